Context: an optimization exercise on an open-source flow, tuned for small area. The choices shown serve that exercise and are no tape-out recipe.
Where RTL was checked, it was by simulation tests only, not by an equivalence proof against the original.
The runs stand in the order in which they began. Some may have run side by side, so a run need not build on the results above it, and the first need not be the original design.
Some runs may be left out. An edit can pass the tests and still lose a function that they never use.
The RTL of runs 6 to 17, 31 and 32 was laid out without a check of its function.
In runs 7 to 33 the design's own scripts or RTL, not TritonCTS, make the clock network.
No driver is modelled on the clock port, so clock power and skew are understated where the tree is cut down; a real chip needs a root buffer or a tree.

$ cat flow/design.v
module Segment_Selector (
    input wire [3:0] input_bits,     
    input wire dash,                 
    output wire [6:0] segments       
    );
    reg [6:0] raw_logic;
    assign segments = ~raw_logic;    
    always @(*) begin
        if (~dash) begin             
            case (input_bits)
                4'h0: raw_logic = 7'b0111111;
                4'h1: raw_logic = 7'b0000110;
                4'h2: raw_logic = 7'b1011011;
                4'h3: raw_logic = 7'b1001111;
                4'h4: raw_logic = 7'b1100110;
                4'h5: raw_logic = 7'b1101101;
                4'h6: raw_logic = 7'b1111101;
                4'h7: raw_logic = 7'b0000111;
                4'h8: raw_logic = 7'b1111111;
                4'h9: raw_logic = 7'b1100111;
                4'hA: raw_logic = 7'b1110111;
                4'hB: raw_logic = 7'b1111100;
                4'hC: raw_logic = 7'b0111001;
                4'hD: raw_logic = 7'b1011110;
                4'hE: raw_logic = 7'b1111001;
                4'hF: raw_logic = 7'b1110001;
                default: raw_logic = 7'b0000000;
            endcase
        end else begin               
            raw_logic = 7'b1000000;
        end
    end
endmodule
module uart_rx(
input  wire       clk          ,  
input  wire       resetn       ,  
input  wire       uart_rxd     ,  
input  wire       uart_rx_en   ,  
output wire       uart_rx_break,  
output wire       uart_rx_valid,  
output reg  [PAYLOAD_BITS-1:0] uart_rx_data    
);
parameter   BIT_RATE        = 9600;  
localparam  BIT_P           = 1_000_000_000 * 1/BIT_RATE;  
parameter   CLK_HZ          =    50_000_000;
localparam  CLK_P           = 1_000_000_000 * 1/CLK_HZ;  
parameter   PAYLOAD_BITS    = 8;
parameter   STOP_BITS       = 1;
localparam       CYCLES_PER_BIT     = BIT_P / CLK_P;
localparam       COUNT_REG_LEN      = 1+$clog2(CYCLES_PER_BIT);
reg rxd_reg;
reg rxd_reg_0;
reg [PAYLOAD_BITS-1:0] recieved_data;
reg [COUNT_REG_LEN-1:0] cycle_counter;
reg [3:0] bit_counter;
reg bit_sample;
reg [2:0] fsm_state;
reg [2:0] n_fsm_state;
localparam FSM_IDLE = 0;
localparam FSM_START= 1;
localparam FSM_RECV = 2;
localparam FSM_STOP = 3;
assign uart_rx_break = uart_rx_valid && ~|recieved_data;
assign uart_rx_valid = fsm_state == FSM_STOP && n_fsm_state == FSM_IDLE;
always @(posedge clk) begin
    if(!resetn) begin
        uart_rx_data  <= {PAYLOAD_BITS{1'b0}};
    end else if (fsm_state == FSM_STOP) begin
        uart_rx_data  <= recieved_data;
    end
end
wire next_bit     = cycle_counter == CYCLES_PER_BIT ||
                        fsm_state       == FSM_STOP && 
                        cycle_counter   == CYCLES_PER_BIT/2;
wire payload_done = bit_counter   == PAYLOAD_BITS  ;
always @(*) begin : p_n_fsm_state
    case(fsm_state)
        FSM_IDLE : n_fsm_state = rxd_reg      ? FSM_IDLE : FSM_START;
        FSM_START: n_fsm_state = next_bit     ? FSM_RECV : FSM_START;
        FSM_RECV : n_fsm_state = payload_done ? FSM_STOP : FSM_RECV ;
        FSM_STOP : n_fsm_state = next_bit     ? FSM_IDLE : FSM_STOP ;
        default  : n_fsm_state = FSM_IDLE;
    endcase
end
integer i;
always @(posedge clk) begin : p_recieved_data
    if(!resetn) begin
        recieved_data <= {PAYLOAD_BITS{1'b0}};
    end else if(fsm_state == FSM_IDLE             ) begin
        recieved_data <= {PAYLOAD_BITS{1'b0}};
    end else if(fsm_state == FSM_RECV && next_bit ) begin
        recieved_data[PAYLOAD_BITS-1] <= bit_sample;
        for ( i = PAYLOAD_BITS-2; i >= 0; i = i - 1) begin
            recieved_data[i] <= recieved_data[i+1];
        end
    end
end
always @(posedge clk) begin : p_bit_counter
    if(!resetn) begin
        bit_counter <= 4'b0;
    end else if(fsm_state != FSM_RECV) begin
        bit_counter <= {COUNT_REG_LEN{1'b0}};
    end else if(fsm_state == FSM_RECV && next_bit) begin
        bit_counter <= bit_counter + 1'b1;
    end
end
always @(posedge clk) begin : p_bit_sample
    if(!resetn) begin
        bit_sample <= 1'b0;
    end else if (cycle_counter == CYCLES_PER_BIT/2) begin
        bit_sample <= rxd_reg;
    end
end
always @(posedge clk) begin : p_cycle_counter
    if(!resetn) begin
        cycle_counter <= {COUNT_REG_LEN{1'b0}};
    end else if(next_bit) begin
        cycle_counter <= {COUNT_REG_LEN{1'b0}};
    end else if(fsm_state == FSM_START || 
                fsm_state == FSM_RECV  || 
                fsm_state == FSM_STOP   ) begin
        cycle_counter <= cycle_counter + 1'b1;
    end
end
always @(posedge clk) begin : p_fsm_state
    if(!resetn) begin
        fsm_state <= FSM_IDLE;
    end else begin
        fsm_state <= n_fsm_state;
    end
end
always @(posedge clk) begin : p_rxd_reg
    if(!resetn) begin
        rxd_reg     <= 1'b1;
        rxd_reg_0   <= 1'b1;
    end else if(uart_rx_en) begin
        rxd_reg     <= rxd_reg_0;
        rxd_reg_0   <= uart_rxd;
    end
end
endmodule
module uart_tx(
input  wire         clk         ,  
input  wire         resetn      ,  
output wire         uart_txd    ,  
output wire         uart_tx_busy,  
input  wire         uart_tx_en  ,  
input  wire [PAYLOAD_BITS-1:0]   uart_tx_data   
);
parameter   BIT_RATE        = 9600;  
localparam  BIT_P           = 1_000_000_000 * 1/BIT_RATE;  
parameter   CLK_HZ          =    50_000_000;
localparam  CLK_P           = 1_000_000_000 * 1/CLK_HZ;  
parameter   PAYLOAD_BITS    = 8;
parameter   STOP_BITS       = 1;
localparam       CYCLES_PER_BIT     = BIT_P / CLK_P;
localparam       COUNT_REG_LEN      = 1+$clog2(CYCLES_PER_BIT);
reg txd_reg;
reg [PAYLOAD_BITS-1:0] data_to_send;
reg [COUNT_REG_LEN-1:0] cycle_counter;
reg [3:0] bit_counter;
reg [2:0] fsm_state;
reg [2:0] n_fsm_state;
localparam FSM_IDLE = 0;
localparam FSM_START= 1;
localparam FSM_SEND = 2;
localparam FSM_STOP = 3;
assign uart_tx_busy = fsm_state != FSM_IDLE;
assign uart_txd     = txd_reg;
wire next_bit     = cycle_counter == CYCLES_PER_BIT;
wire payload_done = bit_counter   == PAYLOAD_BITS  ;
wire stop_done    = bit_counter   == STOP_BITS && fsm_state == FSM_STOP;
always @(*) begin : p_n_fsm_state
    case(fsm_state)
        FSM_IDLE : n_fsm_state = uart_tx_en   ? FSM_START: FSM_IDLE ;
        FSM_START: n_fsm_state = next_bit     ? FSM_SEND : FSM_START;
        FSM_SEND : n_fsm_state = payload_done ? FSM_STOP : FSM_SEND ;
        FSM_STOP : n_fsm_state = stop_done    ? FSM_IDLE : FSM_STOP ;
        default  : n_fsm_state = FSM_IDLE;
    endcase
end
integer i;
always @(posedge clk) begin : p_data_to_send
    if(!resetn) begin
        data_to_send <= {PAYLOAD_BITS{1'b0}};
    end else if(fsm_state == FSM_IDLE && uart_tx_en) begin
        data_to_send <= uart_tx_data;
    end else if(fsm_state       == FSM_SEND       && next_bit ) begin
        for ( i = PAYLOAD_BITS-2; i >= 0; i = i - 1) begin
            data_to_send[i] <= data_to_send[i+1];
        end
    end
end
always @(posedge clk) begin : p_bit_counter
    if(!resetn) begin
        bit_counter <= 4'b0;
    end else if(fsm_state != FSM_SEND && fsm_state != FSM_STOP) begin
        bit_counter <= {COUNT_REG_LEN{1'b0}};
    end else if(fsm_state == FSM_SEND && n_fsm_state == FSM_STOP) begin
        bit_counter <= {COUNT_REG_LEN{1'b0}};
    end else if(fsm_state == FSM_STOP&& next_bit) begin
        bit_counter <= bit_counter + 1'b1;
    end else if(fsm_state == FSM_SEND && next_bit) begin
        bit_counter <= bit_counter + 1'b1;
    end
end
always @(posedge clk) begin : p_cycle_counter
    if(!resetn) begin
        cycle_counter <= {COUNT_REG_LEN{1'b0}};
    end else if(next_bit) begin
        cycle_counter <= {COUNT_REG_LEN{1'b0}};
    end else if(fsm_state == FSM_START || 
                fsm_state == FSM_SEND  || 
                fsm_state == FSM_STOP   ) begin
        cycle_counter <= cycle_counter + 1'b1;
    end
end
always @(posedge clk) begin : p_fsm_state
    if(!resetn) begin
        fsm_state <= FSM_IDLE;
    end else begin
        fsm_state <= n_fsm_state;
    end
end
always @(posedge clk) begin : p_txd_reg
    if(!resetn) begin
        txd_reg <= 1'b1;
    end else if(fsm_state == FSM_IDLE) begin
        txd_reg <= 1'b1;
    end else if(fsm_state == FSM_START) begin
        txd_reg <= 1'b0;
    end else if(fsm_state == FSM_SEND) begin
        txd_reg <= data_to_send[0];
    end else if(fsm_state == FSM_STOP) begin
        txd_reg <= 1'b1;
    end
end
endmodule
module uart_communication #(
    parameter CLK_HZ = 50000000,
    parameter BIT_RATE = 9600,
    parameter PAYLOAD_BITS = 8
) (
    input        clk,            
    input        rst,           
    input  wire  uart_rxd,       
    output wire  uart_txd,       
    output wire [PAYLOAD_BITS-1:0] uart_rx_data,     
    output wire       uart_rx_valid,                 
    output wire  uart_rx_break,                      
    input  wire [PAYLOAD_BITS-1:0] uart_tx_data,     
    input  wire       uart_tx_en,                
    output wire       uart_tx_busy               
);
    uart_rx #(
        .BIT_RATE(BIT_RATE),
        .PAYLOAD_BITS(PAYLOAD_BITS),
        .CLK_HZ  (CLK_HZ  )
    ) i_uart_rx(
        .clk          (clk          ), 
        .resetn       (rst          ),  
        .uart_rxd     (uart_rxd     ), 
        .uart_rx_en   (1'b1         ), 
        .uart_rx_break(uart_rx_break), 
        .uart_rx_valid(uart_rx_valid), 
        .uart_rx_data (uart_rx_data )  
    );
    uart_tx #(
        .BIT_RATE(BIT_RATE),
        .PAYLOAD_BITS(PAYLOAD_BITS),
        .CLK_HZ  (CLK_HZ  )
    ) i_uart_tx(
        .clk          (clk          ),
        .resetn       (rst          ),  
        .uart_txd     (uart_txd     ),
        .uart_tx_en   (uart_tx_en   ),
        .uart_tx_busy (uart_tx_busy ),
        .uart_tx_data (uart_tx_data ) 
    );
endmodule
module uart_full_ssd_display (
    input clk,                   
    input rst,                   
    input wire uart_rxd,         
    output wire uart_txd,        
    output wire [6:0] segments,  
    output reg [3:0] dig_sel     
    );
    parameter PAYLOAD_BITS = 8;
    parameter BIT_RATE = 115200;             
    parameter max_sel_count = 41_667;        
    parameter STARTUP_WAIT = 1_000_000;      
    wire [PAYLOAD_BITS-1:0] uart_rx_data;    
    wire                    uart_rx_valid;   
    reg [3:0] bottom_rx_data;                
    reg [3:0] top_rx_data;                   
    reg [3:0] dig_update;                    
    reg [3:0] input_bits;
    reg       dash;                          
    reg [15:0] sel_counter;                  
    reg [19:0] startup_counter;
    always @ (posedge clk) begin
        if (~rst) begin                              
            startup_counter <= 0;
            dash <= 1'b1;
            bottom_rx_data <= 4'b0000;
            top_rx_data <= 4'b0000;
        end else if (startup_counter < STARTUP_WAIT) begin
            startup_counter <= startup_counter + 1;
            dash <= 1'b1;
        end else if (rst) begin                      
            if (uart_rx_valid) begin
                bottom_rx_data <= uart_rx_data[3:0];
                top_rx_data <= uart_rx_data[7:4];
                dash <= 1'b0;
            end
        end else if (~rst) begin                     
            dash <= 1'b1;
        end
    end
    always @ (posedge clk) begin
        if (~rst) begin                              
            sel_counter <= 0;
            dig_update <= 4'b1110;
            dig_sel <= 4'b0000;
            input_bits <= 4'b0000;
        end else if (sel_counter >= max_sel_count) begin
            sel_counter <= 0;
            if (dig_update == 4'b1110) begin             
                input_bits <= bottom_rx_data;            
                dig_sel <= dig_update;
                dig_update <= 4'b1101;                   
            end else if (dig_update == 4'b1101) begin    
                input_bits <= top_rx_data;               
                dig_sel <= dig_update;
                dig_update <= 4'b1110;                   
            end else begin                               
                dig_update <= 4'b1110;                   
                dig_sel <= dig_update;
            end
        end else
            sel_counter <= sel_counter + 1;
    end
    uart_communication #(
        .BIT_RATE(BIT_RATE)
    ) uart_logic (
        .clk(clk),
        .rst(rst),
        .uart_rxd(uart_rxd),
        .uart_txd(uart_txd),
        .uart_tx_data(uart_rx_data),
        .uart_tx_en(uart_rx_valid),
        .uart_rx_data(uart_rx_data),
        .uart_rx_valid(uart_rx_valid)
    );
    Segment_Selector ssd_display (
        .input_bits(input_bits),
        .dash(dash),
        .segments(segments)
    );
endmodule
$ cat flow/run.sh
#!/bin/bash
# synth_recipe.tcl (not shown) runs the flow's synth.tcl, then flattens the netlist and writes it again
# the make line also repeats each setting of config.mk as NAME=value (left out here)
make -C /OpenROAD-flow-scripts/flow DESIGN_CONFIG=/design/flow/config.mk WORK_HOME=/design/flow/orfs CLKGATE_MAP_FILE= SYNTH_SCRIPT=/design/flow/synth_recipe.tcl finish
$ cat flow/config.mk
export PLATFORM = sky130hd
export DESIGN_NAME = uart_full_ssd_display
export DESIGN_NICKNAME = uart_full_ssd_display
export VERILOG_FILES = /design/flow/design.v
export SDC_FILE = /design/flow/constraint.sdc
export NUM_CORES = 4
export LEC_CHECK = 0
export CAP_MARGIN = 20
export CORE_MARGIN = 2
export CORE_UTILIZATION = 40
export SLEW_MARGIN = 20
$ cat flow/constraint.sdc
create_clock -name core_clock -period 20.0 [get_ports {clk}]
set_input_delay 4.0000 -clock core_clock [delete_from_list [all_inputs] [get_ports {clk}]]
set_output_delay 4.0000 -clock core_clock [all_outputs]
set_load 0.01 [all_outputs]
==> results.toml, run 1 <==
[run_status]
status = "no timing/DRC/antenna violations"

[synthesis]
synth_edf_count = 0
synth_common_cells = "dfxtp_1, nor2_1, nand2_1, a21oi_1, xnor2_1"
yosysUniqueCellTypes = 55
synth_area_per_cell_um2 = 8.85
yosysMostFrequentCell = "dfxtp_1"
yosysTopAreaCellShare_pct = 44.9
netlist_instances = 609
synth-seq-area-share_pct = 44.9
synthTopCellsByArea = "dfxtp_1, nor2_1, xnor2_1, ha_1, nand2_1"
syn_area_um2 = 5390
synth_seq_cells = 121
synth-main-ff-cell = "dfxtp_1"
syn_nets = 632
ys_warn_count = 4
async_reset_ff_share_pct = 0
synth_top_cell_by_area = "dfxtp_1"

[drt]
drc_errors = 0
num_vias = 4077
wl_per_cell_um = 12.2
drtIter0Drc = 241
dr.max_layer_used = "met4"
drt-pass1-iter-count = 4
routed_wirelength_um = 9790
met3_length_um = 245
final_antenna_net_count = 0
drt-vias-per-instance = 5.06
routed-wl-met2_um = 4710
met1_length_um = 4740

[final_layout]
seqCellArea_um2 = 2420
nets = 639
antennaDiodeCount = 0
drive_above_1_share_pct = 7.63
area_growth_pct = 16.7
top_regs = "startup_counter: 20 flops, sel_counter: 16 flops"
n_fill_cell = 1219
top_register = "startup_counter"
largest_reg_flops = 20
multi_input_area_um2 = 2760

[clocking]
ctsHoldBuffers = 0
cts.clk_slew.worst_paths_ps = 50
clock_path_buffers = 2
clk_latency_ps = 410
cts_setup_buffers = 0
numCtsBuffers = 17
ctsResizeCount = 0
cts-root-buf = "clkbuf_16"
cts.sinks = 121
htree_levels = 4
cts_tree = "built"

[sta]
slew_headroom_pct = 44.2
worst_pin_slew_ps = 836
hold_viol = 0
min_period_over_period_pct = 31.7
clock_skew_ps = 6.40
setup_viol = 0
setup_tns_ps = 0
rsz0062_at_grt = "false"
fmax_mhz = 158
layout_min_cycle_time_ps = 6350
finalMaxSlewViolations = 0

[global_routing]
antenna_found_initial = 0
grt_max_degree = 65
grt_first_pass_wirelength_um = 16900
track_usage_pct = 14.6
grt_overflow = 0
grt_pass1_vias = 3833

[setup_path]
crit_fanout = 14
critPathKind = "in2reg"
slowest_delay_ps = 840
reg2reg_slack_ps = 16720
path_cells = "clkdlybuf4s50_1 > clkinv_1 > a211oi_1 > inv_1 > ha_1 > mux2_2 > o211ai_1"
critPathLaunchType = "primary input"
crit_arrival_ps = 6680
reg2regPathDepth = 8
path_depth = 7
worst_setup_path_end_kind = "flop"
cp_slowest_cell = "clkdlybuf4s50_1"
cp.required_ps = 20330
r2r-start = "sel_counter[9]$_SDFF_PP0_"
crit_family = "buffers and inverters"
crit_buf_inv = 3

[floorplanning]
num_io_pins = 15
die_w_um = 120
row_count = 42
fp.dieArea_um2 = 14400
die_h_um = 120
start_util_pct = 40.9
coreArea_um2 = 13200

[place]
io_buffers = 14
dpl.hpwl_um = 6540
place_congestion = 0.749

[worst_hold_path]
hold_end = "uart_logic.i_uart_rx.rxd_reg$_SDFF_PN1_"
hold_depth = 1
hold_path.class = "reg2reg"
hp-start = "uart_logic.i_uart_rx.rxd_reg_0$_SDFF_PN1_"

[job]
drv_cap = 0
area by class of cell:
class,instances,share of cell area [%]
timing repair buffer,16,2.47
multi-input combinational,437,43.8
clock inverter,8,2.62
clock buffer,24,7.66
tap,176,3.50
sequential,121,38.5
inverter,23,1.45
per-layer routing:
metal	global-route usage, %	up-vias
met4	6.91	0
met5	0	-
met1	17.7	1928
met3	5.04	7
li1	-	2099
met2	23.1	43
cell usage in the layout, fill, tap and decap left out, drive strengths merged, types with 2 or more instances in the layout:
cell and instances:
dfxtp 121, nor2 95, nand2 58, a21oi 31
xnor2 29, clkbuf 24, xor2 23, inv 21
mux2i 21, ha 20, o21ai 16, nand3 14
clkdlybuf4s50 14, a211oi 14, nand4 13, nor3 12
a22oi 11, and3 10, nand2b 9, or2 6
nor4 6, nor3b 6, o211ai 5, bufinv 5
clkinv 5, mux2 5, nor4b 4, nand3b 3
nand4b 3, or3 3, and4 3, o211a 2
a21o 2, a21boi 2, buf 2, and2 2
how the worst max path moves through the flow:
| stage | startpoint | to |
|---|---|---|
| 5_1_grt | rst | flop |
| 3_5_place_dp | rst | flop |
| 3_3_place_gp | rst | flop |
| 4_1_cts | rst | flop |
| 6_report | rst | flop |
| 2_1_floorplan | rst | flop |
worst register-to-register path: cells and delay by family (launching register included):
kind	cells	cell delay (ps)
AOI/OAI and AO/OA	4	1520
adders and majority gates	1	410
buffers and inverters	1	230
DFF	1	340
muxes	1	360
and+or+nand+nor	1	340
cells by family (layout without fill, tap and decap cells):
kind of cell,Yosys count,after routing,share of synthesized area [%]
flops,121,121,44.9
compound gates,88,88,10.4
xor+xnor,52,52,8.45
fa+ha+maj,20,20,4.64
simple gates,251,251,22.5
buf+inv,51,71,3.92
mux,26,26,5.08
through the flow:
stage | utilization [%] | worst slack (ps) | hold WS (ps) | cell area, um^2 | instances
3_3_place_gp | 42.8 | 13360 | 397 | 5650 | 773
6_report | 47.7 | 13650 | 413 | 6290 | 805
2_1_floorplan | - | 14300 | 386 | 5390 | 609
4_1_cts | 47.7 | 13670 | 418 | 6290 | 805
5_1_grt | 47.7 | 13360 | 441 | 6290 | 805
3_5_place_dp | 42.8 | 13240 | 405 | 5650 | 773
Power of run 1 is not shown: the default activity estimate is doubtful for this run.
==> run 2, diff against run 1 <==
==> flow/design.v (replaced) <==
module Segment_Selector (
    input wire [3:0] input_bits,     
    input wire dash,                 
    output wire [6:0] segments       
    );
    localparam [111:0] HEX = 112'he3e6f39f9df3ff0ff76e69f6c33f;
    wire [6:0] raw_logic = dash ? 7'b1000000 : HEX[input_bits*7 +: 7];
    assign segments = ~raw_logic;    
endmodule
module uart_full_ssd_display (
    input clk,                   
    input rst,                   
    input wire uart_rxd,         
    output wire uart_txd,        
    output wire [6:0] segments,  
    output wire [3:0] dig_sel    
    );
    localparam BIT_END  = 9'd434;            
    localparam BIT_HALF = 9'd217;            
    localparam SEL_END  = 16'd41667;         
    localparam DONE_SEL = 16'd41635;         
    localparam DONE_W   = 5'd23;
    localparam P_STOP  = 4'd8;
    localparam P_IDLE  = 4'd9;
    localparam P_START = 4'd15;
    reg        rxd_0, rxd_1;
    reg [3:0]  rp;
    reg [8:0]  rc;
    reg [7:0]  rd;
    wire r_half  = rc == BIT_HALF;
    wire r_end   = rc == BIT_END;
    wire r_data  = ~rp[3];
    wire r_stop  = rp == P_STOP;
    wire r_idle  = rp == P_IDLE;
    wire r_valid = r_stop & r_half;
    wire r_just  = r_idle & rc[0];           
    always @(posedge clk) begin
        if (~rst) begin
            rxd_0 <= 1'b1;
            rxd_1 <= 1'b1;
        end else begin
            rxd_0 <= uart_rxd;
            rxd_1 <= rxd_0;
        end
    end
    always @(posedge clk) begin
        if (~rst) begin
            rp <= P_IDLE;
            rc <= 9'd0;
        end else if (r_idle) begin
            rc <= 9'd0;
            if (~rxd_1) rp <= P_START;
        end else if (r_valid) begin
            rp <= P_IDLE;
            rc <= 9'd1;
        end else if (r_end) begin
            rp <= rp + 4'd1;
            rc <= 9'd0;
        end else begin
            rc <= rc + 9'd1;
        end
    end
    always @(posedge clk) begin
        if (r_data & r_half) rd <= {rxd_1, rd[7:1]};
    end
    reg [7:0] last_byte;
    always @(posedge clk) begin
        if (r_valid) last_byte <= rd;
    end
    reg [3:0] tp;
    reg [8:0] tc;
    wire t_data = ~tp[3];
    wire t_idle = tp == P_IDLE;
    wire t_stop = tp == P_STOP;
    wire t_end  = tc == {8'd217, tp == 4'd7};    
    always @(posedge clk) begin
        if (~rst) begin
            tp <= P_IDLE;
            tc <= 9'd0;
        end else if (t_idle) begin
            if (r_just) tp <= P_START;
        end else if (t_end) begin
            tp <= tp + 4'd1;
            tc <= t_stop ? 9'd1 : 9'd0;
        end else begin
            tc <= tc + 9'd1;
        end
    end
    assign uart_txd = t_data ? last_byte[tp[2:0]] : ~tp[2];
    reg [15:0] sel;
    reg [4:0]  w;          
    reg        done;       
    reg        dash;
    reg [3:0]  input_bits;
    wire wrap = sel == SEL_END;
    always @(posedge clk) begin
        if (~rst) begin
            sel  <= 16'd0;
            w    <= 5'd0;
            done <= 1'b0;
            dash <= 1'b1;
        end else begin
            sel <= wrap ? 16'd0 : sel + 16'd1;
            if (wrap) w <= w + 5'd1;
            if (w == DONE_W && sel == DONE_SEL) done <= 1'b1;
            if (done & r_valid) dash <= 1'b0;
        end
    end
    always @(posedge clk) begin
        if (wrap)
            input_bits <= dash ? 4'd0 : (w[0] ? last_byte[7:4] : last_byte[3:0]);
    end
    wire started = done | (|w);
    assign dig_sel = {started, started, w[0], started & ~w[0]};
    Segment_Selector ssd_display (
        .input_bits(input_bits),
        .dash(dash),
        .segments(segments)
    );
endmodule
==> results.toml, run 2 <==
[final_layout]
layout_commonest_cell = "dfxtp_1"
n_fill_cell = 830
top_regs = "sel: 16 flops, rc: 9 flops, tc: 9 flops"
largest_reg_flops = 16
nets = 405
multi_input_area_um2 = 1820
top_register = "sel"
area_growth_pct = 10.0
drive_above_1_share_pct = 5.66
antennaDiodeCount = 0
final_cell_mix = "dfxtp_1, nor2_1, nand2_1, inv_1, edfxtp_1"
seqCellArea_um2 = 1620

[drt]
wl_per_cell_um = 13.2
drt-vias-per-instance = 5.39
final_antenna_net_count = 0
num_vias = 2679
drtIter0Drc = 132
drc_errors = 0
drt-pass1-iter-count = 4
routed_wirelength_um = 6540

[place]
dpl.hpwl_um = 4660
place_congestion = 0.835
io_buffers = 14

[global_routing]
grt_first_pass_wirelength_um = 11400
antenna_found_initial = 0
grt_overflow = 0
track_usage_pct = 14.1
grt_pass1_vias = 2510
grt_max_degree = 27

[sta]
holdWs_ps = 408
worst_pin_slew_ps = 666
fmax_mhz = 163
hold_viol = 0
finalMaxSlewViolations = 0
setup_tns_ps = 0
rsz0062_at_grt = "false"
layout_min_cycle_time_ps = 6130
clock_skew_ps = 9.97
min_period_over_period_pct = 30.6
setup_viol = 0
slew_headroom_pct = 55.4

[floorplanning]
row_count = 34
die_h_um = 98.9
coreArea_um2 = 8720
start_util_pct = 41.3
fp.dieArea_um2 = 9780
num_io_pins = 15
die_w_um = 98.9

[synthesis]
synth_seq_cells = 71
synth_top_cell_by_area = "dfxtp_1"
yosysMostFrequentCell = "dfxtp_1"
synth-seq-area-share_pct = 45.0
syn_nets = 396
synthTopCellsByArea = "dfxtp_1, edfxtp_1, ha_1, nor2_1, xnor2_1"
netlist_instances = 375
async_reset_ff_share_pct = 0
synth_common_cells = "dfxtp_1, nor2_1, nand2_1, inv_1, edfxtp_1"
ys_warn_count = 1
synth_area_per_cell_um2 = 9.61
yosysUniqueCellTypes = 55
synth_edf_count = 20
syn_area_um2 = 3600
yosysTopAreaCellShare_pct = 28.3
synth-main-ff-cell = "dfxtp_1"

[worst_hold_path]
hold_depth = 1
hold_end = "rxd_1$_SDFF_PN1_"
hp-start = "rxd_0$_SDFF_PN1_"
hold_path.class = "reg2reg"

[setup_path]
cp.required_ps = 16000
reg2regPathDepth = 5
r2r_end = "sel[10]$_SDFF_PP0_"
crit_fanout = 4
critPathKind = "reg2out"
worst_setup_path_end_kind = "output pin"
crit_arrival_ps = 2130
r2r-start = "sel[0]$_SDFF_PP0_"
reg2reg_slack_ps = 17600
critPathLaunchType = "flop"

[clocking]
ctsResizeCount = 0
cts-root-buf = "clkbuf_8"
cts_setup_buffers = 0
clock_path_buffers = 2
htree_levels = 3
numCtsBuffers = 9
cts.sinks = 71
cts.clk_slew.worst_paths_ps = 80
clk_latency_ps = 340
ctsHoldBuffers = 0
cts_tree = "built"

[job]
drv_cap = 0

[run_status]
status = "no timing/DRC/antenna violations"
==> run 2: changes by cell type in the layout (fill, tap and decap cells not counted), moves of 6 or more <==
cell,previous run,this run
dfxtp_1,121,51
nor2_1,95,46
nand2_1,58,22
a21oi_1,31,9
edfxtp_1,0,20
clkbuf_16,17,0
xnor2_1,29,16
a211oi_1,13,1
mux2i_1,21,9
a22oi_1,10,0
xor2_1,23,14
clkbuf_8,3,9
==> run 2: final cells by class <==
| class | count | area share [%] |
|---|---|---|
| Clock buffer | 11 | 3.31 |
| Clock inverter | 5 | 0.852 |
| Inverter | 21 | 1.99 |
| Multi-Input combinational cell | 266 | 45.8 |
| Sequential cell | 71 | 40.9 |
| Tap cell | 108 | 3.41 |
| Timing Repair Buffer | 15 | 3.72 |
==> run 2: metal layers <==
layer  wire, um  share of wire (%)  GRT usage [%]  up-vias
li1           -                  -              -     1349
met1       3230                 49           19.1     1277
met2       2940                 45           21.7       42
met3        241                3.7           2.70       11
met4        131                2.0           6.53        0
met5          0                  0              0        -
==> run 2: cells by family (layout without fill, tap and decap cells) <==
group	count (synthesis)	after routing	synth area share (%)
xor gates and xnor gates	30	30	7.29
muxes	11	11	3.75
buffers and inverters	38	52	4.58
AOI/OAI and AO/OA	42	42	7.53
and+or+nand+nor	165	165	25.6
adders and majority gates	18	18	6.25
DFF	71	71	45.0
==> run 2: per-stage QoR <==
| stage | cells | util (%) | instance area (um^2) | worst slack [ps] |
|---|---|---|---|---|
| 6_report | 497 | 45.5 | 3970 | 13870 |
| 5_1_grt | 497 | 45.5 | 3970 | 13760 |
| 4_1_cts | 497 | 45.5 | 3970 | 13870 |
| 3_5_place_dp | 481 | 43.6 | 3800 | 14250 |
| 3_3_place_gp | 481 | 43.6 | 3800 | 14290 |
| 2_1_floorplan | 375 | - | 3600 | 14750 |
==> run 2: worst max-delay path: stages (launching register included) <==
cell,delay [ps]
edfxtp_1,400
inv_1,100
ha_1,240
nor2_1,160
nor3_1,60
or3_1,340
clkdlybuf4s50_1,480
==> run 2: worst max-delay path by stage <==
stage                                            from     endpoint  slack [ps]  cells after the start
after floorplan           input_bits[0]$_SDFFCE_PP0N_  segments[0]       14750                      4
after global placement    input_bits[0]$_SDFFCE_PP0N_  segments[0]       14290                      5
after detailed placement  input_bits[1]$_SDFFCE_PP0N_  segments[0]       14250                      6
after CTS                 input_bits[1]$_SDFFCE_PP0N_  segments[0]       13870                      6
after global routing      input_bits[1]$_SDFFCE_PP0N_  segments[0]       13760                      6
final                     input_bits[1]$_SDFFCE_PP0N_  segments[0]       13870                      6
Power of run 2 is not shown: the default activity estimate is doubtful for this run.
==> run 3, diff against run 2 <==
--- a/flow/design.v
+++ b/flow/design.v
@@ -17,7 +17,16 @@
     );
-    localparam BIT_END  = 9'd434;            
-    localparam BIT_HALF = 9'd217;            
-    localparam SEL_END  = 16'd41667;         
-    localparam DONE_SEL = 16'd41635;         
-    localparam DONE_W   = 5'd23;
+    function [8:0] step9(input [8:0] s);
+        step9 = {s[7:0], ~(s[8] ^ s[4])};
+    endfunction
+    function [15:0] step16(input [15:0] s);
+        step16 = {s[14:0], ~(s[15] ^ s[14] ^ s[12] ^ s[3])};
+    endfunction
+    localparam [8:0]  BIT_END  = 9'b101101100;
+    localparam [8:0]  BIT_HALF = 9'b001001101;
+    localparam [15:0] SEL_END  = 16'b0100111011000001;
+    localparam [4:0]  DONE_W   = 5'd23;
+    localparam [15:0] DONE_SEL = 16'b0111000011001010;
+    localparam [8:0]  CNT_ONE  = 9'b000000001;       
+    localparam [8:0]  CNT_PRE  = 9'b100000000;       
+    localparam P_D6    = 4'd6;
     localparam P_STOP  = 4'd8;
@@ -54,3 +63,3 @@
             rp <= P_IDLE;
-            rc <= 9'd1;
+            rc <= CNT_ONE;
         end else if (r_end) begin
@@ -59,3 +68,3 @@
         end else begin
-            rc <= rc + 9'd1;
+            rc <= step9(rc);
         end
@@ -74,3 +83,3 @@
     wire t_stop = tp == P_STOP;
-    wire t_end  = tc == {8'd217, tp == 4'd7};    
+    wire t_end  = tc == BIT_END;
     always @(posedge clk) begin
@@ -83,5 +92,5 @@
             tp <= tp + 4'd1;
-            tc <= t_stop ? 9'd1 : 9'd0;
+            tc <= t_stop ? CNT_ONE : (tp == P_D6) ? CNT_PRE : 9'd0;
         end else begin
-            tc <= tc + 9'd1;
+            tc <= step9(tc);
         end
@@ -102,3 +111,3 @@
         end else begin
-            sel <= wrap ? 16'd0 : sel + 16'd1;
+            sel <= wrap ? 16'd0 : step16(sel);
             if (wrap) w <= w + 5'd1;
==> results.toml, run 3 <==
[sta]
min_period_over_period_pct = 31.2
layout_min_cycle_time_ps = 6240
hold_viol = 0
setup_viol = 0
setup_tns_ps = 0
worst_pin_slew_ps = 640
finalMaxSlewViolations = 0
clock_skew_ps = 13.1
slew_headroom_pct = 57.1
fmax_mhz = 160
rsz0062_at_grt = "false"
worst_slack_ps = 13760
holdWs_ps = 410

[floorplanning]
num_io_pins = 15
fp.dieArea_um2 = 8530
start_util_pct = 40.8
row_count = 32
die_w_um = 92.3
coreArea_um2 = 7650
die_h_um = 92.3

[final_layout]
largest_reg_flops = 16
top_regs = "sel: 16 flops, rc: 9 flops, tc: 9 flops"
final_cell_mix = "dfxtp_1, nand2_1, edfxtp_1, a21oi_1"
area_growth_pct = 13.3
antennaDiodeCount = 0
nets = 328
post-route-util_pct = 46.3
drive_above_1_share_pct = 8.89
top_register = "sel"
n_fill_cell = 722
layout_commonest_cell = "dfxtp_1"

[global_routing]
antenna_found_initial = 0
grt_max_degree = 30
track_usage_pct = 13.5
grt_overflow = 0
grt_pass1_vias = 1951
grt_first_pass_wirelength_um = 9140

[setup_path]
reg2regPathDepth = 6
worst_setup_path_end_kind = "output pin"
cp.required_ps = 16000
crit_fanout = 5
critPathLaunchType = "flop"
critPathKind = "reg2out"
crit_arrival_ps = 2240

[clocking]
cts-root-buf = "clkbuf_8"
clock_path_buffers = 2
numCtsBuffers = 9
cts_tree = "built"
htree_levels = 3
cts_setup_buffers = 0
cts.clk_slew.worst_paths_ps = 80
clk_latency_ps = 340
ctsResizeCount = 0
cts.sinks = 71
ctsHoldBuffers = 0

[synthesis]
synth_top_cell_by_area = "dfxtp_1"
netlist_instances = 299
synth-seq-area-share_pct = 51.9
synth_area_per_cell_um2 = 10.4
synth_common_cells = "dfxtp_1, nand2_1, edfxtp_1, a21oi_1"
yosysUniqueCellTypes = 47
synth_edf_count = 20
synth-main-ff-cell = "dfxtp_1"
ys_warn_count = 1
syn_nets = 317
synthTopCellsByArea = "dfxtp_1, edfxtp_1, ha_1, nand2_1, and2_1"
yosysTopAreaCellShare_pct = 32.7
yosysMostFrequentCell = "dfxtp_1"
async_reset_ff_share_pct = 0
syn_area_um2 = 3120
synth_seq_cells = 71

[place]
place_congestion = 0.808
io_buffers = 14
place_ws_ps = 14120
dpl.hpwl_um = 3550

[drt]
drtIter0Drc = 96
drt-pass1-iter-count = 4
final_antenna_net_count = 0
drc_errors = 0
routed_wirelength_um = 5150
drt-vias-per-instance = 5.00
wl_per_cell_um = 12.4
num_vias = 2083

[run_status]
status = "no timing/DRC/antenna violations"

[worst_hold_path]
hold_path.class = "reg2reg"
hold_depth = 1

[job]
drv_cap = 0
run 3: cell types whose count changed after synthesis, moves of 5 or more:
cell	previous run	this run
and3_1	4	11
nand2_1	22	27
and2_1	3	15
nand4_1	16	0
xor2_1	14	4
inv_1	21	12
a21oi_1	9	18
nor2_1	46	15
xnor2_1	16	2
nor3_1	12	7
nand3_1	18	3
and4_1	5	0
run 3: final timing paths:
path | from | to | slack [ps]
worst max-delay path | input_bits[0]$_SDFFCE_PP0N_ | segments[0] | 13760
worst min-delay path | rxd_0$_SDFF_PN1_ | rxd_1$_SDFF_PN1_ | 410
worst max register to register | tp[1]$_SDFFE_PN0P_ | tp[2]$_SDFFE_PN0P_ | 17850
worst min register to register | rxd_0$_SDFF_PN1_ | rxd_1$_SDFF_PN1_ | 410
run 3: layout make-up:
type                       count  area (um^2)  area share, %
clock buffer                  13          191           5.41
clock inverter                 3         21.3          0.601
inverter                      13         48.8           1.38
multi-input combinational    199         1370           38.8
sequential                    71         1620           45.8
tap                          102          128           3.61
timing repair buffer          16          155           4.38
run 3: critical path, cell delays in order, from the launching register on:
cell             delay [ps]
edfxtp_1                460
ha_1                    280
nor2b_1                 140
a211oi_1                210
a21oi_1                  50
or2_2                   280
clkdlybuf4s50_1         470
run 3: cells by family after synthesis:
family / share of synthesized area [%]
fa+ha+maj: 6.01
mux: 4.73
simple gates: 22.6
buf+inv: 4.25
compound gates: 8.78
flops: 51.9
xor+xnor: 1.68
run 3: metal layers:
metal | up-vias | track usage, % | share of wire, %
li1 | 1082 | - | -
met1 | 960 | 19.0 | 51
met2 | 30 | 19.8 | 44
met3 | 11 | 2.20 | 2.5
met4 | 0 | 7.59 | 2.2
met5 | - | 0 | 0
run 3: through the flow:
step                std cells  cell area (um^2)
floorplan                 299              3120
global placement          401              3320
detailed placement        401              3320
CTS                       417              3530
global route              417              3540
finish                    417              3540
Power of run 3 is not shown: the default activity estimate is doubtful for this run.
==> run 4, diff against run 3 <==
--- a/flow/config.mk
+++ b/flow/config.mk
@@ -10,2 +10,5 @@
 export CORE_UTILIZATION = 40
+export CTS_BUF_LIST = sky130_fd_sc_hd__clkbuf_2 sky130_fd_sc_hd__clkbuf_4
+export CTS_CLUSTER_DIAMETER = 200
+export CTS_CLUSTER_SIZE = 50
 export SLEW_MARGIN = 20
==> results.toml, run 4 <==
[setup_path]
r2r_end = "tp[2]$_SDFFE_PN0P_"
crit_arrival_ps = 2320
worst_setup_path_end_kind = "output pin"
crit_fanout = 5
reg2regPathDepth = 6
crit_buf_inv = 1
crit_family = "flip-flops"
critPathKind = "reg2out"
cp_slowest_cell = "edfxtp_1"
r2r-start = "tp[1]$_SDFFE_PN0P_"
reg2reg_slack_ps = 17830
cp.required_ps = 16000
critPathLaunchType = "flop"
slowest_delay_ps = 470
path_cells = "ha_1 > nor2b_1 > a211oi_1 > a21oi_1 > or2_2 > clkdlybuf4s50_1"

[synthesis]
synth_edf_count = 20
yosysMostFrequentCell = "dfxtp_1"
synth_seq_cells = 71
synth-seq-area-share_pct = 51.9
async_reset_ff_share_pct = 0
synth_common_cells = "dfxtp_1, nand2_1, edfxtp_1, a21oi_1"
yosysTopAreaCellShare_pct = 32.7
yosysUniqueCellTypes = 47
syn_nets = 317
netlist_instances = 299
synth_area_per_cell_um2 = 10.4
ys_warn_count = 1
synth_top_cell_by_area = "dfxtp_1"
synth-main-ff-cell = "dfxtp_1"
syn_area_um2 = 3120
synthTopCellsByArea = "dfxtp_1, edfxtp_1, ha_1, nand2_1, and2_1"

[drt]
num_vias = 2088
wl_per_cell_um = 12.4
drt-pass1-iter-count = 4
drc_errors = 0
final_antenna_net_count = 0
drtIter0Drc = 104
routed_wirelength_um = 5160
drt-vias-per-instance = 5.01

[clocking]
clock_path_buffers = 2
numCtsBuffers = 9
htree_levels = 3
cts_tree = "built"
clk_latency_ps = 410
cts_setup_buffers = 0
cts.clk_slew.worst_paths_ps = 120
cts.sinks = 71
ctsResizeCount = 0
cts-root-buf = "clkbuf_4"
ctsHoldBuffers = 0

[sta]
min_period_over_period_pct = 31.6
rsz0062_at_grt = "false"
finalMaxSlewViolations = 0
fmax_mhz = 158
setup_tns_ps = 0
hold_viol = 0
setup_viol = 0
layout_min_cycle_time_ps = 6320
worst_pin_slew_ps = 645
holdWs_ps = 418
slew_headroom_pct = 56.7
clock_skew_ps = 17.0

[place]
place_congestion = 0.808
dpl_cell_area_um2 = 3320
dp_cells = 401
io_buffers = 14
dpl.hpwl_um = 3550

[floorplanning]
coreArea_um2 = 7650
row_count = 32
fp.dieArea_um2 = 8530
die_h_um = 92.3
num_io_pins = 15
die_w_um = 92.3
start_util_pct = 40.8

[global_routing]
grt_pass1_vias = 1955
grt_overflow = 0
grt_first_pass_wirelength_um = 9170
antenna_found_initial = 0
track_usage_pct = 13.6
grt_max_degree = 30

[job]
drv_cap = 0

[worst_hold_path]
hp-start = "rxd_0$_SDFF_PN1_"
hold_end = "rxd_1$_SDFF_PN1_"
hold_depth = 1
hold_path.class = "reg2reg"

[final_layout]
area_growth_pct = 11.7
top_register = "sel"
final_cell_mix = "dfxtp_1, nand2_1, edfxtp_1, a21oi_1"
n_fill_cell = 726
nets = 328
top_regs = "sel: 16 flops, rc: 9 flops, tc: 9 flops"
design_area_um2 = 3490
antennaDiodeCount = 0
largest_reg_flops = 16
instances_no_fill = 417
drive_above_1_share_pct = 9.21
layout_commonest_cell = "dfxtp_1"

[run_status]
status = "no timing/DRC/antenna violations"
[run 4: cell families (layout without fill, tap and decap cells)]
logic type                 after synthesis  in the layout  synth area share [%]
buffers and inverters                   29             45                  4.25
DFF                                     71             71                  51.9
AOI/OAI and AO/OA                       45             45                  8.78
muxes                                   12             12                  4.73
adders and majority gates               15             15                  6.01
and+or+nand+nor                        121            121                  22.6
xor gates and xnor gates                 6              6                  1.68
[run 4: area by class of cell]
| class | instances | area [um^2] | area share, % |
|---|---|---|---|
| inverter | 13 | 48.8 | 1.40 |
| clock inverter | 6 | 85.1 | 2.44 |
| clock buffer | 10 | 75.1 | 2.15 |
| multi-input combinational | 199 | 1370 | 39.4 |
| sequential | 71 | 1620 | 46.5 |
| tap | 102 | 128 | 3.66 |
| timing repair buffer | 16 | 155 | 4.45 |
[run 4: how the worst max path moves through the flow]
stage,from,end,slack (ps),depth (start not counted)
3_3_place_gp,input_bits[0]$_SDFFCE_PP0N_,segments[0],14120,6
5_1_grt,input_bits[0]$_SDFFCE_PP0N_,segments[0],13480,6
6_report,input_bits[0]$_SDFFCE_PP0N_,segments[0],13680,6
2_1_floorplan,input_bits[0]$_SDFFCE_PP0N_,segments[0],14640,5
4_1_cts,input_bits[0]$_SDFFCE_PP0N_,segments[0],13650,6
3_5_place_dp,input_bits[1]$_SDFFCE_PP0N_,segments[0],14120,7
[run 4: metrics by stage]
stage | setup WS (ps) | util (%)
global placement | 14120 | 43.4
CTS | 13650 | 45.5
detailed placement | 14120 | 43.4
floorplan | 14640 | -
finish | 13680 | 45.6
global route | 13480 | 45.6
[run 4: worst reg2reg max path: cells and delay by family (launching register included)]
| family | cells | cell delay [ps] |
|---|---|---|
| buffers and inverters | 1 | 120 |
| flip-flops | 1 | 490 |
| adder cells (fa/ha/maj) | 1 | 200 |
| AO/OA/AOI/OAI | 2 | 420 |
| AND/OR/NAND/NOR | 2 | 850 |
[run 4: per-layer routing]
| metal | GRT usage [%] | up-vias | wire length [um] |
|---|---|---|---|
| li1 | - | 1080 | - |
| met4 | 7.59 | 0 | 114 |
| met2 | 19.5 | 29 | 2280 |
| met3 | 2.20 | 9 | 136 |
| met1 | 19.4 | 970 | 2620 |
| met5 | 0 | - | 0 |
Power of run 4 is not shown: the default activity estimate is doubtful for this run.
==> run 5, diff against run 4 <==
--- a/flow/config.mk
+++ b/flow/config.mk
@@ -10,5 +10,5 @@
 export CORE_UTILIZATION = 40
-export CTS_BUF_LIST = sky130_fd_sc_hd__clkbuf_2 sky130_fd_sc_hd__clkbuf_4
-export CTS_CLUSTER_DIAMETER = 200
-export CTS_CLUSTER_SIZE = 50
+export CTS_BUF_LIST = sky130_fd_sc_hd__clkbuf_4
+export CTS_CLUSTER_DIAMETER = 100
+export CTS_CLUSTER_SIZE = 30
 export SLEW_MARGIN = 20
==> results.toml, run 5 <==
[run_status]
status = "no timing/DRC/antenna violations"

[drt]
drt-pass1-iter-count = 4
routed_wirelength_um = 5160
drt-vias-per-instance = 5.01
drc_errors = 0
final_antenna_net_count = 0
num_vias = 2088
wl_per_cell_um = 12.4
drtIter0Drc = 104

[clocking]
ctsResizeCount = 0
cts_tree = "built"
ctsHoldBuffers = 0
cts.sinks = 71
clock_path_buffers = 2
clk_latency_ps = 410
cts-root-buf = "clkbuf_4"
numCtsBuffers = 9
htree_levels = 3
cts.clk_slew.worst_paths_ps = 120
cts_setup_buffers = 0

[sta]
setup_viol = 0
setup_tns_ps = 0
worst_pin_slew_ps = 645
layout_min_cycle_time_ps = 6320
min_period_over_period_pct = 31.6
hold_viol = 0
fmax_mhz = 158
finalMaxSlewViolations = 0
clock_skew_ps = 17.0
slew_headroom_pct = 56.7
rsz0062_at_grt = "false"

[synthesis]
synth_common_cells = "dfxtp_1, nand2_1, edfxtp_1, a21oi_1"
synthSimpleGateAreaFrac_pct = 22.6
synth_area_per_cell_um2 = 10.4
synth_seq_cells = 71
ys_warn_count = 1
synth_top_cell_by_area = "dfxtp_1"
netlist_instances = 299
synth-seq-area-share_pct = 51.9
synth_edf_count = 20
synth_top_family_by_area = "simple AND/OR/NAND/NOR gates"
yosysMostFrequentCell = "dfxtp_1"
yosysUniqueCellTypes = 47
yosysTopAreaCellShare_pct = 32.7
async_reset_ff_share_pct = 0
synthAdderAreaFrac_pct = 6.01
synth_compound_area_share_pct = 8.78
synth-main-ff-cell = "dfxtp_1"
synthTopCellsByArea = "dfxtp_1, edfxtp_1, ha_1, nand2_1, and2_1"
synth_xor_xnor_area_share_pct = 1.68
syn_area_um2 = 3120
synth_mux_area_share_pct = 4.73
syn_nets = 317

[place]
place_congestion = 0.808
dpl.hpwl_um = 3550
io_buffers = 14

[global_routing]
grt_first_pass_wirelength_um = 9170
grt_max_degree = 30
antenna_found_initial = 0
grt_overflow = 0
grt_pass1_vias = 1955
track_usage_pct = 13.6

[final_layout]
drive_above_1_share_pct = 9.21
seqCellArea_um2 = 1620
layout_commonest_cell = "dfxtp_1"
nets = 328
area_growth_pct = 11.7
multi_input_area_um2 = 1370
largest_reg_flops = 16
n_fill_cell = 726
final_cell_mix = "dfxtp_1, nand2_1, edfxtp_1, a21oi_1"
antennaDiodeCount = 0
top_regs = "sel: 16 flops, rc: 9 flops, tc: 9 flops"
top_register = "sel"

[floorplanning]
num_io_pins = 15
start_util_pct = 40.8
row_count = 32
die_w_um = 92.3
coreArea_um2 = 7650
fp.dieArea_um2 = 8530
die_h_um = 92.3

[worst_hold_path]
hold_path.class = "reg2reg"

[setup_path]
critPathKind = "reg2out"
critPathLaunchType = "flop"
cp.required_ps = 16000
crit_arrival_ps = 2320
crit_fanout = 5
worst_setup_path_end_kind = "output pin"

[job]
drv_cap = 0
-- run 5: per-layer routing --
layer  track usage [%]  wire, um  vias up
met2              19.5      2280       29
met1              19.4      2620      970
met4              7.59       114        0
li1                  -         -     1080
met5                 0         0        -
met3              2.20       136        9
-- run 5: kinds of logic (layout without fill, tap and decap cells) --
family,after synthesis,count (layout)
AOI/OAI and AO/OA,45,45
xor gates and xnor gates,6,6
adders and majority gates,15,15
buffers and inverters,29,45
DFF,71,71
muxes,12,12
and+or+nand+nor,121,121
-- run 5: worst max-delay path: stages, from the launching register on --
cell             delay [ps]
edfxtp_1                470
ha_1                    280
nor2b_1                 140
a211oi_1                210
a21oi_1                  50
or2_2                   280
clkdlybuf4s50_1         470
-- run 5: layout make-up --
type                       count  share of cell area (%)
clock buffer                  10                    2.15
tap                          102                    3.66
timing repair buffer          16                    4.45
clock inverter                 6                    2.44
sequential                    71                    46.5
inverter                      13                    1.40
multi-input combinational    199                    39.4
-- run 5: worst paths after layout --
path	start	end	cells after the start	slack [ps]
worst min register to register	rxd_0$_SDFF_PN1_	rxd_1$_SDFF_PN1_	1	420
worst max-delay path	input_bits[0]$_SDFFCE_PP0N_	segments[0]	6	13680
worst min-delay path	rxd_0$_SDFF_PN1_	rxd_1$_SDFF_PN1_	1	420
worst max register to register	tp[1]$_SDFFE_PN0P_	tp[2]$_SDFFE_PN0P_	6	17830
-- run 5: metrics by stage --
stage          hold slack, ps  utilization, %  std cells  cell area (um^2)  worst slack (ps)
3_5_place_dp              394            43.4        401              3320             14120
5_1_grt                   458            45.6        417              3490             13480
4_1_cts                   422            45.5        417              3480             13650
6_report                  418            45.6        417              3490             13680
2_1_floorplan             386               -        299              3120             14640
3_3_place_gp              389            43.4        401              3320             14120
Power of run 5 is not shown: the default activity estimate is doubtful for this run.
==> run 6, diff against run 5 <==
--- a/flow/design.v
+++ b/flow/design.v
@@ -30,2 +30,4 @@
     localparam [8:0]  CNT_PRE  = 9'b100000000;       
+    localparam [8:0]  M9  = 9'b010101010;
+    localparam [15:0] M16 = 16'b0101010101010101;
     localparam P_D6    = 4'd6;
@@ -36,3 +38,4 @@
     reg [3:0]  rp;
-    reg [8:0]  rc;
+    reg [8:0]  rcx;
+    wire [8:0] rc = rcx ^ M9;
     reg [7:0]  rd;
@@ -57,5 +60,5 @@
             rp <= P_IDLE;
-            rc <= 9'd0;
+            rcx <= M9;
         end else if (r_idle) begin
-            rc <= 9'd0;
+            rcx <= M9;
             if (~rxd_1) rp <= P_START;
@@ -63,8 +66,8 @@
             rp <= P_IDLE;
-            rc <= CNT_ONE;
+            rcx <= CNT_ONE ^ M9;
         end else if (r_end) begin
             rp <= rp + 4'd1;
-            rc <= 9'd0;
+            rcx <= M9;
         end else begin
-            rc <= step9(rc);
+            rcx <= step9(rc) ^ M9;
         end
@@ -79,3 +82,4 @@
     reg [3:0] tp;
-    reg [8:0] tc;
+    reg [8:0] tcx;
+    wire [8:0] tc = tcx ^ M9;
     wire t_data = ~tp[3];
@@ -87,3 +91,3 @@
             tp <= P_IDLE;
-            tc <= 9'd0;
+            tcx <= M9;
         end else if (t_idle) begin
@@ -92,5 +96,5 @@
             tp <= tp + 4'd1;
-            tc <= t_stop ? CNT_ONE : (tp == P_D6) ? CNT_PRE : 9'd0;
+            tcx <= (t_stop ? CNT_ONE : (tp == P_D6) ? CNT_PRE : 9'd0) ^ M9;
         end else begin
-            tc <= step9(tc);
+            tcx <= step9(tc) ^ M9;
         end
@@ -98,3 +102,4 @@
     assign uart_txd = t_data ? last_byte[tp[2:0]] : ~tp[2];
-    reg [15:0] sel;
+    reg [15:0] selx;
+    wire [15:0] sel = selx ^ M16;
     reg [4:0]  w;          
@@ -106,3 +111,3 @@
         if (~rst) begin
-            sel  <= 16'd0;
+            selx <= M16;
             w    <= 5'd0;
@@ -111,3 +116,3 @@
         end else begin
-            sel <= wrap ? 16'd0 : step16(sel);
+            selx <= (wrap ? 16'd0 : step16(sel)) ^ M16;
             if (wrap) w <= w + 5'd1;
==> flow/flow/run.sh (new file) <==
#!/bin/bash
set -e
cp standard.sh standard_sh.log
export BUFFER_PORTS_ARGS="-buffer_cell sky130_fd_sc_hd__buf_1"
export CTS_ARGS="-sink_clustering_enable -repair_clock_nets -dont_use_dummy_load -sink_clustering_size 80 -sink_clustering_max_diameter 500 -buf_list sky130_fd_sc_hd__clkbuf_16"
bash standard.sh > standard_flow.log 2>&1
==> flow/standard.sh (new file) <==
#!/bin/bash
# synth_recipe.tcl (not shown) runs the flow's synth.tcl, then flattens the netlist and writes it again
# the make line also repeats each setting of config.mk as NAME=value (left out here)
make -C /OpenROAD-flow-scripts/flow DESIGN_CONFIG=/design/flow/config.mk WORK_HOME=/design/flow/orfs CLKGATE_MAP_FILE= SYNTH_SCRIPT=/design/flow/synth_recipe.tcl "${@:-finish}"
--- a/flow/config.mk
+++ b/flow/config.mk
@@ -10,5 +10,2 @@
 export CORE_UTILIZATION = 40
-export CTS_BUF_LIST = sky130_fd_sc_hd__clkbuf_4
-export CTS_CLUSTER_DIAMETER = 100
-export CTS_CLUSTER_SIZE = 30
 export SLEW_MARGIN = 20
removed: flow/run.sh
==> results.toml, run 6 <==
[clocking]
clock_path_buffers = 2
cts-root-buf = "clkbuf_16"
cts.clk_slew.worst_paths_ps = 60
clk_latency_ps = 330
numCtsBuffers = 9
htree_levels = 3
ctsResizeCount = 0
cts_tree = "built"
cts_setup_buffers = 0
ctsHoldBuffers = 0
cts.sinks = 71

[synthesis]
async_reset_ff_share_pct = 0
synth-main-ff-cell = "dfxtp_1"
synth_top_cell_by_area = "dfxtp_1"
synth_seq_cells = 71
syn_nets = 323
synth_area_per_cell_um2 = 10.2
ys_warn_count = 1
yosysUniqueCellTypes = 49
yosysTopAreaCellShare_pct = 33.0
synthTopCellsByArea = "dfxtp_1, edfxtp_1, ha_1, nand2_1, nor2_1"
netlist_instances = 305
yosysMostFrequentCell = "dfxtp_1"
synth_edf_count = 20
synth_common_cells = "dfxtp_1, nand2_1, nor2_1, edfxtp_1, inv_1"
syn_area_um2 = 3100
synth-seq-area-share_pct = 52.4

[global_routing]
grt_pass1_vias = 2073
antenna_found_initial = 0
track_usage_pct = 14.2
grt_first_pass_wirelength_um = 9460
grt_max_degree = 28
grt_overflow = 0

[sta]
finalMaxSlewViolations = 0
clock_skew_ps = 17.0
layout_min_cycle_time_ps = 5760
worst_pin_slew_ps = 631
slew_headroom_pct = 57.8
setup_viol = 0
fmax_mhz = 174
hold_viol = 0
setup_tns_ps = 0
rsz0062_at_grt = "false"
min_period_over_period_pct = 28.8

[floorplanning]
die_h_um = 92.0
coreArea_um2 = 7610
num_io_pins = 15
die_w_um = 92.0
start_util_pct = 40.7
row_count = 32
fp.dieArea_um2 = 8460

[final_layout]
design_area_um2 = 3440
drive_above_1_share_pct = 6.03
post-route-util_pct = 45.2
nets = 335
area_growth_pct = 11.0
final_cell_mix = "dfxtp_1, nand2_1, nor2_1, edfxtp_1, inv_1"
layout_commonest_cell = "dfxtp_1"
top_register = "selx"
largest_reg_flops = 16
top_regs = "selx: 16 flops, rcx: 9 flops, tcx: 9 flops"
antennaDiodeCount = 0
n_fill_cell = 741

[drt]
drt-pass1-iter-count = 4
wl_per_cell_um = 13.1
routed_wirelength_um = 5460
num_vias = 2120
final_antenna_net_count = 0
drtIter0Drc = 89
drc_errors = 0
drt-vias-per-instance = 5.08

[run_status]
status = "no timing/DRC/antenna violations"

[place]
dpl.hpwl_um = 3720
dpl_cell_area_um2 = 3210
io_buffers = 14
place_congestion = 0.826

[setup_path]
critPathKind = "reg2out"
critPathLaunchType = "flop"
cp.required_ps = 16000
crit_fanout = 5
crit_arrival_ps = 1760
reg2regPathDepth = 6
worst_setup_path_end_kind = "output pin"

[worst_hold_path]
hold_path.class = "reg2reg"
hold_depth = 1

[job]
drv_cap = 0
run 6: cell count changes in the layout (fill, tap and decap cells not counted), sizes merged, moves of 5 or more:
cell / previous run / this run
nor2: 15 / 32
and2: 15 / 1
clkdlybuf4s50: 14 / 0
buf: 2 / 15
nand2: 27 / 37
and3: 11 / 5
inv: 13 / 19
nand4: 0 / 6
a21oi: 18 / 13
nand3: 3 / 8
nor2b: 5 / 0
run 6: logic make-up after synthesis:
kind of cell | synth area share, %
adders and majority gates | 6.06
muxes | 3.72
DFF | 52.4
and+or+nand+nor | 21.1
buffers and inverters | 4.65
AOI/OAI and AO/OA | 10.2
xor gates and xnor gates | 1.98
run 6: through the flow:
step / hold WS [ps] / instances / setup WS [ps]
global placement: 358 / 408 / 14630
detailed placement: 361 / 408 / 14580
global route: 392 / 417 / 14150
CTS: 374 / 417 / 14230
floorplan: 353 / 305 / 14760
finish: 372 / 417 / 14240
run 6: per-layer routing:
layer  global-route usage, %  share of wire, %  routed length (um)
met2                    22.5                45                2440
met3                    3.45               3.6                 194
met4                    7.96               2.4                 129
met1                    17.8                49                2700
met5                       0                 0                   0
run 6: worst max-delay path: stages (launching register included):
cell	delay, ps
edfxtp_1	410
inv_1	100
ha_1	360
nand3b_1	180
a31o_2	270
buf_1	120
run 6: final cells by class:
type / instances / area, um^2 / share of cell area, %
Tap cell: 102 / 128 / 3.71
Timing Repair Buffer: 15 / 60.1 / 1.75
Clock buffer: 9 / 225 / 6.55
Inverter: 19 / 71.3 / 2.07
Multi-Input combinational cell: 201 / 1330 / 38.7
Sequential cell: 71 / 1620 / 47.2
run 6: path summary, 6_finish.rpt:
kind,from,to,slack (ps)
max,input_bits[0]$_SDFFCE_PP0P_,segments[3],14240
max reg2reg,tp[1]$_SDFFE_PN0P_,tp[3]$_SDFFE_PN1P_,17960
min,rcx[2]$_SDFF_PP0_,rcx[3]$_SDFF_PP1_,370
min reg2reg,rcx[2]$_SDFF_PP0_,rcx[3]$_SDFF_PP1_,370
Power of run 6 is not shown: the default activity estimate is doubtful for this run.
==> run 7, diff against run 6 <==
--- a/flow/design.v
+++ b/flow/design.v
@@ -5,4 +5,12 @@
     );
-    localparam [111:0] HEX = 112'he3e6f39f9df3ff0ff76e69f6c33f;
-    wire [6:0] raw_logic = dash ? 7'b1000000 : HEX[input_bits*7 +: 7];
+    localparam [15:0] SEG_A = 16'hd7ed;
+    localparam [15:0] SEG_B = 16'h279f;
+    localparam [15:0] SEG_C = 16'h2ffb;
+    localparam [15:0] SEG_D = 16'h796d;
+    localparam [15:0] SEG_E = 16'hfd45;
+    localparam [15:0] SEG_F = 16'hdf71;
+    localparam [15:0] SEG_G = 16'hef7c;
+    wire [6:0] hex = {SEG_G[input_bits], SEG_F[input_bits], SEG_E[input_bits], SEG_D[input_bits],
+                      SEG_C[input_bits], SEG_B[input_bits], SEG_A[input_bits]};
+    wire [6:0] raw_logic = dash ? 7'b1000000 : hex;
     assign segments = ~raw_logic;    
==> flow/flow/run.sh (replaced) <==
#!/bin/bash
# The standard layout (standard.sh) with two changes:
# - ports are buffered with the smallest buffer, buf_1;
# - clock tree synthesis is replaced by flow/pre_cts.tcl: the clock port
#   drives CLOCK_BUF_GROUPS buffers, one per group of nearby flip-flops.
# standard.sh's full output goes to standard_flow.log; ORFS keeps each
# step's log under orfs/logs/.
set -euo pipefail
export BUFFER_PORTS_ARGS="-buffer_cell sky130_fd_sc_hd__buf_1"
export PRE_CTS_TCL="$PWD/flow/pre_cts.tcl"
export CLOCK_BUF_CELL=sky130_fd_sc_hd__clkbuf_16
export CLOCK_BUF_GROUPS=2
bash standard.sh > standard_flow.log 2>&1
==> flow/flow/pre_cts.tcl (new file) <==
# Replace TritonCTS with a flat clock tree: the flip-flops are split into
# CLOCK_BUF_GROUPS groups by position (1, 2 = halves, 4 = quadrants) and the
# clock port drives one CLOCK_BUF_CELL per group, placed at the group's centre,
# which drives the clock pins of that group.
rename clock_tree_synthesis __tritoncts
proc median {l} {
  set s [lsort -real $l]
  return [lindex $s [expr {[llength $s] / 2}]]
}
proc clock_tree_synthesis {args} {
  set bufcell $::env(CLOCK_BUF_CELL)
  set groups $::env(CLOCK_BUF_GROUPS)
  set block [ord::get_db_block]
  set dbu [$block getDbUnitsPerMicron]
  set pins {}
  set xs {}
  set ys {}
  foreach pin [get_pins -hierarchical */CLK] {
    set inst [[sta::sta_to_db_pin $pin] getInst]
    set bb [$inst getBBox]
    set x [expr {([$bb xMin] + [$bb xMax]) / 2.0 / $dbu}]
    set y [expr {([$bb yMin] + [$bb yMax]) / 2.0 / $dbu}]
    lappend pins [list $pin $x $y]
    lappend xs $x
    lappend ys $y
  }
  set mx [median $xs]
  set my [median $ys]
  array set grp {}
  foreach p $pins {
    lassign $p pin x y
    if {$groups == 1} {
      set g 0
    } elseif {$groups == 2} {
      set g [expr {$x >= $mx}]
    } else {
      set g [expr {($x >= $mx) + 2 * ($y >= $my)}]
    }
    lappend grp($g) $p
  }
  set k 0
  foreach g [lsort [array names grp]] {
    set sx 0; set sy 0; set plist {}
    foreach p $grp($g) {
      lassign $p pin x y
      set sx [expr {$sx + $x}]
      set sy [expr {$sy + $y}]
      lappend plist $pin
    }
    set n [llength $plist]
    set cx [expr {$sx / $n}]
    set cy [expr {$sy / $n}]
    puts "Clock buffer $k: $bufcell at $cx $cy driving $n clock pins"
    insert_buffer -buffer_cell $bufcell -net clk -load_pins $plist -location [list $cx $cy] -buffer_name clkbuf_$k -net_name clk_$k
    incr k
  }
}
==> results.toml, run 7 <==
[setup_path]
cp_slowest_cell = "edfxtp_1"
critPathKind = "reg2out"
crit_fanout = 5
slowest_delay_ps = 440
crit_family = "flip-flops"
worst_setup_path_end_kind = "output pin"
reg2reg_slack_ps = 17860
crit_arrival_ps = 1650
cp.required_ps = 16000
crit_buf_inv = 2
path_cells = "inv_1 > ha_1 > nand3b_1 > a31o_2 > buf_1"
critPathLaunchType = "flop"

[global_routing]
antenna_found_initial = 0
grt_overflow = 0
grt_first_pass_wirelength_um = 8550
grt_pass1_vias = 1899
track_usage_pct = 11.7
grt_max_degree = 37

[run_status]
status = "no timing/DRC/antenna violations"

[sta]
worst_pin_slew_ps = 824
layout_min_cycle_time_ps = 5650
min_period_over_period_pct = 28.2
setup_viol = 0
finalMaxSlewViolations = 0
hold_viol = 0
clock_skew_ps = 15.3
setup_tns_ps = 0
rsz0062_at_grt = "false"
fmax_mhz = 177
slew_headroom_pct = 45.0

[final_layout]
top_register = "selx"
antennaDiodeCount = 0
drive_above_1_share_pct = 4.62
final_cell_mix = "dfxtp_1, nand2_1, nor2_1, edfxtp_1, inv_1"
top_regs = "selx: 16 flops, rcx: 9 flops, tcx: 9 flops"
seqCellArea_um2 = 1620
n_fill_cell = 692
nets = 323
largest_reg_flops = 16
layout_commonest_cell = "dfxtp_1"
design_area_um2 = 3230
multi_input_area_um2 = 1310
area_growth_pct = 5.21

[clocking]
clk_latency_ps = 180
cts_setup_buffers = 0
ctsHoldBuffers = 0
ctsResizeCount = 0
cts.clk_slew.worst_paths_ps = 120

[synthesis]
yosysMostFrequentCell = "dfxtp_1"
synth-seq-area-share_pct = 52.7
syn_nets = 318
async_reset_ff_share_pct = 0
synth_seq_cells = 71
synth_area_per_cell_um2 = 10.2
synth-main-ff-cell = "dfxtp_1"
yosysUniqueCellTypes = 49
yosysTopAreaCellShare_pct = 33.2
synthTopCellsByArea = "dfxtp_1, edfxtp_1, ha_1, nand2_1, nor2_1"
syn_area_um2 = 3070
synth_top_cell_by_area = "dfxtp_1"
ys_warn_count = 1
synth_edf_count = 20
netlist_instances = 300
synth_common_cells = "dfxtp_1, nand2_1, nor2_1, edfxtp_1, inv_1"

[place]
place_congestion = 0.784
dpl.hpwl_um = 3670
dpl_cell_area_um2 = 3180
io_buffers = 14

[drt]
drt-pass1-iter-count = 4
drtIter0Drc = 66
routed_wirelength_um = 5010
drt-vias-per-instance = 5.11
drc_errors = 0
final_antenna_net_count = 0
wl_per_cell_um = 12.5
num_vias = 2054

[floorplanning]
num_io_pins = 15
coreArea_um2 = 7330
row_count = 31
die_h_um = 91.7
start_util_pct = 41.9
die_w_um = 91.7
fp.dieArea_um2 = 8400

[worst_hold_path]
hold_path.class = "reg2reg"

[job]
drv_cap = 0
==> run 7: worst paths after layout <==
kind / start / end / cells past startpoint
max: input_bits[0]$_SDFFCE_PP0P_ / segments[3] / 5
min: selx[5]$_SDFF_PP0_ / selx[6]$_SDFF_PN1_ / 1
max reg2reg: tp[1]$_SDFFE_PN0P_ / tp[0]$_SDFFE_PN1P_ / 6
min reg2reg: selx[5]$_SDFF_PP0_ / selx[6]$_SDFF_PN1_ / 1
==> run 7: cell type report, clock buffers not listed <==
cell class / instances / share of cell area (%)
flip-flops and latches: 71 / 50.1
multi-input cells: 196 / 40.5
well taps: 99 / 3.83
inverters: 19 / 2.21
repair buffers: 15 / 1.78
==> run 7: stage by stage <==
stage / setup slack, ps / utilization, % / hold slack [ps] / cells
floorplan: 14760 / - / 353 / 300
CTS: 14290 / 44.1 / 365 / 402
detailed placement: 14300 / 43.4 / 366 / 400
global route: 14200 / 44.1 / 411 / 402
global placement: 14340 / 43.4 / 366 / 399
finish: 14350 / 44.1 / 387 / 402
==> run 7: cells by family after synthesis <==
kind of cell	share of synthesized area [%]
DFF	52.7
buffers and inverters	4.64
muxes	4.11
xor gates and xnor gates	1.71
adders and majority gates	6.11
AOI/OAI and AO/OA	10.1
and+or+nand+nor	20.6
==> run 7: layer usage <==
| layer | part of all wire [%] | vias up | global-route usage, % | routed length [um] |
|---|---|---|---|---|
| li1 | - | 1052 | - | - |
| met1 | 48 | 967 | 16.1 | 2410 |
| met2 | 48 | 31 | 21.2 | 2400 |
| met3 | 3.3 | 4 | 0.822 | 166 |
| met4 | 0.84 | 0 | 0.884 | 42 |
| met5 | 0 | - | 0 | 0 |
Power of run 7 is not shown: the default activity estimate is doubtful for this run.
==> run 8, diff against run 7 <==
--- a/flow/flow/run.sh
+++ b/flow/flow/run.sh
@@ -10,4 +10,4 @@
 export PRE_CTS_TCL="$PWD/flow/pre_cts.tcl"
-export CLOCK_BUF_CELL=sky130_fd_sc_hd__clkbuf_16
-export CLOCK_BUF_GROUPS=2
+export CLOCK_BUF_CELL=sky130_fd_sc_hd__clkbuf_8
+export CLOCK_BUF_GROUPS=4
 bash standard.sh > standard_flow.log 2>&1
==> results.toml, run 8 <==
[run_status]
status = "no timing/DRC/antenna violations"

[synthesis]
yosysMostFrequentCell = "dfxtp_1"
yosysTopAreaCellShare_pct = 33.2
syn_nets = 318
synth_seq_cells = 71
synth_edf_count = 20
yosysUniqueCellTypes = 49
syn_area_um2 = 3070
netlist_instances = 300
synthTopCellsByArea = "dfxtp_1, edfxtp_1, ha_1, nand2_1, nor2_1"
ys_warn_count = 1
synth-seq-area-share_pct = 52.7
synth_top_cell_by_area = "dfxtp_1"
synth-main-ff-cell = "dfxtp_1"
async_reset_ff_share_pct = 0
synth_area_per_cell_um2 = 10.2
synth_common_cells = "dfxtp_1, nand2_1, nor2_1, edfxtp_1, inv_1"

[final_layout]
drive_above_1_share_pct = 5.25
nets = 325
largest_reg_flops = 16
antennaDiodeCount = 0
n_fill_cell = 696
top_register = "selx"
final_cell_mix = "dfxtp_1, nand2_1, nor2_1, edfxtp_1, inv_1"
layout_commonest_cell = "dfxtp_1"
area_growth_pct = 5.37
top_regs = "selx: 16 flops, rcx: 9 flops, tcx: 9 flops"

[clocking]
cts.clk_slew.worst_paths_ps = 110
cts_setup_buffers = 0
clk_latency_ps = 170
ctsResizeCount = 0
ctsHoldBuffers = 0

[floorplanning]
row_count = 31
fp.dieArea_um2 = 8400
num_io_pins = 15
start_util_pct = 41.9
die_w_um = 91.7
die_h_um = 91.7
coreArea_um2 = 7330

[global_routing]
grt_max_degree = 23
grt_pass1_vias = 1904
grt_overflow = 0
antenna_found_initial = 0
track_usage_pct = 11.8
grt_first_pass_wirelength_um = 8550

[sta]
holdWs_ps = 387
setup_viol = 0
worst_pin_slew_ps = 816
slew_headroom_pct = 45.6
min_period_over_period_pct = 28.1
rsz0062_at_grt = "false"
clock_skew_ps = 33.8
finalMaxSlewViolations = 0
hold_viol = 0
setup_tns_ps = 0
layout_min_cycle_time_ps = 5620
fmax_mhz = 178

[setup_path]
path_cells = "inv_1 > ha_1 > nand3b_1 > a31o_2 > buf_1"
crit_buf_inv = 2
critPathKind = "reg2out"
cp.required_ps = 16000
crit_arrival_ps = 1620
critPathLaunchType = "flop"
crit_family = "flip-flops"
crit_fanout = 5
cp_slowest_cell = "edfxtp_1"
slowest_delay_ps = 440
worst_setup_path_end_kind = "output pin"

[drt]
drtIter0Drc = 77
num_vias = 2052
drc_errors = 0
final_antenna_net_count = 0
wl_per_cell_um = 12.4
drt-pass1-iter-count = 4
drt-vias-per-instance = 5.08
routed_wirelength_um = 5020

[job]
drv_cap = 0

[place]
place_congestion = 0.784
io_buffers = 14
dpl.hpwl_um = 3670

[worst_hold_path]
hold_path.class = "reg2reg"
## run 8: cell counts after synthesis
Identical to the previous run, type by type.
## run 8: logic make-up after synthesis
logic type	synth area share (%)
AND/OR/NAND/NOR	20.6
flip-flops	52.7
AO/OA/AOI/OAI	10.1
buffers and inverters	4.64
adder cells (fa/ha/maj)	6.11
multiplexers	4.11
XOR/XNOR	1.71
## run 8: per-stage QoR
step / instance area [um^2] / std cells / utilization, % / setup slack, ps
after floorplan: 3070 / 300 / - / 14760
after global placement: 3180 / 399 / 43.4 / 14340
after detailed placement: 3180 / 400 / 43.4 / 14300
after CTS: 3240 / 404 / 44.2 / 14290
after global routing: 3240 / 404 / 44.2 / 14220
final: 3240 / 404 / 44.2 / 14380
## run 8: path summary, 6_finish.rpt
check | start | end | slack (ps) | depth (start not counted)
min | selx[7]$_SDFF_PP0_ | selx[8]$_SDFF_PN1_ | 390 | 1
max reg2reg | selx[3]$_SDFF_PP0_ | w[3]$_SDFFE_PN0P_ | 17860 | 4
min reg2reg | selx[7]$_SDFF_PP0_ | selx[8]$_SDFF_PN1_ | 390 | 1
max | input_bits[0]$_SDFFCE_PP0P_ | segments[3] | 14380 | 5
## run 8: layout make-up, clock buffers not listed
type                       instances  area [um^2]  area share, %
sequential                        71         1620           50.1
timing repair buffer              15         57.6           1.78
multi-input combinational        196         1310           40.4
inverter                          19         71.3           2.20
tap                               99          124           3.82
## run 8: worst register-to-register path: stages (launching register included)
cell and delay, ps:
dfxtp_1 370, or4b_1 470, or4_4 580, or3_2 470, a21oi_1 150
## run 8: layer usage
layer | GRT usage (%) | vias to the layer above | part of all wire (%)
li1 | - | 1059 | -
met1 | 16.5 | 972 | 50
met2 | 20.6 | 17 | 47
met3 | 1.07 | 4 | 2.1
met4 | 1.14 | 0 | 0.82
met5 | 0 | - | 0
Power of run 8 is not shown: the default activity estimate is doubtful for this run.
==> run 9, diff against run 8 <==
--- a/flow/flow/run.sh
+++ b/flow/flow/run.sh
@@ -10,3 +10,3 @@
 export PRE_CTS_TCL="$PWD/flow/pre_cts.tcl"
-export CLOCK_BUF_CELL=sky130_fd_sc_hd__clkbuf_8
+export CLOCK_BUF_CELL=sky130_fd_sc_hd__clkbuf_16
 export CLOCK_BUF_GROUPS=4
==> results.toml, run 9 <==
[drt]
drtIter0Drc = 85
drt-pass1-iter-count = 4
wl_per_cell_um = 12.5
drt-vias-per-instance = 5.08
drc_errors = 0
routed_wirelength_um = 5060
final_antenna_net_count = 0
num_vias = 2053

[place]
place_congestion = 0.784
dpl.hpwl_um = 3670
dp_cells = 400
io_buffers = 14

[setup_path]
reg2reg_slack_ps = 17870
critPathLaunchType = "flop"
worst_setup_path_end_kind = "output pin"
crit_fanout = 5
cp.required_ps = 16000
r2r-start = "tp[1]$_SDFFE_PN0P_"
crit_arrival_ps = 1590
cp_slowest_cell = "edfxtp_1"
critPathKind = "reg2out"
r2r_end = "tp[0]$_SDFFE_PN1P_"
path_cells = "inv_1 > ha_1 > nand3b_1 > a31o_2 > buf_1"
reg2regPathDepth = 6
slowest_delay_ps = 420

[synthesis]
yosysTopAreaCellShare_pct = 33.2
synth_top_cell_by_area = "dfxtp_1"
synth-seq-area-share_pct = 52.7
yosysMostFrequentCell = "dfxtp_1"
ys_warn_count = 1
syn_area_um2 = 3070
synthTopCellsByArea = "dfxtp_1, edfxtp_1, ha_1, nand2_1, nor2_1"
synth_common_cells = "dfxtp_1, nand2_1, nor2_1, edfxtp_1, inv_1"
syn_nets = 318
synth_seq_cells = 71
async_reset_ff_share_pct = 0
synth-main-ff-cell = "dfxtp_1"
synth_edf_count = 20
netlist_instances = 300
synth_area_per_cell_um2 = 10.2
yosysUniqueCellTypes = 49

[final_layout]
final_cell_mix = "dfxtp_1, nand2_1, nor2_1, edfxtp_1, inv_1"
nets = 325
largest_reg_flops = 16
area_growth_pct = 6.84
drive_above_1_share_pct = 5.25
instances_no_fill = 404
post-route-util_pct = 44.8
top_regs = "selx: 16 flops, rcx: 9 flops, tcx: 9 flops"
multi_input_area_um2 = 1310
n_fill_cell = 690
seqCellArea_um2 = 1620
top_register = "selx"
layout_commonest_cell = "dfxtp_1"
antennaDiodeCount = 0

[sta]
fmax_mhz = 179
rsz0062_at_grt = "false"
min_period_over_period_pct = 28.0
slew_headroom_pct = 44.2
clock_skew_ps = 18.2
layout_min_cycle_time_ps = 5590
setup_viol = 0
worst_pin_slew_ps = 837
finalMaxSlewViolations = 0
hold_viol = 0
setup_tns_ps = 0

[clocking]
cts.clk_slew.worst_paths_ps = 80
ctsHoldBuffers = 0
ctsResizeCount = 0
cts_setup_buffers = 0
clk_latency_ps = 150

[run_status]
status = "no timing/DRC/antenna violations"

[global_routing]
grt_pass1_vias = 1909
grt_max_degree = 23
track_usage_pct = 11.8
antenna_found_initial = 0
grt_overflow = 0
busiest_layer = "met2"
grt_first_pass_wirelength_um = 8600
grt_use_met3_pct = 0.986
grtUsageMet2_pct = 20.7
gr-usage-met1_pct = 16.5

[worst_hold_path]
hold_end = "selx[8]$_SDFF_PN1_"
hp-start = "selx[7]$_SDFF_PP0_"
hold_path.class = "reg2reg"
hold_depth = 1

[floorplanning]
num_io_pins = 15
fp.dieArea_um2 = 8400
row_count = 31
start_util_pct = 41.9
coreArea_um2 = 7330
die_h_um = 91.7
die_w_um = 91.7

[job]
drv_cap = 0
run 9: kinds of logic after synthesis:
group,synth area share (%)
AOI/OAI and AO/OA,10.1
and+or+nand+nor,20.6
muxes,4.11
adders and majority gates,6.11
DFF,52.7
buffers and inverters,4.64
xor gates and xnor gates,1.71
run 9: metal layers:
metal  up-vias  routed length (um)  share of wire [%]
li1       1063                   -                  -
met1       969                2520                 50
met2        15                2390                 47
met3         6                  98                1.9
met4         0                  48               0.95
met5         -                   0                  0
run 9: stage by stage:
step	hold WS (ps)	setup WS (ps)	instance area, um^2
floorplan	353	14760	3070
global placement	366	14340	3180
finish	383	14410	3280
detailed placement	366	14300	3180
global route	401	14260	3280
CTS	365	14290	3280
run 9: worst max-delay path by stage:
stage | endpoint | startpoint | depth (start not counted)
floorplan | segments[3] | input_bits[0]$_SDFFCE_PP0P_ | 4
global placement | tp[0]$_SDFFE_PN1P_ | rst | 3
detailed placement | tp[0]$_SDFFE_PN1P_ | rst | 3
CTS | tp[0]$_SDFFE_PN1P_ | rst | 3
global route | segments[0] | input_bits[1]$_SDFFCE_PP0P_ | 7
finish | segments[3] | input_bits[0]$_SDFFCE_PP0P_ | 5
run 9: area by class of cell, clock buffers not listed:
| cell class | count | area share, % |
|---|---|---|
| Timing Repair Buffer | 15 | 1.75 |
| Tap cell | 99 | 3.77 |
| Inverter | 19 | 2.17 |
| Multi-Input combinational cell | 196 | 39.9 |
| Sequential cell | 71 | 49.4 |
run 9: worst max-delay path, delay by kind of cell, from the launching register on:
family / cells / cell delay (ps)
AO/OA/AOI/OAI: 1 / 250
adder cells (fa/ha/maj): 1 / 370
buffers and inverters: 2 / 230
flip-flops: 1 / 420
AND/OR/NAND/NOR: 1 / 180
Power of run 9 is not shown: the default activity estimate is doubtful for this run.
==> run 10, diff against run 9 <==
--- a/flow/flow/run.sh
+++ b/flow/flow/run.sh
@@ -10,3 +10,3 @@
 export PRE_CTS_TCL="$PWD/flow/pre_cts.tcl"
-export CLOCK_BUF_CELL=sky130_fd_sc_hd__clkbuf_16
+export CLOCK_BUF_CELL=sky130_fd_sc_hd__buf_8
 export CLOCK_BUF_GROUPS=4
==> results.toml, run 10 <==
[run_status]
status = "no timing/DRC/antenna violations"

[synthesis]
netlist_instances = 300
synth_edf_count = 20
synth-seq-area-share_pct = 52.7
async_reset_ff_share_pct = 0
yosysUniqueCellTypes = 49
syn_area_um2 = 3070
synthTopCellsByArea = "dfxtp_1, edfxtp_1, ha_1, nand2_1, nor2_1"
synth_common_cells = "dfxtp_1, nand2_1, nor2_1, edfxtp_1, inv_1"
synth-main-ff-cell = "dfxtp_1"
synth_seq_cells = 71
ys_warn_count = 1
yosysMostFrequentCell = "dfxtp_1"
syn_nets = 318
synth_top_cell_by_area = "dfxtp_1"
synth_area_per_cell_um2 = 10.2
yosysTopAreaCellShare_pct = 33.2

[setup_path]
crit_buf_inv = 2
crit_fanout = 5
critPathLaunchType = "flop"
worst_setup_path_end_kind = "output pin"
path_cells = "inv_1 > ha_1 > nand3b_1 > a31o_2 > buf_1"
cp.required_ps = 16000
crit_arrival_ps = 1580
slowest_delay_ps = 430
cp_slowest_cell = "edfxtp_1"
crit_family = "flip-flops"
critPathKind = "reg2out"

[sta]
layout_min_cycle_time_ps = 5580
fmax_mhz = 179
slew_headroom_pct = 45.4
clock_skew_ps = 31.5
worst_pin_slew_ps = 819
setup_viol = 0
worst_slack_ps = 14420
hold_viol = 0
finalMaxSlewViolations = 0
min_period_over_period_pct = 27.9
setup_tns_ps = 0
rsz0062_at_grt = "false"

[global_routing]
track_usage_pct = 11.8
grt_pass1_vias = 1903
antenna_found_initial = 0
grt_overflow = 0
grt_first_pass_wirelength_um = 8550
grt_max_degree = 23

[floorplanning]
row_count = 31
start_util_pct = 41.9
num_io_pins = 15
die_h_um = 91.7
die_w_um = 91.7
fp.dieArea_um2 = 8400
coreArea_um2 = 7330

[final_layout]
layout_commonest_cell = "dfxtp_1"
instances_no_fill = 404
final_cell_mix = "dfxtp_1, nand2_1, nor2_1, edfxtp_1, inv_1"
top_register = "selx"
drive_above_1_share_pct = 5.25
n_fill_cell = 692
multi_input_area_um2 = 1310
top_regs = "selx: 16 flops, rcx: 9 flops, tcx: 9 flops"
seqCellArea_um2 = 1620
nets = 325
antennaDiodeCount = 0
largest_reg_flops = 16
design_area_um2 = 3240
area_growth_pct = 5.54

[place]
dp_cells = 400
place_congestion = 0.784
dpl_cell_area_um2 = 3180
dpl.hpwl_um = 3670
place_ws_ps = 14300
io_buffers = 14

[clocking]
cts_setup_buffers = 0
ctsHoldBuffers = 0
clk_latency_ps = 140
cts.clk_slew.worst_paths_ps = 100
ctsResizeCount = 0

[drt]
drt-vias-per-instance = 5.09
drtIter0Drc = 71
final_antenna_net_count = 0
wl_per_cell_um = 12.4
routed_wirelength_um = 5010
drt-pass1-iter-count = 4
drc_errors = 0
num_vias = 2056

[job]
drv_cap = 0

[worst_hold_path]
hold_path.class = "reg2reg"
-- run 10: path summary, 6_finish.rpt --
kind | start | to | slack, ps | depth (start not counted)
setup / recovery | input_bits[0]$_SDFFCE_PP0P_ | segments[3] | 14420 | 5
hold / removal | selx[7]$_SDFF_PP0_ | selx[8]$_SDFF_PN1_ | 390 | 1
setup reg to reg | selx[3]$_SDFF_PP0_ | w[3]$_SDFFE_PN0P_ | 17860 | 4
hold reg to reg | selx[7]$_SDFF_PP0_ | selx[8]$_SDFF_PN1_ | 390 | 1
-- run 10: kinds of logic after synthesis --
family	synth area share, %
compound gates	10.1
flops	52.7
simple gates	20.6
fa+ha+maj	6.11
xor+xnor	1.71
buf+inv	4.64
mux	4.11
-- run 10: per-layer routing --
metal | global-route usage, % | part of all wire [%] | wire (um) | vias up
li1 | - | - | - | 1058
met1 | 16.4 | 49 | 2470 | 972
met2 | 20.6 | 47 | 2370 | 23
met3 | 1.07 | 2.4 | 122 | 3
met4 | 1.14 | 0.96 | 48 | 0
met5 | 0 | 0 | 0 | -
-- run 10: worst reg2reg max path, cell delays in order (launching register included) --
cell	delay, ps
dfxtp_1	370
or4b_1	470
or4_4	580
or3_2	470
a21oi_1	150
-- run 10: final cells by class, clock buffers not listed --
type	count	share of cell area [%]
inverter	19	2.20
multi-input combinational	196	40.4
sequential	71	50.0
tap	99	3.82
timing repair buffer	15	1.77
-- run 10: through the flow --
step,util [%],hold slack [ps]
2_1_floorplan,-,353
6_report,44.3,386
3_5_place_dp,43.4,366
5_1_grt,44.3,405
3_3_place_gp,43.4,366
4_1_cts,44.3,365
Power of run 10 is not shown: the default activity estimate is doubtful for this run.
==> run 11, diff against run 10 <==
--- a/flow/flow/run.sh
+++ b/flow/flow/run.sh
@@ -10,3 +10,3 @@
 export PRE_CTS_TCL="$PWD/flow/pre_cts.tcl"
-export CLOCK_BUF_CELL=sky130_fd_sc_hd__buf_8
+export CLOCK_BUF_CELL=sky130_fd_sc_hd__clkbuf_8
 export CLOCK_BUF_GROUPS=4
--- a/flow/config.mk
+++ b/flow/config.mk
@@ -9,3 +9,4 @@
 export CORE_MARGIN = 2
-export CORE_UTILIZATION = 40
+export CORE_UTILIZATION = 70
+export PLACE_DENSITY = 0.85
 export SLEW_MARGIN = 20
==> results.toml, run 11 <==
[run_status]
status = "no timing/DRC/antenna violations"

[clocking]
clk_latency_ps = 170
cts.clk_slew.worst_paths_ps = 100
ctsHoldBuffers = 0
ctsResizeCount = 0
cts_setup_buffers = 0

[synthesis]
synth_common_cells = "dfxtp_1, nand2_1, nor2_1, edfxtp_1, inv_1"
syn_area_um2 = 3070
synth_area_per_cell_um2 = 10.2
async_reset_ff_share_pct = 0
netlist_instances = 300
yosysTopAreaCellShare_pct = 33.2
yosysUniqueCellTypes = 49
synth_edf_count = 20
synth_seq_cells = 71
yosysMostFrequentCell = "dfxtp_1"
ys_warn_count = 1
synth-seq-area-share_pct = 52.7
synth_top_cell_by_area = "dfxtp_1"
syn_nets = 318
synth-main-ff-cell = "dfxtp_1"
synthTopCellsByArea = "dfxtp_1, edfxtp_1, ha_1, nand2_1, nor2_1"

[floorplanning]
start_util_pct = 71.6
die_h_um = 70.3
fp.dieArea_um2 = 4940
num_io_pins = 15
coreArea_um2 = 4290
die_w_um = 70.3
row_count = 24

[drt]
wl_per_cell_um = 14.6
num_vias = 2106
drc_errors = 0
drtIter0Drc = 129
routed_wirelength_um = 5200
drt-vias-per-instance = 5.92
final_antenna_net_count = 0
drt-pass1-iter-count = 4

[sta]
rsz0062_at_grt = "false"
finalMaxSlewViolations = 0
fmax_mhz = 178
hold_viol = 0
worst_pin_slew_ps = 835
min_period_over_period_pct = 28.1
clock_skew_ps = 25.3
layout_min_cycle_time_ps = 5620
setup_tns_ps = 0
setup_viol = 0
slew_headroom_pct = 44.3

[setup_path]
cp.required_ps = 16000
cp_slowest_cell = "edfxtp_1"
r2r-start = "selx[0]$_SDFF_PN1_"
path_cells = "inv_1 > ha_1 > nand3b_1 > a31o_2 > buf_1"
crit_fanout = 5
reg2reg_slack_ps = 17860
worst_setup_path_end_kind = "output pin"
critPathKind = "reg2out"
reg2regPathDepth = 4
critPathLaunchType = "flop"
r2r_end = "w[3]$_SDFFE_PN0P_"
slowest_delay_ps = 430
crit_arrival_ps = 1620

[global_routing]
grt_first_pass_wirelength_um = 9310
grt_pass1_vias = 2067
track_usage_pct = 22.4
antenna_found_initial = 0
grt_max_degree = 21
grt_overflow = 0

[final_layout]
seqCellArea_um2 = 1620
final_cell_mix = "dfxtp_1, nand2_1, nor2_1, edfxtp_1, inv_1"
layout_commonest_cell = "dfxtp_1"
largest_reg_flops = 16
top_regs = "selx: 16 flops, rcx: 9 flops, tcx: 9 flops"
multi_input_area_um2 = 1320
nets = 324
antennaDiodeCount = 0
top_register = "selx"
n_fill_cell = 318
area_growth_pct = 3.46
drive_above_1_share_pct = 5.26

[worst_hold_path]
hold_end = "selx[8]$_SDFF_PN1_"
hold_path.class = "reg2reg"
hp-start = "selx[7]$_SDFF_PP0_"
hold_depth = 1

[place]
place_congestion = 0.806
io_buffers = 14
dpl.hpwl_um = 3810

[job]
drv_cap = 0
==> run 11: stage by stage <==
stage | hold WS [ps] | utilization [%] | cells | setup slack [ps] | instance area, um^2
6_report | 391 | 74.1 | 356 | 14380 | 3180
5_1_grt | 402 | 74.1 | 356 | 14250 | 3180
4_1_cts | 368 | 74.0 | 356 | 14340 | 3180
3_5_place_dp | 368 | 72.7 | 352 | 14330 | 3120
3_3_place_gp | 364 | 72.7 | 352 | 14390 | 3120
2_1_floorplan | 353 | - | 300 | 14760 | 3070
==> run 11: final cells by class, clock buffers not listed <==
class,count,area share [%]
inverters,19,2.24
flip-flops and latches,71,51.0
well taps,52,2.05
multi-input cells,196,41.3
repair buffers,14,1.65
==> run 11: logic make-up after synthesis <==
logic type	after synthesis	share of synthesized area, %
flip-flops	71	52.7
buffers and inverters	33	4.64
AO/OA/AOI/OAI	47	10.1
AND/OR/NAND/NOR	118	20.6
multiplexers	10	4.11
adder cells (fa/ha/maj)	15	6.11
XOR/XNOR	6	1.71
==> run 11: layer usage <==
layer	wire length, um	global-route usage, %	vias to the layer above
met4	121	4.91	0
met2	2610	39.6	34
met3	110	1.15	12
met1	2360	30.6	996
li1	-	-	1064
met5	0	0	-
==> run 11: worst max-delay path by stage <==
stage | depth (start not counted) | end | startpoint | slack [ps]
after CTS | 3 | tp[0]$_SDFFE_PN1P_ | rst | 14340
after global placement | 3 | tp[0]$_SDFFE_PN1P_ | rst | 14390
after detailed placement | 3 | tp[0]$_SDFFE_PN1P_ | rst | 14330
after floorplan | 4 | segments[3] | input_bits[0]$_SDFFCE_PP0P_ | 14760
final | 5 | segments[3] | input_bits[0]$_SDFFCE_PP0P_ | 14380
after global routing | 7 | segments[0] | input_bits[1]$_SDFFCE_PP0P_ | 14250
==> run 11: worst max-delay path, delay by kind of cell (launching register included) <==
family,cells,cell delay (ps)
adders and majority gates,1,370
AOI/OAI and AO/OA,1,260
and+or+nand+nor,1,190
buffers and inverters,2,230
DFF,1,430
Power of run 11 is not shown: the default activity estimate is doubtful for this run.
==> run 12, diff against run 11 <==
--- a/flow/flow/run.sh
+++ b/flow/flow/run.sh
@@ -10,4 +10,4 @@
 export PRE_CTS_TCL="$PWD/flow/pre_cts.tcl"
-export CLOCK_BUF_CELL=sky130_fd_sc_hd__clkbuf_8
-export CLOCK_BUF_GROUPS=4
+export CLOCK_BUF_CELL=sky130_fd_sc_hd__clkbuf_16
+export CLOCK_BUF_GROUPS=2
 bash standard.sh > standard_flow.log 2>&1
==> results.toml, run 12 <==
[synthesis]
synth_seq_cells = 71
synth_top_cell_by_area = "dfxtp_1"
synth_area_per_cell_um2 = 10.2
syn_area_um2 = 3070
yosysMostFrequentCell = "dfxtp_1"
yosysUniqueCellTypes = 49
synth-main-ff-cell = "dfxtp_1"
synth-seq-area-share_pct = 52.7
syn_nets = 318
async_reset_ff_share_pct = 0
synth_edf_count = 20
synthTopCellsByArea = "dfxtp_1, edfxtp_1, ha_1, nand2_1, nor2_1"
synth_common_cells = "dfxtp_1, nand2_1, nor2_1, edfxtp_1, inv_1"
netlist_instances = 300
yosysTopAreaCellShare_pct = 33.2
ys_warn_count = 1

[final_layout]
drive_above_1_share_pct = 4.64
nets = 322
antennaDiodeCount = 0
area_growth_pct = 3.30
layout_commonest_cell = "dfxtp_1"
post-route-util_pct = 74.0
top_register = "selx"
top_regs = "selx: 16 flops, rcx: 9 flops, tcx: 9 flops"
final_cell_mix = "dfxtp_1, nand2_1, nor2_1, edfxtp_1, inv_1"
largest_reg_flops = 16

[global_routing]
antenna_found_initial = 0
grt_overflow = 0
grt_max_degree = 37
grt_first_pass_wirelength_um = 9350
track_usage_pct = 22.6
grt_pass1_vias = 2056

[run_status]
status = "no timing/DRC/antenna violations"

[sta]
slew_headroom_pct = 45.3
finalMaxSlewViolations = 0
clock_skew_ps = 9.70
worst_slack_ps = 14330
worst_pin_slew_ps = 820
min_period_over_period_pct = 28.3
rsz0062_at_grt = "false"
fmax_mhz = 177
holdWs_ps = 395
hold_viol = 0
setup_viol = 0
layout_min_cycle_time_ps = 5670
setup_tns_ps = 0

[setup_path]
cp_slowest_cell = "edfxtp_1"
crit_arrival_ps = 1670
r2r-start = "selx[0]$_SDFF_PN1_"
cp.required_ps = 16000
startpoint = "input_bits[0]$_SDFFCE_PP0P_"
critPathLaunchType = "flop"
critPathKind = "reg2out"
crit_fanout = 5
slowest_delay_ps = 440
worst_setup_path_end_kind = "output pin"
path_cells = "inv_1 > ha_1 > nand3b_1 > a31o_2 > buf_1"
reg2regPathDepth = 4

[drt]
drt-vias-per-instance = 5.96
drc_errors = 0
final_antenna_net_count = 0
drt-pass1-iter-count = 4
routed_wirelength_um = 5170
drtIter0Drc = 168
num_vias = 2110
wl_per_cell_um = 14.6

[floorplanning]
die_w_um = 70.3
coreArea_um2 = 4290
die_h_um = 70.3
num_io_pins = 15
start_util_pct = 71.6
row_count = 24
fp.dieArea_um2 = 4940

[clocking]
cts.clk_slew.worst_paths_ps = 120
ctsResizeCount = 0
clk_latency_ps = 180
ctsHoldBuffers = 0
cts_setup_buffers = 0

[worst_hold_path]
hold_depth = 1
hp-start = "selx[7]$_SDFF_PP0_"
hold_path.class = "reg2reg"

[place]
place_ws_ps = 14330
dpl.hpwl_um = 3810
place_congestion = 0.806
io_buffers = 14

[job]
drv_cap = 0
==> run 12: cell counts after synthesis <==
No cell type changed its count.
==> run 12: per-layer routing <==
metal / wire [um] / global-route usage (%) / vias up
met5: 0 / 0 / -
met4: 75 / 3.85 / 0
met3: 135 / 1.73 / 7
met2: 2700 / 40.6 / 34
met1: 2270 / 30.3 / 1010
li1: - / - / 1059
==> run 12: cell type report, clock buffers not listed <==
cell class                 count  area [um^2]
sequential                    71         1620
fill                         317         1120
timing repair buffer          14         52.6
multi-input combinational    196         1320
inverter                      19         71.3
tap                           52         65.1
==> run 12: path summary, 6_finish.rpt <==
| check | slack [ps] | endpoint |
|---|---|---|
| worst max-delay path | 14330 | segments[3] |
| worst min-delay path | 400 | selx[8]$_SDFF_PN1_ |
| worst max register to register | 17880 | w[3]$_SDFFE_PN0P_ |
| worst min register to register | 400 | selx[8]$_SDFF_PN1_ |
==> run 12: kinds of logic (layout without fill, tap and decap cells) <==
| kind of cell | Yosys count | count (layout) | share of synthesized area (%) |
|---|---|---|---|
| and+or+nand+nor | 118 | 118 | 20.6 |
| DFF | 71 | 71 | 52.7 |
| AOI/OAI and AO/OA | 47 | 47 | 10.1 |
| buffers and inverters | 33 | 35 | 4.64 |
| adders and majority gates | 15 | 15 | 6.11 |
| muxes | 10 | 10 | 4.11 |
| xor gates and xnor gates | 6 | 6 | 1.71 |
==> run 12: worst max-delay path: cells and delay by family, from the launching register on <==
kind / cells / cell delay (ps)
AOI/OAI and AO/OA: 1 / 260
and+or+nand+nor: 1 / 190
buffers and inverters: 2 / 230
DFF: 1 / 440
adders and majority gates: 1 / 370
==> run 12: metrics by stage <==
step	cells	instance area (um^2)
finish	354	3180
global route	354	3180
CTS	354	3170
detailed placement	352	3120
global placement	352	3120
floorplan	300	3070
Power of run 12 is not shown: the default activity estimate is doubtful for this run.
==> run 13, diff against run 12 <==
--- a/flow/flow/run.sh
+++ b/flow/flow/run.sh
@@ -10,4 +10,4 @@
 export PRE_CTS_TCL="$PWD/flow/pre_cts.tcl"
-export CLOCK_BUF_CELL=sky130_fd_sc_hd__clkbuf_16
-export CLOCK_BUF_GROUPS=2
+export CLOCK_BUF_CELL=sky130_fd_sc_hd__clkbuf_8
+export CLOCK_BUF_GROUPS=4
 bash standard.sh > standard_flow.log 2>&1
==> flow/flow/pre_cts.tcl (replaced) <==
# Replaces TritonCTS with a flat clock tree: the flip-flops are split into
# CLOCK_BUF_GROUPS groups of equal size by position (1; 2 = halves by x;
# 4 = halves by x, each split by y), and the clock port drives one
# CLOCK_BUF_CELL per group, placed at the group's centre, which drives the
# clock pins of that group.
rename clock_tree_synthesis __tritoncts
proc clock_tree_synthesis {args} {
  set bufcell $::env(CLOCK_BUF_CELL)
  set groups $::env(CLOCK_BUF_GROUPS)
  set dbu [[ord::get_db_block] getDbUnitsPerMicron]
  set pins {}
  foreach pin [get_pins -hierarchical */CLK] {
    set bb [[[sta::sta_to_db_pin $pin] getInst] getBBox]
    set x [expr {([$bb xMin] + [$bb xMax]) / 2.0 / $dbu}]
    set y [expr {([$bb yMin] + [$bb yMax]) / 2.0 / $dbu}]
    lappend pins [list $pin $x $y]
  }
  set byx [lsort -real -index 1 $pins]
  set half [expr {[llength $byx] / 2}]
  if {$groups == 1} {
    set parts [list $byx]
  } elseif {$groups == 2} {
    set parts [list [lrange $byx 0 [expr {$half - 1}]] [lrange $byx $half end]]
  } else {
    set parts {}
    foreach h [list [lrange $byx 0 [expr {$half - 1}]] [lrange $byx $half end]] {
      set byy [lsort -real -index 2 $h]
      set q [expr {[llength $byy] / 2}]
      lappend parts [lrange $byy 0 [expr {$q - 1}]] [lrange $byy $q end]
    }
  }
  set k 0
  foreach part $parts {
    set sx 0
    set sy 0
    set plist {}
    foreach p $part {
      lassign $p pin x y
      set sx [expr {$sx + $x}]
      set sy [expr {$sy + $y}]
      lappend plist $pin
    }
    set n [llength $plist]
    set cx [expr {$sx / $n}]
    set cy [expr {$sy / $n}]
    puts "Clock buffer $k: $bufcell at $cx $cy driving $n clock pins"
    insert_buffer -buffer_cell $bufcell -net clk -load_pins $plist -location [list $cx $cy] -buffer_name clkbuf_$k -net_name clk_$k
    incr k
  }
}
--- a/flow/config.mk
+++ b/flow/config.mk
@@ -9,4 +9,3 @@
 export CORE_MARGIN = 2
-export CORE_UTILIZATION = 70
-export PLACE_DENSITY = 0.85
+export CORE_UTILIZATION = 40
 export SLEW_MARGIN = 20
==> results.toml, run 13 <==
[synthesis]
yosysUniqueCellTypes = 49
synth_mux_area_share_pct = 4.11
synthTopCellsByArea = "dfxtp_1, edfxtp_1, ha_1, nand2_1, nor2_1"
synth-main-ff-cell = "dfxtp_1"
synth_edf_count = 20
yosysMostFrequentCell = "dfxtp_1"
syn_area_um2 = 3070
synth_common_cells = "dfxtp_1, nand2_1, nor2_1, edfxtp_1, inv_1"
yosysTopAreaCellShare_pct = 33.2
ys_warn_count = 1
synth_seq_cells = 71
syn_nets = 318
synth_top_cell_by_area = "dfxtp_1"
synthAdderAreaFrac_pct = 6.11
synthSimpleGateAreaFrac_pct = 20.6
synth_top_family_by_area = "simple AND/OR/NAND/NOR gates"
synth_xor_xnor_area_share_pct = 1.71
netlist_instances = 300
synth_compound_area_share_pct = 10.1
synth-seq-area-share_pct = 52.7
synth_area_per_cell_um2 = 10.2
async_reset_ff_share_pct = 0

[global_routing]
grt_first_pass_wirelength_um = 8580
antenna_found_initial = 0
grt_pass1_vias = 1922
grt_overflow = 0
track_usage_pct = 11.8
grt_max_degree = 21

[final_layout]
drive_above_1_share_pct = 5.25
top_regs = "selx: 16 flops, rcx: 9 flops, tcx: 9 flops"
largest_reg_flops = 16
top_register = "selx"
antennaDiodeCount = 0
area_growth_pct = 5.37
layout_commonest_cell = "dfxtp_1"
final_cell_mix = "dfxtp_1, nand2_1, nor2_1, edfxtp_1, inv_1"
n_fill_cell = 697
nets = 325

[floorplanning]
die_h_um = 91.7
row_count = 31
start_util_pct = 41.9
num_io_pins = 15
coreArea_um2 = 7330
fp.dieArea_um2 = 8400
die_w_um = 91.7

[drt]
drc_errors = 0
drtIter0Drc = 96
num_vias = 2045
final_antenna_net_count = 0
wl_per_cell_um = 12.5
drt-vias-per-instance = 5.06
drt-pass1-iter-count = 4
routed_wirelength_um = 5050

[sta]
finalMaxSlewViolations = 0
clock_skew_ps = 9.31
setup_viol = 0
fmax_mhz = 178
layout_min_cycle_time_ps = 5620
slew_headroom_pct = 45.8
hold_viol = 0
min_period_over_period_pct = 28.1
setup_tns_ps = 0
worst_pin_slew_ps = 813
rsz0062_at_grt = "false"

[worst_hold_path]
hp-start = "selx[5]$_SDFF_PP0_"
hold_path.class = "reg2reg"

[run_status]
status = "no timing/DRC/antenna violations"

[setup_path]
critPathLaunchType = "flop"
crit_fanout = 5
r2r-start = "tp[1]$_SDFFE_PN0P_"
reg2reg_slack_ps = 17870
startpoint = "input_bits[0]$_SDFFCE_PP0P_"
cp.required_ps = 16000
crit_arrival_ps = 1620
worst_setup_path_end_kind = "output pin"
critPathKind = "reg2out"

[clocking]
cts_setup_buffers = 0
ctsResizeCount = 0
cts.clk_slew.worst_paths_ps = 100
clk_latency_ps = 160
ctsHoldBuffers = 0

[job]
drv_cap = 0

[place]
dpl.hpwl_um = 3670
place_congestion = 0.784
io_buffers = 14
## run 13: worst max-delay path, cell delays in order (launching register included)
cell and delay (ps):
edfxtp_1 430, inv_1 110, ha_1 370, nand3b_1 180
a31o_2 250, buf_1 120
## run 13: cells by family (layout without fill, tap and decap cells)
kind of cell	count (synthesis)	in the layout
simple gates	118	118
compound gates	47	47
fa+ha+maj	15	15
buf+inv	33	38
mux	10	10
xor+xnor	6	6
flops	71	71
## run 13: routing by layer
metal  part of all wire (%)  wire (um)  track usage (%)  up-vias
met5                      0          0                0        -
met4                   0.93         47             1.52        0
met3                    3.1        154            0.657        4
met2                     47       2380             21.0       20
met1                     49       2470             16.3      963
li1                       -          -                -     1058
## run 13: final timing paths
| path | to | cells past startpoint |
|---|---|---|
| min reg2reg | selx[6]$_SDFF_PN1_ | 1 |
| min | selx[6]$_SDFF_PN1_ | 1 |
| max | segments[3] | 5 |
| max reg2reg | tp[0]$_SDFFE_PN1P_ | 6 |
## run 13: metrics by stage
step                std cells  area (um^2)  util, %  setup slack (ps)  hold WS (ps)
finish                    404         3240     44.2             14380           383
detailed placement        400         3180     43.4             14300           366
global placement          399         3180     43.4             14340           366
floorplan                 300         3070        -             14760           353
global route              404         3240     44.2             14230           407
CTS                       404         3240     44.2             14300           365
## run 13: cell type report, clock buffers not listed
| type | instances | area (um^2) | share of cell area, % |
|---|---|---|---|
| inverters | 19 | 71.3 | 2.20 |
| repair buffers | 15 | 57.6 | 1.78 |
| flip-flops and latches | 71 | 1620 | 50.1 |
| well taps | 99 | 124 | 3.82 |
| multi-input cells | 196 | 1310 | 40.4 |
Power of run 13 is not shown: the default activity estimate is doubtful for this run.
==> run 14, diff against run 13 <==
--- a/flow/flow/run.sh
+++ b/flow/flow/run.sh
@@ -10,4 +10,4 @@
 export PRE_CTS_TCL="$PWD/flow/pre_cts.tcl"
-export CLOCK_BUF_CELL=sky130_fd_sc_hd__clkbuf_8
-export CLOCK_BUF_GROUPS=4
+export CLOCK_BUF_CELL=sky130_fd_sc_hd__clkbuf_16
+export CLOCK_BUF_GROUPS=2
 bash standard.sh > standard_flow.log 2>&1
==> results.toml, run 14 <==
[run_status]
status = "no timing/DRC/antenna violations"

[sta]
setup_viol = 0
worst_slack_ps = 14350
clock_skew_ps = 15.3
setup_tns_ps = 0
min_period_over_period_pct = 28.2
holdWs_ps = 387
worst_pin_slew_ps = 824
rsz0062_at_grt = "false"
hold_viol = 0
finalMaxSlewViolations = 0
fmax_mhz = 177
layout_min_cycle_time_ps = 5650
slew_headroom_pct = 45.0

[synthesis]
async_reset_ff_share_pct = 0
synthTopCellsByArea = "dfxtp_1, edfxtp_1, ha_1, nand2_1, nor2_1"
yosysMostFrequentCell = "dfxtp_1"
synth_common_cells = "dfxtp_1, nand2_1, nor2_1, edfxtp_1, inv_1"
yosysTopAreaCellShare_pct = 33.2
synth_top_cell_by_area = "dfxtp_1"
synth_seq_cells = 71
synth-seq-area-share_pct = 52.7
syn_area_um2 = 3070
synth_area_per_cell_um2 = 10.2
netlist_instances = 300
synth-main-ff-cell = "dfxtp_1"
ys_warn_count = 1
synth_edf_count = 20
yosysUniqueCellTypes = 49
syn_nets = 318

[clocking]
ctsResizeCount = 0
cts_setup_buffers = 0
ctsHoldBuffers = 0
clk_latency_ps = 180
cts.clk_slew.worst_paths_ps = 120

[final_layout]
top_register = "selx"
area_growth_pct = 5.21
final_cell_mix = "dfxtp_1, nand2_1, nor2_1, edfxtp_1, inv_1"
nets = 323
top_regs = "selx: 16 flops, rcx: 9 flops, tcx: 9 flops"
design_area_um2 = 3230
layout_commonest_cell = "dfxtp_1"
antennaDiodeCount = 0
n_fill_cell = 692
drive_above_1_share_pct = 4.62
largest_reg_flops = 16

[global_routing]
grt_max_degree = 37
grt_pass1_vias = 1899
grt_first_pass_wirelength_um = 8550
antenna_found_initial = 0
track_usage_pct = 11.7
grt_overflow = 0

[floorplanning]
die_h_um = 91.7
num_io_pins = 15
fp.dieArea_um2 = 8400
coreArea_um2 = 7330
row_count = 31
start_util_pct = 41.9
die_w_um = 91.7

[setup_path]
path_cells = "inv_1 > ha_1 > nand3b_1 > a31o_2 > buf_1"
worst_setup_path_end_kind = "output pin"
slowest_delay_ps = 440
r2r-start = "tp[1]$_SDFFE_PN0P_"
r2r_end = "tp[0]$_SDFFE_PN1P_"
cp.required_ps = 16000
cp_slowest_cell = "edfxtp_1"
startpoint = "input_bits[0]$_SDFFCE_PP0P_"
critPathKind = "reg2out"
reg2reg_slack_ps = 17860
crit_family = "flip-flops"
crit_arrival_ps = 1650
crit_buf_inv = 2
path_depth = 5
critPathLaunchType = "flop"
crit_fanout = 5
reg2regPathDepth = 6

[place]
dpl_cell_area_um2 = 3180
dpl.hpwl_um = 3670
place_ws_ps = 14300
io_buffers = 14
place_congestion = 0.784

[drt]
wl_per_cell_um = 12.5
num_vias = 2054
routed-wl-met2_um = 2400
drtIter0Drc = 66
met3_length_um = 166
drt-vias-per-instance = 5.11
met1_length_um = 2410
final_antenna_net_count = 0
drt-pass1-iter-count = 4
routed_wirelength_um = 5010
drc_errors = 0
dr.max_layer_used = "met4"

[worst_hold_path]
hold_path.class = "reg2reg"
hp-start = "selx[5]$_SDFF_PP0_"
hold_depth = 1
hold_end = "selx[6]$_SDFF_PN1_"

[job]
drv_cap = 0
run 14: cell count changes in the layout (fill, tap and decap cells not counted), sizes merged:
cell / change
clkbuf: -2
run 14: worst max path at each step:
stage | end | slack [ps]
after detailed placement | tp[0]$_SDFFE_PN1P_ | 14300
after CTS | tp[0]$_SDFFE_PN1P_ | 14290
after global routing | segments[0] | 14200
after floorplan | segments[3] | 14760
after global placement | tp[0]$_SDFFE_PN1P_ | 14340
final | segments[3] | 14350
run 14: routing by layer:
metal | up-vias | global-route usage (%)
li1 | 1052 | -
met1 | 967 | 16.1
met2 | 31 | 21.2
met3 | 4 | 0.822
met4 | 0 | 0.884
met5 | - | 0
run 14: per-stage QoR:
step,utilization (%),instances
global placement,43.4,399
detailed placement,43.4,400
global route,44.1,402
CTS,44.1,402
finish,44.1,402
floorplan,-,300
run 14: kinds of logic (layout without fill, tap and decap cells):
| kind of cell | Yosys count | count (layout) | synth area share (%) |
|---|---|---|---|
| AND/OR/NAND/NOR | 118 | 118 | 20.6 |
| adder cells (fa/ha/maj) | 15 | 15 | 6.11 |
| multiplexers | 10 | 10 | 4.11 |
| XOR/XNOR | 6 | 6 | 1.71 |
| AO/OA/AOI/OAI | 47 | 47 | 10.1 |
| buffers and inverters | 33 | 36 | 4.64 |
| flip-flops | 71 | 71 | 52.7 |
run 14: area by class of cell, clock buffers not listed:
class | count | area (um^2) | share of cell area [%]
Multi-Input combinational cell | 196 | 1310 | 40.5
Sequential cell | 71 | 1620 | 50.1
Inverter | 19 | 71.3 | 2.21
Timing Repair Buffer | 15 | 57.6 | 1.78
Tap cell | 99 | 124 | 3.83
Power of run 14 is not shown: the default activity estimate is doubtful for this run.
==> run 15, diff against run 14 <==
==> flow/flow/run.sh (replaced) <==
#!/bin/bash
# The standard layout (standard.sh, standard synthesis included) with
# three changes, made through ORFS's own hooks and variables:
# - ports are buffered with the smallest buffer, buf_1 (BUFFER_PORTS_ARGS);
# - clock tree synthesis is replaced by flow/pre_cts.tcl: the clock port
#   drives four clkbuf_8, each driving a quarter of the flip-flops;
# - after clock tree synthesis, flow/post_cts.tcl swaps logic cells for the
#   smallest drive strength of the same function and repairs slew and load.
# standard.sh's full output goes to standard_flow.log; ORFS writes each
# step's log under orfs/logs/.
set -euo pipefail
export BUFFER_PORTS_ARGS="-buffer_cell sky130_fd_sc_hd__buf_1"
export PRE_CTS_TCL="$PWD/flow/pre_cts.tcl"
export POST_CTS_TCL="$PWD/flow/post_cts.tcl"
export CLOCK_BUF_CELL=sky130_fd_sc_hd__clkbuf_8
export CLOCK_BUF_GROUPS=4
bash standard.sh > standard_flow.log 2>&1
==> flow/flow/post_cts.tcl (new file) <==
# After clock tree synthesis: swap every logic cell for the smallest cell of
# the same function (same name but the drive-strength suffix), then repair any
# max-slew or max-capacitance violation this causes.  Clock buffers and
# flip-flops are left alone.
proc downsize_logic {} {
  set db [ord::get_db]
  set dont_use $::env(DONT_USE_CELLS)
  set n 0
  set saved 0.0
  foreach inst [[ord::get_db_block] getInsts] {
    set master [$inst getMaster]
    set name [$master getName]
    if {![regexp {^(sky130_fd_sc_hd__[a-z0-9]+)_([0-9]+)$} $name -> base size]} { continue }
    if {[regexp {clkbuf|clkinv|clkdly|df|tap|fill|decap|conb|probe} $base]} { continue }
    if {[$inst isFixed]} { continue }
    set area [expr {[$master getWidth] * [$master getHeight]}]
    set best $name
    set best_area $area
    foreach s {0 1 2 3 4 6 8 12 16} {
      set cand ${base}_$s
      if {[lsearch -exact $dont_use $cand] >= 0} { continue }
      set cm [$db findMaster $cand]
      if {$cm eq "NULL" || $cm eq ""} { continue }
      set ca [expr {[$cm getWidth] * [$cm getHeight]}]
      if {$ca < $best_area} {
        set best $cand
        set best_area $ca
      }
    }
    if {$best ne $name} {
      replace_cell [$inst getName] $best
      incr n
      set saved [expr {$saved + ($area - $best_area) / 1e6}]
    }
  }
  puts "Downsized $n cells, saving $saved um2"
}
downsize_logic
estimate_parasitics -placement
repair_design
==> results.toml, run 15 <==
[drt]
drt-vias-per-instance = 5.09
drtIter0Drc = 90
drt-pass1-iter-count = 4
final_antenna_net_count = 0
drc_errors = 0
wl_per_cell_um = 12.5
num_vias = 2058
routed_wirelength_um = 5040

[synthesis]
netlist_instances = 300
syn_nets = 318
yosysUniqueCellTypes = 49
syn_area_um2 = 3070
async_reset_ff_share_pct = 0
synth_common_cells = "dfxtp_1, nand2_1, nor2_1, edfxtp_1, inv_1"
synth-seq-area-share_pct = 52.7
synthTopCellsByArea = "dfxtp_1, edfxtp_1, ha_1, nand2_1, nor2_1"
yosysTopAreaCellShare_pct = 33.2
ys_warn_count = 1
synth_edf_count = 20
synth_seq_cells = 71
yosysMostFrequentCell = "dfxtp_1"
synth_area_per_cell_um2 = 10.2
synth-main-ff-cell = "dfxtp_1"
synth_top_cell_by_area = "dfxtp_1"

[floorplanning]
num_io_pins = 15
die_w_um = 91.7
start_util_pct = 41.9
die_h_um = 91.7
row_count = 31
fp.dieArea_um2 = 8400
coreArea_um2 = 7330

[worst_hold_path]
hold_path.class = "reg2reg"

[sta]
finalMaxSlewViolations = 0
slew_headroom_pct = 38.8
hold_viol = 0
setup_tns_ps = 0
fmax_mhz = 178
setup_viol = 0
worst_pin_slew_ps = 910
min_period_over_period_pct = 28.1
clock_skew_ps = 9.35
layout_min_cycle_time_ps = 5620
rsz0062_at_grt = "false"

[clocking]
clk_latency_ps = 160
cts.clk_slew.worst_paths_ps = 100

[setup_path]
critPathLaunchType = "flop"
critPathKind = "reg2out"
cp.required_ps = 16000
worst_setup_path_end_kind = "output pin"
crit_arrival_ps = 1620
crit_fanout = 5

[job]
drv_cap = 0

[global_routing]
grt_pass1_vias = 1922
grt_overflow = 0
track_usage_pct = 11.8
antenna_found_initial = 0
grt_first_pass_wirelength_um = 8580
grt_max_degree = 21

[place]
io_buffers = 14
place_congestion = 0.784
dpl.hpwl_um = 3670

[final_layout]
drive_above_1_share_pct = 3.93
top_regs = "selx: 16 flops, rcx: 9 flops, tcx: 9 flops"
antennaDiodeCount = 0
layout_commonest_cell = "dfxtp_1"
n_fill_cell = 701
final_cell_mix = "dfxtp_1, nand2_1, nor2_1, edfxtp_1, inv_1"
nets = 325
top_register = "selx"
post-route-util_pct = 43.9
area_growth_pct = 4.68
largest_reg_flops = 16

[run_status]
status = "no timing/DRC/antenna violations"
run 15: logic make-up after synthesis:
family,count (synthesis),synth area share [%]
and+or+nand+nor,118,20.6
DFF,71,52.7
AOI/OAI and AO/OA,47,10.1
buffers and inverters,33,4.64
adders and majority gates,15,6.11
muxes,10,4.11
xor gates and xnor gates,6,1.71
run 15: worst paths after layout:
check,start,to,slack (ps),cells past startpoint
max,input_bits[0]$_SDFFCE_PP0P_,segments[3],14380,5
min,selx[5]$_SDFF_PP0_,selx[6]$_SDFF_PN1_,380,1
max reg2reg,tp[1]$_SDFFE_PN0P_,tp[0]$_SDFFE_PN1P_,17510,6
min reg2reg,selx[5]$_SDFF_PP0_,selx[6]$_SDFF_PN1_,380,1
run 15: layer usage:
layer  vias up  wire, um  global-route usage, %
met2        22      2360                   21.0
met5         -         0                      0
met1       974      2490                   16.3
li1       1058         -                      -
met4         0        47                   1.52
met3         4       152                  0.657
run 15: per-stage QoR:
step,worst slack (ps),hold slack [ps],cells,instance area [um^2]
after global routing,14230,407,404,3220
after floorplan,14760,353,300,3070
after detailed placement,14300,366,400,3180
final,14380,383,404,3220
after global placement,14340,366,399,3180
run 15: layout make-up, clock buffers not listed:
type | instances | area, um^2 | area share [%]
repair buffers | 15 | 56.3 | 1.75
well taps | 99 | 124 | 3.85
inverters | 19 | 71.3 | 2.22
flip-flops and latches | 71 | 1620 | 50.4
multi-input cells | 196 | 1290 | 40.1
run 15: worst max-delay path, stage by stage, from the launching register on:
cell and delay (ps):
edfxtp_1 430, inv_1 110, ha_1 370, nand3b_1 180, a31o_2 250, buf_1 120
Power of run 15 is not shown: the default activity estimate is doubtful for this run.
==> run 16, diff against run 15 <==
--- a/flow/design.v
+++ b/flow/design.v
@@ -25,15 +25,22 @@
     );
-    function [8:0] step9(input [8:0] s);
-        step9 = {s[7:0], ~(s[8] ^ s[4])};
+    function [8:0] rx_step(input [8:0] s);
+        rx_step = {s[7:0], ~(s[8] ^ s[4])};
     endfunction
-    function [15:0] step16(input [15:0] s);
-        step16 = {s[14:0], ~(s[15] ^ s[14] ^ s[12] ^ s[3])};
+    function [8:0] tx_step(input [8:0] s);
+        tx_step = {s[7:0], ~(s[8] ^ s[4])};
     endfunction
-    localparam [8:0]  BIT_END  = 9'b101101100;
-    localparam [8:0]  BIT_HALF = 9'b001001101;
-    localparam [15:0] SEL_END  = 16'b0100111011000001;
+    function [15:0] sel_step(input [15:0] s);
+        sel_step = {s[14:0], ~(s[15] ^ s[11] ^ s[2] ^ s[0])};
+    endfunction
+    localparam [8:0]  RX_SEED  = 9'b000000000;
+    localparam [8:0]  RX_HALF  = 9'b001001101;
+    localparam [8:0]  RX_END   = 9'b101101100;
+    localparam [8:0]  TX_SEED  = 9'b000000000;
+    localparam [8:0]  TX_ONE   = 9'b000000001;
+    localparam [8:0]  TX_END   = 9'b101101100;
+    localparam [15:0] SEL_SEED = 16'b1001111100110101;
+    localparam [15:0] SEL_END  = 16'b1111100111111111;
     localparam [4:0]  DONE_W   = 5'd23;
-    localparam [15:0] DONE_SEL = 16'b0111000011001010;
-    localparam [8:0]  CNT_ONE  = 9'b000000001;       
-    localparam [8:0]  CNT_PRE  = 9'b100000000;       
+    localparam [15:0] DONE_SEL = 16'b1111100111111110;
+    localparam [8:0]  TX_PRE   = 9'b100000000;       
     localparam [8:0]  M9  = 9'b010101010;
@@ -43,2 +50,3 @@
     localparam P_IDLE  = 4'd9;
+    localparam P_JUST  = 4'd11;
     localparam P_START = 4'd15;
@@ -49,9 +57,10 @@
     reg [7:0]  rd;
-    wire r_half  = rc == BIT_HALF;
-    wire r_end   = rc == BIT_END;
+    wire r_hi    = rc[8:1] == RX_HALF[8:1];
+    wire r_half  = (RX_HALF[8:1] == RX_END[8:1]) ? r_hi & (rc[0] == RX_HALF[0]) : rc == RX_HALF;
+    wire r_end   = (RX_HALF[8:1] == RX_END[8:1]) ? r_hi & (rc[0] == RX_END[0])  : rc == RX_END;
     wire r_data  = ~rp[3];
     wire r_stop  = rp == P_STOP;
-    wire r_idle  = rp == P_IDLE;
+    wire r_idle  = rp[3] & ~rp[2] & rp[0];   
+    wire r_just  = r_idle & rp[1];           
     wire r_valid = r_stop & r_half;
-    wire r_just  = r_idle & rc[0];           
     always @(posedge clk) begin
@@ -67,15 +76,15 @@
         if (~rst) begin
-            rp <= P_IDLE;
-            rcx <= M9;
+            rp  <= P_IDLE;
+            rcx <= RX_SEED ^ M9;
         end else if (r_idle) begin
-            rcx <= M9;
-            if (~rxd_1) rp <= P_START;
+            rcx <= RX_SEED ^ M9;
+            rp  <= rxd_1 ? P_IDLE : P_START;
         end else if (r_valid) begin
-            rp <= P_IDLE;
-            rcx <= CNT_ONE ^ M9;
+            rp  <= P_JUST;
+            rcx <= RX_SEED ^ M9;
         end else if (r_end) begin
-            rp <= rp + 4'd1;
-            rcx <= M9;
+            rp  <= rp + 4'd1;
+            rcx <= RX_SEED ^ M9;
         end else begin
-            rcx <= step9(rc) ^ M9;
+            rcx <= rx_step(rc) ^ M9;
         end
@@ -95,7 +104,7 @@
     wire t_stop = tp == P_STOP;
-    wire t_end  = tc == BIT_END;
+    wire t_end  = tc == TX_END;
     always @(posedge clk) begin
         if (~rst) begin
-            tp <= P_IDLE;
-            tcx <= M9;
+            tp  <= P_IDLE;
+            tcx <= TX_SEED ^ M9;
         end else if (t_idle) begin
@@ -103,6 +112,6 @@
         end else if (t_end) begin
-            tp <= tp + 4'd1;
-            tcx <= (t_stop ? CNT_ONE : (tp == P_D6) ? CNT_PRE : 9'd0) ^ M9;
+            tp  <= tp + 4'd1;
+            tcx <= (t_stop ? TX_ONE : (tp == P_D6) ? TX_PRE : TX_SEED) ^ M9;
         end else begin
-            tcx <= step9(tc) ^ M9;
+            tcx <= tx_step(tc) ^ M9;
         end
@@ -116,6 +125,8 @@
     reg [3:0]  input_bits;
-    wire wrap = sel == SEL_END;
+    wire s_hi     = sel[15:1] == SEL_END[15:1];
+    wire wrap     = (SEL_END[15:1] == DONE_SEL[15:1]) ? s_hi & (sel[0] == SEL_END[0])  : sel == SEL_END;
+    wire done_sel = (SEL_END[15:1] == DONE_SEL[15:1]) ? s_hi & (sel[0] == DONE_SEL[0]) : sel == DONE_SEL;
     always @(posedge clk) begin
         if (~rst) begin
-            selx <= M16;
+            selx <= SEL_SEED ^ M16;
             w    <= 5'd0;
@@ -124,5 +135,5 @@
         end else begin
-            selx <= (wrap ? 16'd0 : step16(sel)) ^ M16;
+            selx <= (wrap ? SEL_SEED : sel_step(sel)) ^ M16;
             if (wrap) w <= w + 5'd1;
-            if (w == DONE_W && sel == DONE_SEL) done <= 1'b1;
+            if (w == DONE_W && done_sel) done <= 1'b1;
             if (done & r_valid) dash <= 1'b0;
==> results.toml, run 16 <==
[setup_path]
crit_family = "simple AND/OR/NAND/NOR gates"
r2r_end = "tp[3]$_SDFFE_PN1P_"
path_cells = "inv_1 > ha_1 > nand2b_1 > a21oi_1 > a211oi_1 > or2_2 > buf_1"
cp.required_ps = 16000
worst_setup_path_end_kind = "output pin"
reg2regPathDepth = 6
critPathLaunchType = "flop"
critPathKind = "reg2out"
cp_slowest_cell = "edfxtp_1"
crit_buf_inv = 2
reg2reg_slack_ps = 17740
slowest_delay_ps = 430
crit_arrival_ps = 1800
r2r-start = "tp[1]$_SDFFE_PN0P_"
crit_fanout = 5
startpoint = "input_bits[0]$_SDFFCE_PP0P_"

[synthesis]
yosysUniqueCellTypes = 50
ys_warn_count = 1
synth_area_per_cell_um2 = 10.4
yosysTopAreaCellShare_pct = 33.3
async_reset_ff_share_pct = 0
synthTopCellsByArea = "dfxtp_1, edfxtp_1, ha_1, nand2_1, nor2_1"
synth_xor_xnor_area_share_pct = 2.00
syn_nets = 311
synthAdderAreaFrac_pct = 5.31
synth_top_family_by_area = "simple AND/OR/NAND/NOR gates"
synth_edf_count = 20
synth-seq-area-share_pct = 52.9
synth_top_cell_by_area = "dfxtp_1"
synth_compound_area_share_pct = 9.84
syn_area_um2 = 3060
netlist_instances = 295
synthSimpleGateAreaFrac_pct = 21.9
yosysMostFrequentCell = "dfxtp_1"
synth_mux_area_share_pct = 4.08
synth-main-ff-cell = "dfxtp_1"
synth_seq_cells = 71
synth_common_cells = "dfxtp_1, nand2_1, nor2_1, edfxtp_1, inv_1"

[worst_hold_path]
hp-start = "rcx[2]$_SDFF_PP0_"
hold_end = "rcx[3]$_SDFF_PP1_"
hold_depth = 1
hold_path.class = "reg2reg"

[drt]
drtIter0Drc = 95
num_vias = 2013
wl_per_cell_um = 12.8
drc_errors = 0
final_antenna_net_count = 0
drt-vias-per-instance = 5.05
routed_wirelength_um = 5110
drt-pass1-iter-count = 4

[sta]
hold_viol = 0
clock_skew_ps = 10.1
worst_pin_slew_ps = 919
layout_min_cycle_time_ps = 5800
fmax_mhz = 172
rsz0062_at_grt = "false"
setup_tns_ps = 0
setup_viol = 0
slew_headroom_pct = 37.9
finalMaxSlewViolations = 0
min_period_over_period_pct = 29.0

[final_layout]
largest_reg_flops = 16
final_cell_mix = "dfxtp_1, nand2_1, nor2_1, edfxtp_1, inv_1"
top_regs = "selx: 16 flops, rcx: 9 flops, tcx: 9 flops"
n_fill_cell = 696
top_register = "selx"
antennaDiodeCount = 0
layout_commonest_cell = "dfxtp_1"
nets = 318
drive_above_1_share_pct = 4.33
area_growth_pct = 5.51

[global_routing]
grt_overflow = 0
grt_pass1_vias = 1960
track_usage_pct = 12.4
grt_first_pass_wirelength_um = 8990
antenna_found_initial = 0
grt_max_degree = 37

[floorplanning]
start_util_pct = 41.8
die_w_um = 91.5
die_h_um = 91.5
num_io_pins = 15
row_count = 31
fp.dieArea_um2 = 8370
coreArea_um2 = 7330

[place]
io_buffers = 14
dpl.hpwl_um = 3660
place_congestion = 0.847

[run_status]
status = "no timing/DRC/antenna violations"

[job]
drv_cap = 0

[clocking]
clk_latency_ps = 160
cts.clk_slew.worst_paths_ps = 100
run 16: cell types whose count changed in the layout (fill, tap and decap cells not counted), moves of 3 or more:
cell | previous run | this run
inv_1 | 19 | 15
o31ai_1 | 0 | 3
nor2_1 | 31 | 28
nor2b_1 | 0 | 6
or3_1 | 6 | 2
nand4_1 | 2 | 5
o21ai_0 | 10 | 5
run 16: metal layers:
layer / up-vias / track usage [%] / part of all wire (%)
met1: 938 / 17.1 / 50
li1: 1046 / - / -
met3: 5 / 1.08 / 2.9
met5: - / 0 / 0
met4: 0 / 1.01 / 0.92
met2: 24 / 21.9 / 47
run 16: through the flow:
stage	utilization (%)	std cells	hold slack [ps]	area, um^2	setup WS, ps
after floorplan	-	295	353	3060	14590
after global placement	43.4	395	359	3180	14450
after detailed placement	43.4	395	365	3180	14400
after global routing	44.1	399	406	3230	14060
final	44.1	399	386	3230	14200
run 16: worst max path at each step:
stage	to	slack [ps]	depth (start not counted)
2_1_floorplan	segments[3]	14590	6
3_3_place_gp	segments[3]	14450	7
3_5_place_dp	segments[3]	14400	7
5_1_grt	segments[3]	14060	7
6_report	segments[3]	14200	7
run 16: cell type report, clock buffers not listed:
| type | instances | area (um^2) | share of cell area (%) |
|---|---|---|---|
| Tap cell | 99 | 124 | 3.83 |
| Inverter | 15 | 56.3 | 1.74 |
| Multi-Input combinational cell | 195 | 1320 | 40.8 |
| Timing Repair Buffer | 15 | 57.6 | 1.78 |
| Sequential cell | 71 | 1620 | 50.2 |
run 16: cell families after synthesis:
kind of cell,count (synthesis)
AND/OR/NAND/NOR,122
flip-flops,71
AO/OA/AOI/OAI,43
buffers and inverters,29
adder cells (fa/ha/maj),13
multiplexers,10
XOR/XNOR,7
Power of run 16 is not shown: the default activity estimate is doubtful for this run.
==> run 17, diff against run 16 <==
--- a/flow/design.v
+++ b/flow/design.v
@@ -26,3 +26,3 @@
     function [8:0] rx_step(input [8:0] s);
-        rx_step = {s[7:0], ~(s[8] ^ s[4])};
+        rx_step = {s[7:0], ~(s[8] ^ s[3])};
     endfunction
@@ -34,5 +34,5 @@
     endfunction
-    localparam [8:0]  RX_SEED  = 9'b000000000;
-    localparam [8:0]  RX_HALF  = 9'b001001101;
-    localparam [8:0]  RX_END   = 9'b101101100;
+    localparam [8:0]  RX_SEED  = 9'b000111000;
+    localparam [8:0]  RX_HALF  = 9'b011100010;
+    localparam [8:0]  RX_END   = 9'b011000010;
     localparam [8:0]  TX_SEED  = 9'b000000000;
==> results.toml, run 17 <==
[final_layout]
area_growth_pct = 4.67
design_area_um2 = 3190
largest_reg_flops = 16
top_regs = "selx: 16 flops, rcx: 9 flops, tcx: 9 flops"
top_register = "selx"
layout_commonest_cell = "dfxtp_1"
drive_above_1_share_pct = 3.00
final_cell_mix = "dfxtp_1, nor2_1, nand2_1, edfxtp_1"
antennaDiodeCount = 0
multi_input_area_um2 = 1270
seqCellArea_um2 = 1620
n_fill_cell = 717
nets = 318

[floorplanning]
fp.dieArea_um2 = 8340
die_h_um = 91.3
num_io_pins = 15
row_count = 31
die_w_um = 91.3
coreArea_um2 = 7330
start_util_pct = 41.6

[setup_path]
critPathLaunchType = "primary input"
cp.required_ps = 20050
crit_fanout = 22
worst_setup_path_end_kind = "flop"
critPathKind = "in2reg"
crit_arrival_ps = 5850

[place]
place_congestion = 0.756
dpl.hpwl_um = 3530
dpl_cell_area_um2 = 3180
io_buffers = 14

[clocking]
cts.clk_slew.worst_paths_ps = 100
clk_latency_ps = 160

[run_status]
status = "no timing/DRC/antenna violations"

[sta]
worst_pin_slew_ps = 921
finalMaxSlewViolations = 0
hold_viol = 0
clock_skew_ps = 7.98
setup_tns_ps = 0
rsz0062_at_grt = "false"
fmax_mhz = 172
min_period_over_period_pct = 29.0
setup_viol = 0
slew_headroom_pct = 38.6
layout_min_cycle_time_ps = 5800

[synthesis]
yosysMostFrequentCell = "dfxtp_1"
synth-seq-area-share_pct = 53.1
yosysTopAreaCellShare_pct = 33.5
synth_mux_area_share_pct = 4.14
synth_top_family_by_area = "simple AND/OR/NAND/NOR gates"
synth_xor_xnor_area_share_pct = 1.44
synthAdderAreaFrac_pct = 5.33
synth_common_cells = "dfxtp_1, nor2_1, nand2_1, edfxtp_1, inv_1"
synthTopCellsByArea = "dfxtp_1, edfxtp_1, ha_1, nor2_1, nand2_1"
yosysUniqueCellTypes = 56
syn_area_um2 = 3050
synth_seq_cells = 71
synth_edf_count = 20
netlist_instances = 295
synth_area_per_cell_um2 = 10.3
async_reset_ff_share_pct = 0
synth-main-ff-cell = "dfxtp_1"
synth_compound_area_share_pct = 12.0
synthSimpleGateAreaFrac_pct = 19.8
ys_warn_count = 1
synth_top_cell_by_area = "dfxtp_1"
syn_nets = 311

[drt]
drt-vias-per-instance = 5.16
final_antenna_net_count = 0
num_vias = 2057
routed_wirelength_um = 4940
drtIter0Drc = 62
drt-pass1-iter-count = 4
wl_per_cell_um = 12.4
drc_errors = 0

[global_routing]
grt_first_pass_wirelength_um = 8650
antenna_found_initial = 0
track_usage_pct = 11.8
grt_max_degree = 23
grt_overflow = 0
grt_pass1_vias = 1951

[worst_hold_path]
hold_path.class = "reg2reg"

[job]
drv_cap = 0
-- run 17: cell families after synthesis --
logic type / after synthesis
XOR/XNOR: 5
AO/OA/AOI/OAI: 52
adder cells (fa/ha/maj): 13
buffers and inverters: 31
multiplexers: 10
flip-flops: 71
AND/OR/NAND/NOR: 113
-- run 17: area by class of cell, clock buffers not listed --
type,count,area share (%)
Inverter,16,1.88
Timing Repair Buffer,16,1.88
Multi-Input combinational cell,193,39.9
Tap cell,99,3.88
Sequential cell,71,50.8
-- run 17: per-stage QoR --
stage	setup WS [ps]	hold WS, ps	instances	util (%)
2_1_floorplan	14670	353	295	-
3_3_place_gp	14590	361	395	43.4
3_5_place_dp	14550	364	395	43.4
5_1_grt	13900	409	399	43.6
6_report	14200	386	399	43.6
-- run 17: worst paths after layout --
path | depth (start not counted) | end | slack [ps] | startpoint
worst max register to register | 6 | tp[2]$_SDFFE_PN0P_ | 17550 | tp[1]$_SDFFE_PN0P_
worst min-delay path | 1 | selx[15]$_SDFF_PP1_ | 390 | selx[14]$_SDFF_PN1_
worst max-delay path | 5 | selx[5]$_SDFF_PP1_ | 14200 | rst
worst min register to register | 1 | selx[15]$_SDFF_PP1_ | 390 | selx[14]$_SDFF_PN1_
-- run 17: worst max-delay path, cell delays in order --
cell and delay (ps):
buf_1 60, buf_1 690, inv_1 500, a21oi_1 490, nand2_1 100
-- run 17: metal layers --
metal  up-vias  global-route usage, %  wire (um)  share of wire [%]
met5         -                      0          0                  0
met4         0                   1.14         55                1.1
li1       1062                      -          -                  -
met1       956                   16.9       2500                 51
met3         5                   1.24        218                4.4
met2        34                   20.0       2170                 44
Power of run 17 is not shown: the default activity estimate is doubtful for this run.
==> run 18, diff against run 17 <==
==> flow/design.v (replaced) <==
module Segment_Selector (
    input wire [3:0] input_bits,     
    input wire dash,                 
    output wire [6:0] segments       
    );
    localparam [15:0] SEG_A = 16'hd7ed;
    localparam [15:0] SEG_B = 16'h279f;
    localparam [15:0] SEG_C = 16'h2ffb;
    localparam [15:0] SEG_D = 16'h796d;
    localparam [15:0] SEG_E = 16'hfd45;
    localparam [15:0] SEG_F = 16'hdf71;
    localparam [15:0] SEG_G = 16'hef7c;
    wire [15:0] digit;
    genvar d;
    generate
        for (d = 0; d < 16; d = d + 1) begin : dec
            assign digit[d] = input_bits == d;
        end
    endgenerate
    wire [6:0] hex = {|(digit & SEG_G), |(digit & SEG_F), |(digit & SEG_E), |(digit & SEG_D),
                      |(digit & SEG_C), |(digit & SEG_B), |(digit & SEG_A)};
    wire [6:0] raw_logic = dash ? 7'b1000000 : hex;
    assign segments = ~raw_logic;    
endmodule
module uart_full_ssd_display (
    input clk,                   
    input rst,                   
    input wire uart_rxd,         
    output wire uart_txd,        
    output wire [6:0] segments,  
    output wire [3:0] dig_sel    
    );
    function [8:0] step9(input [8:0] s);
        step9 = {s[7:0], ~(s[8] ^ s[4])};
    endfunction
    function [15:0] step16(input [15:0] s);
        step16 = {s[14:0], ~(s[15] ^ s[14] ^ s[12] ^ s[3])};
    endfunction
    localparam [8:0]  BIT_END  = 9'b101101100;
    localparam [8:0]  BIT_HALF = 9'b001001101;
    localparam [15:0] SEL_END  = 16'b0100111011000001;
    localparam [4:0]  DONE_W   = 5'd23;
    localparam [15:0] DONE_SEL = 16'b0111000011001010;
    localparam [8:0]  CNT_ONE  = 9'b000000001;       
    localparam [8:0]  CNT_PRE  = 9'b100000000;       
    localparam [8:0]  M9  = 9'b010101010;
    localparam [15:0] M16 = 16'b0101010101010101;
    localparam P_D6    = 4'd6;
    localparam P_STOP  = 4'd8;
    localparam P_IDLE  = 4'd9;
    localparam P_START = 4'd15;
    reg        rxd_0, rxd_1;
    reg [3:0]  rp;
    reg [8:0]  rcx;
    wire [8:0] rc = rcx ^ M9;
    reg [7:0]  rd;
    wire r_half  = rc == BIT_HALF;
    wire r_end   = rc == BIT_END;
    wire r_data  = ~rp[3];
    wire r_stop  = rp == P_STOP;
    wire r_idle  = rp == P_IDLE;
    wire r_valid = r_stop & r_half;
    wire r_just  = r_idle & rc[0];           
    always @(posedge clk) begin
        if (~rst) begin
            rxd_0 <= 1'b1;
            rxd_1 <= 1'b1;
        end else begin
            rxd_0 <= uart_rxd;
            rxd_1 <= rxd_0;
        end
    end
    always @(posedge clk) begin
        if (~rst) begin
            rp <= P_IDLE;
            rcx <= M9;
        end else if (r_idle) begin
            rcx <= M9;
            if (~rxd_1) rp <= P_START;
        end else if (r_valid) begin
            rp <= P_IDLE;
            rcx <= CNT_ONE ^ M9;
        end else if (r_end) begin
            rp <= rp + 4'd1;
            rcx <= M9;
        end else begin
            rcx <= step9(rc) ^ M9;
        end
    end
    always @(posedge clk) begin
        if (r_data & r_half) rd <= {rxd_1, rd[7:1]};
    end
    reg [7:0] last_byte;
    always @(posedge clk) begin
        if (r_valid) last_byte <= rd;
    end
    reg [3:0] tp;
    reg [8:0] tcx;
    wire [8:0] tc = tcx ^ M9;
    wire t_data = ~tp[3];
    wire t_idle = tp == P_IDLE;
    wire t_stop = tp == P_STOP;
    wire t_end  = tc == BIT_END;
    always @(posedge clk) begin
        if (~rst) begin
            tp <= P_IDLE;
            tcx <= M9;
        end else if (t_idle) begin
            if (r_just) tp <= P_START;
        end else if (t_end) begin
            tp <= tp + 4'd1;
            tcx <= (t_stop ? CNT_ONE : (tp == P_D6) ? CNT_PRE : 9'd0) ^ M9;
        end else begin
            tcx <= step9(tc) ^ M9;
        end
    end
    assign uart_txd = t_data ? last_byte[tp[2:0]] : ~tp[2];
    reg [15:0] selx;
    wire [15:0] sel = selx ^ M16;
    reg [4:0]  w;          
    reg        done;       
    reg        dash;
    reg [3:0]  input_bits;
    wire wrap = sel == SEL_END;
    always @(posedge clk) begin
        if (~rst) begin
            selx <= M16;
            w    <= 5'd0;
            done <= 1'b0;
            dash <= 1'b1;
        end else begin
            selx <= (wrap ? 16'd0 : step16(sel)) ^ M16;
            if (wrap) w <= w + 5'd1;
            if (w == DONE_W && sel == DONE_SEL) done <= 1'b1;
            if (done & r_valid) dash <= 1'b0;
        end
    end
    always @(posedge clk) begin
        if (wrap)
            input_bits <= dash ? 4'd0 : (w[0] ? last_byte[7:4] : last_byte[3:0]);
    end
    wire started = done | (|w);
    assign dig_sel = {started, started, w[0], started & ~w[0]};
    Segment_Selector ssd_display (
        .input_bits(input_bits),
        .dash(dash),
        .segments(segments)
    );
endmodule
==> results.toml, run 18 <==
[floorplanning]
start_util_pct = 41.7
die_w_um = 91.4
coreArea_um2 = 7330
fp.dieArea_um2 = 8360
row_count = 31
die_h_um = 91.4
num_io_pins = 15

[drt]
drt-pass1-iter-count = 4
routed_wirelength_um = 4860
num_vias = 1985
drt-vias-per-instance = 5.01
final_antenna_net_count = 0
wl_per_cell_um = 12.3
drc_errors = 0
drtIter0Drc = 67

[synthesis]
yosysMostFrequentCell = "dfxtp_1"
netlist_instances = 292
synth_edf_count = 20
synth_common_cells = "dfxtp_1, nand2_1, nor2_1, edfxtp_1, inv_1"
yosysTopAreaCellShare_pct = 33.4
synth-seq-area-share_pct = 53.0
synth-main-ff-cell = "dfxtp_1"
synth_seq_cells = 71
yosysUniqueCellTypes = 56
ys_warn_count = 1
async_reset_ff_share_pct = 0
syn_area_um2 = 3060
syn_nets = 305
synth_area_per_cell_um2 = 10.5
synth_top_cell_by_area = "dfxtp_1"
synthTopCellsByArea = "dfxtp_1, edfxtp_1, nand2_1, ha_1, nor2_1"

[setup_path]
critPathKind = "reg2out"
crit_fanout = 14
worst_setup_path_end_kind = "output pin"
reg2reg_slack_ps = 18070
critPathLaunchType = "flop"
crit_arrival_ps = 1680
cp.required_ps = 16000

[final_layout]
top_regs = "selx: 16 flops, rcx: 9 flops, tcx: 9 flops"
top_register = "selx"
final_cell_mix = "dfxtp_1, nand2_1, nor2_1, edfxtp_1, buf_1"
layout_commonest_cell = "dfxtp_1"
instances_no_fill = 396
drive_above_1_share_pct = 4.38
largest_reg_flops = 16
nets = 312
area_growth_pct = 4.34
antennaDiodeCount = 0
design_area_um2 = 3190

[sta]
setup_viol = 0
layout_min_cycle_time_ps = 5680
slew_headroom_pct = 59.5
min_period_over_period_pct = 28.4
finalMaxSlewViolations = 0
rsz0062_at_grt = "false"
clock_skew_ps = 11.1
holdWs_ps = 399
hold_viol = 0
worst_pin_slew_ps = 604
fmax_mhz = 176
setup_tns_ps = 0

[global_routing]
grt_max_degree = 26
grtUsageMet2_pct = 18.4
grt_first_pass_wirelength_um = 8070
grt_overflow = 0
gr-usage-met1_pct = 16.1
grt_use_met3_pct = 0.830
track_usage_pct = 11.1
busiest_layer = "met2"
antenna_found_initial = 0
grt_pass1_vias = 1763

[clocking]
cts.clk_slew.worst_paths_ps = 100
clk_latency_ps = 160

[place]
place_congestion = 0.765
dp_cells = 392
io_buffers = 14
dpl_cell_area_um2 = 3170
dpl.hpwl_um = 3430

[job]
drv_cap = 0

[worst_hold_path]
hold_path.class = "reg2reg"

[run_status]
status = "no timing/DRC/antenna violations"
## run 18: cell types whose count changed after synthesis, moves of 3 or more
cell      delta
clkbuf_1     -4
nand2_1      +8
and3_1       +3
o21ai_0      +3
xor2_1       +3
nor2b_1      +3
nor3_1       -3
inv_1        -3
a211oi_1     -3
nand4b_1     +3
ha_1         -3
nor2_1       -7
## run 18: kinds of logic after synthesis
logic type / after synthesis / share of synthesized area, %
simple gates: 121 / 22.3
flops: 71 / 53.0
compound gates: 43 / 9.45
xor+xnor: 9 / 2.58
fa+ha+maj: 10 / 4.09
buf+inv: 28 / 4.42
mux: 10 / 4.09
## run 18: layout make-up, clock buffers not listed
cell class / count / area (um^2)
Multi-Input combinational cell: 193 / 1280
Inverter: 13 / 48.8
Timing Repair Buffer: 16 / 61.3
Fill cell: 718 / 4140
Tap cell: 99 / 124
Sequential cell: 71 / 1620
## run 18: per-stage QoR
stage / worst slack [ps] / util (%)
5_1_grt: 14230 / 43.5
6_report: 14320 / 43.5
3_5_place_dp: 14520 / 43.2
3_3_place_gp: 14530 / 43.2
2_1_floorplan: 14580 / -
## run 18: worst max-delay path, cell delays in order (launching register included)
cell,delay (ps)
edfxtp_1,570
or3b_2,510
a311oi_1,260
buf_1,180
## run 18: final timing paths
path,startpoint,endpoint,depth (start not counted)
worst max-delay path,input_bits[0]$_SDFFCE_PP0P_,segments[6],3
worst min-delay path,selx[7]$_SDFF_PP0_,selx[8]$_SDFF_PN1_,1
worst max register to register,rp[0]$_SDFFE_PN1P_,dash$_SDFFE_PN1P_,7
worst min register to register,selx[7]$_SDFF_PP0_,selx[8]$_SDFF_PN1_,1
## run 18: per-layer routing
metal  wire length, um  share of wire [%]  vias up
met1              2510                 52      917
li1                  -                  -     1043
met4                87                1.8        0
met2              2140                 44       18
met5                 0                  0        -
met3               124                2.6        7
Power of run 18 is not shown: the default activity estimate is doubtful for this run.
==> run 19, diff against run 18 <==
--- a/flow/design.v
+++ b/flow/design.v
@@ -32,15 +32,22 @@
     );
-    function [8:0] step9(input [8:0] s);
-        step9 = {s[7:0], ~(s[8] ^ s[4])};
+    function [8:0] rx_step(input [8:0] s);
+        rx_step = {s[7:0], ~(s[8] ^ s[3])};
     endfunction
-    function [15:0] step16(input [15:0] s);
-        step16 = {s[14:0], ~(s[15] ^ s[14] ^ s[12] ^ s[3])};
+    function [8:0] tx_step(input [8:0] s);
+        tx_step = {s[7:0], ~(s[8] ^ s[4])};
     endfunction
-    localparam [8:0]  BIT_END  = 9'b101101100;
-    localparam [8:0]  BIT_HALF = 9'b001001101;
-    localparam [15:0] SEL_END  = 16'b0100111011000001;
+    function [15:0] sel_step(input [15:0] s);
+        sel_step = {s[14:0], ~(s[15] ^ s[11] ^ s[2] ^ s[0])};
+    endfunction
+    localparam [8:0]  RX_SEED  = 9'b000111000;
+    localparam [8:0]  RX_HALF  = 9'b011100010;
+    localparam [8:0]  RX_END   = 9'b011000010;
+    localparam [8:0]  TX_SEED  = 9'b000000000;
+    localparam [8:0]  TX_ONE   = 9'b000000001;
+    localparam [8:0]  TX_END   = 9'b101101100;
+    localparam [15:0] SEL_SEED = 16'b1001111100110101;
+    localparam [15:0] SEL_END  = 16'b1111100111111111;
     localparam [4:0]  DONE_W   = 5'd23;
-    localparam [15:0] DONE_SEL = 16'b0111000011001010;
-    localparam [8:0]  CNT_ONE  = 9'b000000001;       
-    localparam [8:0]  CNT_PRE  = 9'b100000000;       
+    localparam [15:0] DONE_SEL = 16'b1111100111111110;
+    localparam [8:0]  TX_PRE   = 9'b100000000;       
     localparam [8:0]  M9  = 9'b010101010;
@@ -50,2 +57,3 @@
     localparam P_IDLE  = 4'd9;
+    localparam P_JUST  = 4'd11;
     localparam P_START = 4'd15;
@@ -56,9 +64,10 @@
     reg [7:0]  rd;
-    wire r_half  = rc == BIT_HALF;
-    wire r_end   = rc == BIT_END;
+    wire r_hi    = rc[8:1] == RX_HALF[8:1];
+    wire r_half  = (RX_HALF[8:1] == RX_END[8:1]) ? r_hi & (rc[0] == RX_HALF[0]) : rc == RX_HALF;
+    wire r_end   = (RX_HALF[8:1] == RX_END[8:1]) ? r_hi & (rc[0] == RX_END[0])  : rc == RX_END;
     wire r_data  = ~rp[3];
     wire r_stop  = rp == P_STOP;
-    wire r_idle  = rp == P_IDLE;
+    wire r_idle  = rp[3] & ~rp[2] & rp[0];   
+    wire r_just  = r_idle & rp[1];           
     wire r_valid = r_stop & r_half;
-    wire r_just  = r_idle & rc[0];           
     always @(posedge clk) begin
@@ -74,15 +83,15 @@
         if (~rst) begin
-            rp <= P_IDLE;
-            rcx <= M9;
+            rp  <= P_IDLE;
+            rcx <= RX_SEED ^ M9;
         end else if (r_idle) begin
-            rcx <= M9;
-            if (~rxd_1) rp <= P_START;
+            rcx <= RX_SEED ^ M9;
+            rp  <= rxd_1 ? P_IDLE : P_START;
         end else if (r_valid) begin
-            rp <= P_IDLE;
-            rcx <= CNT_ONE ^ M9;
+            rp  <= P_JUST;
+            rcx <= RX_SEED ^ M9;
         end else if (r_end) begin
-            rp <= rp + 4'd1;
-            rcx <= M9;
+            rp  <= rp + 4'd1;
+            rcx <= RX_SEED ^ M9;
         end else begin
-            rcx <= step9(rc) ^ M9;
+            rcx <= rx_step(rc) ^ M9;
         end
@@ -102,7 +111,7 @@
     wire t_stop = tp == P_STOP;
-    wire t_end  = tc == BIT_END;
+    wire t_end  = tc == TX_END;
     always @(posedge clk) begin
         if (~rst) begin
-            tp <= P_IDLE;
-            tcx <= M9;
+            tp  <= P_IDLE;
+            tcx <= TX_SEED ^ M9;
         end else if (t_idle) begin
@@ -110,6 +119,6 @@
         end else if (t_end) begin
-            tp <= tp + 4'd1;
-            tcx <= (t_stop ? CNT_ONE : (tp == P_D6) ? CNT_PRE : 9'd0) ^ M9;
+            tp  <= tp + 4'd1;
+            tcx <= (t_stop ? TX_ONE : (tp == P_D6) ? TX_PRE : TX_SEED) ^ M9;
         end else begin
-            tcx <= step9(tc) ^ M9;
+            tcx <= tx_step(tc) ^ M9;
         end
@@ -123,6 +132,8 @@
     reg [3:0]  input_bits;
-    wire wrap = sel == SEL_END;
+    wire s_hi     = sel[15:1] == SEL_END[15:1];
+    wire wrap     = (SEL_END[15:1] == DONE_SEL[15:1]) ? s_hi & (sel[0] == SEL_END[0])  : sel == SEL_END;
+    wire done_sel = (SEL_END[15:1] == DONE_SEL[15:1]) ? s_hi & (sel[0] == DONE_SEL[0]) : sel == DONE_SEL;
     always @(posedge clk) begin
         if (~rst) begin
-            selx <= M16;
+            selx <= SEL_SEED ^ M16;
             w    <= 5'd0;
@@ -131,5 +142,5 @@
         end else begin
-            selx <= (wrap ? 16'd0 : step16(sel)) ^ M16;
+            selx <= (wrap ? SEL_SEED : sel_step(sel)) ^ M16;
             if (wrap) w <= w + 5'd1;
-            if (w == DONE_W && sel == DONE_SEL) done <= 1'b1;
+            if (w == DONE_W && done_sel) done <= 1'b1;
             if (done & r_valid) dash <= 1'b0;
==> results.toml, run 19 <==
[synthesis]
yosysTopAreaCellShare_pct = 34.1
synth_common_cells = "dfxtp_1, nor2_1, nand2_1, edfxtp_1, a21oi_1"
synth_area_per_cell_um2 = 10.5
synth_top_cell_by_area = "dfxtp_1"
syn_area_um2 = 2990
synth-seq-area-share_pct = 54.2
synthTopCellsByArea = "dfxtp_1, edfxtp_1, nor2_1, ha_1, nand2_1"
yosysMostFrequentCell = "dfxtp_1"
synth_edf_count = 20
ys_warn_count = 1
syn_nets = 295
yosysUniqueCellTypes = 53
async_reset_ff_share_pct = 0
synth_seq_cells = 71
netlist_instances = 284
synth-main-ff-cell = "dfxtp_1"

[setup_path]
crit_buf_inv = 1
worstSetupEndpoint = "segments[6]"
path_cells = "or3b_2 > a311oi_1 > buf_1"
critPathKind = "reg2out"
startpoint = "input_bits[0]$_SDFFCE_PP0P_"
crit_family = "flip-flops"
crit_arrival_ps = 1730
reg2regPathDepth = 6
r2r-start = "tp[1]$_SDFFE_PN0P_"
reg2reg_slack_ps = 17790
r2r_end = "tp[0]$_SDFFE_PN1P_"
crit_fanout = 15
cp_slowest_cell = "edfxtp_1"
worst_setup_path_end_kind = "output pin"
cp.required_ps = 16000
slowest_delay_ps = 590
path_depth = 3
critPathLaunchType = "flop"

[final_layout]
nets = 301
final_cell_mix = "dfxtp_1, nor2_1, nand2_1, edfxtp_1, buf_1"
n_fill_cell = 710
top_register = "selx"
top_regs = "selx: 16 flops, rcx: 9 flops, tcx: 9 flops"
drive_above_1_share_pct = 2.78
antennaDiodeCount = 0
layout_commonest_cell = "dfxtp_1"
largest_reg_flops = 16
area_growth_pct = 4.22

[drt]
drtIter0Drc = 150
final_antenna_net_count = 0
drt-vias-per-instance = 5.23
drt-pass1-iter-count = 4
wl_per_cell_um = 13.8
routed_wirelength_um = 5330
drc_errors = 0
num_vias = 2024

[place]
io_buffers = 14
place_congestion = 0.771
dpl.hpwl_um = 3750

[floorplanning]
coreArea_um2 = 7250
die_w_um = 90.5
num_io_pins = 15
start_util_pct = 41.3
die_h_um = 90.5
fp.dieArea_um2 = 8190
row_count = 31

[sta]
finalMaxSlewViolations = 0
layout_min_cycle_time_ps = 5730
setup_tns_ps = 0
worst_pin_slew_ps = 796
slew_headroom_pct = 46.2
min_period_over_period_pct = 28.6
rsz0062_at_grt = "false"
clock_skew_ps = 11.1
setup_viol = 0
fmax_mhz = 175
hold_viol = 0

[global_routing]
grt_overflow = 0
grt_pass1_vias = 1857
antenna_found_initial = 0
grt_max_degree = 19
grt_first_pass_wirelength_um = 8820
track_usage_pct = 12.4

[clocking]
cts.clk_slew.worst_paths_ps = 110
clk_latency_ps = 160

[run_status]
status = "no timing/DRC/antenna violations"

[worst_hold_path]
hold_path.class = "reg2reg"

[job]
drv_cap = 0
-- run 19: changes by cell type in the layout (fill, tap and decap cells not counted), moves of 3 or more --
cell       change
nand2_1       -11
or3_1          -3
xnor2_1        +3
nor3_1         +5
o2111ai_1      -3
a211o_1        +5
inv_1          -4
mux2i_1        -3
a21oi_1        +3
nor2_1         +9
-- run 19: logic make-up after synthesis --
group,synth area share (%)
multiplexers,3.18
adder cells (fa/ha/maj),3.34
AO/OA/AOI/OAI,11.7
flip-flops,54.2
XOR/XNOR,2.93
buffers and inverters,3.76
AND/OR/NAND/NOR,20.9
-- run 19: cell type report, clock buffers not listed --
type | instances | area (um^2) | area share, %
inverters | 9 | 33.8 | 1.08
multi-input cells | 189 | 1230 | 39.4
flip-flops and latches | 71 | 1620 | 52.0
well taps | 99 | 124 | 3.97
repair buffers | 15 | 56.3 | 1.80
-- run 19: per-stage QoR --
stage	setup WS [ps]	utilization (%)	hold slack [ps]	instances	area, um^2
floorplan	14550	-	353	284	2990
global placement	14470	42.7	356	383	3100
detailed placement	14350	42.7	363	383	3100
global route	14180	43.0	404	387	3120
finish	14270	43.0	382	387	3120
-- run 19: how the worst min path moves through the flow --
stage	slack (ps)	from	depth (start not counted)	end
after floorplan	350	rcx[6]$_SDFF_PP0_	1	rcx[7]$_SDFF_PP1_
after global placement	360	selx[14]$_SDFF_PN1_	1	selx[15]$_SDFF_PP1_
after detailed placement	360	selx[14]$_SDFF_PN1_	1	selx[15]$_SDFF_PP1_
after global routing	400	selx[14]$_SDFF_PN1_	1	selx[15]$_SDFF_PP1_
final	380	selx[14]$_SDFF_PN1_	1	selx[15]$_SDFF_PP1_
-- run 19: per-layer routing --
| metal | up-vias | routed length [um] | global-route usage, % | share of wire [%] |
|---|---|---|---|---|
| li1 | 1027 | - | - | - |
| met2 | 23 | 2520 | 21.8 | 47 |
| met4 | 0 | 85 | 1.67 | 1.6 |
| met1 | 968 | 2600 | 17.3 | 49 |
| met5 | - | 0 | 0 | 0 |
| met3 | 6 | 131 | 0.751 | 2.5 |
Power of run 19 is not shown: the default activity estimate is doubtful for this run.
==> run 20, diff against run 19 <==
--- a/flow/config.mk
+++ b/flow/config.mk
@@ -7,2 +7,3 @@
 export LEC_CHECK = 0
+export ABC_AREA = 1
 export CAP_MARGIN = 20
==> results.toml, run 20 <==
[synthesis]
yosysUniqueCellTypes = 42
synth_mux_area_share_pct = 0
synth_top_family_by_area = "simple AND/OR/NAND/NOR gates"
netlist_instances = 364
syn_area_um2 = 3140
synthAdderAreaFrac_pct = 3.18
yosysMostFrequentCell = "nand2_1"
synth-seq-area-share_pct = 51.6
syn_nets = 375
synth_compound_area_share_pct = 9.67
synth_edf_count = 20
synth_common_cells = "nand2_1, nor2_1, dfxtp_1, inv_1, nand3_1"
yosysTopAreaCellShare_pct = 32.5
synthTopCellsByArea = "dfxtp_1, edfxtp_1, nand2_1, nor2_1, inv_1"
synthSimpleGateAreaFrac_pct = 25.2
async_reset_ff_share_pct = 0
synth_seq_cells = 71
synth_top_cell_by_area = "dfxtp_1"
synth_xor_xnor_area_share_pct = 2.79
synth_area_per_cell_um2 = 8.64
synth-main-ff-cell = "dfxtp_1"
ys_warn_count = 1

[sta]
worst_pin_slew_ps = 627
setup_tns_ps = 0
clock_skew_ps = 8.65
finalMaxSlewViolations = 0
hold_viol = 0
layout_min_cycle_time_ps = 5470
slew_headroom_pct = 58.1
setup_viol = 0
min_period_over_period_pct = 27.4
rsz0062_at_grt = "false"
fmax_mhz = 183

[setup_path]
critPathKind = "reg2out"
crit_fanout = 5
cp_slowest_cell = "edfxtp_1"
slowest_delay_ps = 420
crit_buf_inv = 3
crit_family = "flip-flops"
worst_setup_path_end_kind = "output pin"
crit_arrival_ps = 1470
path_cells = "inv_1 > nand2_1 > a21oi_1 > inv_1 > a21oi_1 > nand3b_1 > nand2_1 > buf_1"
critPathLaunchType = "flop"
cp.required_ps = 16000

[global_routing]
grt_first_pass_wirelength_um = 9270
grt_max_degree = 20
grt_use_met3_pct = 1.06
busiest_layer = "met2"
grt_pass1_vias = 2055
grt_overflow = 0
gr-usage-met1_pct = 17.8
grtUsageMet2_pct = 22.0
antenna_found_initial = 0
track_usage_pct = 12.7

[final_layout]
largest_reg_flops = 16
nets = 388
layout_commonest_cell = "nand2_1"
drive_above_1_share_pct = 3.73
area_growth_pct = 2.19
top_regs = "selx: 16 flops, rcx: 9 flops, tcx: 9 flops"
final_cell_mix = "nand2_1, nor2_1, dfxtp_1, inv_1, nand3_1"
antennaDiodeCount = 0
top_register = "selx"

[floorplanning]
row_count = 32
start_util_pct = 40.9
num_io_pins = 15
die_w_um = 92.7
coreArea_um2 = 7690
die_h_um = 92.7
fp.dieArea_um2 = 8590

[run_status]
status = "no timing/DRC/antenna violations"

[place]
place_congestion = 0.888
dpl.hpwl_um = 4010
io_buffers = 14

[clocking]
cts.clk_slew.worst_paths_ps = 100
clk_latency_ps = 160

[drt]
num_vias = 2278
wl_per_cell_um = 11.4
drtIter0Drc = 89
drt-vias-per-instance = 4.78
final_antenna_net_count = 0
drc_errors = 0
routed_wirelength_um = 5430
drt-pass1-iter-count = 4

[worst_hold_path]
hold_path.class = "reg2reg"

[job]
drv_cap = 0
==> run 20: worst reg2reg max path: stages (launching register included) <==
cell and delay [ps]:
dfxtp_1 470, inv_1 140, ha_1 200, nand2_1 290, nand4_1 350, nand2_1 240, o21ai_1 80, nor2_1 110
==> run 20: final timing paths <==
path                                                   from             endpoint  slack (ps)  cells past startpoint
worst max-delay path            input_bits[1]$_SDFFCE_PP0P_          segments[4]       14530                      8
worst max register to register           tp[1]$_SDFFE_PN0P_   tp[1]$_SDFFE_PN0P_       18060                      7
worst min-delay path                    selx[14]$_SDFF_PN1_  selx[15]$_SDFF_PP1_         400                      1
worst min register to register          selx[14]$_SDFF_PN1_  selx[15]$_SDFF_PP1_         400                      1
==> run 20: final cells by class, clock buffers not listed <==
cell class / count / area (um^2)
flip-flops and latches: 71 / 1620
well taps: 102 / 128
repair buffers: 14 / 52.6
inverters: 49 / 190
fillers: 795 / 4470
multi-input cells: 237 / 1170
==> run 20: cell families (layout without fill, tap and decap cells) <==
group / count (synthesis) / in the layout
AND/OR/NAND/NOR: 167 / 167
flip-flops: 71 / 71
buffers and inverters: 56 / 67
AO/OA/AOI/OAI: 52 / 52
XOR/XNOR: 10 / 10
adder cells (fa/ha/maj): 8 / 8
==> run 20: per-layer routing <==
metal / vias to the layer above / share of wire, %
met1: 1040 / 51
li1: 1194 / -
met2: 36 / 45
met4: 0 / 1.3
met3: 8 / 2.7
met5: - / 0
==> run 20: stage by stage <==
stage	hold WS [ps]	cells	setup WS, ps	utilization [%]	area (um^2)
global route	406	477	14360	41.8	3210
finish	396	477	14530	41.8	3210
floorplan	365	364	14900	-	3140
detailed placement	375	473	14700	42.6	3280
global placement	371	473	14750	42.6	3280
Power of run 20 is not shown: the default activity estimate is doubtful for this run.
==> run 21, diff against run 20 <==
--- a/flow/design.v
+++ b/flow/design.v
@@ -57,5 +57,9 @@
     localparam P_IDLE  = 4'd9;
-    localparam P_JUST  = 4'd11;
     localparam P_START = 4'd15;
-    reg        rxd_0, rxd_1;
+    localparam R_IDLE  = 4'b1011;
+    localparam R_J1    = 4'b1100;
+    localparam R_J2    = 4'b1010;
+    localparam R_J3    = 4'b1001;
+    localparam R_S2    = 4'b1110;
+    localparam R_S3    = 4'b1101;
     reg [3:0]  rp;
@@ -68,13 +72,47 @@
     wire r_data  = ~rp[3];
-    wire r_stop  = rp == P_STOP;
-    wire r_idle  = rp[3] & ~rp[2] & rp[0];   
-    wire r_just  = r_idle & rp[1];           
-    wire r_valid = r_stop & r_half;
+    wire r_valid = rp == R_J2 || rp == R_S2;     
+    wire r_just  = rp == R_J3 || rp == R_S3;     
     always @(posedge clk) begin
         if (~rst) begin
-            rxd_0 <= 1'b1;
-            rxd_1 <= 1'b1;
+            rp  <= R_IDLE;
+            rcx <= RX_SEED ^ M9;
         end else begin
-            rxd_0 <= uart_rxd;
-            rxd_1 <= rxd_0;
+            case (rp)
+                R_IDLE, R_J3: begin
+                    rcx <= RX_SEED ^ M9;
+                    rp  <= uart_rxd ? R_IDLE : P_START;
+                end
+                R_J1: begin
+                    rcx <= RX_SEED ^ M9;
+                    rp  <= uart_rxd ? R_J2 : R_S2;
+                end
+                R_J2: begin
+                    rcx <= RX_SEED ^ M9;
+                    rp  <= uart_rxd ? R_J3 : R_S3;
+                end
+                R_S2: begin
+                    rcx <= rx_step(rc) ^ M9;
+                    rp  <= R_S3;
+                end
+                R_S3: begin
+                    rcx <= rx_step(rc) ^ M9;
+                    rp  <= P_START;
+                end
+                P_STOP: begin
+                    if (r_half) begin
+                        rcx <= RX_SEED ^ M9;
+                        rp  <= R_J1;
+                    end else begin
+                        rcx <= rx_step(rc) ^ M9;
+                    end
+                end
+                default: begin           
+                    if (r_end) begin
+                        rcx <= RX_SEED ^ M9;
+                        rp  <= rp + 4'd1;
+                    end else begin
+                        rcx <= rx_step(rc) ^ M9;
+                    end
+                end
+            endcase
         end
@@ -82,20 +120,3 @@
     always @(posedge clk) begin
-        if (~rst) begin
-            rp  <= P_IDLE;
-            rcx <= RX_SEED ^ M9;
-        end else if (r_idle) begin
-            rcx <= RX_SEED ^ M9;
-            rp  <= rxd_1 ? P_IDLE : P_START;
-        end else if (r_valid) begin
-            rp  <= P_JUST;
-            rcx <= RX_SEED ^ M9;
-        end else if (r_end) begin
-            rp  <= rp + 4'd1;
-            rcx <= RX_SEED ^ M9;
-        end else begin
-            rcx <= rx_step(rc) ^ M9;
-        end
-    end
-    always @(posedge clk) begin
-        if (r_data & r_half) rd <= {rxd_1, rd[7:1]};
+        if (r_data & r_half) rd <= {uart_rxd, rd[7:1]};
     end
--- a/flow/config.mk
+++ b/flow/config.mk
@@ -7,3 +7,2 @@
 export LEC_CHECK = 0
-export ABC_AREA = 1
 export CAP_MARGIN = 20
==> results.toml, run 21 <==
[place]
dpl.hpwl_um = 3730
place_congestion = 0.858
io_buffers = 14
place_ws_ps = 14150

[synthesis]
yosysMostFrequentCell = "dfxtp_1"
synthAdderAreaFrac_pct = 4.03
syn_area_um2 = 3110
synthSimpleGateAreaFrac_pct = 21.2
async_reset_ff_share_pct = 0
synth-seq-area-share_pct = 50.9
synthTopCellsByArea = "dfxtp_1, edfxtp_1, nor2_1, ha_1, a21oi_1"
synth_area_per_cell_um2 = 9.65
synth_top_cell_by_area = "dfxtp_1"
synth_compound_area_share_pct = 14.3
yosysUniqueCellTypes = 54
ys_warn_count = 1
synth_mux_area_share_pct = 3.42
syn_nets = 335
synth_edf_count = 20
netlist_instances = 322
synth_seq_cells = 69
synth_xor_xnor_area_share_pct = 2.25
synth_common_cells = "dfxtp_1, nor2_1, nand2_1, a21oi_1, edfxtp_1"
synth_top_family_by_area = "simple AND/OR/NAND/NOR gates"
yosysTopAreaCellShare_pct = 31.6
synth-main-ff-cell = "dfxtp_1"

[sta]
clock_skew_ps = 6.63
hold_viol = 0
rsz0062_at_grt = "false"
slew_headroom_pct = 50.8
setup_viol = 0
min_period_over_period_pct = 28.3
layout_min_cycle_time_ps = 5660
finalMaxSlewViolations = 0
worst_slack_ps = 14340
setup_tns_ps = 0
worst_pin_slew_ps = 736
fmax_mhz = 177

[floorplanning]
start_util_pct = 40.9
row_count = 32
coreArea_um2 = 7610
die_h_um = 92.1
fp.dieArea_um2 = 8490
num_io_pins = 15
die_w_um = 92.1

[setup_path]
cp.required_ps = 16000
crit_fanout = 14
critPathLaunchType = "flop"
crit_arrival_ps = 1660
critPathKind = "reg2out"
worst_setup_path_end_kind = "output pin"

[final_layout]
drive_above_1_share_pct = 3.42
nets = 337
area_growth_pct = 4.75
top_regs = "selx: 16 flops, rcx: 9 flops, tcx: 9 flops"
final_cell_mix = "dfxtp_1, nor2_1, nand2_1, a21oi_1, edfxtp_1"
antennaDiodeCount = 0
multi_input_area_um2 = 1400
largest_reg_flops = 16
layout_commonest_cell = "dfxtp_1"
seqCellArea_um2 = 1580
n_fill_cell = 772
top_register = "selx"

[global_routing]
grt_pass1_vias = 1978
antenna_found_initial = 0
track_usage_pct = 12.2
grt_first_pass_wirelength_um = 8890
grt_overflow = 0
grt_max_degree = 24

[drt]
drtIter0Drc = 104
drc_errors = 0
num_vias = 2236
routed_wirelength_um = 5350
final_antenna_net_count = 0
drt-vias-per-instance = 5.27
drt-pass1-iter-count = 4
wl_per_cell_um = 12.6

[clocking]
clk_latency_ps = 160
cts.clk_slew.worst_paths_ps = 100

[worst_hold_path]
hold_path.class = "reg2reg"

[job]
drv_cap = 0

[run_status]
status = "no timing/DRC/antenna violations"
-- run 21: final timing paths --
| path | from | end | slack, ps | cells after the start |
|---|---|---|---|---|
| setup / recovery | input_bits[0]$_SDFFCE_PP0P_ | segments[3] | 14340 | 5 |
| hold / removal | selx[14]$_SDFF_PN1_ | selx[15]$_SDFF_PP1_ | 380 | 1 |
| setup reg to reg | rp[0]$_SDFFE_PN1P_ | rcx[0]$_SDFF_PN0_ | 17520 | 7 |
| hold reg to reg | selx[14]$_SDFF_PN1_ | selx[15]$_SDFF_PP1_ | 380 | 1 |
-- run 21: cell families (layout without fill, tap and decap cells) --
group | count (synthesis) | in the layout
simple gates | 129 | 129
compound gates | 69 | 69
flops | 69 | 69
buf+inv | 29 | 29
fa+ha+maj | 10 | 10
xor+xnor | 8 | 8
mux | 8 | 8
-- run 21: metal layers --
metal  part of all wire (%)  track usage [%]  up-vias
li1                       -                -     1146
met5                      0                0        -
met2                     45             21.0       28
met1                     50             17.3     1056
met3                    3.3             1.31        6
met4                    1.0            0.871        0
-- run 21: cell type report, clock buffers not listed --
| type | instances | area share [%] |
|---|---|---|
| Tap cell | 102 | 3.92 |
| Timing Repair Buffer | 14 | 1.61 |
| Sequential cell | 69 | 48.6 |
| Multi-Input combinational cell | 224 | 42.9 |
| Inverter | 11 | 1.27 |
-- run 21: critical path, stage by stage, from the launching register on --
cell and delay, ps:
edfxtp_1 570, nor2b_1 220, a211oi_1 240, a21oi_1 50, or2_2 270, buf_1 130
-- run 21: stage by stage --
| stage | instances | hold slack (ps) | util [%] | cell area, um^2 |
|---|---|---|---|---|
| detailed placement | 420 | 364 | 42.3 | 3210 |
| finish | 424 | 385 | 42.8 | 3260 |
| global route | 424 | 408 | 42.8 | 3260 |
| floorplan | 322 | 353 | - | 3110 |
| global placement | 420 | 363 | 42.2 | 3210 |
Power of run 21 is not shown: the default activity estimate is doubtful for this run.
==> run 22, diff against run 21 <==
==> flow/design.v: back to that of run 19 <==
--- a/flow/flow/post_cts.tcl
+++ b/flow/flow/post_cts.tcl
@@ -1,5 +1,61 @@
-# After clock tree synthesis: swap every logic cell for the smallest cell of
-# the same function (same name but the drive-strength suffix), then repair any
-# max-slew or max-capacitance violation this causes.  Clock buffers and
-# flip-flops are left alone.
+# After clock tree synthesis:
+# - a half adder (ha) with one output unused becomes the single gate for the
+#   used output: and2 for the carry, xor2 for the sum;
+# - every other logic cell is swapped for the smallest cell of the same
+#   function (same name but the drive-strength suffix).
+# Clock buffers and flip-flops are left alone.  Then any max-slew or
+# max-capacitance violation is repaired and the placement legalized.
+proc net_has_loads {net} {
+  if {$net eq "NULL" || $net eq ""} { return 0 }
+  if {[llength [$net getBTerms]] > 0} { return 1 }
+  set n 0
+  foreach it [$net getITerms] {
+    if {[$it isInputSignal]} { incr n }
+  }
+  return [expr {$n > 0}]
+}
+
+proc split_half_adders {} {
+  set db [ord::get_db]
+  set block [ord::get_db_block]
+  set n 0
+  foreach inst [$block getInsts] {
+    if {![string match "sky130_fd_sc_hd__ha_*" [[$inst getMaster] getName]]} { continue }
+    set a [[$inst findITerm A] getNet]
+    set b [[$inst findITerm B] getNet]
+    set cout [[$inst findITerm COUT] getNet]
+    set sum [[$inst findITerm SUM] getNet]
+    set use_cout [net_has_loads $cout]
+    set use_sum [net_has_loads $sum]
+    if {$use_cout && $use_sum} { continue }
+    if {$use_cout} {
+      set cell sky130_fd_sc_hd__and2_1
+      set out $cout
+      set dead $sum
+    } elseif {$use_sum} {
+      set cell sky130_fd_sc_hd__xor2_1
+      set out $sum
+      set dead $cout
+    } else {
+      continue
+    }
+    set name [$inst getName]
+    set loc [$inst getLocation]
+    set orient [$inst getOrient]
+    odb::dbInst_destroy $inst
+    if {$dead ne "NULL" && $dead ne "" && [llength [$dead getITerms]] == 0 && [llength [$dead getBTerms]] == 0} {
+      odb::dbNet_destroy $dead
+    }
+    set new [odb::dbInst_create $block [$db findMaster $cell] $name]
+    $new setOrient $orient
+    $new setLocation [lindex $loc 0] [lindex $loc 1]
+    $new setPlacementStatus PLACED
+    [$new findITerm A] connect $a
+    [$new findITerm B] connect $b
+    [$new findITerm X] connect $out
+    incr n
+  }
+  puts "Replaced $n half adders with one output unused"
+}
+
 proc downsize_logic {} {
@@ -37,2 +93,4 @@
 }
+
+split_half_adders
 downsize_logic
@@ -40 +98,3 @@
 repair_design
+detailed_placement
+check_placement -verbose
==> results.toml, run 22 <==
[setup_path]
reg2reg_slack_ps = 17890
cp.required_ps = 16000
reg2regPathDepth = 4
worst_setup_path_end_kind = "output pin"
r2r_end = "rd[1]$_DFFE_PP_"
crit_fanout = 15
startpoint = "input_bits[0]$_SDFFCE_PP0P_"
critPathKind = "reg2out"
critPathLaunchType = "flop"
slowest_delay_ps = 590
cp_slowest_cell = "edfxtp_1"
r2r-start = "rcx[1]$_SDFF_PP1_"
crit_arrival_ps = 1730
path_cells = "or3b_2 > a311oi_1 > buf_1"

[worst_hold_path]
hold_end = "selx[15]$_SDFF_PP1_"
hold_path.class = "reg2reg"
hold_depth = 1
hp-start = "selx[14]$_SDFF_PN1_"

[drt]
drtIter0Drc = 122
drt-pass1-iter-count = 4
wl_per_cell_um = 13.7
final_antenna_net_count = 0
routed_wirelength_um = 5310
num_vias = 2037
drc_errors = 0
drt-vias-per-instance = 5.26

[final_layout]
antennaDiodeCount = 0
drive_above_1_share_pct = 2.78
final_cell_mix = "dfxtp_1, nor2_1, nand2_1, edfxtp_1, buf_1"
multi_input_area_um2 = 1200
top_regs = "selx: 16 flops, rcx: 9 flops, tcx: 9 flops"
n_fill_cell = 717
nets = 296
top_register = "selx"
seqCellArea_um2 = 1620
largest_reg_flops = 16
area_growth_pct = 3.18
layout_commonest_cell = "dfxtp_1"

[sta]
layout_min_cycle_time_ps = 5730
worst_pin_slew_ps = 796
clock_skew_ps = 11.1
slew_headroom_pct = 46.2
finalMaxSlewViolations = 0
hold_viol = 0
setup_viol = 0
fmax_mhz = 175
setup_tns_ps = 0
min_period_over_period_pct = 28.6
rsz0062_at_grt = "false"

[global_routing]
grt_pass1_vias = 1857
track_usage_pct = 12.4
grt_overflow = 0
grt_first_pass_wirelength_um = 8830
antenna_found_initial = 0
grt_max_degree = 19

[run_status]
status = "no timing/DRC/antenna violations"

[job]
drv_cap = 0

[floorplanning]
start_util_pct = 41.3
fp.dieArea_um2 = 8190
row_count = 31
die_w_um = 90.5
coreArea_um2 = 7250
die_h_um = 90.5
num_io_pins = 15

[clocking]
clk_latency_ps = 160
cts.clk_slew.worst_paths_ps = 110

[synthesis]
synth_area_per_cell_um2 = 10.5
synth_top_cell_by_area = "dfxtp_1"
synthTopCellsByArea = "dfxtp_1, edfxtp_1, nor2_1, ha_1, nand2_1"
netlist_instances = 284
yosysMostFrequentCell = "dfxtp_1"
synth_seq_cells = 71
ys_warn_count = 1
synth_edf_count = 20
synth-seq-area-share_pct = 54.2
yosysUniqueCellTypes = 53
synth-main-ff-cell = "dfxtp_1"
async_reset_ff_share_pct = 0
yosysTopAreaCellShare_pct = 34.1
syn_area_um2 = 2990
synth_common_cells = "dfxtp_1, nor2_1, nand2_1, edfxtp_1, a21oi_1"
syn_nets = 295

[place]
io_buffers = 14
place_congestion = 0.771
dpl.hpwl_um = 3750
[run 22: cell types whose count changed after synthesis, sizes merged, moves of 3 or more]
cell / delta
o21ai: -4
a21oi: -8
buf: +4
clkbuf: -7
nor3: -6
nor2: -8
nor2b: -4
nand4b: +3
[run 22: per-stage QoR]
step / area [um^2] / worst slack (ps) / hold slack [ps] / util [%] / instances
final: 3090 / 14270 / 382 / 42.6 / 387
after global routing: 3090 / 14180 / 404 / 42.6 / 387
after detailed placement: 3100 / 14350 / 363 / 42.7 / 383
after global placement: 3100 / 14470 / 356 / 42.7 / 383
after floorplan: 2990 / 14550 / 353 / - / 284
[run 22: cell type report, clock buffers not listed]
cell class,count,area share (%)
inverters,9,1.09
repair buffers,15,1.82
flip-flops and latches,71,52.5
well taps,99,4.01
multi-input cells,189,38.8
[run 22: kinds of logic after synthesis]
kind of cell	share of synthesized area, %
and+or+nand+nor	20.9
DFF	54.2
AOI/OAI and AO/OA	11.7
buffers and inverters	3.76
xor gates and xnor gates	2.93
adders and majority gates	3.34
muxes	3.18
[run 22: critical path: cells and delay by family (launching register included)]
family                 cells  cell delay, ps
AO/OA/AOI/OAI              1             270
flip-flops                 1             590
AND/OR/NAND/NOR            1             520
buffers and inverters      1             180
[run 22: routing by layer]
layer	part of all wire, %	vias to the layer above	GRT usage, %
li1	-	1027	-
met1	49	980	17.3
met2	47	24	21.8
met3	2.5	6	0.751
met4	1.6	0	1.67
met5	0	-	0
[run 22: worst max-delay path by stage]
stage	end	cells after the start	slack, ps
global route	segments[6]	3	14180
global placement	rcx[4]$_SDFF_PP1_	5	14470
floorplan	segments[6]	3	14550
detailed placement	rcx[0]$_SDFF_PP0_	5	14350
finish	segments[6]	3	14270
Power of run 22 is not shown: the default activity estimate is doubtful for this run.
==> run 23, diff against run 22 <==
==> flow/design.v: back to that of run 21 <==
==> flow/flow/run.sh (replaced) <==
#!/bin/bash
# The standard layout (standard.sh, standard synthesis included) with
# four changes, made through ORFS's own hooks and variables:
# - after floorplan, flow/post_floorplan.tcl resynthesizes the combinational
#   logic for area with OpenROAD's restructure (registers untouched);
# - ports are buffered with the smallest buffer, buf_1 (BUFFER_PORTS_ARGS);
# - clock tree synthesis is replaced by flow/pre_cts.tcl: the clock port
#   drives four clkbuf_8, each driving a quarter of the flip-flops;
# - after clock tree synthesis, flow/post_cts.tcl replaces half adders that
#   have an output unused, swaps logic cells for the smallest drive strength
#   of the same function, and repairs slew and load.
# standard.sh's full output goes to standard_flow.log; ORFS writes each
# step's log under orfs/logs/, and restructure's ABC log is
# restructure/abc.log.
set -euo pipefail
export POST_FLOORPLAN_TCL="$PWD/flow/post_floorplan.tcl"
export RESTRUCTURE_DIR="$PWD/restructure"
export BUFFER_PORTS_ARGS="-buffer_cell sky130_fd_sc_hd__buf_1"
export PRE_CTS_TCL="$PWD/flow/pre_cts.tcl"
export POST_CTS_TCL="$PWD/flow/post_cts.tcl"
export CLOCK_BUF_CELL=sky130_fd_sc_hd__clkbuf_8
export CLOCK_BUF_GROUPS=4
bash standard.sh > standard_flow.log 2>&1
==> flow/flow/post_floorplan.tcl (new file) <==
# After floorplan: resynthesize the combinational logic for area with
# OpenROAD's restructure (ABC on the logic between registers and ports).
# Registers are not touched.
set rs_dir $::env(RESTRUCTURE_DIR)
file mkdir $rs_dir
restructure -target area \
  -liberty_file [lindex $::env(LIB_FILES) 0] \
  -tielo_port sky130_fd_sc_hd__conb_1/LO \
  -tiehi_port sky130_fd_sc_hd__conb_1/HI \
  -abc_logfile $rs_dir/abc.log \
  -work_dir $rs_dir
==> results.toml, run 23 <==
[global_routing]
grt_pass1_vias = 1898
grt_first_pass_wirelength_um = 8760
track_usage_pct = 12.0
grt_overflow = 0
grt_max_degree = 23
antenna_found_initial = 0

[final_layout]
drive_above_1_share_pct = 1.37
final_cell_mix = "dfxtp_1, nor2_1, clkinv_1, edfxtp_1, buf_1"
area_growth_pct = -3.95
layout_commonest_cell = "dfxtp_1"
top_regs = "selx: 16 flops, rcx: 9 flops, tcx: 9 flops"
antennaDiodeCount = 0
top_register = "selx"
largest_reg_flops = 16
nets = 296

[setup_path]
crit_family = "buffers and inverters"
critPathKind = "in2reg"
slowest_delay_ps = 720
cp_slowest_cell = "buf_1"
path_cells = "buf_1 > buf_1 > clkinv_1 > nor2_1 > o221ai_1"
worst_setup_path_end_kind = "flop"
crit_arrival_ps = 5940
critPathLaunchType = "primary input"
path_common_cell = "buf_1"
crit_fanout = 22
cp.required_ps = 20030
crit_buf_inv = 3

[job]
drv_cap = 0

[worst_hold_path]
hold_path.class = "reg2reg"

[synthesis]
yosysMostFrequentCell = "dfxtp_1"
async_reset_ff_share_pct = 0
syn_nets = 335
synth_common_cells = "dfxtp_1, nor2_1, nand2_1, a21oi_1, edfxtp_1"
synth-main-ff-cell = "dfxtp_1"
synth_top_cell_by_area = "dfxtp_1"
yosysUniqueCellTypes = 54
yosysTopAreaCellShare_pct = 31.6
syn_area_um2 = 3110
netlist_instances = 322
synth_area_per_cell_um2 = 9.65
synth_edf_count = 20
synthTopCellsByArea = "dfxtp_1, edfxtp_1, nor2_1, ha_1, a21oi_1"
synth-seq-area-share_pct = 50.9
synth_seq_cells = 69
ys_warn_count = 1

[drt]
wl_per_cell_um = 12.8
drtIter0Drc = 144
drc_errors = 0
routed_wirelength_um = 5010
drt-pass1-iter-count = 4
drt-vias-per-instance = 5.39
num_vias = 2118
final_antenna_net_count = 0

[floorplanning]
num_io_pins = 15
fp.dieArea_um2 = 8490
coreArea_um2 = 7610
die_h_um = 92.1
start_util_pct = 40.9
row_count = 32
die_w_um = 92.1

[sta]
clock_skew_ps = 5.59
rsz0062_at_grt = "false"
finalMaxSlewViolations = 0
min_period_over_period_pct = 29.5
slew_headroom_pct = 35.0
fmax_mhz = 169
worst_pin_slew_ps = 975
setup_tns_ps = 0
layout_min_cycle_time_ps = 5910
hold_viol = 0
setup_viol = 0

[clocking]
clk_latency_ps = 160
cts.clk_slew.worst_paths_ps = 100

[run_status]
status = "no timing/DRC/antenna violations"

[place]
io_buffers = 14
dpl.hpwl_um = 3650
place_congestion = 0.809
-- run 23: final timing paths --
check	startpoint	to	slack (ps)	cells past startpoint
max	rst	tcx[7]$_SDFFE_PN1N_	14090	5
min	rcx[6]$_SDFF_PN0_	rcx[7]$_SDFF_PN1_	390	1
max reg2reg	selx[2]$_SDFF_PN0_	selx[0]$_SDFF_PN0_	17230	6
min reg2reg	rcx[6]$_SDFF_PN0_	rcx[7]$_SDFF_PN1_	390	1
-- run 23: stage by stage --
step	util, %	instances	setup slack (ps)	cell area, um^2	hold WS [ps]
after global routing	39.2	393	13850	2990	406
after detailed placement	38.7	389	14440	2940	374
final	39.2	393	14090	2990	394
after floorplan	-	322	14760	3110	353
after global placement	38.7	389	14510	2940	371
-- run 23: final cells by class, clock buffers not listed --
class	count	area (um^2)
flip-flops and latches	69	1580
multi-input cells	168	1030
well taps	102	128
fillers	761	4620
repair buffers	17	63.8
inverters	33	124
-- run 23: metal layers --
layer | vias to the layer above | global-route usage, % | share of wire (%)
met5 | - | 0 | 0
li1 | 1075 | - | -
met3 | 2 | 1.23 | 5.4
met1 | 996 | 17.0 | 49
met4 | 0 | 1.62 | 0.42
met2 | 45 | 20.4 | 45
-- run 23: worst register-to-register path, cell delays in order (launching register included) --
cell and delay [ps]:
dfxtp_1 340, or4b_1 500, or4_1 460, nor2_1 480, clkinv_1 410, nand2_1 370
a211oi_1 80
-- run 23: cell families after synthesis --
kind of cell	synth area share (%)
AND/OR/NAND/NOR	21.2
buffers and inverters	3.86
AO/OA/AOI/OAI	14.3
adder cells (fa/ha/maj)	4.03
multiplexers	3.42
XOR/XNOR	2.25
flip-flops	50.9
Power of run 23 is not shown: the default activity estimate is doubtful for this run.
==> run 24, diff against run 23 <==
==> flow/design.v: back to that of run 19 <==
==> results.toml, run 24 <==
[setup_path]
cp.required_ps = 20100
critPathLaunchType = "primary input"
reg2reg_slack_ps = 17360
reg2regPathDepth = 6
startpoint = "rst"
critPathKind = "in2reg"
r2r_end = "selx[8]$_SDFF_PN0_"
crit_fanout = 20
worstSetupEndpoint = "rcx[6]$_SDFF_PP0_"
crit_arrival_ps = 6220
worst_setup_path_end_kind = "flop"
r2r-start = "selx[2]$_SDFF_PN0_"

[drt]
drt-pass1-iter-count = 7
final_antenna_net_count = 0
routed_wirelength_um = 4870
drc_errors = 0
wl_per_cell_um = 12.9
drtIter0Drc = 169
num_vias = 2017
drt-vias-per-instance = 5.34

[global_routing]
track_usage_pct = 11.6
grt_max_degree = 21
grt_overflow = 0
grt_first_pass_wirelength_um = 8320
antenna_found_initial = 0
grt_pass1_vias = 1816

[synthesis]
yosysTopAreaCellShare_pct = 34.1
ys_warn_count = 1
synth_top_cell_by_area = "dfxtp_1"
synthSimpleGateAreaFrac_pct = 20.9
synth_compound_area_share_pct = 11.7
netlist_instances = 284
synth-seq-area-share_pct = 54.2
synthAdderAreaFrac_pct = 3.34
synth_edf_count = 20
yosysUniqueCellTypes = 53
synthTopCellsByArea = "dfxtp_1, edfxtp_1, nor2_1, ha_1, nand2_1"
synth_common_cells = "dfxtp_1, nor2_1, nand2_1, edfxtp_1, a21oi_1"
synth_area_per_cell_um2 = 10.5
syn_area_um2 = 2990
syn_nets = 295
yosysMostFrequentCell = "dfxtp_1"
synth_seq_cells = 71
synth_mux_area_share_pct = 3.18
synth_top_family_by_area = "simple AND/OR/NAND/NOR gates"
synth_xor_xnor_area_share_pct = 2.93
async_reset_ff_share_pct = 0
synth-main-ff-cell = "dfxtp_1"

[final_layout]
area_growth_pct = -1.59
design_area_um2 = 2950
nets = 284
final_cell_mix = "dfxtp_1, clkinv_1, nor2_1, edfxtp_1, buf_1"
top_register = "selx"
top_regs = "selx: 16 flops, rcx: 9 flops, tcx: 9 flops"
post-route-util_pct = 40.6
antennaDiodeCount = 0
drive_above_1_share_pct = 1.43
layout_commonest_cell = "dfxtp_1"
largest_reg_flops = 16

[sta]
clock_skew_ps = 9.16
setup_viol = 0
rsz0062_at_grt = "false"
hold_viol = 0
holdWs_ps = 392
layout_min_cycle_time_ps = 6120
min_period_over_period_pct = 30.6
setup_tns_ps = 0
slew_headroom_pct = 35.2
worst_pin_slew_ps = 972
finalMaxSlewViolations = 0
fmax_mhz = 163

[worst_hold_path]
hp-start = "selx[14]$_SDFF_PN1_"
hold_path.class = "reg2reg"

[floorplanning]
die_w_um = 90.5
die_h_um = 90.5
coreArea_um2 = 7250
num_io_pins = 15
row_count = 31
start_util_pct = 41.3
fp.dieArea_um2 = 8190

[run_status]
status = "no timing/DRC/antenna violations"

[place]
io_buffers = 14
dpl_cell_area_um2 = 2900
place_congestion = 0.846
dpl.hpwl_um = 3530

[clocking]
cts.clk_slew.worst_paths_ps = 100
clk_latency_ps = 160

[job]
drv_cap = 0
run 24: through the flow:
step / instances / setup slack, ps
3_3_place_gp: 374 / 14510
6_report: 378 / 13880
5_1_grt: 378 / 13700
2_1_floorplan: 284 / 14550
3_5_place_dp: 374 / 14420
run 24: layout make-up, clock buffers not listed:
| class | instances | area (um^2) |
|---|---|---|
| multi-input combinational | 151 | 947 |
| fill | 741 | 4310 |
| tap | 99 | 124 |
| timing repair buffer | 16 | 60.1 |
| sequential | 71 | 1620 |
| inverter | 37 | 139 |
run 24: cell families after synthesis:
family                   Yosys count
multiplexers                       7
XOR/XNOR                          10
buffers and inverters             24
flip-flops                        71
AND/OR/NAND/NOR                  113
adder cells (fa/ha/maj)            8
AO/OA/AOI/OAI                     51
run 24: how the worst min path moves through the flow:
stage                                      to  slack, ps  depth (start not counted)
final                     selx[15]$_SDFF_PP1_        390                          1
after floorplan             rcx[7]$_SDFF_PP1_        350                          1
after global placement    selx[15]$_SDFF_PP1_        370                          1
after detailed placement  selx[15]$_SDFF_PP1_        370                          1
after global routing      selx[15]$_SDFF_PP1_        430                          1
run 24: metal layers:
metal,share of wire [%],routed length (um),track usage (%),vias up
li1,-,-,-,1026
met1,49,2380,16.6,932
met2,43,2120,18.4,47
met3,4.7,230,1.59,12
met4,2.9,140,3.08,0
met5,0,0,0,-
run 24: worst max-delay path, stage by stage:
cell and delay [ps]:
buf_1 60, buf_1 720, clkinv_1 600, nor2_1 450, nand2_1 230, nor2_1 160
Power of run 24 is not shown: the default activity estimate is doubtful for this run.
==> run 25, diff against run 24 <==
==> flow/flow/run.sh (replaced) <==
#!/bin/bash
# The standard layout (standard.sh) with these changes, made through
# ORFS's own hooks and variables and one step between synthesis and floorplan:
# - after the standard synthesis, flow/resynth.tcl (Yosys + ABC) remaps the
#   combinational logic for area; the flip-flops keep their names and cells;
# - ports are buffered with the smallest buffer, buf_1 (BUFFER_PORTS_ARGS);
# - clock tree synthesis is replaced by flow/pre_cts.tcl: the clock port
#   drives four clkbuf_8, each driving a quarter of the flip-flops;
# - after clock tree synthesis, flow/post_cts.tcl replaces half adders that
#   have an output unused, swaps logic cells for the smallest drive strength
#   of the same function, and repairs slew and load.
# Logs: synth.log, comb_cells.log, resynth.log, standard_flow.log here, and
# ORFS's per-step logs under orfs/logs/.
set -euo pipefail
export BUFFER_PORTS_ARGS="-buffer_cell sky130_fd_sc_hd__buf_1"
export PRE_CTS_TCL="$PWD/flow/pre_cts.tcl"
export POST_CTS_TCL="$PWD/flow/post_cts.tcl"
export CLOCK_BUF_CELL=sky130_fd_sc_hd__clkbuf_8
export CLOCK_BUF_GROUPS=4

bash standard.sh synth > synth.log 2>&1

RES=orfs/results/$FLOW_PLATFORM/uart_full_ssd_display/base
export LIB=$FLOW_HOME/platforms/$FLOW_PLATFORM/lib/sky130_fd_sc_hd__tt_025C_1v80.lib
export NETLIST_IN=$RES/1_2_yosys.v.std
export NETLIST_OUT=$RES/1_2_yosys.v
DONT_USE=$(make -s -C "$FLOW_HOME" DESIGN_CONFIG="$PWD/config.mk" print-DONT_USE_CELLS 2>/dev/null | sed 's/^DONT_USE_CELLS[ :=]*//')
export ABC_DONT_USE=""
for c in $DONT_USE; do ABC_DONT_USE="$ABC_DONT_USE -dont_use $c"; done
python3 flow/comb_cells.py "$LIB" > comb_cells.v 2> comb_cells.log
cp $RES/1_2_yosys.v $NETLIST_IN
"$FLOW_HOME/../tools/install/yosys/bin/yosys" -c flow/resynth.tcl > resynth.log 2>&1
rm -f $RES/1_synth.odb $RES/1_synth.sdc

bash standard.sh > standard_flow.log 2>&1
==> flow/flow/area.abc (new file) <==
strash
&get -n
&st
&dch
&nf -a -R 1000
&put
mfs3 -a
==> flow/flow/comb_cells.py (new file) <==
#!/usr/bin/env python3
"""Write a Verilog module, with its boolean function, for every
combinational cell of a liberty file (cells with ff, latch or statetable
groups are skipped).  Usage: comb_cells.py LIB > comb_cells.v"""
import re
import sys

lib = open(sys.argv[1]).read()

def group_end(text, start):
    depth = 1
    i = start
    while depth > 0:
        if text[i] == '{':
            depth += 1
        elif text[i] == '}':
            depth -= 1
        i += 1
    return i

def expr(f):
    f = f.replace('!', '~').replace('+', '|').replace('*', '&')
    return re.sub(r'(\w)\s+(?=[\w(~])', r'\1 & ', f)

for m in re.finditer(r'\n\s*cell\s*\(\s*"?(\w+)"?\s*\)\s*\{', lib):
    body = lib[m.end():group_end(lib, m.end())]
    if re.search(r'\b(ff|latch|statetable)\s*\(', body):
        continue
    ins, outs = [], []
    for pm in re.finditer(r'\n\s*pin\s*\(\s*"?(\w+)"?\s*\)\s*\{', body):
        pb = body[pm.end():group_end(body, pm.end())]
        d = re.search(r'direction\s*:\s*"?(\w+)"?', pb)
        f = re.search(r'\bfunction\s*:\s*"([^"]*)"', pb)
        if d and d.group(1) == 'input':
            ins.append(pm.group(1))
        elif d and d.group(1) == 'output':
            outs.append((pm.group(1), f.group(1) if f else None))
    if not outs or any(f is None for _, f in outs):
        continue
    print("module %s(%s);" % (m.group(1), ", ".join(ins + [o for o, _ in outs])))
    for p in ins:
        print("  input %s;" % p)
    for o, f in outs:
        print("  output %s;\n  assign %s = %s;" % (o, o, expr(f)))
    print("endmodule")
==> flow/flow/resynth.tcl (new file) <==
yosys -import
# Resynthesize the standard synthesis's combinational logic for area.  The
# flip-flop cells stay as they are (blackboxes, names and types kept); every
# other cell is replaced by its boolean function, and ABC maps the logic
# between flip-flops and ports again with flow/area.abc.
read_liberty -lib $::env(LIB)
read_verilog -overwrite comb_cells.v
read_verilog $::env(NETLIST_IN)
hierarchy -top $::env(FLOW_TOP)
flatten
techmap
opt -purge
abc -liberty $::env(LIB) {*}$::env(ABC_DONT_USE) -script flow/area.abc
# Cells are blackboxes again, so that check can see their pin directions.
read_liberty -lib -overwrite $::env(LIB)
opt_clean -purge
hilomap -singleton -hicell sky130_fd_sc_hd__conb_1 HI -locell sky130_fd_sc_hd__conb_1 LO
insbuf -buf sky130_fd_sc_hd__buf_4 A X
opt_clean -purge
check -assert
tee -o resynth_stat.txt stat -liberty $::env(LIB)
write_verilog -noexpr -noattr -nohex $::env(NETLIST_OUT)
removed: flow/flow/post_floorplan.tcl
==> results.toml, run 25 <==
[run_status]
status = "no timing/DRC/antenna violations"

[sta]
finalMaxSlewViolations = 0
slew_headroom_pct = 39.6
fmax_mhz = 180
worst_pin_slew_ps = 896
layout_min_cycle_time_ps = 5560
setup_viol = 0
clock_skew_ps = 7.38
setup_tns_ps = 0
hold_viol = 0
rsz0062_at_grt = "false"
min_period_over_period_pct = 27.8

[final_layout]
final_cell_mix = "dfxtp_1, nor2_1, nand2_1, edfxtp_1, a21oi_1"
top_regs = "selx: 16 flops, rcx: 9 flops, tcx: 9 flops"
antennaDiodeCount = 0
post-route-util_pct = 42.7
drive_above_1_share_pct = 1.76
largest_reg_flops = 16
n_fill_cell = 646
top_register = "selx"
layout_commonest_cell = "dfxtp_1"
area_growth_pct = 4.75
instances_no_fill = 364
nets = 289

[drt]
drt-pass1-iter-count = 4
final_antenna_net_count = 0
drc_errors = 0
num_vias = 1889
drt-vias-per-instance = 5.19
routed_wirelength_um = 4370
wl_per_cell_um = 12.0
drtIter0Drc = 73

[floorplanning]
die_h_um = 86.8
coreArea_um2 = 6720
die_w_um = 86.8
start_util_pct = 40.8
fp.dieArea_um2 = 7530
num_io_pins = 15
row_count = 30

[global_routing]
grt_overflow = 0
track_usage_pct = 11.3
grt_first_pass_wirelength_um = 7310
antenna_found_initial = 0
grt_max_degree = 21
grt_pass1_vias = 1660

[place]
dp_cells = 360
place_congestion = 0.810
io_buffers = 14
dpl.hpwl_um = 3110

[synthesis]
ys_warn_count = 1
syn_nets = 280
synth_area_per_cell_um2 = 9.90
netlist_instances = 277
syn_area_um2 = 2740

[setup_path]
critPathLaunchType = "flop"
crit_fanout = 11
cp.required_ps = 16000
critPathKind = "reg2out"
crit_arrival_ps = 1560
worst_setup_path_end_kind = "output pin"

[job]
drv_cap = 0

[worst_hold_path]
hold_path.class = "reg2reg"

[clocking]
cts.clk_slew.worst_paths_ps = 110
clk_latency_ps = 160
==> run 25: layer usage <==
layer	track usage, %	routed length [um]	vias to the layer above
met5	0	0	-
met4	1.42	56	0
met2	19.4	1980	29
met1	15.9	2170	868
li1	-	-	988
met3	1.33	164	4
==> run 25: worst paths after layout <==
| path | from | endpoint | slack [ps] | depth (start not counted) |
|---|---|---|---|---|
| max | input_bits[0]$_SDFFCE_PP0P_ | segments[0] | 14440 | 6 |
| min reg2reg | selx[5]$_SDFF_PP1_ | selx[6]$_SDFF_PN1_ | 400 | 1 |
| min | selx[5]$_SDFF_PP1_ | selx[6]$_SDFF_PN1_ | 400 | 1 |
| max reg2reg | tp[0]$_SDFFE_PN1P_ | tp[2]$_SDFFE_PN0P_ | 17270 | 8 |
==> run 25: cell type report, clock buffers not listed <==
cell class	instances	area, um^2	area share (%)
Timing Repair Buffer	14	52.6	1.83
Inverter	5	18.8	0.654
Multi-Input combinational cell	190	1020	35.6
Sequential cell	71	1620	56.5
Tap cell	80	100	3.49
==> run 25: per-stage QoR <==
stage                     worst slack, ps  hold WS (ps)  instance area [um^2]
after detailed placement            14310           368                  2810
final                               14440           397                  2870
after global routing                14280           414                  2870
after global placement              14370           366                  2810
after floorplan                     14840           353                  2740
==> run 25: critical path, cell delays in order (launching register included) <==
cell      delay, ps
edfxtp_1        540
nor2b_1         320
a21oi_1          80
a31oi_1         180
nor2_1           50
o21ai_0          80
buf_1           170
Power of run 25 is not shown: the default activity estimate is doubtful for this run.
==> run 26, diff against run 25 <==
--- a/flow/flow/run.sh
+++ b/flow/flow/run.sh
@@ -4,3 +4,5 @@
 # - after the standard synthesis, flow/resynth.tcl (Yosys + ABC) remaps the
-#   combinational logic for area; the flip-flops keep their names and cells;
+#   combinational logic for area; the flip-flops keep their names and cells.
+#   ABC runs flow/area.abc.in with four random seeds and the smallest
+#   result is kept;
 # - ports are buffered with the smallest buffer, buf_1 (BUFFER_PORTS_ARGS);
@@ -11,4 +13,4 @@
 #   of the same function, and repairs slew and load.
-# Logs: synth.log, comb_cells.log, resynth.log, standard_flow.log here, and
-# ORFS's per-step logs under orfs/logs/.
+# Logs: synth.log, comb_cells.log, resynth_<seed>.log, standard_flow.log
+# here, and ORFS's per-step logs under orfs/logs/.
 set -euo pipefail
@@ -25,3 +27,2 @@
 export NETLIST_IN=$RES/1_2_yosys.v.std
-export NETLIST_OUT=$RES/1_2_yosys.v
 DONT_USE=$(make -s -C "$FLOW_HOME" DESIGN_CONFIG="$PWD/config.mk" print-DONT_USE_CELLS 2>/dev/null | sed 's/^DONT_USE_CELLS[ :=]*//')
@@ -31,3 +32,22 @@
 cp $RES/1_2_yosys.v $NETLIST_IN
-"$FLOW_HOME/../tools/install/yosys/bin/yosys" -c flow/resynth.tcl > resynth.log 2>&1
+YOSYS="$FLOW_HOME/../tools/install/yosys/bin/yosys"
+
+for s in 1 2 3 4; do
+  sed "s/SEED/$s/" flow/area.abc.in > area_$s.abc
+  ABC_SCRIPT="$PWD/area_$s.abc" NETLIST_OUT=resynth_$s.v STAT_OUT=resynth_stat_$s.txt \
+    "$YOSYS" -c flow/resynth.tcl > resynth_$s.log 2>&1 &
+done
+wait
+best=""
+best_area=""
+for s in 1 2 3 4; do
+  a=$(sed -n "s/.*Chip area for module .*: \([0-9.]*\).*/\1/p" resynth_stat_$s.txt 2>/dev/null | tail -n 1)
+  [ -n "$a" ] && [ -s resynth_$s.v ] || continue
+  if [ -z "$best" ] || python3 -c "import sys; sys.exit(0 if $a < $best_area else 1)"; then
+    best=$s
+    best_area=$a
+  fi
+done
+echo "resynthesis: seed $best, area $best_area" > resynth_choice.log
+cp resynth_$best.v $RES/1_2_yosys.v
 rm -f $RES/1_synth.odb $RES/1_synth.sdc
==> flow/flow/area.abc.in (new file) <==
strash
&get -n
&deepsyn -T 60 -S SEED
&put
strash
&get -n
&st
&nf -a -R 1000
&put
mfs3 -a
--- a/flow/flow/resynth.tcl
+++ b/flow/flow/resynth.tcl
@@ -4,3 +4,3 @@
 # other cell is replaced by its boolean function, and ABC maps the logic
-# between flip-flops and ports again with flow/area.abc.
+# between flip-flops and ports again with the script $ABC_SCRIPT.
 read_liberty -lib $::env(LIB)
@@ -12,3 +12,3 @@
 opt -purge
-abc -liberty $::env(LIB) {*}$::env(ABC_DONT_USE) -script flow/area.abc
+abc -liberty $::env(LIB) {*}$::env(ABC_DONT_USE) -script $::env(ABC_SCRIPT)
 # Cells are blackboxes again, so that check can see their pin directions.
@@ -20,3 +20,3 @@
 check -assert
-tee -o resynth_stat.txt stat -liberty $::env(LIB)
+tee -o $::env(STAT_OUT) stat -liberty $::env(LIB)
 write_verilog -noexpr -noattr -nohex $::env(NETLIST_OUT)
removed: flow/flow/area.abc
==> results.toml, run 26 <==
[clocking]
cts.clk_slew.worst_paths_ps = 100
clk_latency_ps = 160

[floorplanning]
start_util_pct = 41.8
coreArea_um2 = 6390
row_count = 29
die_h_um = 85.7
die_w_um = 85.7
num_io_pins = 15
fp.dieArea_um2 = 7340

[sta]
min_period_over_period_pct = 29.6
slew_headroom_pct = 40.1
worst_pin_slew_ps = 889
layout_min_cycle_time_ps = 5930
fmax_mhz = 169
hold_viol = 0
rsz0062_at_grt = "false"
finalMaxSlewViolations = 0
clock_skew_ps = 9.39
setup_viol = 0
setup_tns_ps = 0

[worst_hold_path]
hp-start = "selx[8]$_SDFF_PN0_"
hold_depth = 1
hold_path.class = "reg2reg"

[setup_path]
crit_arrival_ps = 1930
slowest_delay_ps = 490
worstSetupEndpoint = "segments[1]"
startpoint = "input_bits[2]$_SDFFCE_PP0P_"
reg2regPathDepth = 6
critPathKind = "reg2out"
reg2reg_slack_ps = 17760
path_cells = "xnor2_1 > a21oi_1 > a211oi_1 > o21ai_0 > o21ai_0 > o21a_1 > buf_1"
cp.required_ps = 16000
r2r-start = "rcx[7]$_SDFF_PP1_"
worst_setup_path_end_kind = "output pin"
critPathLaunchType = "flop"
cp_slowest_cell = "edfxtp_1"
r2r_end = "last_byte[5]$_DFFE_PP_"
crit_fanout = 6
path_common_cell = "o21ai_0"

[global_routing]
grt_overflow = 0
track_usage_pct = 12.0
antenna_found_initial = 0
grt_max_degree = 26
grt_first_pass_wirelength_um = 7640
grt_pass1_vias = 1707

[final_layout]
design_area_um2 = 2810
drive_above_1_share_pct = 3.00
layout_commonest_cell = "dfxtp_1"
largest_reg_flops = 16
area_growth_pct = 5.20
final_cell_mix = "dfxtp_1, nand2_1, nor2_1, edfxtp_1, o21ai_0"
nets = 272
post-route-util_pct = 44.0
top_regs = "selx: 16 flops, rcx: 9 flops, tcx: 9 flops"
antennaDiodeCount = 0
top_register = "selx"

[synthesis]
netlist_instances = 257
ys_warn_count = 1
synth_area_per_cell_um2 = 10.4
syn_nets = 260
syn_area_um2 = 2670

[drt]
wl_per_cell_um = 12.4
drt-vias-per-instance = 5.22
final_antenna_net_count = 0
num_vias = 1796
routed_wirelength_um = 4250
drt-pass1-iter-count = 4
drtIter0Drc = 65
drc_errors = 0

[job]
drv_cap = 0

[place]
dpl.hpwl_um = 3060
dpl_cell_area_um2 = 2760
io_buffers = 14
place_congestion = 0.795

[run_status]
status = "no timing/DRC/antenna violations"
-- run 26: routing by layer --
metal | global-route usage, % | share of wire, %
met5 | 0 | 0
met4 | 3.32 | 1.9
met3 | 0.962 | 3.3
met2 | 21.0 | 44
met1 | 16.2 | 50
-- run 26: cell type report, clock buffers not listed --
type / instances / area, um^2
inverters: 5 / 18.8
repair buffers: 17 / 65.1
multi-input cells: 170 / 952
well taps: 77 / 96.3
fillers: 605 / 3580
flip-flops and latches: 71 / 1620
-- run 26: how the worst min path moves through the flow --
stage / to / slack (ps)
2_1_floorplan: selx[9]$_SDFF_PP1_ / 360
3_3_place_gp: selx[9]$_SDFF_PP1_ / 360
3_5_place_dp: selx[9]$_SDFF_PP1_ / 370
5_1_grt: selx[9]$_SDFF_PP1_ / 410
6_report: selx[9]$_SDFF_PP1_ / 390
-- run 26: stage by stage --
step / cells / setup slack (ps) / hold WS, ps
global placement: 340 / 14410 / 363
global route: 344 / 13850 / 414
detailed placement: 340 / 14290 / 368
finish: 344 / 14070 / 388
floorplan: 257 / 14510 / 358
-- run 26: worst max-delay path, delay by kind of cell, from the launching register on --
kind / cells / cell delay, ps
buffers and inverters: 1 / 140
DFF: 1 / 490
AOI/OAI and AO/OA: 5 / 960
xor gates and xnor gates: 1 / 190
Power of run 26 is not shown: the default activity estimate is doubtful for this run.
==> run 27, diff against run 26 <==
==> flow/design.v: back to that of run 18 <==
--- a/flow/flow/run.sh
+++ b/flow/flow/run.sh
@@ -5,4 +5,4 @@
 #   combinational logic for area; the flip-flops keep their names and cells.
-#   ABC runs flow/area.abc.in with four random seeds and the smallest
-#   result is kept;
+#   ABC runs flow/area.abc.in with four random seeds, and flow/area_base.abc
+#   (no random search) as a fallback; the smallest result is kept;
 # - ports are buffered with the smallest buffer, buf_1 (BUFFER_PORTS_ARGS);
@@ -34,4 +34,7 @@
 
+cp flow/area_base.abc area_0.abc
 for s in 1 2 3 4; do
   sed "s/SEED/$s/" flow/area.abc.in > area_$s.abc
+done
+for s in 0 1 2 3 4; do
   ABC_SCRIPT="$PWD/area_$s.abc" NETLIST_OUT=resynth_$s.v STAT_OUT=resynth_stat_$s.txt \
@@ -42,4 +45,4 @@
 best_area=""
-for s in 1 2 3 4; do
-  a=$(sed -n "s/.*Chip area for module .*: \([0-9.]*\).*/\1/p" resynth_stat_$s.txt 2>/dev/null | tail -n 1)
+for s in 0 1 2 3 4; do
+  a=$(sed -n "s/.*Chip area for module .*: \([0-9.]*\).*/\1/p" resynth_stat_$s.txt 2>/dev/null | tail -n 1 || true)
   [ -n "$a" ] && [ -s resynth_$s.v ] || continue
@@ -50,3 +53,4 @@
 done
-echo "resynthesis: seed $best, area $best_area" > resynth_choice.log
+echo "resynthesis: run $best, area $best_area" > resynth_choice.log
+[ -n "$best" ]
 cp resynth_$best.v $RES/1_2_yosys.v
==> flow/flow/area_base.abc (new file) <==
strash
&get -n
&st
&dch
&nf -a -R 1000
&put
mfs3 -a
==> results.toml, run 27 <==
[run_status]
status = "no timing/DRC/antenna violations"

[worst_hold_path]
hold_path.class = "reg2reg"

[global_routing]
grt_overflow = 0
track_usage_pct = 13.4
antenna_found_initial = 0
grt_pass1_vias = 1764
grt_first_pass_wirelength_um = 8250
grt_max_degree = 20

[drt]
final_antenna_net_count = 0
wl_per_cell_um = 13.4
num_vias = 1862
drc_errors = 0
routed_wirelength_um = 4740
drt-pass1-iter-count = 23
drt-vias-per-instance = 5.27
drtIter0Drc = 100

[job]
drv_cap = 0

[floorplanning]
coreArea_um2 = 6420
start_util_pct = 41.6
die_h_um = 85.7
fp.dieArea_um2 = 7350
row_count = 29
die_w_um = 85.7
num_io_pins = 15

[synthesis]
synth_area_per_cell_um2 = 10.0
syn_nets = 269
syn_area_um2 = 2670
netlist_instances = 266
ys_warn_count = 1

[sta]
layout_min_cycle_time_ps = 5930
clock_skew_ps = 10.7
setup_tns_ps = 0
slew_headroom_pct = 36.7
finalMaxSlewViolations = 0
hold_viol = 0
setup_viol = 0
fmax_mhz = 169
worst_pin_slew_ps = 949
rsz0062_at_grt = "false"
min_period_over_period_pct = 29.6

[setup_path]
crit_buf_inv = 3
critPathLaunchType = "primary input"
path_common_cell = "buf_1"
critPathKind = "in2reg"
crit_fanout = 19
cp_slowest_cell = "buf_1"
path_cells = "buf_1 > buf_1 > clkinv_1 > nor2_1 > nand3b_1 > o31ai_1"
worst_setup_path_end_kind = "flop"
cp.required_ps = 20090
slowest_delay_ps = 700
crit_family = "buffers and inverters"
crit_arrival_ps = 6010

[clocking]
cts.clk_slew.worst_paths_ps = 100
clk_latency_ps = 160

[place]
io_buffers = 14
place_congestion = 0.839
dpl.hpwl_um = 3550
dp_cells = 349

[final_layout]
n_fill_cell = 620
layout_commonest_cell = "dfxtp_1"
instances_no_fill = 353
antennaDiodeCount = 0
largest_reg_flops = 16
drive_above_1_share_pct = 1.45
seqCellArea_um2 = 1620
top_register = "selx"
area_growth_pct = 4.96
multi_input_area_um2 = 942
post-route-util_pct = 43.7
nets = 281
final_cell_mix = "dfxtp_1, nand2_1, nor2_1, edfxtp_1, a21oi_1"
top_regs = "selx: 16 flops, rcx: 9 flops, tcx: 9 flops"
run 27: cell type report, clock buffers not listed:
class / count / area share, %
Inverter: 7 / 0.937
Tap cell: 77 / 3.43
Multi-Input combinational cell: 177 / 33.6
Sequential cell: 71 / 57.8
Timing Repair Buffer: 17 / 2.27
run 27: worst paths after layout:
path | startpoint | end | slack [ps] | cells after the start
max | rst | tp[1]$_SDFFE_PN0P_ | 14070 | 6
min | selx[5]$_SDFF_PP0_ | selx[6]$_SDFF_PN1_ | 390 | 1
max reg2reg | selx[5]$_SDFF_PP0_ | w[4]$_SDFFE_PN0P_ | 17860 | 7
min reg2reg | selx[5]$_SDFF_PP0_ | selx[6]$_SDFF_PN1_ | 390 | 1
run 27: metal layers:
layer | GRT usage [%] | wire (um) | up-vias
met2 | 23.2 | 2210 | 43
li1 | - | - | 947
met5 | 0 | 0 | -
met4 | 1.88 | 55 | 0
met1 | 19.1 | 2280 | 867
met3 | 0.770 | 205 | 5
run 27: metrics by stage:
step	instance area [um^2]	setup WS (ps)	hold slack, ps
final	2810	14070	388
after global routing	2810	13820	406
after detailed placement	2760	14460	365
after global placement	2760	14510	368
after floorplan	2670	14680	353
run 27: worst register-to-register path: cells and delay by family, from the launching register on:
family | cells | cell delay (ps)
flops | 1 | 320
compound gates | 2 | 230
simple gates | 5 | 1540
Power of run 27 is not shown: the default activity estimate is doubtful for this run.
==> run 28, diff against run 27 <==
==> flow/design.v: back to that of run 21 <==
==> results.toml, run 28 <==
[clocking]
clk_latency_ps = 160
cts.clk_slew.worst_paths_ps = 100

[floorplanning]
fp.dieArea_um2 = 7290
row_count = 29
num_io_pins = 15
die_w_um = 85.4
start_util_pct = 41.5
coreArea_um2 = 6390
die_h_um = 85.4

[sta]
setup_tns_ps = 0
setup_viol = 0
worst_pin_slew_ps = 908
hold_viol = 0
clock_skew_ps = 8.04
slew_headroom_pct = 38.8
rsz0062_at_grt = "false"
min_period_over_period_pct = 29.2
layout_min_cycle_time_ps = 5840
finalMaxSlewViolations = 0
fmax_mhz = 171

[final_layout]
post-route-util_pct = 43.5
area_growth_pct = 4.77
top_register = "selx"
layout_commonest_cell = "dfxtp_1"
antennaDiodeCount = 0
largest_reg_flops = 16
nets = 281
top_regs = "selx: 16 flops, rcx: 9 flops, tcx: 9 flops"
final_cell_mix = "dfxtp_1, nand2_1, nor2_1, edfxtp_1, a21oi_1"
drive_above_1_share_pct = 1.81

[setup_path]
slowest_delay_ps = 450
worst_setup_path_end_kind = "output pin"
crit_family = "simple AND/OR/NAND/NOR gates"
crit_buf_inv = 1
crit_arrival_ps = 1840
cp.required_ps = 16000
path_cells = "nor2b_1 > xnor2_1 > nand2_1 > a21oi_1 > nand3_1 > nor2_1 > buf_1"
crit_fanout = 5
critPathKind = "reg2out"
cp_slowest_cell = "edfxtp_1"
critPathLaunchType = "flop"

[drt]
drc_errors = 0
drtIter0Drc = 93
wl_per_cell_um = 12.8
routed_wirelength_um = 4500
num_vias = 1813
drt-vias-per-instance = 5.14
final_antenna_net_count = 0
drt-pass1-iter-count = 4

[synthesis]
syn_nets = 272
synth_area_per_cell_um2 = 9.85
netlist_instances = 269
ys_warn_count = 1
syn_area_um2 = 2650

[job]
drv_cap = 0

[global_routing]
grt_overflow = 0
grt_pass1_vias = 1719
grt_first_pass_wirelength_um = 7850
antenna_found_initial = 0
track_usage_pct = 12.6
grt_max_degree = 19

[place]
dpl.hpwl_um = 3280
place_congestion = 0.728
io_buffers = 14

[run_status]
status = "no timing/DRC/antenna violations"

[worst_hold_path]
hold_path.class = "reg2reg"
[run 28: path summary, 6_finish.rpt]
check / from / end / slack, ps / cells after the start
max: input_bits[1]$_SDFFCE_PP0P_ / segments[6] / 14160 / 7
min: selx[8]$_SDFF_PN0_ / selx[9]$_SDFF_PP1_ / 390 / 1
max reg2reg: rcx[1]$_SDFF_PN1_ / rcx[4]$_SDFF_PN1_ / 17720 / 10
min reg2reg: selx[8]$_SDFF_PN0_ / selx[9]$_SDFF_PP1_ / 390 / 1
[run 28: area by class of cell, clock buffers not listed]
type / count / area [um^2]
fillers: 650 / 3610
inverters: 8 / 30.0
multi-input cells: 181 / 961
flip-flops and latches: 69 / 1580
well taps: 77 / 96.3
repair buffers: 14 / 52.6
[run 28: routing by layer]
| metal | global-route usage [%] | vias to the layer above | share of wire (%) | wire [um] |
|---|---|---|---|---|
| met1 | 18.7 | 842 | 51 | 2310 |
| met3 | 1.07 | 4 | 3.4 | 151 |
| met2 | 20.8 | 23 | 44 | 1990 |
| met5 | 0 | - | 0 | 0 |
| met4 | 1.15 | 0 | 0.98 | 44 |
| li1 | - | 944 | - | - |
[run 28: worst register-to-register path, cell delays in order (launching register included)]
cell and delay (ps):
dfxtp_1 330, nor3_1 180, nand2_1 80, nor4_1 440, and3_1 240, and2_0 180, nand2_1 80, a21oi_1 180
nand3_1 140, nand2b_1 240, nand2b_1 140
[run 28: per-stage QoR]
step / worst slack [ps] / hold slack (ps) / cells / cell area (um^2)
floorplan: 14580 / 358 / 269 / 2650
global route: 13980 / 410 / 353 / 2780
global placement: 14110 / 364 / 349 / 2720
detailed placement: 14010 / 368 / 349 / 2720
finish: 14160 / 389 / 353 / 2780
Power of run 28 is not shown: the default activity estimate is doubtful for this run.
==> run 29, diff against run 28 <==
--- a/flow/design.v
+++ b/flow/design.v
@@ -58,2 +58,4 @@
     localparam P_START = 4'd15;
+    localparam R_HALF  = 4'b0000;
+    localparam R_P8    = 4'b1000;
     localparam R_IDLE  = 4'b1011;
@@ -64,2 +66,3 @@
     localparam R_S3    = 4'b1101;
+    localparam R_START = 4'b1111;
     reg [3:0]  rp;
@@ -67,9 +70,10 @@
     wire [8:0] rc = rcx ^ M9;
-    reg [7:0]  rd;
-    wire r_hi    = rc[8:1] == RX_HALF[8:1];
-    wire r_half  = (RX_HALF[8:1] == RX_END[8:1]) ? r_hi & (rc[0] == RX_HALF[0]) : rc == RX_HALF;
-    wire r_end   = (RX_HALF[8:1] == RX_END[8:1]) ? r_hi & (rc[0] == RX_END[0])  : rc == RX_END;
-    wire r_data  = ~rp[3];
+    reg [7:0]  rb;
+    wire r_half  = rc == RX_HALF;
+    wire r_end   = rc == RX_END;
+    wire r_shift = (rp == R_HALF) ? r_half : (~rp[3] & r_end);    
     wire r_valid = rp == R_J2 || rp == R_S2;     
     wire r_just  = rp == R_J3 || rp == R_S3;     
+    wire r_whole = rp == R_IDLE || rp == R_START || rp == R_HALF || rp == R_J3 || rp == R_S3;
+    wire [2:0] r_shifted = rp[3] ? 3'd0 : rp[2:0];     
     always @(posedge clk) begin
@@ -82,3 +86,3 @@
                     rcx <= RX_SEED ^ M9;
-                    rp  <= uart_rxd ? R_IDLE : P_START;
+                    rp  <= uart_rxd ? R_IDLE : R_START;
                 end
@@ -98,6 +102,14 @@
                     rcx <= rx_step(rc) ^ M9;
-                    rp  <= P_START;
+                    rp  <= R_START;
                 end
-                P_STOP: begin
+                R_HALF: begin
                     if (r_half) begin
+                        rcx <= RX_SEED ^ M9;
+                        rp  <= rp + 4'd1;
+                    end else begin
+                        rcx <= rx_step(rc) ^ M9;
+                    end
+                end
+                R_P8: begin
+                    if (r_end) begin
                         rcx <= RX_SEED ^ M9;
@@ -120,7 +132,3 @@
     always @(posedge clk) begin
-        if (r_data & r_half) rd <= {uart_rxd, rd[7:1]};
-    end
-    reg [7:0] last_byte;
-    always @(posedge clk) begin
-        if (r_valid) last_byte <= rd;
+        if (r_shift) rb <= {uart_rxd, rb[7:1]};
     end
@@ -129,2 +137,3 @@
     wire [8:0] tc = tcx ^ M9;
+    reg       tb;
     wire t_data = ~tp[3];
@@ -133,2 +142,3 @@
     wire t_end  = tc == TX_END;
+    wire [3:0] t_next = tp + 4'd1;
     always @(posedge clk) begin
@@ -140,3 +150,3 @@
         end else if (t_end) begin
-            tp  <= tp + 4'd1;
+            tp  <= t_next;
             tcx <= (t_stop ? TX_ONE : (tp == P_D6) ? TX_PRE : TX_SEED) ^ M9;
@@ -146,3 +156,6 @@
     end
-    assign uart_txd = t_data ? last_byte[tp[2:0]] : ~tp[2];
+    always @(posedge clk) begin
+        if (t_end & ~t_next[3]) tb <= rb[t_next[2:0] - r_shifted];
+    end
+    assign uart_txd = t_data ? tb : ~tp[2];
     reg [15:0] selx;
@@ -153,2 +166,3 @@
     reg [3:0]  input_bits;
+    reg [3:0]  saved;      
     wire s_hi     = sel[15:1] == SEL_END[15:1];
@@ -169,5 +183,9 @@
     end
+    wire [3:0] rb_nibble = w[0] ? rb[7:4] : rb[3:0];
+    always @(posedge clk) begin
+        if (r_whole) saved <= rb_nibble;
+    end
     always @(posedge clk) begin
         if (wrap)
-            input_bits <= dash ? 4'd0 : (w[0] ? last_byte[7:4] : last_byte[3:0]);
+            input_bits <= dash ? 4'd0 : (r_whole ? rb_nibble : saved);
     end
==> results.toml, run 29 <==
[floorplanning]
start_util_pct = 41.5
fp.dieArea_um2 = 7250
die_h_um = 85.2
coreArea_um2 = 6350
row_count = 29
die_w_um = 85.2
num_io_pins = 15

[global_routing]
grt_overflow = 0
grt_max_degree = 23
grt_pass1_vias = 1815
antenna_found_initial = 0
grt_first_pass_wirelength_um = 7910
track_usage_pct = 12.5

[setup_path]
slowest_delay_ps = 700
crit_buf_inv = 2
cp_slowest_cell = "a2111oi_0"
reg2reg_slack_ps = 17350
path_common_cell = "o21ai_0"
worst_setup_path_end_kind = "output pin"
path_cells = "clkinv_1 > o21a_1 > a2111oi_0 > o21ai_0 > o21ai_0 > o41ai_1 > buf_1"
critPathKind = "reg2out"
critPathLaunchType = "flop"
r2r-start = "rp[3]$_SDFFE_PN1P_"
crit_arrival_ps = 2270
r2r_end = "tb$_DFFE_PP_"
crit_fanout = 5
crit_family = "compound AO/OA/AOI/OAI gates"
reg2regPathDepth = 10
cp.required_ps = 16000

[clocking]
cts.clk_slew.worst_paths_ps = 90
clk_latency_ps = 160

[synthesis]
netlist_instances = 280
ys_warn_count = 1
synth_area_per_cell_um2 = 9.41
syn_area_um2 = 2640
syn_nets = 283

[sta]
clock_skew_ps = 10.1
layout_min_cycle_time_ps = 6270
min_period_over_period_pct = 31.3
worst_slack_ps = 13730
worst_pin_slew_ps = 875
fmax_mhz = 160
finalMaxSlewViolations = 0
setup_viol = 0
slew_headroom_pct = 41.7
setup_tns_ps = 0
hold_viol = 0
rsz0062_at_grt = "false"

[place]
dpl.hpwl_um = 3310
dpl_cell_area_um2 = 2710
io_buffers = 14
place_congestion = 0.818
place_ws_ps = 14000

[final_layout]
drive_above_1_share_pct = 1.39
layout_commonest_cell = "dfxtp_1"
design_area_um2 = 2760
n_fill_cell = 608
top_register = "selx"
area_growth_pct = 4.75
final_cell_mix = "dfxtp_1, nor2_1, nand2_1, o21ai_0, buf_1"
nets = 293
largest_reg_flops = 16
antennaDiodeCount = 0
top_regs = "selx: 16 flops, rcx: 9 flops, tcx: 9 flops"

[drt]
wl_per_cell_um = 12.3
drc_errors = 0
drtIter0Drc = 146
routed_wirelength_um = 4490
drt-vias-per-instance = 5.16
final_antenna_net_count = 0
num_vias = 1884
drt-pass1-iter-count = 4

[worst_hold_path]
hp-start = "selx[8]$_SDFF_PN0_"
hold_path.class = "reg2reg"
hold_end = "selx[9]$_SDFF_PP1_"
hold_depth = 1

[run_status]
status = "no timing/DRC/antenna violations"

[job]
drv_cap = 0
==> run 29: layout make-up, clock buffers not listed <==
class,count,area (um^2),share of cell area (%)
well taps,77,96.3,3.49
inverters,11,41.3,1.50
multi-input cells,192,1060,38.4
flip-flops and latches,66,1450,52.6
repair buffers,15,56.3,2.04
==> run 29: per-stage QoR <==
stage	hold slack [ps]	util [%]	cells
global route	405	43.5	365
floorplan	358	-	280
finish	391	43.5	365
global placement	366	42.7	361
detailed placement	370	42.7	361
==> run 29: worst max path at each step <==
stage | start | endpoint | slack (ps) | cells after the start
after detailed placement | input_bits[1]$_SDFFCE_PP0P_ | segments[2] | 14000 | 7
final | input_bits[1]$_SDFFCE_PP0P_ | segments[2] | 13730 | 7
after global placement | input_bits[1]$_SDFFCE_PP0P_ | segments[2] | 14130 | 7
after global routing | input_bits[1]$_SDFFCE_PP0P_ | segments[2] | 13350 | 7
after floorplan | input_bits[1]$_SDFFCE_PP0P_ | segments[2] | 14250 | 7
==> run 29: metal layers <==
metal	part of all wire [%]	routed length [um]	global-route usage [%]
met1	51	2290	17.1
met2	46	2050	21.8
met3	2.3	104	0.973
met4	1.2	52	2.45
met5	0	0	0
Power of run 29 is not shown: the default activity estimate is doubtful for this run.
==> run 30, diff against run 29 <==
--- a/flow/flow/run.sh
+++ b/flow/flow/run.sh
@@ -5,4 +5,5 @@
 #   combinational logic for area; the flip-flops keep their names and cells.
-#   ABC runs flow/area.abc.in with four random seeds, and flow/area_base.abc
-#   (no random search) as a fallback; the smallest result is kept;
+#   ABC runs flow/area.abc.in with eight random seeds (four at a time), and
+#   flow/area_base.abc (no random search) as a fallback; the smallest result
+#   is kept;
 # - ports are buffered with the smallest buffer, buf_1 (BUFFER_PORTS_ARGS);
@@ -35,13 +36,15 @@
 cp flow/area_base.abc area_0.abc
-for s in 1 2 3 4; do
+for s in 1 2 3 4 5 6 7 8; do
   sed "s/SEED/$s/" flow/area.abc.in > area_$s.abc
 done
-for s in 0 1 2 3 4; do
-  ABC_SCRIPT="$PWD/area_$s.abc" NETLIST_OUT=resynth_$s.v STAT_OUT=resynth_stat_$s.txt \
-    "$YOSYS" -c flow/resynth.tcl > resynth_$s.log 2>&1 &
+for wave in "0 1 2 3 4" "5 6 7 8"; do
+  for s in $wave; do
+    ABC_SCRIPT="$PWD/area_$s.abc" NETLIST_OUT=resynth_$s.v STAT_OUT=resynth_stat_$s.txt \
+      "$YOSYS" -c flow/resynth.tcl > resynth_$s.log 2>&1 &
+  done
+  wait
 done
-wait
 best=""
 best_area=""
-for s in 0 1 2 3 4; do
+for s in 0 1 2 3 4 5 6 7 8; do
   a=$(sed -n "s/.*Chip area for module .*: \([0-9.]*\).*/\1/p" resynth_stat_$s.txt 2>/dev/null | tail -n 1 || true)
==> results.toml, run 30 <==
[run_status]
status = "no timing/DRC/antenna violations"

[floorplanning]
start_util_pct = 41.5
row_count = 29
num_io_pins = 15
coreArea_um2 = 6350
die_w_um = 85.2
fp.dieArea_um2 = 7250
die_h_um = 85.2

[clocking]
clk_latency_ps = 160
cts.clk_slew.worst_paths_ps = 90

[setup_path]
r2r_end = "tb$_DFFE_PP_"
critPathKind = "reg2out"
startpoint = "input_bits[1]$_SDFFCE_PP0P_"
reg2reg_slack_ps = 17350
critPathLaunchType = "flop"
worstSetupEndpoint = "segments[2]"
worst_setup_path_end_kind = "output pin"
crit_arrival_ps = 2270
r2r-start = "rp[3]$_SDFFE_PN1P_"
cp.required_ps = 16000
crit_fanout = 5
reg2regPathDepth = 10

[final_layout]
seqCellArea_um2 = 1450
final_cell_mix = "dfxtp_1, nor2_1, nand2_1, o21ai_0, buf_1"
top_register = "selx"
multi_input_area_um2 = 1060
n_fill_cell = 608
nets = 293
largest_reg_flops = 16
antennaDiodeCount = 0
drive_above_1_share_pct = 1.39
layout_commonest_cell = "dfxtp_1"
top_regs = "selx: 16 flops, rcx: 9 flops, tcx: 9 flops"
area_growth_pct = 4.75

[sta]
setup_tns_ps = 0
finalMaxSlewViolations = 0
slew_headroom_pct = 41.7
worst_pin_slew_ps = 875
rsz0062_at_grt = "false"
layout_min_cycle_time_ps = 6270
setup_viol = 0
fmax_mhz = 160
hold_viol = 0
min_period_over_period_pct = 31.3
clock_skew_ps = 10.1

[synthesis]
ys_warn_count = 1
synth_area_per_cell_um2 = 9.41
syn_area_um2 = 2640
syn_nets = 283
netlist_instances = 280

[place]
dpl.hpwl_um = 3310
place_congestion = 0.818
io_buffers = 14

[drt]
drc_errors = 0
num_vias = 1884
final_antenna_net_count = 0
drt-vias-per-instance = 5.16
drt-pass1-iter-count = 4
routed_wirelength_um = 4490
drtIter0Drc = 146
wl_per_cell_um = 12.3

[global_routing]
track_usage_pct = 12.5
antenna_found_initial = 0
grt_max_degree = 23
grt_pass1_vias = 1815
grt_first_pass_wirelength_um = 7910
grt_overflow = 0

[job]
drv_cap = 0

[worst_hold_path]
hold_path.class = "reg2reg"
hp-start = "selx[8]$_SDFF_PN0_"
run 30: metrics by stage:
| stage | hold slack (ps) | std cells | util (%) | worst slack (ps) | area (um^2) |
|---|---|---|---|---|---|
| final | 391 | 365 | 43.5 | 13730 | 2760 |
| after global placement | 366 | 361 | 42.7 | 14130 | 2710 |
| after floorplan | 358 | 280 | - | 14250 | 2640 |
| after detailed placement | 370 | 361 | 42.7 | 14000 | 2710 |
| after global routing | 405 | 365 | 43.5 | 13350 | 2760 |
run 30: layout make-up, clock buffers not listed:
cell class | count | share of cell area (%)
sequential | 66 | 52.6
multi-input combinational | 192 | 38.4
tap | 77 | 3.49
timing repair buffer | 15 | 2.04
inverter | 11 | 1.50
run 30: layer usage:
| metal | GRT usage (%) | part of all wire [%] |
|---|---|---|
| met1 | 17.1 | 51 |
| met2 | 21.8 | 46 |
| met3 | 0.973 | 2.3 |
| met4 | 2.45 | 1.2 |
| met5 | 0 | 0 |
run 30: worst min-delay path by stage:
stage               slack (ps)  cells after the start                   to
finish                     390                      1   selx[9]$_SDFF_PP1_
global route               400                      1   selx[5]$_SDFF_PP1_
detailed placement         370                      1  selx[11]$_SDFF_PP1_
global placement           370                      1  selx[11]$_SDFF_PP1_
floorplan                  360                      1   selx[9]$_SDFF_PP1_
run 30: worst max-delay path: stages, from the launching register on:
cell	delay [ps]
edfxtp_1	420
clkinv_1	110
o21a_1	220
a2111oi_0	700
o21ai_0	250
o21ai_0	190
o41ai_1	90
buf_1	130
Power of run 30 is not shown: the default activity estimate is doubtful for this run.
==> run 31, diff against run 30 <==
--- a/flow/design.v
+++ b/flow/design.v
@@ -63,5 +63,3 @@
     localparam R_J2    = 4'b1010;
-    localparam R_J3    = 4'b1001;
     localparam R_S2    = 4'b1110;
-    localparam R_S3    = 4'b1101;
     localparam R_START = 4'b1111;
@@ -75,4 +73,3 @@
     wire r_valid = rp == R_J2 || rp == R_S2;     
-    wire r_just  = rp == R_J3 || rp == R_S3;     
-    wire r_whole = rp == R_IDLE || rp == R_START || rp == R_HALF || rp == R_J3 || rp == R_S3;
+    wire r_whole = rp == R_IDLE || rp == R_START || rp == R_HALF;
     wire [2:0] r_shifted = rp[3] ? 3'd0 : rp[2:0];     
@@ -84,3 +81,3 @@
             case (rp)
-                R_IDLE, R_J3: begin
+                R_IDLE, R_J2: begin
                     rcx <= RX_SEED ^ M9;
@@ -92,11 +89,3 @@
                 end
-                R_J2: begin
-                    rcx <= RX_SEED ^ M9;
-                    rp  <= uart_rxd ? R_J3 : R_S3;
-                end
                 R_S2: begin
-                    rcx <= rx_step(rc) ^ M9;
-                    rp  <= R_S3;
-                end
-                R_S3: begin
                     rcx <= rx_step(rc) ^ M9;
@@ -137,8 +126,8 @@
     wire [8:0] tc = tcx ^ M9;
-    reg       tb;
-    wire t_data = ~tp[3];
-    wire t_idle = tp == P_IDLE;
-    wire t_stop = tp == P_STOP;
-    wire t_end  = tc == TX_END;
-    wire [3:0] t_next = tp + 4'd1;
+    reg       txd;
+    wire t_data  = ~tp[3];
+    wire t_idle  = tp == P_IDLE;
+    wire t_stop  = tp == P_STOP;
+    wire t_end   = tc == TX_END;
+    wire t_first = tc == ((tp[2:0] == 3'd7) ? TX_PRE : TX_SEED);
     always @(posedge clk) begin
@@ -148,5 +137,5 @@
         end else if (t_idle) begin
-            if (r_just) tp <= P_START;
+            if (r_valid) tp <= P_START;
         end else if (t_end) begin
-            tp  <= t_next;
+            tp  <= tp + 4'd1;
             tcx <= (t_stop ? TX_ONE : (tp == P_D6) ? TX_PRE : TX_SEED) ^ M9;
@@ -157,5 +146,10 @@
     always @(posedge clk) begin
-        if (t_end & ~t_next[3]) tb <= rb[t_next[2:0] - r_shifted];
+        if (~rst)
+            txd <= 1'b1;
+        else if (~t_data)
+            txd <= ~tp[2];                       
+        else if (t_first)
+            txd <= rb[tp[2:0] - r_shifted];
     end
-    assign uart_txd = t_data ? tb : ~tp[2];
+    assign uart_txd = txd;
     reg [15:0] selx;
==> results.toml, run 31 <==
[sta]
min_period_over_period_pct = 29.2
holdWs_ps = 388
setup_viol = 0
clock_skew_ps = 6.47
finalMaxSlewViolations = 0
slew_headroom_pct = 35.1
setup_tns_ps = 0
rsz0062_at_grt = "false"
hold_viol = 0
layout_min_cycle_time_ps = 5830
fmax_mhz = 171
worst_pin_slew_ps = 963

[setup_path]
crit_fanout = 4
crit_arrival_ps = 1830
slowest_delay_ps = 400
critPathLaunchType = "flop"
path_cells = "clkinv_1 > nor2_1 > clkinv_1 > a21oi_1 > o21ai_0 > o21ai_0 > o41ai_1 > buf_1"
cp_slowest_cell = "edfxtp_1"
critPathKind = "reg2out"
reg2reg_slack_ps = 17100
cp.required_ps = 16000
worst_setup_path_end_kind = "output pin"

[floorplanning]
coreArea_um2 = 6390
fp.dieArea_um2 = 7270
row_count = 29
start_util_pct = 41.4
die_w_um = 85.3
num_io_pins = 15
die_h_um = 85.3

[final_layout]
area_growth_pct = 4.60
nets = 302
top_regs = "selx: 16 flops, rcx: 9 flops, tcx: 9 flops"
antennaDiodeCount = 0
top_register = "selx"
final_cell_mix = "dfxtp_1, nor2_1, nand2_1, o21ai_0, a21oi_1"
drive_above_1_share_pct = 2.02
n_fill_cell = 625
largest_reg_flops = 16
post-route-util_pct = 43.3
layout_commonest_cell = "dfxtp_1"

[place]
dpl.hpwl_um = 3400
io_buffers = 14
place_congestion = 0.885

[global_routing]
grt_use_met3_pct = 0.875
antenna_found_initial = 0
grt_pass1_vias = 1854
busiest_layer = "met2"
grt_first_pass_wirelength_um = 8330
grtUsageMet2_pct = 21.4
grt_overflow = 0
track_usage_pct = 13.1
gr-usage-met1_pct = 19.8
grt_max_degree = 23

[drt]
final_antenna_net_count = 0
routed_wirelength_um = 4650
drt-pass1-iter-count = 4
wl_per_cell_um = 12.4
drtIter0Drc = 217
num_vias = 1943
drt-vias-per-instance = 5.20
drc_errors = 0

[synthesis]
syn_area_um2 = 2640
ys_warn_count = 1
synth_area_per_cell_um2 = 9.11
syn_nets = 293
netlist_instances = 290

[clocking]
clk_latency_ps = 160
cts.clk_slew.worst_paths_ps = 100

[run_status]
status = "no timing/DRC/antenna violations"

[worst_hold_path]
hold_path.class = "reg2reg"

[job]
drv_cap = 0
==> run 31: final cells by class, clock buffers not listed <==
type	count	area (um^2)	area share [%]
flip-flops and latches	66	1440	52.2
multi-input cells	203	1080	39.1
well taps	77	96.3	3.49
repair buffers	14	52.6	1.90
inverters	10	37.5	1.36
==> run 31: metal layers <==
layer | share of wire [%] | vias to the layer above
met5 | 0 | -
met4 | 1.6 | 0
met3 | 3.7 | 5
met2 | 43 | 37
met1 | 52 | 883
li1 | - | 1018
==> run 31: worst paths after layout <==
path,end,cells past startpoint,startpoint
hold / removal,selx[9]$_SDFF_PP1_,1,selx[8]$_SDFF_PN0_
setup / recovery,segments[2],8,input_bits[1]$_SDFFCE_PP0P_
hold reg to reg,selx[9]$_SDFF_PP1_,1,selx[8]$_SDFF_PN0_
setup reg to reg,rcx[0]$_SDFF_PN0_,7,rcx[8]$_SDFF_PN0_
==> run 31: stage by stage <==
stage / area [um^2] / worst slack (ps) / instances
2_1_floorplan: 2640 / 14550 / 290
3_3_place_gp: 2710 / 14330 / 370
3_5_place_dp: 2710 / 14270 / 370
5_1_grt: 2760 / 13940 / 374
6_report: 2760 / 14170 / 374
==> run 31: critical path, delay by kind of cell, from the launching register on <==
| kind | cells | cell delay (ps) |
|---|---|---|
| compound gates | 4 | 650 |
| buf+inv | 3 | 370 |
| flops | 1 | 400 |
| simple gates | 1 | 250 |
Power of run 31 is not shown: the default activity estimate is doubtful for this run.
==> run 32, diff against run 31 <==
--- a/flow/design.v
+++ b/flow/design.v
@@ -63,3 +63,5 @@
     localparam R_J2    = 4'b1010;
+    localparam R_J3    = 4'b1001;
     localparam R_S2    = 4'b1110;
+    localparam R_S3    = 4'b1101;
     localparam R_START = 4'b1111;
@@ -73,3 +75,4 @@
     wire r_valid = rp == R_J2 || rp == R_S2;     
-    wire r_whole = rp == R_IDLE || rp == R_START || rp == R_HALF;
+    wire r_just  = rp == R_J3 || rp == R_S3;     
+    wire r_whole = rp == R_IDLE || rp == R_START || rp == R_HALF || rp == R_J3 || rp == R_S3;
     wire [2:0] r_shifted = rp[3] ? 3'd0 : rp[2:0];     
@@ -81,3 +84,3 @@
             case (rp)
-                R_IDLE, R_J2: begin
+                R_IDLE, R_J3: begin
                     rcx <= RX_SEED ^ M9;
@@ -89,3 +92,11 @@
                 end
+                R_J2: begin
+                    rcx <= RX_SEED ^ M9;
+                    rp  <= uart_rxd ? R_J3 : R_S3;
+                end
                 R_S2: begin
+                    rcx <= rx_step(rc) ^ M9;
+                    rp  <= R_S3;
+                end
+                R_S3: begin
                     rcx <= rx_step(rc) ^ M9;
@@ -126,8 +137,8 @@
     wire [8:0] tc = tcx ^ M9;
-    reg       txd;
-    wire t_data  = ~tp[3];
-    wire t_idle  = tp == P_IDLE;
-    wire t_stop  = tp == P_STOP;
-    wire t_end   = tc == TX_END;
-    wire t_first = tc == ((tp[2:0] == 3'd7) ? TX_PRE : TX_SEED);
+    reg       tb;
+    wire t_data = ~tp[3];
+    wire t_idle = tp == P_IDLE;
+    wire t_stop = tp == P_STOP;
+    wire t_end  = tc == TX_END;
+    wire [3:0] t_next = tp + 4'd1;
     always @(posedge clk) begin
@@ -137,5 +148,5 @@
         end else if (t_idle) begin
-            if (r_valid) tp <= P_START;
+            if (r_just) tp <= P_START;
         end else if (t_end) begin
-            tp  <= tp + 4'd1;
+            tp  <= t_next;
             tcx <= (t_stop ? TX_ONE : (tp == P_D6) ? TX_PRE : TX_SEED) ^ M9;
@@ -146,10 +157,5 @@
     always @(posedge clk) begin
-        if (~rst)
-            txd <= 1'b1;
-        else if (~t_data)
-            txd <= ~tp[2];                       
-        else if (t_first)
-            txd <= rb[tp[2:0] - r_shifted];
+        if (t_end & ~t_next[3]) tb <= rb[t_next[2:0] - r_shifted];
     end
-    assign uart_txd = txd;
+    assign uart_txd = t_data ? tb : ~tp[2];
     reg [15:0] selx;
@@ -179,3 +185,3 @@
     always @(posedge clk) begin
-        if (r_whole) saved <= rb_nibble;
+        if (r_whole | r_valid) saved <= rb_nibble;
     end
@@ -183,3 +189,3 @@
         if (wrap)
-            input_bits <= dash ? 4'd0 : (r_whole ? rb_nibble : saved);
+            input_bits <= dash ? 4'd0 : saved;
     end
==> results.toml, run 32 <==
[drt]
wl_per_cell_um = 12.9
final_antenna_net_count = 0
drt-pass1-iter-count = 4
num_vias = 1897
drc_errors = 0
drt-vias-per-instance = 5.17
drtIter0Drc = 82
routed_wirelength_um = 4730

[place]
io_buffers = 14
place_congestion = 0.760
place_ws_ps = 13830
dp_cells = 363
dpl.hpwl_um = 3460

[final_layout]
layout_commonest_cell = "dfxtp_1"
final_cell_mix = "dfxtp_1, nor2_1, nand2_1, o21ai_0, a21oi_1"
area_growth_pct = 4.97
instances_no_fill = 367
top_regs = "selx: 16 flops, rcx: 9 flops, tcx: 9 flops"
n_fill_cell = 613
top_register = "selx"
largest_reg_flops = 16
antennaDiodeCount = 0
nets = 295
drive_above_1_share_pct = 1.38

[floorplanning]
die_h_um = 85.7
row_count = 29
fp.dieArea_um2 = 7340
die_w_um = 85.7
coreArea_um2 = 6390
num_io_pins = 15
start_util_pct = 41.8

[setup_path]
cp.required_ps = 20100
crit_arrival_ps = 6110
crit_family = "buffers and inverters"
slowest_delay_ps = 630
worst_setup_path_end_kind = "flop"
cp_slowest_cell = "buf_1"
crit_fanout = 19
crit_buf_inv = 2
critPathLaunchType = "primary input"
critPathKind = "in2reg"
path_cells = "buf_1 > clkinv_1 > or3_1 > or2_0 > nor2_1"

[global_routing]
grt_overflow = 0
grt_pass1_vias = 1674
antenna_found_initial = 0
grt_first_pass_wirelength_um = 7970
track_usage_pct = 12.8
grt_max_degree = 20

[sta]
hold_viol = 0
min_period_over_period_pct = 30.0
layout_min_cycle_time_ps = 6010
setup_viol = 0
slew_headroom_pct = 42.2
finalMaxSlewViolations = 0
worst_slack_ps = 13990
fmax_mhz = 166
clock_skew_ps = 13.0
worst_pin_slew_ps = 867
setup_tns_ps = 0
rsz0062_at_grt = "false"

[job]
drv_cap = 0

[synthesis]
syn_area_um2 = 2670
syn_nets = 283
ys_warn_count = 1
netlist_instances = 280
synth_area_per_cell_um2 = 9.54

[worst_hold_path]
hold_path.class = "reg2reg"

[clocking]
clk_latency_ps = 160
cts.clk_slew.worst_paths_ps = 100

[run_status]
status = "no timing/DRC/antenna violations"
## run 32: path summary, 6_finish.rpt
kind	start	to	slack, ps	depth (start not counted)
min	selx[10]$_SDFF_PN0_	selx[11]$_SDFF_PP1_	390	1
max	rst	rcx[5]$_SDFF_PN0_	13990	5
min reg2reg	selx[10]$_SDFF_PN0_	selx[11]$_SDFF_PP1_	390	1
max reg2reg	rp[1]$_SDFFE_PN1P_	rcx[5]$_SDFF_PN0_	17450	6
## run 32: area by class of cell, clock buffers not listed
type / instances / area (um^2) / share of cell area (%)
Multi-Input combinational cell: 196 / 1070 / 38.2
Sequential cell: 66 / 1490 / 53.2
Inverter: 7 / 26.3 / 0.937
Timing Repair Buffer: 17 / 63.8 / 2.28
Tap cell: 77 / 96.3 / 3.44
## run 32: stage by stage
step	util, %	area, um^2	hold slack [ps]
after floorplan	-	2670	353
after global placement	43.2	2760	369
after detailed placement	43.2	2760	367
after global routing	43.9	2800	408
final	43.9	2800	390
## run 32: worst reg2reg max path, stage by stage (launching register included)
cell and delay (ps):
dfxtp_1 420, o41ai_1 600, o21ai_0 140, a21oi_1 650, or3_1 290, or2_0 260
nor2_1 70
## run 32: layer usage
layer  up-vias  part of all wire (%)  GRT usage [%]
met5         -                     0              0
met4         0                   1.1           1.59
met3         3                   1.7           1.25
met2        13                    45           20.3
met1       881                    52           19.4
li1       1000                     -              -
Power of run 32 is not shown: the default activity estimate is doubtful for this run.
==> run 33, diff against run 32 <==
--- a/flow/design.v
+++ b/flow/design.v
@@ -185,3 +185,3 @@
     always @(posedge clk) begin
-        if (r_whole | r_valid) saved <= rb_nibble;
+        if (r_whole) saved <= rb_nibble;
     end
@@ -189,3 +189,3 @@
         if (wrap)
-            input_bits <= dash ? 4'd0 : saved;
+            input_bits <= dash ? 4'd0 : (r_whole ? rb_nibble : saved);
     end
--- a/flow/flow/run.sh
+++ b/flow/flow/run.sh
@@ -5,3 +5,3 @@
 #   combinational logic for area; the flip-flops keep their names and cells.
-#   ABC runs flow/area.abc.in with eight random seeds (four at a time), and
+#   ABC runs flow/area.abc.in with sixteen random seeds (four at a time), and
 #   flow/area_base.abc (no random search) as a fallback; the smallest result
@@ -36,6 +36,6 @@
 cp flow/area_base.abc area_0.abc
-for s in 1 2 3 4 5 6 7 8; do
+for s in $(seq 1 16); do
   sed "s/SEED/$s/" flow/area.abc.in > area_$s.abc
 done
-for wave in "0 1 2 3 4" "5 6 7 8"; do
+for wave in "0 1 2 3 4" "5 6 7 8" "9 10 11 12" "13 14 15 16"; do
   for s in $wave; do
@@ -48,3 +48,3 @@
 best_area=""
-for s in 0 1 2 3 4 5 6 7 8; do
+for s in $(seq 0 16); do
   a=$(sed -n "s/.*Chip area for module .*: \([0-9.]*\).*/\1/p" resynth_stat_$s.txt 2>/dev/null | tail -n 1 || true)
==> results.toml, run 33 <==
[run_status]
status = "no timing/DRC/antenna violations"

[setup_path]
crit_fanout = 5
critPathKind = "reg2out"
crit_arrival_ps = 2270
critPathLaunchType = "flop"
cp_slowest_cell = "a2111oi_0"
path_cells = "clkinv_1 > o21a_1 > a2111oi_0 > o21ai_0 > o21ai_0 > o41ai_1 > buf_1"
cp.required_ps = 16000
worst_setup_path_end_kind = "output pin"
path_common_cell = "o21ai_0"
slowest_delay_ps = 700

[final_layout]
instances_no_fill = 365
layout_commonest_cell = "dfxtp_1"
final_cell_mix = "dfxtp_1, nor2_1, nand2_1, o21ai_0, buf_1"
antennaDiodeCount = 0
nets = 293
area_growth_pct = 4.75
multi_input_area_um2 = 1060
largest_reg_flops = 16
drive_above_1_share_pct = 1.39
top_regs = "selx: 16 flops, rcx: 9 flops, tcx: 9 flops"
n_fill_cell = 608
top_register = "selx"
seqCellArea_um2 = 1450

[place]
io_buffers = 14
place_congestion = 0.818
place_ws_ps = 14000
dpl.hpwl_um = 3310
dp_cells = 361

[drt]
drt-vias-per-instance = 5.16
dr.max_layer_used = "met4"
drtIter0Drc = 146
met3_length_um = 104
wl_per_cell_um = 12.3
drc_errors = 0
routed_wirelength_um = 4490
drt-pass1-iter-count = 4
routed-wl-met2_um = 2050
met1_length_um = 2290
num_vias = 1884
final_antenna_net_count = 0

[sta]
worst_slack_ps = 13730
setup_viol = 0
clock_skew_ps = 10.1
holdWs_ps = 391
min_period_over_period_pct = 31.3
rsz0062_at_grt = "false"
finalMaxSlewViolations = 0
fmax_mhz = 160
setup_tns_ps = 0
layout_min_cycle_time_ps = 6270
hold_viol = 0
slew_headroom_pct = 41.7
worst_pin_slew_ps = 875

[clocking]
cts.clk_slew.worst_paths_ps = 90
clk_latency_ps = 160

[synthesis]
syn_area_um2 = 2640
synth_area_per_cell_um2 = 9.41
netlist_instances = 280
syn_nets = 283
ys_warn_count = 1

[floorplanning]
num_io_pins = 15
die_w_um = 85.2
die_h_um = 85.2
start_util_pct = 41.5
fp.dieArea_um2 = 7250
coreArea_um2 = 6350
row_count = 29

[worst_hold_path]
hold_path.class = "reg2reg"

[global_routing]
grt_first_pass_wirelength_um = 7910
grt_pass1_vias = 1815
grt_max_degree = 23
antenna_found_initial = 0
grt_overflow = 0
track_usage_pct = 12.5

[job]
drv_cap = 0
==> run 33: changes by cell type in the layout (fill, tap and decap cells not counted), moves of 3 or more <==
cell      change
o21ai_0       -6
a21oi_1       -5
a222oi_1      +4
clkinv_1      +4
dfxtp_1       +4
edfxtp_1      -4
mux2_1        -4
nor2_1        +4
a21boi_0      +3
nand2_1       -3
nor2b_1       +3
xnor2_1       -3
==> run 33: path summary, 6_finish.rpt <==
kind | startpoint | end | slack [ps] | cells after the start
min reg2reg | selx[8]$_SDFF_PN0_ | selx[9]$_SDFF_PP1_ | 390 | 1
max reg2reg | rp[3]$_SDFFE_PN1P_ | tb$_DFFE_PP_ | 17350 | 10
min | selx[8]$_SDFF_PN0_ | selx[9]$_SDFF_PP1_ | 390 | 1
max | input_bits[1]$_SDFFCE_PP0P_ | segments[2] | 13730 | 7
==> run 33: final cells by class, clock buffers not listed <==
type | instances | share of cell area [%]
inverters | 11 | 1.50
multi-input cells | 192 | 38.4
flip-flops and latches | 66 | 52.6
well taps | 77 | 3.49
repair buffers | 15 | 2.04
==> run 33: metal layers <==
layer / track usage, % / vias to the layer above
met3: 0.973 / 4
met1: 17.1 / 862
met5: 0 / -
li1: - / 994
met4: 2.45 / 0
met2: 21.8 / 24
==> run 33: worst max-delay path, delay by kind of cell, from the launching register on <==
kind                   cells  cell delay (ps)
AO/OA/AOI/OAI              5             1450
flip-flops                 1              420
buffers and inverters      2              240
==> run 33: stage by stage <==
stage	utilization, %	instance area (um^2)
3_5_place_dp	42.7	2710
5_1_grt	43.5	2760
2_1_floorplan	-	2640
3_3_place_gp	42.7	2710
6_report	43.5	2760
Power of run 33 is not shown: the default activity estimate is doubtful for this run.

-- static timing again, ports no longer ideal --
The results above use ideal ports. As a check the final layouts listed here were re-extracted and re-timed, cells and wires unchanged. Step 1 assumes that a clkbuf_16 drives the clock port and a buf_2 every other input. Step 2 times the ports against the registers' clock, not the clock port: input delays grow and output delays shrink by t, the midpoint of the rising clock arrivals with the driver on. a / b / c = no drivers / after step 1 / after step 2; a / b = the first two.
| run | t, ns | slack for setup (ns) | worst setup path at the end |
|---|---|---|---|
| run 1 | 0.446 | 13.654 / 13.672 / 13.226 | input to register |
| run 2 | 0.369 | 13.871 / 13.839 / 14.208 | register to output |
| run 3 | 0.365 | 13.762 / 13.734 / 14.099 | register to output |
| run 4 | 0.426 | 13.681 / 13.655 / 14.081 | register to output |
| run 5 | 0.426 | 13.681 / 13.655 / 14.081 | register to output |
| run 6 | 0.356 | 14.238 / 14.203 / 14.559 | register to output |
| run 7 | 0.223 | 14.351 / 14.303 / 14.295 | input to register |
| run 8 | 0.215 | 14.375 / 14.317 / 14.324 | input to register |
| run 9 | 0.210 | 14.408 / 14.335 / 14.288 | input to register |
| run 10 | 0.193 | 14.415 / 14.343 / 14.322 | input to register |
| run 11 | 0.214 | 14.382 / 14.325 / 14.357 | input to register |
| run 12 | 0.222 | 14.334 / 14.286 / 14.344 | input to register |
| run 13 | 0.216 | 14.383 / 14.325 / 14.289 | input to register |
| run 14 | 0.223 | 14.351 / 14.303 / 14.295 | input to register |
| run 15 | 0.217 | 14.383 / 14.325 / 14.288 | input to register |
| run 16 | 0.217 | 14.197 / 14.138 / 14.355 | register to output |
| run 17 | 0.215 | 14.198 / 14.235 / 14.019 | input to register |
| run 18 | 0.213 | 14.316 / 14.259 / 14.472 | register to output |
| run 19 | 0.215 | 14.273 / 14.214 / 14.429 | register to output |
| run 20 | 0.220 | 14.526 / 14.466 / 14.626 | input to register |
| run 21 | 0.214 | 14.343 / 14.285 / 14.171 | input to register |
| run 22 | 0.214 | 14.273 / 14.214 / 14.429 | register to output |
| run 23 | 0.210 | 14.093 / 14.125 / 13.914 | input to register |
| run 24 | 0.213 | 13.875 / 13.909 / 13.696 | input to register |
| run 25 | 0.211 | 14.436 / 14.380 / 14.338 | input to register |
| run 26 | 0.215 | 14.071 / 14.013 / 14.228 | register to output |
| run 27 | 0.206 | 14.073 / 14.103 / 13.897 | input to register |
| run 28 | 0.213 | 14.158 / 14.102 / 14.015 | input to register |
| run 29 | 0.212 | 13.731 / 13.674 / 13.887 | register to output |
| run 30 | 0.212 | 13.731 / 13.674 / 13.887 | register to output |
| run 31 | 0.209 | 14.168 / 14.111 / 14.284 | input to register |
| run 32 | 0.209 | 13.993 / 14.021 / 13.813 | input to register |
| run 33 | 0.212 | 13.731 / 13.674 / 13.887 | register to output |
After both steps every run listed still meets setup and hold. The setup slack of run 1, which loses most, moves by +0.018 ns with the drivers and by -0.428 ns with both steps.
